From an optimization exercise on the open Yosys and OpenROAD flow, aimed at a short achievable clock period and few clock cycles; shortcuts taken in it are not production practice. Where RTL was checked, it was by simulation tests only, not by an equivalence proof against the original. Order is by start time. A run may have started before the one above it ended, and the first run may already hold edits. Some runs may be left out. An edit can pass the tests and still lose a function that they never use. No functional check of the RTL was part of runs 5, 6 and 9. The clock cells of runs 8 to 12 and 14 come from the design's own scripts or RTL, not from TritonCTS. The clock port is modelled as an ideal driver, which makes a skipped or thinned clock tree look cheaper than it is; a real chip needs a root buffer or a tree. Power is estimated from default activity; no workload was simulated.

==> flow/config.mk <==
export PLATFORM = sky130hd
export DESIGN_NAME = zoom_coproc
export DESIGN_NICKNAME = zoom_coproc
export VERILOG_FILES = /design/flow/design.v
export SDC_FILE = /design/flow/constraint.sdc
export NUM_CORES = 4
export LEC_CHECK = 0
export CAP_MARGIN = 20
export CORE_MARGIN = 2
export CORE_UTILIZATION = 40
export SLEW_MARGIN = 20
==> flow/design.v <==
module zoom_coproc(
    input             clk,
    input             rst,
    input      [2:0]  INSTRUCTION,
    input      [7:0]  DATA_IN,
    input      [16:0] MEM_ADDR,
    input             SEL_MEM,
    input             ENABLE,
    output reg [7:0]  DATA_OUT,
    output reg        FLAG_DONE,
    output reg        FLAG_ERROR,
    output            FLAG_ZOOM_MAX,
    output            FLAG_ZOOM_MIN,
    output     [16:0] mem1_rdaddr,
    input      [7:0]  mem1_q,
    output     [16:0] mem1_wraddr,
    output     [7:0]  mem1_wdata,
    output            mem1_wren,
    output     [16:0] mem2_wraddr,
    output     [7:0]  mem2_wdata,
    output            mem2_wren,
    output     [16:0] mem3_rdaddr,
    input      [7:0]  mem3_q,
    output     [16:0] mem3_wraddr,
    output     [7:0]  mem3_wdata,
    output            mem3_wren
);
    localparam REFRESH_SCREEN = 3'b000, LOAD = 3'b001, STORE = 3'b010, NHI_ALG = 3'b011;   
    localparam PR_ALG = 3'b100, BA_ALG = 3'b101, NH_ALG = 3'b110, RESET_INST = 3'b111;   
    localparam IDLE = 3'b00, READ_AND_WRITE = 3'b001, ALGORITHM = 3'b010, RESET = 3'b011, COPY_READ = 3'b100, COPY_WRITE = 3'b101, WAIT_WR_OR_RD = 3'b111;  
    reg [2:0] uc_state;
    reg [2:0] last_instruction;
    reg  enable_ff;
    wire enable_pulse;
    always @(posedge clk) enable_ff <= !ENABLE;
    assign enable_pulse = !ENABLE && !enable_ff;
    wire [16:0] addr_mem1, addr_mem3;
    reg [7:0]  data_in_mem1, data_in_mem2;
    reg        wren_mem1, wren_mem2;
    reg wren_mem3;
    wire [7:0] data_out_mem1 = mem1_q;
    wire [7:0] data_out_mem3 = mem3_q;
    reg [16:0] counter_address;
    reg [16:0] addr_wr_mem2;
    reg [16:0] addr_wr_mem1;
    reg [16:0] addr_for_read;
    reg [16:0] addr_for_write;
    reg [7:0] data_to_write;
    assign addr_mem1 = (uc_state != ALGORITHM && uc_state != WAIT_WR_OR_RD && uc_state != READ_AND_WRITE) ? counter_address: addr_for_read;  
    assign addr_mem3 = counter_address;
    assign mem1_rdaddr = addr_mem1;
    assign mem1_wraddr = addr_wr_mem1;
    assign mem1_wdata  = data_in_mem1;
    assign mem1_wren   = wren_mem1;
    assign mem2_wraddr = addr_wr_mem2;
    assign mem2_wdata  = data_in_mem2;
    assign mem2_wren   = wren_mem2;
    assign mem3_rdaddr = addr_mem3;
    assign mem3_wraddr = addr_for_write;
    assign mem3_wdata  = data_to_write;
    assign mem3_wren   = wren_mem3;
    reg [1:0] counter_rd_wr;
    reg [2:0] next_zoom;
    reg [2:0] current_zoom;
    reg has_alg_on_exec;
    reg [9:0] new_x, new_y;
    reg [9:0] old_x, old_y;
    reg [16:0] needed_steps, current_step;
    reg [3:0] op_step;
    reg [31:0] data_to_avg;
    wire [9:0] avg_sum = data_to_avg[7:0] + data_to_avg[15:8] + data_to_avg[23:16] + data_to_avg[31:24];
    assign FLAG_ZOOM_MAX = (current_zoom == 3'b111) ? 1'b1: 1'b0;
    assign FLAG_ZOOM_MIN = (current_zoom == 3'b001) ? 1'b1: 1'b0;
    always @(posedge clk) begin
      if (rst) begin
        uc_state         <= IDLE;
        last_instruction <= RESET_INST;
        has_alg_on_exec  <= 1'b0;
        FLAG_DONE        <= 1'b1;
        FLAG_ERROR       <= 1'b0;
        DATA_OUT         <= 8'd0;
        current_zoom     <= 3'b100;
        next_zoom        <= 3'b100;
        counter_address  <= 17'd0;
        addr_for_read    <= 17'd0;
        wren_mem1        <= 1'b0;
        wren_mem2        <= 1'b0;
        wren_mem3        <= 1'b0;
      end else begin
        case (uc_state) 
            IDLE: begin 
                has_alg_on_exec     <= 1'b0;
                FLAG_DONE           <= 1'b1;
                wren_mem1 <= 1'b0;
                wren_mem2 <= 1'b0;
                wren_mem3 <= 1'b0;
                if (enable_pulse) begin
                    FLAG_DONE <= 1'b0;  
                    counter_address <= 17'd0;
                    counter_rd_wr <= 2'b0;
                    if (INSTRUCTION == LOAD || INSTRUCTION == STORE) begin
                        uc_state         <= READ_AND_WRITE;
                        last_instruction <= INSTRUCTION;
                    end else if (INSTRUCTION >= NHI_ALG && INSTRUCTION <= NH_ALG) begin
                            case (INSTRUCTION)
                                NH_ALG:begin
                                    if (FLAG_ZOOM_MIN) begin
                                        FLAG_DONE <= 1'b1;
                                        uc_state <= IDLE;
                                    end else begin
                                        next_zoom <=  current_zoom - 1'b1;
                                        if (current_zoom == 3'b101) begin
                                            uc_state <= COPY_READ;
                                            last_instruction <= RESET_INST;
                                        end
                                        else if (current_zoom <= 3'b100) begin
                                            last_instruction <= NH_ALG;
                                            uc_state         <= ALGORITHM;
                                        end else if (next_zoom > 3'b100) begin
                                            last_instruction <= NHI_ALG;
                                            uc_state         <= ALGORITHM;
                                        end else begin
                                            FLAG_DONE <= 1'b1;
                                            uc_state <= IDLE;
                                        end
                                    end
                                end
                                NHI_ALG: begin
                                    if (FLAG_ZOOM_MAX) begin
                                        FLAG_DONE <= 1'b1;
                                        uc_state <= IDLE;
                                    end else begin
                                        next_zoom <= current_zoom + 1'b1;
                                        if (current_zoom == 3'b011) begin
                                            uc_state <= COPY_READ;
                                            last_instruction <= RESET_INST;
                                        end
                                        else if (current_zoom >= 3'b100) begin
                                            last_instruction <= NHI_ALG;
                                            uc_state         <= ALGORITHM;
                                        end else if (next_zoom < 3'b100) begin
                                            last_instruction <= NH_ALG;
                                            uc_state         <= ALGORITHM;
                                        end else begin
                                            FLAG_DONE <= 1'b1;
                                            uc_state <= IDLE;
                                        end
                                    end
                                end
                                BA_ALG:begin
                                    if (FLAG_ZOOM_MIN) begin
                                        FLAG_DONE <= 1'b1;
                                        uc_state <= IDLE;
                                    end else begin
                                        next_zoom <=  current_zoom - 1'b1;
                                        if (current_zoom == 3'b101) begin
                                            uc_state <= COPY_READ;
                                            last_instruction <= RESET_INST;
                                        end
                                        else if (current_zoom <= 3'b100) begin
                                            last_instruction <= BA_ALG;
                                            uc_state         <= ALGORITHM;
                                        end else if (current_zoom > 3'b100) begin
                                            last_instruction <= PR_ALG;
                                            uc_state         <= ALGORITHM;
                                        end else begin
                                            FLAG_DONE <= 1'b1;
                                            uc_state <= IDLE;
                                        end
                                    end
                                end
                                PR_ALG: begin
                                    if (FLAG_ZOOM_MAX) begin
                                        FLAG_DONE <= 1'b1;
                                        uc_state <= IDLE;
                                    end else begin
                                        next_zoom <=  current_zoom + 1'b1;
                                        if (current_zoom == 3'b011) begin
                                            uc_state <= COPY_READ;
                                            last_instruction <= RESET_INST;
                                        end
                                        else if (current_zoom >= 3'b100) begin
                                            last_instruction <= PR_ALG;
                                            uc_state         <= ALGORITHM;
                                        end else if (current_zoom < 3'b100) begin
                                            last_instruction <= BA_ALG;
                                            uc_state         <= ALGORITHM;
                                        end else begin
                                            FLAG_DONE <= 1'b1;
                                            uc_state <= IDLE;
                                        end
                                    end
                                end
                            endcase
                            counter_address <= 17'd0;
                            counter_rd_wr <= 2'b0;
                    end else if (INSTRUCTION == RESET_INST) begin
                        last_instruction <= 3'b111;
                        uc_state <= RESET;
                        counter_address <= 17'd0;
                        counter_rd_wr <= 2'b0;
                    end else if (INSTRUCTION == REFRESH_SCREEN) begin
                        last_instruction <= 3'b111;
                        uc_state <= COPY_READ;
                        counter_address <= 17'b0;
                        counter_rd_wr <= 2'b0;
                    end
                end
            end
            READ_AND_WRITE: begin
                if (MEM_ADDR > 17'd76799) begin
                    FLAG_ERROR <= 1'b1;
                end
                FLAG_DONE <= 1'b0;
                if (last_instruction == STORE) begin
                    addr_wr_mem1 <= MEM_ADDR;
                    data_in_mem1 <= DATA_IN;
                    wren_mem1 <= 1'b1;
                    uc_state <= WAIT_WR_OR_RD;
                    counter_rd_wr <= 2'b00;
                end else begin
                    if (SEL_MEM) begin
                        counter_address <= MEM_ADDR;
                        wren_mem3 <= 1'b0;
                    end else begin
                        addr_for_read <= MEM_ADDR;
                        wren_mem1 <= 1'b0;
                    end
                    counter_rd_wr <= 2'b0;
                    uc_state <= WAIT_WR_OR_RD;
                end
            end
            ALGORITHM: begin
                wren_mem1 <= 1'b0;
                FLAG_DONE <= 1'b0;
                case (last_instruction)
                    PR_ALG: begin
                        if (!has_alg_on_exec) begin
                            current_step <= 19'd0;
                            has_alg_on_exec <= 1'b1;
                            needed_steps <= 19'd19199;
                            op_step <= 3'b0;
                            new_x <= 10'b0;
                            new_y <= 10'b0;
                            if (next_zoom == 3'b101) begin
                                old_x <= 10'd80;
                                old_y <= 10'd60;
                            end else if (next_zoom == 3'b110) begin
                                old_x <= 10'd120;
                                old_y <= 10'd90;
                            end else if (next_zoom == 3'b111) begin
                                old_x <= 10'd140;
                                old_y <= 10'd105;
                            end else begin
                                old_x <= 10'd0;
                                old_y <= 10'd0;
                            end
                        end else begin
                            if (current_step >= needed_steps) begin
                                counter_address <= 17'd0;
                                counter_rd_wr <= 2'b0;
                                has_alg_on_exec <= 1'b0;
                                wren_mem3 <= 1'b0;
                                uc_state <= COPY_READ;
                            end else begin
                                if (op_step == 3'b000) begin
                                    addr_for_read <= old_x + (old_y*10'd320);
                                    counter_rd_wr <= 2'b0;
                                    op_step <= 3'b001;
                                    wren_mem3 <= 1'b0;
                                    uc_state <= WAIT_WR_OR_RD;
                                end else if (op_step == 3'b001) begin
                                    data_to_write <= data_out_mem1;
                                    counter_rd_wr <= 2'b0;
                                    addr_for_write <= new_x + (new_y*10'd320);
                                    wren_mem3 <= 1'b1;
                                    op_step <= 3'b010;
                                    uc_state <= WAIT_WR_OR_RD;
                                    new_x <= new_x + 1'b1;
                                end else if (op_step == 3'b010) begin
                                    data_to_write <= data_out_mem1;
                                    counter_rd_wr <= 2'b0;
                                    addr_for_write <= new_x + (new_y*10'd320);
                                    wren_mem3 <= 1'b1;
                                    op_step <= 3'b011;
                                    uc_state <= WAIT_WR_OR_RD;
                                    new_x <= new_x - 1'b1;
                                    new_y <= new_y + 1'b1;
                                end else if (op_step == 3'b011) begin
                                    data_to_write <= data_out_mem1;
                                    counter_rd_wr <= 2'b0;
                                    addr_for_write <= new_x + (new_y*10'd320);
                                    wren_mem3 <= 1'b1;
                                    op_step <= 3'b100;
                                    uc_state <= WAIT_WR_OR_RD;
                                    new_x <= new_x + 1'b1;
                                end else if (op_step == 3'b100) begin
                                    data_to_write <= data_out_mem1;
                                    counter_rd_wr <= 2'b0;
                                    addr_for_write <= new_x + (new_y*10'd320);
                                    wren_mem3 <= 1'b1;
                                    op_step <= 3'b000;
                                    uc_state <= WAIT_WR_OR_RD;
                                    if (new_x >= 10'd319) begin
                                        new_x <= 10'd0;
                                        new_y <= new_y + 1'b1;
                                        if (next_zoom == 3'b101) begin
                                            old_x <= 10'd80;
                                            old_y <= (new_y >> 2'b1) + 10'd60;
                                        end else if (next_zoom == 3'b110) begin
                                            old_x <= 10'd120;
                                            old_y <= (new_y >> 2'd2) + 10'd90;
                                        end else  if (next_zoom == 3'b111) begin
                                            old_x <= 10'd140;
                                            old_y <= (new_y>>2'd3) + 10'd105;
                                        end else begin
                                            old_x <= new_x;
                                            old_y <= new_y;
                                        end
                                    end else begin
                                        new_x <= new_x + 1'b1;
                                        new_y <= new_y - 1'b1;
                                        if (next_zoom == 3'b101) begin
                                            old_x <= (new_x >> 1'b1) + 10'd80;
                                        end else if(next_zoom == 3'b110) begin
                                            old_x <= (new_x >> 2'd2) + 10'd120;
                                        end else if (next_zoom == 3'b111) begin
                                            old_x <= (new_x >> 2'd3) + 10'd140;
                                        end else begin
                                            old_x <= new_x;
                                        end
                                        current_step <= current_step + 1;
                                    end
                                end
                            end
                        end
                    end
                    NHI_ALG: begin
                        if (!has_alg_on_exec) begin
                            has_alg_on_exec <= 1'b1;
                            current_step <= 19'd0;
                            needed_steps <= 19'd76799;
                            op_step <= 3'b0;
                            new_x <= 10'b0;
                            new_y <= 10'b0;
                            if (next_zoom == 3'b101) begin
                                old_x <= 10'd80;
                                old_y <= 10'd60;
                            end else if (next_zoom == 3'b110) begin
                                old_x <= 10'd120;
                                old_y <= 10'd90;
                            end else if (next_zoom == 3'b111) begin
                                old_x <= 10'd140;
                                old_y <= 10'd105;
                            end else begin
                                old_x <= 10'd0;
                                old_y <= 10'd0;
                            end
                        end else begin
                            if (current_step >= needed_steps) begin
                                counter_address <= 17'd0;
                                counter_rd_wr <= 2'b0;
                                has_alg_on_exec <= 1'b0;
                                wren_mem3 <= 1'b0;
                                uc_state <= COPY_READ;
                            end else begin
                                if (op_step == 3'b000) begin
                                    addr_for_read <= old_x + (old_y*10'd320);
                                    counter_rd_wr <= 2'b0;
                                    op_step <= 3'b001;
                                    wren_mem3 <= 1'b0;
                                    uc_state <= WAIT_WR_OR_RD;
                                end else if (op_step == 3'b001) begin
                                    current_step <= current_step + 1'b1;
                                    data_to_write <= data_out_mem1;
                                    counter_rd_wr <= 2'b0;
                                    addr_for_write <= new_x + (new_y*10'd320);
                                    wren_mem3 <= 1'b1;
                                    op_step <= 3'b000;
                                    uc_state <= WAIT_WR_OR_RD;
                                    if (new_x >= 10'd319) begin
                                        new_x <= 10'd0;
                                        new_y <= new_y + 1'b1;
                                        if (next_zoom == 3'b101) begin
                                            old_x <= 10'd80;
                                            old_y <= (new_y>>1'b1) + 10'd60;
                                        end else if (next_zoom == 3'b110) begin
                                            old_x <= 10'd120;
                                            old_y <= (new_y>>2'd2) + 10'd90;
                                        end else if (next_zoom == 3'b111) begin
                                            old_x <= 10'd140;
                                            old_y <= (new_y>>2'd3) + 10'd105;
                                        end else begin
                                            old_x <= new_x;
                                            old_y <= new_y;
                                        end
                                    end else begin
                                        new_x <= new_x + 1'b1;
                                        if (next_zoom == 3'b101) begin
                                            old_x <= (new_x>>1'b1) + 10'd80;
                                        end else if (next_zoom == 3'b110) begin
                                            old_x <= (new_x>>2'd2) + 10'd120;
                                        end else if (next_zoom == 3'b111) begin
                                            old_x <= (new_x>>2'd3) + 10'd140;
                                        end else begin
                                            old_x <= new_x;
                                        end
                                    end
                                end
                            end
                        end
                    end
                    BA_ALG: begin
                        if (!has_alg_on_exec) begin
                            has_alg_on_exec <= 1'b1;
                            current_step <= 19'd0;
                            needed_steps <= 19'd76799;
                            op_step <= 3'b0;
                            new_x <= 10'b0;
                            new_y <= 10'b0;
                            old_x <= 10'd0;
                            old_y <= 10'd0;
                        end else begin
                            if (current_step >= needed_steps) begin
                                counter_address <= 17'd0;
                                counter_rd_wr <= 2'b0;
                                has_alg_on_exec <= 1'b0;
                                wren_mem3 <= 1'b0;
                                uc_state <= COPY_READ;
                            end else begin
                                if ((((new_x < 10'd80 || new_x > 10'd239 ) || (new_y < 10'd60 ||  new_y > 10'd179)) && next_zoom == 3'b011) || (((new_x < 10'd120 || new_x > 10'd199 ) || (new_y < 10'd90 ||  new_y > 10'd149)) && next_zoom == 3'b010) || (((new_x < 10'd140 || new_x > 10'd179 ) || (new_y < 10'd105 ||  new_y > 10'd134)) && next_zoom == 3'b001)) begin
                                    current_step <= current_step + 1'b1;
                                    data_to_write <= 8'b0;
                                    counter_rd_wr <= 2'b0;
                                    wren_mem3 <= 1'b1;
                                    addr_for_write <= new_x + (new_y*10'd320);
                                    op_step <= 3'b000;
                                    if(new_x >= 10'd319) begin
                                        new_x <= 10'd0;
                                        new_y <= new_y + 1'b1;
                                    end else begin
                                        new_x <= new_x + 1'b1;
                                    end
                                    uc_state <= WAIT_WR_OR_RD;
                                end else begin
                                    if (op_step == 3'b000) begin
                                        addr_for_read <= old_x + (old_y*10'd320);
                                        counter_rd_wr <= 2'b0;
                                        wren_mem3 <= 1'b0;
                                        uc_state <= WAIT_WR_OR_RD;
                                        if (next_zoom == 3'b011) begin
                                            old_x <= old_x + 1'b1;
                                        end else if (next_zoom == 3'b010) begin
                                            old_x <= old_x + 2'd2;
                                        end else if (next_zoom == 3'b001) begin
                                            old_x <= old_x + 3'd4;
                                        end
                                        op_step <= 3'b001;
                                    end else if (op_step == 3'b001) begin
                                        data_to_avg[7:0] <= data_out_mem1;
                                        addr_for_read <= old_x + (old_y*10'd320);
                                        counter_rd_wr <= 2'b0;
                                        wren_mem3 <= 1'b0;
                                        uc_state <= WAIT_WR_OR_RD;
                                        if (next_zoom == 3'b011) begin
                                            old_x <= old_x - 1'b1;
                                            old_y <= old_y + 1'b1;
                                        end else if (next_zoom == 3'b010) begin
                                            old_x <= old_x - 2'd2;
                                            old_y <= old_y + 2'd2;
                                        end else if (next_zoom == 3'b001) begin
                                            old_x <= old_x - 3'd4;
                                            old_y <= old_y + 3'd4;
                                        end
                                        op_step <= 3'b010;
                                    end else if (op_step == 3'b010) begin
                                        data_to_avg[15:8] <= data_out_mem1;
                                        addr_for_read <= old_x + (old_y*10'd320);
                                        counter_rd_wr <= 2'b0;
                                        wren_mem3 <= 1'b0;
                                        uc_state <=WAIT_WR_OR_RD;
                                        if (next_zoom == 3'b011) begin
                                            old_x <= old_x + 1'b1;
                                        end else if (next_zoom == 3'b010) begin
                                            old_x <= old_x + 2'd2;
                                        end else if (next_zoom == 3'b001) begin
                                            old_x <= old_x + 3'd4;
                                        end
                                        op_step <= 3'b011;
                                    end else if (op_step == 3'b011) begin
                                        data_to_avg[23:16] <= data_out_mem1;
                                        addr_for_read <= old_x + (old_y*10'd320);
                                        counter_rd_wr <= 2'b0;
                                        wren_mem3 <= 1'b0;
                                        uc_state <= WAIT_WR_OR_RD;
                                        if (((old_x >= 10'd319) && (next_zoom == 3'b011)) || ((old_x >= 10'd318) && (next_zoom == 3'b010)) || ((old_x >= 10'd316) && (next_zoom == 3'b001))) begin
                                            old_x <= 10'd0;
                                            if (next_zoom == 3'b011) begin
                                                old_y <= old_y + 1'b1;
                                            end else if (next_zoom == 3'b010) begin
                                                old_y <= old_y + 2'd2;
                                            end else if (next_zoom == 3'b001) begin
                                                old_y <= old_y + 3'd4;
                                            end
                                        end else begin
                                            if (next_zoom == 3'b011) begin
                                                old_y <= old_y - 1'b1;
                                                old_x <= old_x + 1'b1;
                                            end else if (next_zoom == 3'b010) begin
                                                old_y <= old_y - 2'd2;
                                                old_x <= old_x + 2'd2;
                                            end else if (next_zoom == 3'b001) begin
                                                old_y <= old_y - 3'd4;
                                                old_x <= old_x + 3'd4;
                                            end
                                        end
                                        op_step <= 3'b100;
                                    end else if (op_step == 3'b100) begin
                                        data_to_avg[31:24] <= data_out_mem1;
                                        uc_state <= ALGORITHM;
                                        op_step <= 3'b101;
                                    end else if (op_step == 3'b101) begin
                                        current_step <= current_step + 1'b1;
                                        data_to_write <= avg_sum[9:2];  
                                        addr_for_write <= new_x + (new_y*10'd320);
                                        counter_rd_wr <= 2'b0;
                                        wren_mem3 <= 1'b1;
                                        op_step <= 3'b000;
                                        if (new_x >= 10'd319) begin
                                            new_x <= 10'd0;
                                            new_y <= new_y + 1'b1;
                                        end else begin
                                            new_x <= new_x + 1'b1;
                                        end
                                        uc_state <= WAIT_WR_OR_RD;
                                    end
                                end
                            end
                        end
                    end
                    NH_ALG: begin
                        if (!has_alg_on_exec) begin
                            has_alg_on_exec <= 1'b1;
                            current_step <= 19'd0;
                            needed_steps <= 19'd76799;
                            op_step <= 3'b0;
                            new_x <= 10'b0;
                            new_y <= 10'b0;
                            old_x <= 10'd0;
                            old_y <= 10'd0;
                        end else begin
                            if (current_step >= needed_steps) begin
                                counter_address <= 17'd0;
                                counter_rd_wr <= 2'b0;
                                has_alg_on_exec <= 1'b0;
                                wren_mem3 <= 1'b0;
                                uc_state <= COPY_READ;
                            end else begin
                                if ((((new_x < 10'd80 || new_x > 10'd239 ) || (new_y < 10'd60 ||  new_y > 10'd179)) && next_zoom == 3'b011) || (((new_x < 10'd120 || new_x > 10'd199 ) || (new_y < 10'd90 ||  new_y > 10'd149)) && next_zoom == 3'b010) || (((new_x < 10'd140 || new_x > 10'd179 ) || (new_y < 10'd105 ||  new_y > 10'd134)) && next_zoom == 3'b001)) begin
                                    current_step <= current_step + 1'b1;
                                    data_to_write <= 8'b0;
                                    counter_rd_wr <= 2'b0;
                                    wren_mem3 <= 1'b1;
                                    addr_for_write <= new_x + (new_y*10'd320);
                                    op_step <= 3'b000;
                                    if(new_x >= 10'd319) begin
                                        new_x <= 10'd0;
                                        new_y <= new_y + 1'b1;
                                    end else begin
                                        new_x <= new_x + 1'b1;
                                    end
                                    uc_state <= WAIT_WR_OR_RD;
                                end else begin
                                    if (op_step == 3'b000) begin
                                        if (next_zoom == 3'b011) begin
                                            addr_for_read <= (old_x<<1) + ((old_y<<1)*10'd320);
                                        end else if (next_zoom == 3'b010) begin
                                            addr_for_read <= (old_x<<2) + ((old_y<<2)*10'd320);
                                        end else if (next_zoom == 3'b001) begin
                                            addr_for_read <= (old_x<<3) + ((old_y<<3)*10'd320);
                                        end
                                        counter_rd_wr <= 2'b0;
                                        wren_mem3 <= 1'b0;
                                        uc_state <= WAIT_WR_OR_RD;
                                        if (next_zoom == 3'b011) begin
                                            if (old_x >= 10'd159) begin
                                                old_x <= 10'd0;
                                                old_y <= old_y + 2'd1;
                                            end else begin
                                                old_x <= old_x + 2'd1;
                                            end
                                        end else if (next_zoom == 3'b010) begin
                                            if (old_x >= 10'd79) begin
                                                old_x <= 10'd0;
                                                old_y <= old_y + 2'd1;
                                            end else begin
                                                old_x <= old_x + 2'd1;
                                            end
                                        end else if (next_zoom == 3'b001) begin
                                            if (old_x >= 10'd39) begin
                                                old_x <= 10'd0;
                                                old_y <= old_y + 2'd1;
                                            end else begin
                                                old_x <= old_x + 2'd1;
                                            end
                                        end else begin
                                            old_x <= new_x;
                                            old_y <= new_y;
                                        end
                                        op_step <= 3'b001;
                                    end else if (op_step == 3'b001) begin
                                        current_step <= current_step + 1'b1;
                                        data_to_write <= data_out_mem1;
                                        counter_rd_wr <= 2'b0;
                                        addr_for_write <= new_x + (new_y*10'd320);
                                        wren_mem3 <= 1'b1;
                                        op_step <= 3'b000;
                                        uc_state <= WAIT_WR_OR_RD;
                                        if (new_x >= 10'd319) begin
                                            new_x <= 10'd0;
                                            new_y <= new_y + 1'b1;
                                        end else begin
                                            new_x <= new_x + 1'b1;
                                        end
                                    end
                                end
                            end
                        end
                    end
                endcase
            end
            RESET: begin
                FLAG_DONE <= 1'b0;
                next_zoom <= 3'b100;
                FLAG_ERROR <= 1'b0;
                last_instruction <= RESET_INST;
                counter_address <= 17'd0;
                counter_rd_wr <= 2'b0;
                uc_state       <= COPY_READ;
            end
            COPY_READ: begin
                if(counter_rd_wr == 2'b10) begin
                    wren_mem2 <= 1'b0;  
                    counter_rd_wr <= 2'b00;
                    uc_state <= COPY_WRITE;
                end else begin
                    counter_rd_wr <= counter_rd_wr + 1;
                end
            end
            COPY_WRITE: begin
                if (last_instruction == RESET_INST || last_instruction == STORE) begin
                    data_in_mem2 <= data_out_mem1;
                end else begin
                    data_in_mem2 <= data_out_mem3;
                end
                addr_wr_mem2 <= counter_address;  
                wren_mem2    <= 1'b1;              
                if (counter_rd_wr == 2'b10) begin
                    counter_rd_wr <= 2'b00;
                    if (counter_address == 17'd76799) begin  
                        current_zoom <= next_zoom;
                        FLAG_DONE <= 1'b1;
                        uc_state <= IDLE;  
                    end else begin
                        counter_address <= counter_address + 1'b1;  
                        uc_state <= COPY_READ;  
                    end
                end else begin
                    counter_rd_wr <= counter_rd_wr + 1;
                end
            end
            WAIT_WR_OR_RD: begin
                if (counter_rd_wr == 2'b10) begin
                    counter_rd_wr <= 2'b00;
                    if (last_instruction == LOAD) begin
                        uc_state <= IDLE;
                        if (SEL_MEM) begin
                            DATA_OUT <= data_out_mem3;
                        end else begin
                            DATA_OUT <= data_out_mem1;
                        end
                        FLAG_DONE <= 1'b1;
                    end else if (last_instruction == STORE) begin
                        uc_state <= IDLE;
                        wren_mem1 <= 1'b0;
                        counter_rd_wr <= 2'b0;
                        counter_address <= 17'd0;
                    end else begin
                        wren_mem3 <= 1'b0;
                        uc_state <= ALGORITHM;
                    end
                end else begin
                    counter_rd_wr <= counter_rd_wr + 1;
                end
            end
            default: uc_state <= IDLE;
        endcase
      end
    end
endmodule
==> flow/run.sh <==
#!/bin/bash
# synth_recipe.tcl (not shown) runs the flow's synth.tcl, then flattens the netlist and writes it again
# the make line also repeats each setting of config.mk as NAME=value (left out here)
make -C /OpenROAD-flow-scripts/flow DESIGN_CONFIG=/design/flow/config.mk WORK_HOME=/design/flow/orfs CLKGATE_MAP_FILE= SYNTH_SCRIPT=/design/flow/synth_recipe.tcl finish
==> flow/constraint.sdc <==
create_clock -name core_clock -period 6.0 [get_ports {clk}]
set_input_delay 1.2000 -clock core_clock [delete_from_list [all_inputs] [get_ports {clk}]]
set_output_delay 1.2000 -clock core_clock [all_outputs]
set_load 0.01 [all_outputs]
==> impl_metrics.tcl, run 1 <==
set metrics [dict create \
    synthMuxAreaShare_pct 3.091 \
    synth.distinct_cells 96 \
    std_cell_rows 79 \
    finalMaxSlewViolations 0 \
    synth_compound_area_share_pct 25.43 \
    combPwrFrac_pct 20.2 \
    critical_path_class "reg2reg" \
    power_density_nw_per_um2 207.8 \
    drc 0 \
    drtIter0Drc 2209 \
    ys_top_cells_by_count "nor2_1, nand2_1, a21oi_1" \
    routed_wl_mm 64.76 \
    ys_seq_area_share_pct 33.85 \
    cts_buffer_depth 3 \
    synthXorXnorAreaFrac_pct 5.598 \
    coreArea_sq_um 46560 \
    finalCritPeriodShare_pct 75.06 \
    io_pins 172 \
    path_clk_slew_ps 60 \
    setup-tns-final_ps 0 \
    yosysTopAreaCellShare_pct 27.38 \
    ys_async_sr_fraction_pct 0 \
    crit_path_start_kind "flop" \
    num_antenna_cells 0 \
    grt_overflow 0 \
    ys_ff_latch 233 \
    mappedNetlistArea_sq_um 18860 \
    synth_cells 2222 \
    synthAdderAreaFrac_pct 8.224 \
    r2r_start "new_y[3]$_DFFE_PP_" \
    cts.htree.levels 1 \
    skew_ps 33.86 \
    p_clk_share_pct 38.2 \
    min_path_type "reg2reg" \
    min_from "addr_for_read[1]$_SDFFE_PP0P_" \
    leakage_nw 7.603 \
    initial_utilization_pct 40.52 \
    max_freq_mhz 222.0 \
    holdBufCountCts 0 \
    cap_violations 0 \
    clk-insertion-delay-late_ps 580 \
    dieArea_sq_um 48910 \
    worst_r2r_path_depth 9 \
    synthSimpleGateAreaFrac_pct 18.76 \
    dp_slack_ps 1519 \
    antenna_left 0 \
    yosys_warnings 1 \
    grt_pass1_vias 17340 \
    critPathMaxFanout 24 \
    hold_violations 0 \
    first_pass_iters 7 \
    synth_top_family_by_area "compound AO/OA/AOI/OAI gates" \
    synth_area_leader_cell "edfxtp_1" \
    post-route-util_pct 47.03 \
    power.switching_mw 1.390 \
    end_kind "flop" \
    fin_ws_ps 1496 \
    synth-edff-count 172 \
    drive_above_1_share_pct 6.943 \
    grtUsageTotal_pct 25.22 \
    cts_made_buffers 29 \
    crit_path_end "data_to_avg[1]$_DFFE_PP_" \
    yosys.cell_count.top_type "nor2_1" \
    antenna_found_initial 1 \
    tritoncts "yes" \
    setup_viol 0 \
    cts-root-buf "clkbuf_16" \
    seqPwrFrac_pct 41.5 \
    via_count 18320 \
    cts_sinks 233 \
    p_int_mw 3.159 \
    fin_hold_ws_ps 454.7 \
    p_sw_share_pct 30.56 \
    gp_congestion 0.9859 \
    slew_headroom_pct 27.05 \
    postCtsSetupBuffers 0 \
    final_cell_area_sq_um 21890 \
    dpl_cell_area_sq_um 20960 \
    die_w_um 221.2 \
    timing.rr.end "data_to_avg[1]$_DFFE_PP_" \
    arrival_ps 4670 \
    routedWlPerCell_um 22.13 \
    syn2layout_area_growth_pct 16.06 \
    synth_nets 2382 \
    grt_max_degree 66 \
    hpwl_mm 46.91 \
    ctsResizeCount 0 \
    rsz0062_at_grt "no" \
    n_fill_cell 4452 \
    synthTopCellsByArea "edfxtp_1, dfxtp_1, ha_1, a21oi_1, nor2_1" \
    syn_area_per_cell_sq_um 8.490 \
    viasPerCell 6.261 \
    fin_nets 2457 \
    crit_path_start "new_y[3]$_DFFE_PP_" \
    worst_ep_required_time_ps 6170 \
    tightest_slew_ps 1087 \
    ir_drop_uv 204.6 \
    status "finished clean" \
    port-buffer-count 171 \
    grt_pass1_wl_mm 100.4 \
    ff2ff_setup_slack_ps 1500 \
    final_period_minus_worst_setup_slack_ps 4504 \
    die_h_um 221.2 \
    synthFlopType "edfxtp_1" \
]
==> registers in the layout, summed over array words and instances, names as in the netlist, 3 cells and up <==
register	count
data_in_mem2	8
old_y	10
data_to_avg	32
op_step	4
new_x	10
last_instruction	3
data_to_write	8
new_y	10
addr_for_read	17
current_step	17
data_in_mem1	8
counter_address	17
uc_state	3
DATA_OUT	8
addr_wr_mem2	17
old_x	10
current_zoom	3
addr_for_write	17
addr_wr_mem1	17
next_zoom	3
==> cell usage in the layout, fill, tap and decap left out, drive strengths merged, types with 38 or more instances in the layout <==
cell type        n
a211oi          42
a21oi          179
buf             39
clkdlybuf4s50  170
dfxtp           61
edfxtp         172
ha              92
inv             62
nand2          221
nand3           77
nor2           232
nor3            62
o211ai          38
o21ai          165
xnor2           78
xor2            40
==> how the worst min path moves through the flow <==
stage | endpoint | cells past startpoint
2_1_floorplan | addr_for_read[10]$_SDFFE_PP0P_ | 2
3_3_place_gp | addr_for_read[2]$_SDFFE_PP0P_ | 2
3_5_place_dp | addr_for_read[6]$_SDFFE_PP0P_ | 2
4_1_cts | addr_for_read[6]$_SDFFE_PP0P_ | 2
5_1_grt | addr_for_read[1]$_SDFFE_PP0P_ | 2
6_report | addr_for_read[1]$_SDFFE_PP0P_ | 2
==> cells by family (layout without fill, tap and decap cells) <==
| group | count (synthesis) | after routing |
|---|---|---|
| AOI/OAI and AO/OA | 715 | 715 |
| xor gates and xnor gates | 119 | 119 |
| adders and majority gates | 112 | 112 |
| buffers and inverters | 231 | 328 |
| DFF | 233 | 233 |
| muxes | 55 | 55 |
| and+or+nand+nor | 757 | 757 |
==> metrics by stage <==
| stage | power [mW] | std cells |
|---|---|---|
| 3_3_place_gp | 2.813 | 2872 |
| 6_report | 4.550 | 2926 |
| 4_1_cts | 4.563 | 2926 |
| 5_1_grt | 4.722 | 2926 |
| 2_1_floorplan | 2.482 | 2222 |
| 3_5_place_dp | 2.822 | 2873 |
==> routing by layer <==
layer | part of all wire (%) | wire length [um] | GRT usage, %
met1 | 43 | 28000 | 35.37
met2 | 45 | 29390 | 40.28
met3 | 8.5 | 5474 | 3.506
met4 | 2.9 | 1893 | 7.707
met5 | 0 | 0 | 0
==> cell type report <==
cell class	count	area [sq um]	area share, %
multi-input combinational	1758	11570	52.87
sequential	233	6387	29.17
timing repair buffer	209	1996	9.115
tap	607	759.5	3.469
clock buffer	31	733.2	3.349
inverter	66	247.7	1.132
clock inverter	22	195.2	0.8915
==> critical path: stages, from the launching register on <==
cell and delay (ps):
edfxtp_1 720, inv_1 240, ha_1 280, nand4b_1 110, a211oi_1 280, a311oi_1 90, or3_1 600, nor2_2 480
nand2_1 400, nor4_2 900
==> power groups by stage <==
stage / clock [mW] / sequential, mW / combinational, mW
after floorplan: 0 / 1.87 / 0.616
after global placement: 0 / 1.92 / 0.894
after detailed placement: 0 / 1.92 / 0.902
after CTS: 1.77 / 1.89 / 0.907
after global routing: 1.83 / 1.90 / 0.993
final: 1.74 / 1.89 / 0.920
Testbench counts, summed over its fixed seeds: cycles 55,036,728.
==> inputs of run 2 (changes only) <==
==> flow/design.v (replaced) <==
module zoom_coproc(
    input             clk,
    input             rst,
    input      [2:0]  INSTRUCTION,
    input      [7:0]  DATA_IN,
    input      [16:0] MEM_ADDR,
    input             SEL_MEM,
    input             ENABLE,
    output reg [7:0]  DATA_OUT,
    output reg        FLAG_DONE,
    output reg        FLAG_ERROR,
    output            FLAG_ZOOM_MAX,
    output            FLAG_ZOOM_MIN,
    output     [16:0] mem1_rdaddr,
    input      [7:0]  mem1_q,
    output     [16:0] mem1_wraddr,
    output     [7:0]  mem1_wdata,
    output            mem1_wren,
    output     [16:0] mem2_wraddr,
    output     [7:0]  mem2_wdata,
    output            mem2_wren,
    output     [16:0] mem3_rdaddr,
    input      [7:0]  mem3_q,
    output     [16:0] mem3_wraddr,
    output     [7:0]  mem3_wdata,
    output            mem3_wren
);
    localparam REFRESH_SCREEN = 3'b000, LOAD = 3'b001, STORE = 3'b010, NHI_ALG = 3'b011;
    localparam PR_ALG = 3'b100, BA_ALG = 3'b101, NH_ALG = 3'b110, RESET_INST = 3'b111;
    localparam K_DATA = 2'd0, K_AVG = 2'd1, K_ZERO = 2'd2, K_FIX = 2'd3;
    localparam D_NONE = 2'd0, D_LOAD = 2'd1, D_ACC = 2'd2;
    reg        en_prev;
    reg        busy;
    reg [2:0]  cz;             
    reg        zmax, zmin;
    reg        zs;             
    assign FLAG_ZOOM_MAX = zmax;
    assign FLAG_ZOOM_MIN = zmin;
    always @(posedge clk) en_prev <= ENABLE;
    wire issue   = !busy && !ENABLE && en_prev;
    wire i_store = (INSTRUCTION == STORE);
    wire i_noop  = ((INSTRUCTION == NHI_ALG || INSTRUCTION == PR_ALG) && zmax) ||
                   ((INSTRUCTION == BA_ALG  || INSTRUCTION == NH_ALG) && zmin);
    reg        issue_q;
    reg [2:0]  ins_q;
    reg        sel_q;
    reg        aerr_q;
    reg [16:0] m1_wa;
    reg [7:0]  m1_wd;
    reg        m1_we;
    assign mem1_wraddr = m1_wa;
    assign mem1_wdata  = m1_wd;
    assign mem1_wren   = m1_we;
    always @(posedge clk) begin
        m1_wa <= MEM_ADDR;
        m1_wd <= DATA_IN;
        if (!busy) begin
            ins_q  <= INSTRUCTION;
            sel_q  <= SEL_MEM;
            aerr_q <= (MEM_ADDR > 17'd76799);
        end
    end
    reg        eng;         
    reg [1:0]  st;          
    reg        run;         
    reg        m_copy, m_nhi, m_pr, m_nh, m_ba;
    reg [2:0]  nz;
    reg        z_full, z_empty;    
    reg [2:0]  zlev;               
    reg [1:0]  ld_cnt;
    reg        ld_act;
    wire [2:0] czp1 = cz + 3'd1;
    wire [2:0] czm1 = cz - 3'd1;
    reg [1:0]  c_s;             
    reg [8:0]  c_bx;            
    reg [7:0]  c_by;
    reg [1:0]  c_k;             
    reg [8:0]  c_ix0;           
    reg [7:0]  c_iy0;
    reg [8:0]  c_iend;          
    reg [8:0]  c_iend_last;     
    reg [7:0]  c_jend;          
    reg        c_sub4;          
    reg [8:0]  c_zx0, c_zx1, c_zskip_from, c_zskip_to;
    reg [7:0]  c_zy0, c_zy1, c_ziy0m1, c_ziy1;
    reg        in_act;
    reg [1:0]  sub;
    reg [8:0]  gi, gim1;
    reg [7:0]  gj, gjm1;
    reg        gi_zero, gj_zero, gj_last;
    reg        z_act;
    reg [8:0]  zx;
    reg [7:0]  zy;
    reg        z_inrow;
    reg        z_lastrow;
    wire sub_wrap = c_sub4 ? (sub == 2'd3) : 1'b1;
    wire [8:0] iend_cur = gj_last ? c_iend_last : c_iend;
    wire i_wrap   = (gi == iend_cur);
    wire in_last  = sub_wrap && i_wrap && gj_last;
    wire in_wr    = m_ba ? (sub == 2'd3) : 1'b1;
    wire use_in   = run && in_act && in_wr;
    wire use_z    = run && !use_in && z_act;
    wire z_rowend = (zx == c_zx1);
    wire z_skip   = z_inrow && (zx == c_zskip_from);
    wire z_last   = z_rowend && z_lastrow;
    reg [9:0]  ra_offx;    
    reg [8:0]  ra_offy;
    reg        ra_xz, ra_yz;
    reg [8:0]  rb_x;
    reg [7:0]  rb_y;
    reg [10:0] rc_y5;
    reg [8:0]  rc_x;
    reg [16:0] rd_addr;
    reg [16:0] r3_addr;
    assign mem1_rdaddr = rd_addr;
    assign mem3_rdaddr = r3_addr;
    reg        wa_v, wa_w3, wa_w2, wa_done;
    reg [1:0]  wa_kind, wa_dop;
    reg [8:0]  wa_x;
    reg [7:0]  wa_y;
    reg        wb_v, wb_w3, wb_w2, wb_done;
    reg [1:0]  wb_kind, wb_dop;
    reg [8:0]  wb_x;
    reg [10:0] wb_y5;
    reg        wc_v, wc_w3, wc_w2, wc_done;
    reg [1:0]  wc_kind, wc_dop;
    reg [16:0] wc_addr;
    reg        wd_v, we_v, wf_v, wg_v;
    reg        wd_w3, we_w3, wf_w3, wg_w3;
    reg        wd_w2, we_w2, wf_w2, wg_w2;
    reg        wd_done, we_done, wf_done, wg_done;
    reg [1:0]  wd_kind, we_kind, wf_kind, wg_kind;
    reg [1:0]  wd_dop, we_dop, wf_dop, wg_dop;
    reg [16:0] wd_addr, we_addr, wf_addr, wg_addr;
    reg [7:0]  q1_r;
    reg [9:0]  acc;
    reg [7:0]  fix_r;
    reg [16:0] w_addr;
    reg [7:0]  w_data;
    reg        w3_en, w2_en;
    assign mem3_wraddr = w_addr;
    assign mem3_wdata  = w_data;
    assign mem3_wren   = w3_en;
    assign mem2_wraddr = w_addr;
    assign mem2_wdata  = w_data;
    assign mem2_wren   = w2_en;
    wire done_tok = run && !in_act && !z_act;
    always @(posedge clk) begin
        if (rst) begin
            busy       <= 1'b0;
            FLAG_DONE  <= 1'b1;
            FLAG_ERROR <= 1'b0;
            DATA_OUT   <= 8'd0;
            cz         <= 3'd4;
            zmax       <= 1'b0;
            zmin       <= 1'b0;
            zs         <= 1'b0;
            issue_q    <= 1'b0;
            m1_we      <= 1'b0;
            eng        <= 1'b0;
            st         <= 2'd0;
            run        <= 1'b0;
            ld_act     <= 1'b0;
            ld_cnt     <= 2'd0;
        end else begin
            issue_q <= issue;
            m1_we   <= issue && i_store;
            if (issue) begin
                FLAG_DONE <= i_noop;
                busy      <= !i_noop;
            end
            if (issue_q) begin
                case (ins_q)
                    LOAD: begin
                        if (aerr_q) FLAG_ERROR <= 1'b1;
                        ld_act <= 1'b1;
                        ld_cnt <= 2'd0;
                    end
                    STORE: begin
                        if (aerr_q) FLAG_ERROR <= 1'b1;
                        FLAG_DONE <= 1'b1;
                        busy      <= 1'b0;
                    end
                    default: if (busy) begin
                        eng <= 1'b1;
                        st  <= 2'd1;
                        m_copy <= 1'b0; m_nhi <= 1'b0; m_pr <= 1'b0; m_nh <= 1'b0; m_ba <= 1'b0;
                        z_full <= !zs;
                        z_empty <= 1'b0;
                        zlev <= cz;
                        case (ins_q)
                            REFRESH_SCREEN: begin m_copy <= 1'b1; nz <= cz; end
                            RESET_INST: begin m_copy <= 1'b1; nz <= 3'd4; FLAG_ERROR <= 1'b0; end
                            NH_ALG, BA_ALG: begin
                                nz <= czm1;
                                if (cz == 3'd5) m_copy <= 1'b1;
                                else if (cz <= 3'd4) begin
                                    if (ins_q == NH_ALG) m_nh <= 1'b1; else m_ba <= 1'b1;
                                end else begin
                                    if (ins_q == NH_ALG) m_nhi <= 1'b1; else m_pr <= 1'b1;
                                end
                            end
                            default: begin  
                                nz <= czp1;
                                if (cz == 3'd3) m_copy <= 1'b1;
                                else if (cz >= 3'd4) begin
                                    if (ins_q == NHI_ALG) m_nhi <= 1'b1; else m_pr <= 1'b1;
                                end else begin
                                    if (ins_q == NHI_ALG) m_nh <= 1'b1; else m_ba <= 1'b1;
                                    z_empty <= zs;  
                                end
                            end
                        endcase
                    end
                endcase
            end
            if (ld_act) begin
                ld_cnt <= ld_cnt + 2'd1;
                if (ld_cnt == 2'd1) begin
                    DATA_OUT  <= sel_q ? mem3_q : mem1_q;
                    FLAG_DONE <= 1'b1;
                    busy      <= 1'b0;
                    ld_act    <= 1'b0;
                end
            end
            if (st == 2'd1) st <= 2'd2;
            if (st == 2'd2) begin st <= 2'd0; run <= 1'b1; end
            if (done_tok) run <= 1'b0;
            if (wg_done) begin
                FLAG_DONE <= 1'b1;
                busy      <= 1'b0;
                eng       <= 1'b0;
                cz        <= nz;
                zmax      <= (nz == 3'd7);
                zmin      <= (nz == 3'd1);
                zs        <= m_nh || m_ba;
            end
        end
    end
    always @(posedge clk) begin
        if (st == 2'd1) begin
            case (nz)
                3'd6:    begin c_s <= 2'd2; c_bx <= 9'd120; c_by <= 8'd90;  end
                3'd7:    begin c_s <= 2'd3; c_bx <= 9'd140; c_by <= 8'd105; end
                default: begin c_s <= 2'd1; c_bx <= 9'd80;  c_by <= 8'd60;  end
            endcase
            case (nz)
                3'd2:    begin c_k <= 2'd2; c_ix0 <= 9'd120; c_iy0 <= 8'd90;  end
                3'd1:    begin c_k <= 2'd3; c_ix0 <= 9'd140; c_iy0 <= 8'd105; end
                default: begin c_k <= 2'd1; c_ix0 <= 9'd80;  c_iy0 <= 8'd60;  end
            endcase
            c_sub4 <= m_pr || m_ba;
            if (m_pr) begin
                c_iend <= 9'd159; c_iend_last <= 9'd118; c_jend <= 8'd120;
            end else if (m_nh || m_ba) begin
                case (nz)
                    3'd2:    begin c_iend <= 9'd79;  c_iend_last <= 9'd79;  c_jend <= 8'd59;  end
                    3'd1:    begin c_iend <= 9'd39;  c_iend_last <= 9'd39;  c_jend <= 8'd29;  end
                    default: begin c_iend <= 9'd159; c_iend_last <= 9'd159; c_jend <= 8'd119; end
                endcase
            end else begin
                c_iend <= 9'd319; c_iend_last <= 9'd319; c_jend <= 8'd239;
            end
            case (nz)
                3'd2:    begin c_zskip_from <= 9'd119; c_zskip_to <= 9'd200; c_ziy0m1 <= 8'd89;  c_ziy1 <= 8'd149; end
                3'd1:    begin c_zskip_from <= 9'd139; c_zskip_to <= 9'd180; c_ziy0m1 <= 8'd104; c_ziy1 <= 8'd134; end
                default: begin c_zskip_from <= 9'd79;  c_zskip_to <= 9'd240; c_ziy0m1 <= 8'd59;  c_ziy1 <= 8'd179; end
            endcase
            if (z_full) begin
                c_zx0 <= 9'd0; c_zx1 <= 9'd319; c_zy0 <= 8'd0; c_zy1 <= 8'd239;
            end else begin
                case (zlev)
                    3'd2:    begin c_zx0 <= 9'd120; c_zx1 <= 9'd199; c_zy0 <= 8'd90;  c_zy1 <= 8'd149; end
                    3'd1:    begin c_zx0 <= 9'd140; c_zx1 <= 9'd179; c_zy0 <= 8'd105; c_zy1 <= 8'd134; end
                    default: begin c_zx0 <= 9'd80;  c_zx1 <= 9'd239; c_zy0 <= 8'd60;  c_zy1 <= 8'd179; end
                endcase
            end
        end
    end
    always @(posedge clk) begin
        if (rst) begin
            in_act <= 1'b0;
            z_act  <= 1'b0;
        end else if (st == 2'd2) begin
            in_act  <= 1'b1;
            z_act   <= (m_nh || m_ba) && !z_empty;
            sub     <= 2'd0;
            gi      <= 9'd0;   gim1 <= 9'h1ff; gi_zero <= 1'b1;
            gj      <= 8'd0;   gjm1 <= 8'hff;  gj_zero <= 1'b1;
            gj_last <= (c_jend == 8'd0);
            zx      <= c_zx0;
            zy      <= c_zy0;
            z_inrow <= 1'b0;
            z_lastrow <= (c_zy0 == c_zy1);
        end else if (run) begin
            if (in_act) begin
                if (!sub_wrap) sub <= sub + 2'd1;
                else begin
                    sub <= 2'd0;
                    if (!i_wrap) begin
                        gi <= gi + 9'd1; gim1 <= gi; gi_zero <= 1'b0;
                    end else begin
                        gi <= 9'd0; gim1 <= 9'h1ff; gi_zero <= 1'b1;
                        gj <= gj + 8'd1; gjm1 <= gj; gj_zero <= 1'b0;
                        gj_last <= (gj + 8'd1 == c_jend);
                        if (gj_last) in_act <= 1'b0;
                    end
                end
            end
            if (use_z) begin
                if (z_rowend) begin
                    zx <= c_zx0;
                    zy <= zy + 8'd1;
                    z_lastrow <= (zy + 8'd1 == c_zy1);
                    if (zy == c_ziy0m1) z_inrow <= 1'b1;
                    else if (zy == c_ziy1) z_inrow <= 1'b0;
                    if (z_lastrow) z_act <= 1'b0;
                end else if (z_skip) begin
                    zx <= c_zskip_to;
                end else begin
                    zx <= zx + 9'd1;
                end
            end
        end
    end
    wire [9:0] um1x = m_pr ? {gim1, 1'b1} : {1'b0, gim1};
    wire [8:0] um1y = m_pr ? {gjm1, 1'b1} : {1'b0, gjm1};
    always @(posedge clk) begin
        ra_xz <= gi_zero;
        ra_yz <= gj_zero;
        if (m_nhi || m_pr) begin
            case (c_s)
                2'd2:    begin ra_offx <= um1x >> 2; ra_offy <= um1y >> 2; end
                2'd3:    begin ra_offx <= um1x >> 3; ra_offy <= um1y >> 3; end
                default: begin ra_offx <= um1x >> 1; ra_offy <= um1y >> 1; end
            endcase
        end else if (m_nh || m_ba) begin
            case (c_k)
                2'd2:    begin ra_offx <= {gi, 2'b00} | {sub[0], 1'b0}; ra_offy <= {gj, 2'b00} | {sub[1], 1'b0}; end
                2'd3:    begin ra_offx <= {gi, 3'b000} | {sub[0], 2'b00}; ra_offy <= {gj, 3'b000} | {sub[1], 2'b00}; end
                default: begin ra_offx <= {gi, 1'b0} | sub[0]; ra_offy <= {gj, 1'b0} | sub[1]; end
            endcase
        end else begin
            ra_offx <= {1'b0, gi};
            ra_offy <= {1'b0, gj};
        end
        if (m_nhi || m_pr) begin
            rb_x <= ra_xz ? c_bx : c_bx + ra_offx[8:0];
            rb_y <= ra_yz ? c_by : c_by + ra_offy[7:0];
        end else begin
            rb_x <= ra_offx[8:0];
            rb_y <= ra_offy[7:0];
        end
        rc_y5 <= {1'b0, rb_y, 2'b00} + {3'b000, rb_y};
        rc_x  <= rb_x;
    end
    always @(posedge clk) begin
        if (eng) begin
            rd_addr <= {rc_y5 + {8'd0, rc_x[8:6]}, rc_x[5:0]};
            r3_addr <= 17'd76799;
        end else begin
            rd_addr <= MEM_ADDR;
            r3_addr <= MEM_ADDR;
        end
        if (eng) fix_r <= mem3_q;
    end
    always @(posedge clk) begin
        if (rst) begin
            wa_v <= 1'b0; wb_v <= 1'b0; wc_v <= 1'b0; wd_v <= 1'b0; we_v <= 1'b0; wf_v <= 1'b0; wg_v <= 1'b0;
            wa_done <= 1'b0; wb_done <= 1'b0; wc_done <= 1'b0; wd_done <= 1'b0; we_done <= 1'b0; wf_done <= 1'b0; wg_done <= 1'b0;
            w3_en <= 1'b0; w2_en <= 1'b0;
        end else begin
            wa_done <= done_tok;
            wa_v    <= use_in || use_z;
            if (use_in) begin
                if (m_nhi && in_last) begin
                    wa_kind <= K_FIX; wa_w3 <= 1'b0; wa_w2 <= 1'b1;
                end else begin
                    wa_kind <= m_ba ? K_AVG : K_DATA;
                    wa_w3   <= !m_copy;
                    wa_w2   <= !(m_pr && gj_last);
                end
            end else begin
                if (z_full && z_last) begin
                    wa_kind <= K_FIX; wa_w3 <= 1'b0; wa_w2 <= 1'b1;
                end else begin
                    wa_kind <= K_ZERO; wa_w3 <= 1'b1; wa_w2 <= 1'b1;
                end
            end
            if (run && in_act && m_ba)
                wa_dop <= (sub == 2'd0) ? D_LOAD : D_ACC;
            else
                wa_dop <= D_NONE;
            if (use_in) begin
                if (m_pr) begin
                    wa_x <= {gi[7:0], sub[0]};
                    wa_y <= {gj[6:0], sub[1]};
                end else if (m_nh || m_ba) begin
                    wa_x <= c_ix0 + gi;
                    wa_y <= c_iy0 + gj;
                end else begin
                    wa_x <= gi;
                    wa_y <= gj;
                end
            end else begin
                wa_x <= zx;
                wa_y <= zy;
            end
            wb_v <= wa_v; wb_w3 <= wa_w3; wb_w2 <= wa_w2; wb_done <= wa_done; wb_kind <= wa_kind; wb_dop <= wa_dop;
            wb_x  <= wa_x;
            wb_y5 <= {1'b0, wa_y, 2'b00} + {3'b000, wa_y};
            wc_v <= wb_v; wc_w3 <= wb_w3; wc_w2 <= wb_w2; wc_done <= wb_done; wc_kind <= wb_kind; wc_dop <= wb_dop;
            wc_addr <= {wb_y5 + {8'd0, wb_x[8:6]}, wb_x[5:0]};
            wd_v <= wc_v; wd_w3 <= wc_w3; wd_w2 <= wc_w2; wd_done <= wc_done; wd_kind <= wc_kind; wd_dop <= wc_dop; wd_addr <= wc_addr;
            we_v <= wd_v; we_w3 <= wd_w3; we_w2 <= wd_w2; we_done <= wd_done; we_kind <= wd_kind; we_dop <= wd_dop; we_addr <= wd_addr;
            wf_v <= we_v; wf_w3 <= we_w3; wf_w2 <= we_w2; wf_done <= we_done; wf_kind <= we_kind; wf_dop <= we_dop; wf_addr <= we_addr;
            wg_v <= wf_v; wg_w3 <= wf_w3; wg_w2 <= wf_w2; wg_done <= wf_done; wg_kind <= wf_kind; wg_dop <= wf_dop; wg_addr <= wf_addr;
            w3_en <= wg_v && wg_w3;
            w2_en <= wg_v && wg_w2;
        end
    end
    wire [9:0] sum = acc + {2'b00, q1_r};
    always @(posedge clk) begin
        q1_r <= mem1_q;
        if (wg_dop == D_LOAD) acc <= {2'b00, q1_r};
        else if (wg_dop == D_ACC) acc <= sum;
        w_addr <= wg_addr;
        case (wg_kind)
            K_DATA: w_data <= q1_r;
            K_AVG:  w_data <= sum[9:2];
            K_ZERO: w_data <= 8'd0;
            default: w_data <= fix_r;
        endcase
    end
endmodule
==> impl_metrics.tcl, run 2 <==
set metrics [dict create \
    holdBufCountCts 0 \
    final_common_cell "edfxtp_1" \
    final_cell_area_sq_um 24570 \
    dieArea_sq_um 53700 \
    dpl_cell_area_sq_um 22850 \
    ir_drop_uv 191.1 \
    synth_area_leader_cell "edfxtp_1" \
    cap_violations 0 \
    fin_nets 1982 \
    cts_made_buffers 49 \
    grt_max_degree 95 \
    crit_chain "ha_1 -> inv_1 -> a21o_1 -> nand3_1 -> a21oi_2 -> and2_1" \
    antenna_left 0 \
    antenna_found_initial 0 \
    drtIter0Drc 870 \
    cts_buffer_depth 3 \
    drc 0 \
    std_cell_rows 83 \
    synthFlopType "edfxtp_1" \
    p_sw_share_pct 21.48 \
    ys_seq_area_share_pct 61.81 \
    gp_congestion 0.8528 \
    hpwl_mm 30.88 \
    p_clk_share_pct 42.4 \
    slowest_delay_ps 810 \
    setup_viol 0 \
    skew_ps 22.67 \
    routedWlPerCell_um 17.17 \
    setup-tns-final_ps 0 \
    power_density_nw_per_um2 300.3 \
    num_antenna_cells 0 \
    tightest_slew_ps 1032 \
    viasPerCell 5.089 \
    port-buffer-count 171 \
    crit_path_start_kind "flop" \
    yosysTopAreaCellShare_pct 42.99 \
    clk-insertion-delay-late_ps 590 \
    fin_ws_ps 2704 \
    dp_slack_ps 2180 \
    syn_area_per_cell_sq_um 11.90 \
    mappedNetlistArea_sq_um 20740 \
    grt_overflow 0 \
    synth_cells 1743 \
    critPathMaxFanout 38 \
    cts-root-buf "clkbuf_16" \
    multi_input_area_sq_um 7099 \
    ys_top_cells_by_count "edfxtp_1, dfxtp_1, nand2_1" \
    p_int_mw 5.795 \
    die_h_um 231.7 \
    seqPwrFrac_pct 51.2 \
    cts_sinks 492 \
    final_period_minus_worst_setup_slack_ps 3296 \
    tritoncts "yes" \
    combPwrFrac_pct 6.4 \
    critical_path_class "reg2reg" \
    slew_headroom_pct 30.94 \
    total_power_mw 7.380 \
    initial_utilization_pct 40.43 \
    ctsResizeCount 0 \
    worst_ep_required_time_ps 6240 \
    synthTopCellsByArea "edfxtp_1, dfxtp_1, ha_1, xnor2_1, nand2_1" \
    first_pass_iters 5 \
    coreArea_sq_um 51300 \
    finalMaxSlewViolations 0 \
    yosys_warnings 1 \
    drive_above_1_share_pct 7.870 \
    max_freq_mhz 303.4 \
    io_pins 172 \
    n_fill_cell 4565 \
    path_clk_slew_ps 60 \
    status "finished clean" \
    postCtsSetupBuffers 0 \
    via_count 13160 \
    seqCellArea_sq_um 12820 \
    power.switching_mw 1.585 \
    arrival_ps 3540 \
    yosys.cell_count.top_type "edfxtp_1" \
    ys_ff_latch 492 \
    leakage_nw 9.240 \
    routed_wl_mm 44.39 \
    grt_pass1_vias 12970 \
    syn2layout_area_growth_pct 18.46 \
    end_kind "flop" \
    hold_violations 0 \
    final_cell_mix "edfxtp_1, dfxtp_1, clkdlybuf4s50_1, nand2_1, nor2_1" \
    synth_nets 1860 \
    min_path_type "reg2reg" \
    cts.htree.levels 2 \
    finalCritPeriodShare_pct 54.94 \
    synth-edff-count 297 \
    synth.distinct_cells 71 \
    grt_pass1_wl_mm 70.44 \
    cpMaxStageDelayCell "a21o_1" \
    die_w_um 231.7 \
    rsz0062_at_grt "no" \
    ys_async_sr_fraction_pct 0 \
    grtUsageTotal_pct 16.53 \
]
[run 2: cell count changes after synthesis, moves of 54 or more]
cell	previous run	this run
dfxtp_1	61	195
clkbuf_1	118	64
nor2_1	230	124
a21oi_1	177	94
edfxtp_1	172	297
o21ai_0	158	87
nand2_1	219	143
[run 2: metal layers]
metal	vias to the layer above	share of wire, %	track usage (%)
met1	6275	45	22.12
met4	0	3.1	5.889
met3	88	5.3	2.849
li1	6408	-	-
met5	-	0	0
met2	389	47	27.02
[run 2: power groups by stage]
stage          Combinational (mW)  Clock [mW]  Sequential (mW)
2_1_floorplan               0.283           0             3.85
3_3_place_gp                0.465           0             3.84
3_5_place_dp                0.475           0             3.85
4_1_cts                     0.476        3.22             3.78
5_1_grt                     0.523        3.36             3.79
6_report                    0.474        3.13             3.78
[run 2: path summary, 6_finish.rpt]
check	startpoint	slack, ps	cells after the start	end
worst max-delay path	sub[0]$_SDFFCE_PP0P_	2700	6	zy[1]$_DFFE_PP_
worst min-delay path	rb_x[1]$_DFF_P_	330	0	rc_x[1]$_DFF_P_
worst max register to register	sub[0]$_SDFFCE_PP0P_	2700	6	zy[1]$_DFFE_PP_
worst min register to register	rb_x[1]$_DFF_P_	330	0	rc_x[1]$_DFF_P_
[run 2: cell families (layout without fill, tap and decap cells)]
family	after synthesis	after routing	share of synthesized area [%]
compound gates	315	315	9.355
xor+xnor	114	114	4.952
fa+ha+maj	69	69	4.524
buf+inv	187	350	4.047
flops	492	492	61.81
mux	75	75	3.860
simple gates	491	491	11.45
[run 2: critical path, delay by kind of cell, from the launching register on]
| kind | cells | cell delay [ps] |
|---|---|---|
| buffers and inverters | 1 | 90 |
| AO/OA/AOI/OAI | 2 | 1410 |
| AND/OR/NAND/NOR | 2 | 690 |
| adder cells (fa/ha/maj) | 1 | 250 |
| flip-flops | 1 | 490 |
[run 2: through the flow]
| step | util (%) | hold WS [ps] | instances |
|---|---|---|---|
| 2_1_floorplan | - | 309.6 | 1743 |
| 3_3_place_gp | 44.55 | 311.8 | 2493 |
| 3_5_place_dp | 44.55 | 312.1 | 2493 |
| 4_1_cts | 47.83 | 324.8 | 2585 |
| 5_1_grt | 47.90 | 339.0 | 2586 |
| 6_report | 47.90 | 325.4 | 2586 |
[run 2: final cells by class]
class	count	share of cell area, %
clock buffer	68	5.952
sequential	492	52.18
tap	680	3.463
inverter	73	1.135
clock inverter	24	0.9013
multi-input combinational	1064	28.89
timing repair buffer	185	7.475
Testbench counts for the RTL of run 2, summed over its fixed seeds: cycles 6,516,036.
==> inputs of run 3 (changes only) <==
--- a/flow/config.mk
+++ b/flow/config.mk
@@ -7,2 +7,3 @@
 export LEC_CHECK = 0
+export ABC_CLOCK_PERIOD_IN_PS = 2000
 export CAP_MARGIN = 20
@@ -10,2 +11,4 @@
 export CORE_UTILIZATION = 40
+export SETUP_SLACK_MARGIN = 3.8
 export SLEW_MARGIN = 20
+export TNS_END_PERCENT = 100
==> impl_metrics.tcl, run 3 <==
set metrics [dict create \
    crit_path_start "zmax$_SDFFE_PP0P_" \
    path_clk_slew_ps 60 \
    clk-insertion-delay-late_ps 590 \
    grt_pass1_vias 12840 \
    viasPerCell 5.124 \
    status "finished clean" \
    ys_async_sr_fraction_pct 0 \
    yosys_warnings 1 \
    io_pins 172 \
    crit_path_end "FLAG_ZOOM_MAX" \
    synth_cells 1743 \
    coreArea_sq_um 51300 \
    critical_path_class "reg2out" \
    power_density_nw_per_um2 293.1 \
    dp_slack_ps 1976 \
    arrival_ps 1060 \
    die_h_um 231.7 \
    routed_wl_mm 45.87 \
    hold_violations 0 \
    drtIter0Drc 1030 \
    syn_area_per_cell_sq_um 11.90 \
    mappedNetlistArea_sq_um 20740 \
    slowest_delay_ps 360 \
    grt_overflow 0 \
    num_antenna_cells 0 \
    max_freq_mhz 443.4 \
    cap_violations 0 \
    grtUsageTotal_pct 16.69 \
    std_cell_rows 83 \
    die_w_um 231.7 \
    grt_max_degree 59 \
    synthTopCellsByArea "edfxtp_1, dfxtp_1, ha_1, xnor2_1, nand2_1" \
    setup-tns-final_ps 0 \
    post-route-util_pct 49.52 \
    antenna_left 0 \
    crit_path_start_kind "flop" \
    critical_path.top_delay_family "flip-flops" \
    setup_viol 0 \
    rsz0062_at_grt "yes" \
    cts_made_buffers 50 \
    ys_top_cells_by_count "edfxtp_1, dfxtp_1, nand2_1" \
    cp.buffers_inverters 1 \
    fin_hold_ws_ps 325.3 \
    cts_buffer_depth 3 \
    leakage_nw 9.808 \
    ys_ff_latch 492 \
    port-buffer-count 171 \
    critPathMaxFanout 2 \
    timing.rr.end "wa_x[8]$_DFFE_PN_" \
    path_depth 1 \
    syn2layout_area_growth_pct 22.46 \
    worst_ep_required_time_ps 4800 \
    min_path_type "reg2reg" \
    yosysTopAreaCellShare_pct 42.99 \
    antenna_found_initial 0 \
    synth_nets 1860 \
    cts-root-buf "clkbuf_16" \
    slew_headroom_pct 46.90 \
    final_cell_mix "edfxtp_1, nand2_1, dfxtp_1, nor2_1, buf_6" \
    synth-edff-count 297 \
    min_from "rb_x[4]$_DFF_P_" \
    finalCritPeriodShare_pct 37.59 \
    final_period_minus_worst_setup_slack_ps 2255 \
    fin_ws_ps 3745 \
    tritoncts "yes" \
    ys_seq_area_share_pct 61.81 \
    hpwl_mm 30.62 \
    total_power_mw 7.445 \
    synth_area_leader_cell "edfxtp_1" \
    worst_r2r_path_depth 9 \
    synthFlopType "edfxtp_1" \
    r2r_start "c_iy0[0]$_DFFE_PP_" \
    finalMaxSlewViolations 0 \
    cts_sinks 492 \
    via_count 13630 \
    first_pass_iters 6 \
    initial_utilization_pct 40.43 \
    hold_path_depth 0 \
    ir_drop_uv 192.7 \
    drc 0 \
    skew_ps 14.50 \
    routedWlPerCell_um 17.25 \
    grt_pass1_wl_mm 71.08 \
    crit_chain "buf_6" \
    synth.distinct_cells 71 \
    ff2ff_setup_slack_ps 3790 \
    cts.htree.levels 2 \
    tightest_slew_ps 796.4 \
    n_fill_cell 4522 \
    cpMaxStageDelayCell "dfxtp_4" \
    yosys.cell_count.top_type "edfxtp_1" \
    holdBufCountCts 0 \
    dieArea_sq_um 53700 \
    final_common_cell "edfxtp_1" \
    drive_above_1_share_pct 22.84 \
    end_kind "output pin" \
    gp_congestion 0.8493 \
    fin_nets 2055 \
]
run 3: cells by family (layout without fill, tap and decap cells):
logic type,after synthesis,count (layout),share of synthesized area (%)
flip-flops,492,492,61.81
buffers and inverters,187,420,4.047
AO/OA/AOI/OAI,315,316,9.355
adder cells (fa/ha/maj),69,69,4.524
XOR/XNOR,114,114,4.952
multiplexers,75,75,3.860
AND/OR/NAND/NOR,491,493,11.45
run 3: timing repair:
| action | in CTS | in global routing |
|---|---|---|
| buffers inserted | 30 | 36 |
| endpoints found under the setup margin | 445 | 197 |
| gates resized for setup | 667 | 64 |
| gates cloned | 3 | 1 |
| pin swaps | 9 | 26 |
run 3: how the worst min path moves through the flow:
stage                            to  slack [ps]
floorplan           rc_x[0]$_DFF_P_         310
global placement    rc_x[4]$_DFF_P_         310
detailed placement  rc_x[5]$_DFF_P_         310
CTS                 rc_x[4]$_DFF_P_         330
global route        rc_x[4]$_DFF_P_         330
finish              rc_x[4]$_DFF_P_         330
run 3: layer usage:
layer	wire (um)	track usage, %	share of wire (%)	up-vias
met5	0	0	0	-
met4	1074	4.768	2.3	0
met3	2280	2.910	5.0	74
met2	22290	27.66	49	371
met1	20220	22.48	44	6622
li1	-	-	-	6558
run 3: report_power, final:
group | switching (mW) | internal [mW] | total [mW]
Clock | 1.30 | 1.88 | 3.18
Combinational | 0.249 | 0.241 | 0.490
Sequential | 0.0617 | 3.72 | 3.78
Total | 1.61 | 5.84 | 7.44
run 3: final cells by class:
| class | count | area, sq um | area share, % |
|---|---|---|---|
| Clock inverter | 29 | 341.6 | 1.345 |
| Timing Repair Buffer | 253 | 2283 | 8.989 |
| Tap cell | 680 | 850.8 | 3.349 |
| Timing Repair inverter | 1 | 7.507 | 0.02955 |
| Sequential cell | 492 | 12900 | 50.78 |
| Multi-Input combinational cell | 1067 | 7373 | 29.03 |
| Clock buffer | 64 | 1364 | 5.369 |
| Inverter | 73 | 282.8 | 1.113 |
run 3: metrics by stage:
step | cells | cell area, sq um
final | 2659 | 25400
after global routing | 2659 | 25400
after CTS | 2621 | 24870
after detailed placement | 2495 | 22870
after global placement | 2494 | 22870
after floorplan | 1743 | 20780
==> inputs of run 4 (changes only) <==
--- a/flow/config.mk
+++ b/flow/config.mk
@@ -11,2 +11,5 @@
 export CORE_UTILIZATION = 40
+export CTS_BUF_LIST = sky130_fd_sc_hd__clkbuf_16
+export CTS_CLUSTER_DIAMETER = 100
+export CTS_CLUSTER_SIZE = 30
 export SETUP_SLACK_MARGIN = 3.8
==> impl_metrics.tcl, run 4 <==
set metrics [dict create \
    coreArea_sq_um 51300 \
    synth-edff-count 297 \
    antenna_left 0 \
    crit_top_cell "buf_6" \
    setup-tns-final_ps 0 \
    setup_viol 0 \
    power_density_nw_per_um2 242.1 \
    cts_sinks 492 \
    initial_utilization_pct 40.43 \
    first_pass_iters 6 \
    cap_violations 0 \
    drtIter0Drc 1074 \
    seqPwrFrac_pct 63.7 \
    ys_top_cells_by_count "edfxtp_1, dfxtp_1, nand2_1" \
    port-buffer-count 171 \
    std_cell_rows 83 \
    worst_ep_required_time_ps 4800 \
    cts-root-buf "clkbuf_16" \
    slew_headroom_pct 45.86 \
    synth_nets 1860 \
    arrival_ps 1120 \
    combPwrFrac_pct 8.4 \
    fin_nets 2030 \
    cp.buffers_inverters 2 \
    routed_wl_mm 44.96 \
    cts.htree.levels 1 \
    gp_congestion 0.8493 \
    dp_slack_ps 1976 \
    synth_cells 1743 \
    ys_ff_latch 492 \
    holdBufCountCts 0 \
    drive_above_1_share_pct 21.08 \
    p_sw_share_pct 22.06 \
    tightest_slew_ps 812.1 \
    grt_pass1_wl_mm 69.85 \
    cts_made_buffers 20 \
    drc 0 \
    power.switching_mw 1.305 \
    mappedNetlistArea_sq_um 20740 \
    viasPerCell 5.119 \
    finalCritPeriodShare_pct 38.60 \
    max_freq_mhz 431.8 \
    io_pins 172 \
    status "finished clean" \
    dp_cells 2495 \
    antenna_found_initial 0 \
    tritoncts "yes" \
    dieArea_sq_um 53700 \
    critPathMaxFanout 2 \
    yosys.cell_count.top_type "edfxtp_1" \
    path_clk_slew_ps 120 \
    via_count 13340 \
    fin_ws_ps 3684 \
    grt_max_degree 59 \
    ir_drop_uv 194.1 \
    crit_path_start_kind "flop" \
    yosys_warnings 1 \
    slowest_delay_ps 350 \
    leakage_nw 9.373 \
    n_fill_cell 4626 \
    p_clk_share_pct 27.9 \
    ys_seq_area_share_pct 61.81 \
    syn_area_per_cell_sq_um 11.90 \
    final_common_cell "edfxtp_1" \
    finalMaxSlewViolations 0 \
    grt_pass1_vias 12580 \
    routedWlPerCell_um 17.25 \
    synthTopCellsByArea "edfxtp_1, dfxtp_1, ha_1, xnor2_1, nand2_1" \
    multi_input_area_sq_um 7426 \
    yosysTopAreaCellShare_pct 42.99 \
    synth_area_leader_cell "edfxtp_1" \
    hpwl_mm 30.62 \
    synth.distinct_cells 71 \
    crit_chain "buf_6 -> buf_6" \
    clk-insertion-delay-late_ps 560 \
    num_antenna_cells 0 \
    skew_ps 29.23 \
    hold_violations 0 \
    grt_overflow 0 \
    instances_no_fill 2606 \
    synthFlopType "edfxtp_1" \
    syn2layout_area_growth_pct 17.82 \
    end_kind "output pin" \
    ys_async_sr_fraction_pct 0 \
    critical_path.top_delay_family "flip-flops" \
    p_int_mw 4.613 \
    final_period_minus_worst_setup_slack_ps 2316 \
    die_w_um 231.7 \
    grtUsageTotal_pct 16.20 \
    final_cell_mix "edfxtp_1, nand2_1, dfxtp_1, nor2_1, buf_6" \
    cpMaxStageDelayCell "dfxtp_2" \
    critical_path_class "reg2out" \
    die_h_um 231.7 \
    rsz0062_at_grt "yes" \
    min_path_type "reg2reg" \
    seqCellArea_sq_um 12900 \
    cts_buffer_depth 3 \
]
[run 4: cell count changes in the layout (fill, tap and decap cells not counted), moves of 4 or more]
cell,delta
clkbuf_1,-8
buf_4,-7
clkbuf_8,-6
inv_6,-4
clkinv_2,-7
buf_6,+13
bufinv_16,-6
clkinvlp_4,-5
clkbuf_16,-29
inv_1,+12
[run 4: per-stage QoR]
stage	area, sq um	hold slack (ps)	power [mW]	utilization [%]
floorplan	20780	309.6	4.130	-
global placement	22870	312.4	4.312	44.57
detailed placement	22870	312.1	4.324	44.59
CTS	23850	328.6	5.970	46.48
global route	24440	346.2	6.172	47.64
finish	24440	329.3	5.918	47.64
[run 4: area by class of cell]
| class | count | area share (%) |
|---|---|---|
| Multi-Input combinational cell | 1068 | 30.38 |
| Clock buffer | 21 | 2.150 |
| Sequential cell | 492 | 52.80 |
| Timing Repair inverter | 1 | 0.03072 |
| Tap cell | 680 | 3.481 |
| Inverter | 73 | 1.157 |
| Clock inverter | 14 | 0.2816 |
| Timing Repair Buffer | 257 | 9.717 |
[run 4: timing repair]
| item | 4_1_cts | 5_1_grt |
|---|---|---|
| setup buffers | 38 | 32 |
| pin swaps | 10 | 31 |
| gates resized for setup | 676 | 83 |
| setup endpoints to repair | 454 | 198 |
| cloned | 3 | 2 |
[run 4: cells by family after synthesis]
kind of cell	Yosys count	synth area share, %
XOR/XNOR	114	4.952
AO/OA/AOI/OAI	315	9.355
adder cells (fa/ha/maj)	69	4.524
multiplexers	75	3.860
buffers and inverters	187	4.047
AND/OR/NAND/NOR	491	11.45
flip-flops	492	61.81
[run 4: power groups by stage]
stage | registers, mW | clock network, mW | logic, mW
after CTS | 3.77 | 1.71 | 0.486
after detailed placement | 3.85 | 0 | 0.477
after global placement | 3.84 | 0 | 0.469
after global routing | 3.79 | 1.83 | 0.550
final | 3.77 | 1.65 | 0.497
after floorplan | 3.85 | 0 | 0.284
[run 4: worst paths after layout]
kind | from | to | slack, ps | depth (start not counted)
max reg2reg | c_iy0[0]$_DFFE_PP_ | wa_x[8]$_DFFE_PN_ | 3770 | 9
max | w_data[7]$_DFF_P_ | mem2_wdata[7] | 3680 | 2
min | rb_x[5]$_DFF_P_ | rc_x[5]$_DFF_P_ | 330 | 0
min reg2reg | rb_x[5]$_DFF_P_ | rc_x[5]$_DFF_P_ | 330 | 0
[run 4: layer usage]
metal | share of wire (%) | global-route usage (%) | up-vias
met3 | 4.8 | 1.658 | 49
li1 | - | - | 6471
met5 | 0 | 0 | -
met4 | 1.8 | 3.265 | 0
met1 | 44 | 22.32 | 6489
met2 | 49 | 27.77 | 330
==> inputs of run 5 (changes only) <==
==> flow/design.v (replaced) <==
module zoom_coproc(
    input             clk,
    input             rst,
    input      [2:0]  INSTRUCTION,
    input      [7:0]  DATA_IN,
    input      [16:0] MEM_ADDR,
    input             SEL_MEM,
    input             ENABLE,
    output reg [7:0]  DATA_OUT,
    output reg        FLAG_DONE,
    output reg        FLAG_ERROR,
    output            FLAG_ZOOM_MAX,
    output            FLAG_ZOOM_MIN,
    output     [16:0] mem1_rdaddr,
    input      [7:0]  mem1_q,
    output     [16:0] mem1_wraddr,
    output     [7:0]  mem1_wdata,
    output            mem1_wren,
    output     [16:0] mem2_wraddr,
    output     [7:0]  mem2_wdata,
    output            mem2_wren,
    output     [16:0] mem3_rdaddr,
    input      [7:0]  mem3_q,
    output     [16:0] mem3_wraddr,
    output     [7:0]  mem3_wdata,
    output            mem3_wren
);
    localparam REFRESH_SCREEN = 3'b000, LOAD = 3'b001, STORE = 3'b010, NHI_ALG = 3'b011;
    localparam PR_ALG = 3'b100, BA_ALG = 3'b101, NH_ALG = 3'b110, RESET_INST = 3'b111;
    localparam K_DATA = 2'd0, K_AVG = 2'd1, K_ZERO = 2'd2, K_FIX = 2'd3;
    localparam D_NONE = 2'd0, D_LOAD = 2'd1, D_ACC = 2'd2;
    reg        en_prev;
    reg        busy;
    reg [2:0]  cz;             
    reg        zmax, zmin;
    reg        zs;             
    assign FLAG_ZOOM_MAX = zmax;
    assign FLAG_ZOOM_MIN = zmin;
    always @(posedge clk) en_prev <= ENABLE;
    wire issue   = !busy && !ENABLE && en_prev;
    wire i_store = (INSTRUCTION == STORE);
    wire i_noop  = ((INSTRUCTION == NHI_ALG || INSTRUCTION == PR_ALG) && zmax) ||
                   ((INSTRUCTION == BA_ALG  || INSTRUCTION == NH_ALG) && zmin);
    reg        issue_q;
    reg [2:0]  ins_q;
    reg        sel_q;
    reg        aerr_q;
    reg [16:0] m1_wa;
    reg [7:0]  m1_wd;
    reg        m1_we;
    assign mem1_wraddr = m1_wa;
    assign mem1_wdata  = m1_wd;
    assign mem1_wren   = m1_we;
    always @(posedge clk) begin
        m1_wa <= MEM_ADDR;
        m1_wd <= DATA_IN;
        if (!busy) begin
            ins_q  <= INSTRUCTION;
            sel_q  <= SEL_MEM;
            aerr_q <= (MEM_ADDR > 17'd76799);
        end
    end
    reg        eng;         
    reg [1:0]  st;          
    reg        run;         
    reg        m_copy, m_nhi, m_pr, m_nh, m_ba;
    reg [2:0]  nz;
    reg        z_full, z_empty;    
    reg [2:0]  zlev;               
    reg [1:0]  ld_cnt;
    reg        ld_act;
    wire [2:0] czp1 = cz + 3'd1;
    wire [2:0] czm1 = cz - 3'd1;
    reg [1:0]  c_s;             
    reg [8:0]  c_bx;            
    reg [7:0]  c_by;
    reg [1:0]  c_k;             
    reg [8:0]  c_ix0;           
    reg [7:0]  c_iy0;
    reg [8:0]  c_iend_m1;       
    reg [8:0]  c_iend_last_m1;  
    reg [7:0]  c_jend_m1;       
    reg        c_sub4;          
    reg [8:0]  c_zx0, c_zx1m1, c_zskip_from_m1, c_zskip_to;
    reg [7:0]  c_zy0, c_zy1m1, c_ziy0m1, c_ziy1;
    reg        in_act;
    reg [1:0]  sub;
    reg        sub_last;
    reg [8:0]  gi, gim1;
    reg [7:0]  gj, gjm1;
    reg        gi_zero, gj_zero, gj_last, i_last;
    reg [8:0]  wxi;
    reg [7:0]  wyi;
    reg        z_act;
    reg [8:0]  zx;
    reg [7:0]  zy;
    reg        z_inrow, z_lastrow, z_rowend, z_atskip;
    wire in_last  = sub_last && i_last && gj_last;
    wire in_wr    = !m_ba || sub_last;
    wire use_in   = run && in_act && in_wr;
    wire use_z    = run && !use_in && z_act;
    wire z_last   = z_rowend && z_lastrow;
    wire done_tok = run && !in_act && !z_act;
    always @(posedge clk) begin
        if (rst) begin
            busy       <= 1'b0;
            FLAG_DONE  <= 1'b1;
            FLAG_ERROR <= 1'b0;
            DATA_OUT   <= 8'd0;
            cz         <= 3'd4;
            zmax       <= 1'b0;
            zmin       <= 1'b0;
            zs         <= 1'b0;
            issue_q    <= 1'b0;
            m1_we      <= 1'b0;
            eng        <= 1'b0;
            st         <= 2'd0;
            run        <= 1'b0;
            ld_act     <= 1'b0;
        end else begin
            issue_q <= issue;
            m1_we   <= issue && i_store;
            if (issue) begin
                FLAG_DONE <= i_noop;
                busy      <= !i_noop;
            end
            if (issue_q) begin
                case (ins_q)
                    LOAD: begin
                        if (aerr_q) FLAG_ERROR <= 1'b1;
                        ld_act <= 1'b1;
                    end
                    STORE: begin
                        if (aerr_q) FLAG_ERROR <= 1'b1;
                        FLAG_DONE <= 1'b1;
                        busy      <= 1'b0;
                    end
                    default: if (busy) begin
                        eng <= 1'b1;
                        st  <= 2'd1;
                        if (ins_q == RESET_INST) FLAG_ERROR <= 1'b0;
                    end
                endcase
            end
            if (ld_act && ld_cnt == 2'd1) begin
                DATA_OUT  <= sel_q ? mem3_q : mem1_q;
                FLAG_DONE <= 1'b1;
                busy      <= 1'b0;
                ld_act    <= 1'b0;
            end
            if (st == 2'd1) st <= 2'd2;
            if (st == 2'd2) begin st <= 2'd0; run <= 1'b1; end
            if (done_tok) run <= 1'b0;
            if (wf_done) begin
                FLAG_DONE <= 1'b1;
                busy      <= 1'b0;
                eng       <= 1'b0;
                cz        <= nz;
                zmax      <= (nz == 3'd7);
                zmin      <= (nz == 3'd1);
                zs        <= m_nh || m_ba;
            end
        end
    end
    always @(posedge clk) begin
        ld_cnt <= ld_act ? ld_cnt + 2'd1 : 2'd0;
    end
    always @(posedge clk) begin
        if (issue_q) begin
            m_copy <= 1'b0; m_nhi <= 1'b0; m_pr <= 1'b0; m_nh <= 1'b0; m_ba <= 1'b0;
            z_full  <= !zs;
            z_empty <= 1'b0;
            zlev    <= cz;
            case (ins_q)
                REFRESH_SCREEN: begin m_copy <= 1'b1; nz <= cz; end
                RESET_INST:     begin m_copy <= 1'b1; nz <= 3'd4; end
                NH_ALG, BA_ALG: begin
                    nz <= czm1;
                    if (cz == 3'd5) m_copy <= 1'b1;
                    else if (cz <= 3'd4) begin
                        if (ins_q == NH_ALG) m_nh <= 1'b1; else m_ba <= 1'b1;
                    end else begin
                        if (ins_q == NH_ALG) m_nhi <= 1'b1; else m_pr <= 1'b1;
                    end
                end
                default: begin  
                    nz <= czp1;
                    if (cz == 3'd3) m_copy <= 1'b1;
                    else if (cz >= 3'd4) begin
                        if (ins_q == NHI_ALG) m_nhi <= 1'b1; else m_pr <= 1'b1;
                    end else begin
                        if (ins_q == NHI_ALG) m_nh <= 1'b1; else m_ba <= 1'b1;
                        z_empty <= zs;  
                    end
                end
            endcase
        end
    end
    always @(posedge clk) begin
        if (st == 2'd1) begin
            case (nz)
                3'd6:    begin c_s <= 2'd2; c_bx <= 9'd120; c_by <= 8'd90;  end
                3'd7:    begin c_s <= 2'd3; c_bx <= 9'd140; c_by <= 8'd105; end
                default: begin c_s <= 2'd1; c_bx <= 9'd80;  c_by <= 8'd60;  end
            endcase
            case (nz)
                3'd2:    c_k <= 2'd2;
                3'd1:    c_k <= 2'd3;
                default: c_k <= 2'd1;
            endcase
            c_sub4 <= m_pr || m_ba;
            if (m_pr) begin
                c_ix0 <= 9'd0; c_iy0 <= 8'd0;
                c_iend_m1 <= 9'd158; c_iend_last_m1 <= 9'd117; c_jend_m1 <= 8'd119;
            end else if (m_nh || m_ba) begin
                case (nz)
                    3'd2:    begin c_ix0 <= 9'd120; c_iy0 <= 8'd90;  c_iend_m1 <= 9'd78;  c_iend_last_m1 <= 9'd78;  c_jend_m1 <= 8'd58;  end
                    3'd1:    begin c_ix0 <= 9'd140; c_iy0 <= 8'd105; c_iend_m1 <= 9'd38;  c_iend_last_m1 <= 9'd38;  c_jend_m1 <= 8'd28;  end
                    default: begin c_ix0 <= 9'd80;  c_iy0 <= 8'd60;  c_iend_m1 <= 9'd158; c_iend_last_m1 <= 9'd158; c_jend_m1 <= 8'd118; end
                endcase
            end else begin
                c_ix0 <= 9'd0; c_iy0 <= 8'd0;
                c_iend_m1 <= 9'd318; c_iend_last_m1 <= 9'd318; c_jend_m1 <= 8'd238;
            end
            case (nz)
                3'd2:    begin c_zskip_from_m1 <= 9'd118; c_zskip_to <= 9'd200; c_ziy0m1 <= 8'd89;  c_ziy1 <= 8'd149; end
                3'd1:    begin c_zskip_from_m1 <= 9'd138; c_zskip_to <= 9'd180; c_ziy0m1 <= 8'd104; c_ziy1 <= 8'd134; end
                default: begin c_zskip_from_m1 <= 9'd78;  c_zskip_to <= 9'd240; c_ziy0m1 <= 8'd59;  c_ziy1 <= 8'd179; end
            endcase
            if (z_full) begin
                c_zx0 <= 9'd0; c_zx1m1 <= 9'd318; c_zy0 <= 8'd0; c_zy1m1 <= 8'd238;
            end else begin
                case (zlev)
                    3'd2:    begin c_zx0 <= 9'd120; c_zx1m1 <= 9'd198; c_zy0 <= 8'd90;  c_zy1m1 <= 8'd148; end
                    3'd1:    begin c_zx0 <= 9'd140; c_zx1m1 <= 9'd178; c_zy0 <= 8'd105; c_zy1m1 <= 8'd133; end
                    default: begin c_zx0 <= 9'd80;  c_zx1m1 <= 9'd238; c_zy0 <= 8'd60;  c_zy1m1 <= 8'd178; end
                endcase
            end
        end
    end
    always @(posedge clk) begin
        if (rst) begin
            in_act <= 1'b0;
            z_act  <= 1'b0;
        end else if (st == 2'd2) begin
            in_act <= 1'b1;
            z_act  <= (m_nh || m_ba) && !z_empty;
        end else if (run) begin
            if (in_act && in_last) in_act <= 1'b0;
            if (use_z && z_last) z_act <= 1'b0;
        end
    end
    always @(posedge clk) begin
        if (st == 2'd2) begin
            sub      <= 2'd0;
            sub_last <= !c_sub4;
            gi       <= 9'd0;   gim1 <= 9'h1ff; gi_zero <= 1'b1; i_last <= 1'b0;
            gj       <= 8'd0;   gjm1 <= 8'hff;  gj_zero <= 1'b1; gj_last <= 1'b0;
            wxi      <= c_ix0;
            wyi      <= c_iy0;
            zx       <= c_zx0;
            zy       <= c_zy0;
            z_inrow  <= 1'b0;
            z_lastrow <= 1'b0;
            z_rowend <= 1'b0;
            z_atskip <= 1'b0;
        end else begin
            if (in_act) begin
                if (!sub_last) begin
                    sub      <= sub + 2'd1;
                    sub_last <= (sub == 2'd2);
                end else begin
                    sub      <= 2'd0;
                    sub_last <= !c_sub4;
                    if (!i_last) begin
                        gi <= gi + 9'd1; gim1 <= gi; gi_zero <= 1'b0;
                        wxi <= wxi + 9'd1;
                        i_last <= (gi == (gj_last ? c_iend_last_m1 : c_iend_m1));
                    end else begin
                        gi <= 9'd0; gim1 <= 9'h1ff; gi_zero <= 1'b1;
                        wxi <= c_ix0;
                        i_last <= 1'b0;
                        gj <= gj + 8'd1; gjm1 <= gj; gj_zero <= 1'b0;
                        wyi <= wyi + 8'd1;
                        gj_last <= (gj == c_jend_m1);
                    end
                end
            end
            if (use_z) begin
                if (z_rowend) begin
                    zx <= c_zx0;
                    zy <= zy + 8'd1;
                    z_lastrow <= (zy == c_zy1m1);
                    if (zy == c_ziy0m1) z_inrow <= 1'b1;
                    else if (zy == c_ziy1) z_inrow <= 1'b0;
                    z_rowend <= 1'b0;
                    z_atskip <= 1'b0;
                end else if (z_atskip) begin
                    zx <= c_zskip_to;
                    z_rowend <= 1'b0;
                    z_atskip <= 1'b0;
                end else begin
                    zx <= zx + 9'd1;
                    z_rowend <= (zx == c_zx1m1);
                    z_atskip <= z_inrow && (zx == c_zskip_from_m1);
                end
            end
        end
    end
    reg [8:0]  ra_x;
    reg [7:0]  ra_y;
    reg [16:0] rd_addr;
    reg [16:0] r3_addr;
    reg [7:0]  fix_r;
    assign mem1_rdaddr = rd_addr;
    assign mem3_rdaddr = r3_addr;
    wire [9:0] um1x = m_pr ? {gim1, 1'b1} : {1'b0, gim1};
    wire [8:0] um1y = m_pr ? {gjm1, 1'b1} : {1'b0, gjm1};
    reg  [8:0] shx;
    reg  [7:0] shy;
    always @(*) begin
        case (c_s)
            2'd2:    begin shx = um1x[9:2]; shy = um1y[8:2]; end
            2'd3:    begin shx = um1x[9:3]; shy = um1y[8:3]; end
            default: begin shx = um1x[9:1]; shy = um1y[8:1]; end
        endcase
    end
    reg  [8:0] kx;
    reg  [7:0] ky;
    always @(*) begin
        case (c_k)
            2'd2:    begin kx = {gi[6:0], sub[0], 1'b0};  ky = {gj[5:0], sub[1], 1'b0};  end
            2'd3:    begin kx = {gi[5:0], sub[0], 2'b00}; ky = {gj[4:0], sub[1], 2'b00}; end
            default: begin kx = {gi[7:0], sub[0]};        ky = {gj[6:0], sub[1]};        end
        endcase
    end
    always @(posedge clk) begin
        if (m_nhi || m_pr) begin
            ra_x <= c_bx + (gi_zero ? 9'd0 : shx);
            ra_y <= c_by + (gj_zero ? 8'd0 : shy);
        end else if (m_nh || m_ba) begin
            ra_x <= kx;
            ra_y <= ky;
        end else begin
            ra_x <= gi;
            ra_y <= gj;
        end
        if (eng) begin
            rd_addr <= {{1'b0, ra_y, 2'b00} + {3'b000, ra_y} + {8'd0, ra_x[8:6]}, ra_x[5:0]};
            r3_addr <= 17'd76799;
            fix_r   <= mem3_q;
        end else begin
            rd_addr <= MEM_ADDR;
            r3_addr <= MEM_ADDR;
        end
    end
    reg        wa_v, wb_v, wc_v, wd_v, wf_v;
    reg        wa_done, wb_done, wc_done, wd_done, wf_done;
    reg        wa_w3, wb_w3, wc_w3, wd_w3, wf_w3;
    reg        wa_w2, wb_w2, wc_w2, wd_w2, wf_w2;
    reg [1:0]  wa_kind, wb_kind, wc_kind, wd_kind, wf_kind;
    reg [1:0]  wa_dop, wb_dop, wc_dop, wd_dop, wf_dop;
    reg [8:0]  wa_x;
    reg [7:0]  wa_y;
    reg [16:0] wb_addr, wc_addr, wd_addr, wf_addr;
    reg [7:0]  q1_r;
    reg [9:0]  acc;
    reg [16:0] w_addr;
    reg [7:0]  w_data;
    reg        w3_en, w2_en;
    assign mem3_wraddr = w_addr;
    assign mem3_wdata  = w_data;
    assign mem3_wren   = w3_en;
    assign mem2_wraddr = w_addr;
    assign mem2_wdata  = w_data;
    assign mem2_wren   = w2_en;
    always @(posedge clk) begin
        if (rst) begin
            wa_v <= 1'b0; wb_v <= 1'b0; wc_v <= 1'b0; wd_v <= 1'b0; wf_v <= 1'b0;
            wa_done <= 1'b0; wb_done <= 1'b0; wc_done <= 1'b0; wd_done <= 1'b0; wf_done <= 1'b0;
            w3_en <= 1'b0; w2_en <= 1'b0;
        end else begin
            wa_v    <= use_in || use_z;
            wa_done <= done_tok;
            wb_v <= wa_v; wb_done <= wa_done;
            wc_v <= wb_v; wc_done <= wb_done;
            wd_v <= wc_v; wd_done <= wc_done;
            wf_v <= wd_v; wf_done <= wd_done;
            w3_en <= wf_v && wf_w3;
            w2_en <= wf_v && wf_w2;
        end
    end
    always @(posedge clk) begin
        if (use_in) begin
            if (m_nhi && in_last) begin
                wa_kind <= K_FIX; wa_w3 <= 1'b0; wa_w2 <= 1'b1;
            end else begin
                wa_kind <= m_ba ? K_AVG : K_DATA;
                wa_w3   <= !m_copy;
                wa_w2   <= !(m_pr && gj_last);
            end
            if (m_pr) begin
                wa_x <= {gi[7:0], sub[0]};
                wa_y <= {gj[6:0], sub[1]};
            end else begin
                wa_x <= wxi;
                wa_y <= wyi;
            end
        end else begin
            if (z_full && z_last) begin
                wa_kind <= K_FIX; wa_w3 <= 1'b0; wa_w2 <= 1'b1;
            end else begin
                wa_kind <= K_ZERO; wa_w3 <= 1'b1; wa_w2 <= 1'b1;
            end
            wa_x <= zx;
            wa_y <= zy;
        end
        if (in_act && m_ba)
            wa_dop <= (sub == 2'd0) ? D_LOAD : D_ACC;
        else
            wa_dop <= D_NONE;
        wb_w3 <= wa_w3; wb_w2 <= wa_w2; wb_kind <= wa_kind; wb_dop <= wa_dop;
        wb_addr <= {{1'b0, wa_y, 2'b00} + {3'b000, wa_y} + {8'd0, wa_x[8:6]}, wa_x[5:0]};
        wc_w3 <= wb_w3; wc_w2 <= wb_w2; wc_kind <= wb_kind; wc_dop <= wb_dop; wc_addr <= wb_addr;
        wd_w3 <= wc_w3; wd_w2 <= wc_w2; wd_kind <= wc_kind; wd_dop <= wc_dop; wd_addr <= wc_addr;
        wf_w3 <= wd_w3; wf_w2 <= wd_w2; wf_kind <= wd_kind; wf_dop <= wd_dop; wf_addr <= wd_addr;
    end
    wire [9:0] sum = acc + {2'b00, q1_r};
    always @(posedge clk) begin
        q1_r <= mem1_q;
        if (wf_dop == D_LOAD) acc <= {2'b00, q1_r};
        else if (wf_dop == D_ACC) acc <= sum;
        w_addr <= wf_addr;
        case (wf_kind)
            K_DATA: w_data <= q1_r;
            K_AVG:  w_data <= sum[9:2];
            K_ZERO: w_data <= 8'd0;
            default: w_data <= fix_r;
        endcase
    end
endmodule
--- a/flow/config.mk
+++ b/flow/config.mk
@@ -11,5 +11,2 @@
 export CORE_UTILIZATION = 40
-export CTS_BUF_LIST = sky130_fd_sc_hd__clkbuf_16
-export CTS_CLUSTER_DIAMETER = 100
-export CTS_CLUSTER_SIZE = 30
 export SETUP_SLACK_MARGIN = 3.8
==> impl_metrics.tcl, run 5 <==
set metrics [dict create \
    ys_ff_latch 429 \
    crit_path_start_kind "flop" \
    tritoncts "yes" \
    antenna_found_initial 0 \
    num_antenna_cells 0 \
    tightest_slew_ps 872.7 \
    synthFlopType "dfxtp_1" \
    dpl_cell_area_sq_um 19330 \
    cts_made_buffers 47 \
    grt_pass1_vias 11820 \
    via_count 12160 \
    hpwl_mm 27.31 \
    final_cell_area_sq_um 21570 \
    final_common_cell "dfxtp_1" \
    critical_path_class "reg2reg" \
    setup_viol 0 \
    yosysTopAreaCellShare_pct 35.96 \
    finalMaxSlewViolations 0 \
    worst_ep_required_time_ps 6430 \
    cts_buffer_depth 3 \
    hold_violations 0 \
    ys_async_sr_fraction_pct 0 \
    p_clk_share_pct 43.2 \
    drive_above_1_share_pct 23.20 \
    combPwrFrac_pct 9.2 \
    initial_utilization_pct 40.38 \
    slew_headroom_pct 41.82 \
    antenna_left 0 \
    r2r_start "m_pr$_DFFE_PP_" \
    power_density_nw_per_um2 309.3 \
    status "finished clean" \
    crit_path_start "m_pr$_DFFE_PP_" \
    synth.distinct_cells 72 \
    io_pins 172 \
    clk-insertion-delay-late_ps 590 \
    ff2ff_setup_slack_ps 3210 \
    skew_ps 16.02 \
    die_h_um 212.1 \
    mappedNetlistArea_sq_um 17320 \
    gp_congestion 0.8727 \
    yosys.cell_count.top_type "dfxtp_1" \
    crit_path_end "ra_x[8]$_DFF_P_" \
    grtUsageTotal_pct 17.90 \
    ir_drop_uv 225.5 \
    finalCritPeriodShare_pct 46.54 \
    first_pass_iters 5 \
    n_fill_cell 3839 \
    multi_input_area_sq_um 7071 \
    setup-tns-final_ps 0 \
    rsz0062_at_grt "yes" \
    leakage_nw 8.738 \
    min_path_type "reg2reg" \
    path_clk_slew_ps 60 \
    dieArea_sq_um 44970 \
    total_power_mw 6.672 \
    worst_r2r_path_depth 13 \
    yosys_warnings 1 \
    std_cell_rows 76 \
    cts_sinks 429 \
    grt_overflow 0 \
    synth_cells 1631 \
    max_freq_mhz 358.1 \
    synth-edff-count 118 \
    seqCellArea_sq_um 9858 \
    routedWlPerCell_um 16.90 \
    arrival_ps 3220 \
    viasPerCell 5.058 \
    routed_wl_mm 40.63 \
    grt_max_degree 50 \
    power.switching_mw 1.596 \
    drc 0 \
    ys_top_cells_by_count "dfxtp_1, nand2_1, edfxtp_1" \
    syn2layout_area_growth_pct 24.56 \
    cap_violations 0 \
    synthTopCellsByArea "dfxtp_1, edfxtp_1, ha_1, mux2i_1, nand2_1" \
    ys_seq_area_share_pct 56.42 \
    timing.rr.end "ra_x[8]$_DFF_P_" \
    coreArea_sq_um 42890 \
    fin_nets 1898 \
    p_int_mw 5.076 \
    die_w_um 212.1 \
    final_cell_mix "dfxtp_1, nand2_1, edfxtp_1, nor2_1, buf_6" \
    cts-root-buf "clkbuf_16" \
    seqPwrFrac_pct 47.6 \
    drtIter0Drc 763 \
    p_sw_share_pct 23.92 \
    end_kind "flop" \
    hold_path_depth 0 \
    post-route-util_pct 50.29 \
    port-buffer-count 171 \
    critPathMaxFanout 8 \
    synth_nets 1749 \
    syn_area_per_cell_sq_um 10.62 \
    grt_pass1_wl_mm 63.74 \
    cts.htree.levels 2 \
    synth_area_leader_cell "dfxtp_1" \
    final_period_minus_worst_setup_slack_ps 2793 \
]
==> run 5: changes by cell type after synthesis, sizes merged, moves of 14 or more <==
cell,previous run,this run
a211oi,13,34
a21oi,94,71
clkbuf,65,80
dfxtp,195,311
edfxtp,297,118
nor2,124,110
xnor2,65,51
==> run 5: power groups by stage <==
| stage | sequential, mW | combinational [mW] | clock [mW] |
|---|---|---|---|
| CTS | 3.17 | 0.584 | 2.97 |
| global placement | 3.23 | 0.536 | 0 |
| detailed placement | 3.23 | 0.546 | 0 |
| floorplan | 3.19 | 0.382 | 0 |
| global route | 3.18 | 0.685 | 3.09 |
| finish | 3.17 | 0.614 | 2.88 |
==> run 5: cells by family after synthesis <==
group	Yosys count	share of synthesized area, %
buffers and inverters	189	4.711
multiplexers	66	3.902
AO/OA/AOI/OAI	302	11.14
flip-flops	429	56.42
AND/OR/NAND/NOR	472	13.21
XOR/XNOR	103	5.210
adder cells (fa/ha/maj)	70	5.405
==> run 5: layout make-up <==
cell class | instances | share of cell area [%]
flip-flops and latches | 429 | 45.71
multi-input cells | 1015 | 32.78
repair buffers | 220 | 9.723
clock buffers | 68 | 6.149
well taps | 585 | 3.394
inverters | 67 | 1.166
clock inverters | 20 | 1.079
==> run 5: worst min-delay path by stage <==
stage / endpoint / from / slack [ps]
floorplan: w_addr[0]$_DFF_P_ / wf_addr[0]$_DFF_P_ / 310
global route: wf_addr[4]$_DFF_P_ / wd_addr[4]$_DFF_P_ / 330
detailed placement: w_addr[10]$_DFF_P_ / wf_addr[10]$_DFF_P_ / 310
finish: wd_kind[0]$_DFF_P_ / wc_kind[0]$_DFF_P_ / 320
global placement: wc_addr[12]$_DFF_P_ / wb_addr[12]$_DFF_P_ / 310
CTS: wd_kind[0]$_DFF_P_ / wc_kind[0]$_DFF_P_ / 310
==> run 5: routing by layer <==
metal  vias to the layer above  GRT usage (%)  wire (um)
li1                       5939              -          -
met1                      5835          23.85      18380
met2                       316          29.23      19030
met3                        69          3.338       2240
met4                         0          6.144        988
met5                         -              0          0
==> run 5: worst max-delay path: stages, from the launching register on <==
cell and delay [ps]:
edfxtp_1 530, buf_6 190, nor2b_4 280, nor2_4 110
nand2_2 90, a311oi_2 90, ha_2 230, fa_2 340
a21o_1 200, a21oi_2 150, o21bai_1 100, a21oi_2 130
xnor2_1 120, a21oi_1 80
==> run 5: metrics by stage <==
| stage | setup slack (ps) | hold WS (ps) | cells |
|---|---|---|---|
| 5_1_grt | 3040 | 325.8 | 2404 |
| 3_5_place_dp | 2715 | 312.1 | 2272 |
| 2_1_floorplan | 3409 | 309.6 | 1631 |
| 3_3_place_gp | 2869 | 310.8 | 2272 |
| 6_report | 3207 | 315.9 | 2404 |
| 4_1_cts | 3282 | 306.7 | 2390 |
==> run 5: what timing repair did <==
item | CTS | global route
endpoints found under the setup margin | 183 | 177
cloned | 3 | 0
hold buffers | 0 | 0
pin swaps | 36 | 22
setup buffers | 27 | 12
resized for setup | 665 | 57
==> inputs of run 6 (changes only) <==
--- a/flow/config.mk
+++ b/flow/config.mk
@@ -7,3 +7,3 @@
 export LEC_CHECK = 0
-export ABC_CLOCK_PERIOD_IN_PS = 2000
+export ABC_CLOCK_PERIOD_IN_PS = 1800
 export CAP_MARGIN = 20
@@ -11,3 +11,6 @@
 export CORE_UTILIZATION = 40
-export SETUP_SLACK_MARGIN = 3.8
+export CTS_BUF_LIST = sky130_fd_sc_hd__clkbuf_16
+export CTS_CLUSTER_DIAMETER = 60
+export CTS_CLUSTER_SIZE = 40
+export SETUP_SLACK_MARGIN = 4.0
 export SLEW_MARGIN = 20
==> impl_metrics.tcl, run 6 <==
set metrics [dict create \
    status "finished clean" \
    grt_pass1_vias 11620 \
    yosysTopAreaCellShare_pct 35.96 \
    initial_utilization_pct 40.38 \
    syn2layout_area_growth_pct 23.51 \
    yosys.cell_count.top_type "dfxtp_1" \
    drc 0 \
    leakage_nw 8.649 \
    ff2ff_setup_slack_ps 3350 \
    arrival_ps 3130 \
    coreArea_sq_um 42890 \
    synth_top_family_by_area "simple AND/OR/NAND/NOR gates" \
    r2r_start "m_pr$_DFFE_PP_" \
    grtUsageTotal_pct 17.49 \
    ys_async_sr_fraction_pct 0 \
    drive_above_1_share_pct 24.50 \
    finalCritPeriodShare_pct 44.23 \
    cts-root-buf "clkbuf_16" \
    synthSimpleGateAreaFrac_pct 13.21 \
    viasPerCell 5.079 \
    tightest_slew_ps 879.1 \
    critical_path_class "reg2reg" \
    synth_area_leader_cell "dfxtp_1" \
    cts.htree.levels 2 \
    slew_headroom_pct 41.39 \
    synthMuxAreaShare_pct 3.902 \
    std_cell_rows 76 \
    syn_area_per_cell_sq_um 10.62 \
    mappedNetlistArea_sq_um 17320 \
    via_count 12150 \
    synth_nets 1749 \
    worst_ep_required_time_ps 6470 \
    synthAdderAreaFrac_pct 5.405 \
    end_kind "flop" \
    routedWlPerCell_um 16.74 \
    crit_path_start "m_pr$_DFFE_PP_" \
    ys_top_cells_by_count "dfxtp_1, nand2_1, edfxtp_1" \
    max_freq_mhz 376.8 \
    timing.rr.end "ra_y[6]$_DFF_P_" \
    clk-insertion-delay-late_ps 570 \
    port-buffer-count 171 \
    yosys_warnings 1 \
    setup-tns-final_ps 0 \
    grt_overflow 0 \
    grt_max_degree 50 \
    hpwl_mm 27.01 \
    critPathMaxFanout 6 \
    antenna_left 0 \
    first_pass_iters 5 \
    setup_viol 0 \
    cts_buffer_depth 3 \
    die_h_um 212.1 \
    num_antenna_cells 0 \
    ys_ff_latch 429 \
    synth_cells 1631 \
    die_w_um 212.1 \
    finalMaxSlewViolations 0 \
    final_common_cell "dfxtp_1" \
    synth.distinct_cells 72 \
    synth_compound_area_share_pct 11.14 \
    antenna_found_initial 0 \
    io_pins 172 \
    cts_made_buffers 35 \
    dieArea_sq_um 44970 \
    synth-edff-count 118 \
    dp_cells 2274 \
    cts_sinks 429 \
    worst_r2r_path_depth 11 \
    ys_seq_area_share_pct 56.42 \
    routed_wl_mm 40.06 \
    synthFlopType "dfxtp_1" \
    crit_path_end "ra_y[6]$_DFF_P_" \
    instances_no_fill 2393 \
    synthTopCellsByArea "dfxtp_1, edfxtp_1, ha_1, mux2i_1, nand2_1" \
    n_fill_cell 3864 \
    synthXorXnorAreaFrac_pct 5.210 \
    fin_nets 1901 \
    power_density_nw_per_um2 291.1 \
    final_cell_mix "dfxtp_1, nand2_1, edfxtp_1, nor2_1, buf_6" \
    hold_violations 0 \
    tritoncts "yes" \
    ir_drop_uv 232.5 \
    grt_pass1_wl_mm 62.29 \
    gp_congestion 0.9022 \
    path_clk_slew_ps 100 \
    min_path_type "reg2reg" \
    skew_ps 33.99 \
    rsz0062_at_grt "yes" \
    cap_violations 0 \
    crit_path_start_kind "flop" \
    final_period_minus_worst_setup_slack_ps 2654 \
    drtIter0Drc 773 \
]
run 6: worst min-delay path by stage:
stage,startpoint,end,slack [ps],depth (start not counted)
global route,wf_addr[7]$_DFF_P_,w_addr[7]$_DFF_P_,330,0
global placement,wd_dop[1]$_DFF_P_,wf_dop[1]$_DFF_P_,310,0
finish,wf_addr[7]$_DFF_P_,w_addr[7]$_DFF_P_,320,0
detailed placement,wf_addr[13]$_DFF_P_,w_addr[13]$_DFF_P_,310,0
CTS,wa_kind[0]$_DFF_P_,wb_kind[0]$_DFF_P_,320,0
floorplan,wf_addr[0]$_DFF_P_,w_addr[0]$_DFF_P_,310,0
run 6: routing by layer:
layer | vias to the layer above | global-route usage [%] | share of wire [%]
li1 | 5947 | - | -
met1 | 5838 | 23.87 | 46
met2 | 315 | 28.46 | 47
met3 | 54 | 3.146 | 5.4
met4 | 0 | 4.954 | 2.1
met5 | - | 0 | 0
run 6: critical path: stages, from the launching register on:
cell	delay, ps
edfxtp_1	470
nor2b_4	330
buf_4	170
a22oi_1	100
a311oi_1	310
ha_2	250
inv_2	40
fa_2	370
nor2b_4	130
o41ai_2	80
xor2_1	160
a21oi_1	160
run 6: power by group:
part	total, mW	switching [mW]	internal, mW
registers	3.16	0.0980	3.06
clock network	2.44	1.22	1.21
logic	0.626	0.304	0.322
total	6.22	1.63	4.60
run 6: cells by family after synthesis:
family / count (synthesis)
compound gates: 302
flops: 429
mux: 66
simple gates: 472
xor+xnor: 103
buf+inv: 189
fa+ha+maj: 70
run 6: stage by stage:
stage | power (mW) | util [%] | worst slack (ps) | hold slack, ps | instance area [sq um]
6_report | 6.224 | 49.87 | 3346 | 322.5 | 21390
5_1_grt | 6.484 | 49.87 | 3230 | 327.0 | 21390
4_1_cts | 6.243 | 48.85 | 3385 | 321.9 | 20950
3_5_place_dp | 3.771 | 45.15 | 2516 | 312.1 | 19360
3_3_place_gp | 3.762 | 45.15 | 2619 | 310.8 | 19360
2_1_floorplan | 3.574 | - | 3413 | 309.6 | 17430
run 6: timing repair:
action                     in CTS  in global routing
buffers inserted               39                 15
hold buffers                    0                  0
pin swaps                      37                 46
gates cloned                    2                  0
setup endpoints to repair     207                177
gates resized for setup       661                 79
run 6: layout make-up:
| type | instances | area, sq um | share of cell area (%) |
|---|---|---|---|
| inverter | 67 | 251.5 | 1.176 |
| clock inverter | 27 | 336.6 | 1.574 |
| timing repair buffer | 236 | 2148 | 10.05 |
| multi-input combinational | 1014 | 7193 | 33.64 |
| tap | 585 | 732.0 | 3.423 |
| sequential | 429 | 9848 | 46.05 |
| clock buffer | 35 | 875.8 | 4.095 |
==> inputs of run 7 (changes only) <==
--- a/flow/design.v
+++ b/flow/design.v
@@ -153,3 +153,3 @@
             if (done_tok) run <= 1'b0;
-            if (wf_done) begin
+            if (wg_done) begin
                 FLAG_DONE <= 1'b1;
@@ -309,4 +309,7 @@
     end
-    reg [8:0]  ra_x;
-    reg [7:0]  ra_y;
+    reg [8:0]  ra_offx, rb_x, rc_x;
+    reg [7:0]  ra_offy, rb_y;
+    reg [10:0] rc_y5;
+    reg [8:0]  c_rbx;           
+    reg [7:0]  c_rby;
     reg [16:0] rd_addr;
@@ -337,14 +340,22 @@
     always @(posedge clk) begin
+        if (st == 2'd2) begin
+            c_rbx <= (m_nhi || m_pr) ? c_bx : 9'd0;
+            c_rby <= (m_nhi || m_pr) ? c_by : 8'd0;
+        end
         if (m_nhi || m_pr) begin
-            ra_x <= c_bx + (gi_zero ? 9'd0 : shx);
-            ra_y <= c_by + (gj_zero ? 8'd0 : shy);
+            ra_offx <= gi_zero ? 9'd0 : shx;
+            ra_offy <= gj_zero ? 8'd0 : shy;
         end else if (m_nh || m_ba) begin
-            ra_x <= kx;
-            ra_y <= ky;
+            ra_offx <= kx;
+            ra_offy <= ky;
         end else begin
-            ra_x <= gi;
-            ra_y <= gj;
+            ra_offx <= gi;
+            ra_offy <= gj;
         end
+        rb_x <= c_rbx + ra_offx;
+        rb_y <= c_rby + ra_offy;
+        rc_y5 <= {1'b0, rb_y, 2'b00} + {3'b000, rb_y};
+        rc_x  <= rb_x;
         if (eng) begin
-            rd_addr <= {{1'b0, ra_y, 2'b00} + {3'b000, ra_y} + {8'd0, ra_x[8:6]}, ra_x[5:0]};
+            rd_addr <= {rc_y5 + {8'd0, rc_x[8:6]}, rc_x[5:0]};
             r3_addr <= 17'd76799;
@@ -356,11 +367,12 @@
     end
-    reg        wa_v, wb_v, wc_v, wd_v, wf_v;
-    reg        wa_done, wb_done, wc_done, wd_done, wf_done;
-    reg        wa_w3, wb_w3, wc_w3, wd_w3, wf_w3;
-    reg        wa_w2, wb_w2, wc_w2, wd_w2, wf_w2;
-    reg [1:0]  wa_kind, wb_kind, wc_kind, wd_kind, wf_kind;
-    reg [1:0]  wa_dop, wb_dop, wc_dop, wd_dop, wf_dop;
-    reg [8:0]  wa_x;
+    reg        wa_v, wb_v, wc_v, wd_v, we_v, wf_v, wg_v;
+    reg        wa_done, wb_done, wc_done, wd_done, we_done, wf_done, wg_done;
+    reg        wa_w3, wb_w3, wc_w3, wd_w3, we_w3, wf_w3, wg_w3;
+    reg        wa_w2, wb_w2, wc_w2, wd_w2, we_w2, wf_w2, wg_w2;
+    reg [1:0]  wa_kind, wb_kind, wc_kind, wd_kind, we_kind, wf_kind, wg_kind;
+    reg [1:0]  wa_dop, wb_dop, wc_dop, wd_dop, we_dop, wf_dop, wg_dop;
+    reg [8:0]  wa_x, wb_x;
     reg [7:0]  wa_y;
-    reg [16:0] wb_addr, wc_addr, wd_addr, wf_addr;
+    reg [10:0] wb_y5;
+    reg [16:0] wc_addr, wd_addr, we_addr, wf_addr, wg_addr;
     reg [7:0]  q1_r;
@@ -378,4 +390,4 @@
         if (rst) begin
-            wa_v <= 1'b0; wb_v <= 1'b0; wc_v <= 1'b0; wd_v <= 1'b0; wf_v <= 1'b0;
-            wa_done <= 1'b0; wb_done <= 1'b0; wc_done <= 1'b0; wd_done <= 1'b0; wf_done <= 1'b0;
+            wa_v <= 1'b0; wb_v <= 1'b0; wc_v <= 1'b0; wd_v <= 1'b0; we_v <= 1'b0; wf_v <= 1'b0; wg_v <= 1'b0;
+            wa_done <= 1'b0; wb_done <= 1'b0; wc_done <= 1'b0; wd_done <= 1'b0; we_done <= 1'b0; wf_done <= 1'b0; wg_done <= 1'b0;
             w3_en <= 1'b0; w2_en <= 1'b0;
@@ -387,5 +399,7 @@
             wd_v <= wc_v; wd_done <= wc_done;
-            wf_v <= wd_v; wf_done <= wd_done;
-            w3_en <= wf_v && wf_w3;
-            w2_en <= wf_v && wf_w2;
+            we_v <= wd_v; we_done <= wd_done;
+            wf_v <= we_v; wf_done <= we_done;
+            wg_v <= wf_v; wg_done <= wf_done;
+            w3_en <= wg_v && wg_w3;
+            w2_en <= wg_v && wg_w2;
         end
@@ -422,6 +436,10 @@
         wb_w3 <= wa_w3; wb_w2 <= wa_w2; wb_kind <= wa_kind; wb_dop <= wa_dop;
-        wb_addr <= {{1'b0, wa_y, 2'b00} + {3'b000, wa_y} + {8'd0, wa_x[8:6]}, wa_x[5:0]};
-        wc_w3 <= wb_w3; wc_w2 <= wb_w2; wc_kind <= wb_kind; wc_dop <= wb_dop; wc_addr <= wb_addr;
+        wb_x  <= wa_x;
+        wb_y5 <= {1'b0, wa_y, 2'b00} + {3'b000, wa_y};
+        wc_w3 <= wb_w3; wc_w2 <= wb_w2; wc_kind <= wb_kind; wc_dop <= wb_dop;
+        wc_addr <= {wb_y5 + {8'd0, wb_x[8:6]}, wb_x[5:0]};
         wd_w3 <= wc_w3; wd_w2 <= wc_w2; wd_kind <= wc_kind; wd_dop <= wc_dop; wd_addr <= wc_addr;
-        wf_w3 <= wd_w3; wf_w2 <= wd_w2; wf_kind <= wd_kind; wf_dop <= wd_dop; wf_addr <= wd_addr;
+        we_w3 <= wd_w3; we_w2 <= wd_w2; we_kind <= wd_kind; we_dop <= wd_dop; we_addr <= wd_addr;
+        wf_w3 <= we_w3; wf_w2 <= we_w2; wf_kind <= we_kind; wf_dop <= we_dop; wf_addr <= we_addr;
+        wg_w3 <= wf_w3; wg_w2 <= wf_w2; wg_kind <= wf_kind; wg_dop <= wf_dop; wg_addr <= wf_addr;
     end
@@ -430,6 +448,6 @@
         q1_r <= mem1_q;
-        if (wf_dop == D_LOAD) acc <= {2'b00, q1_r};
-        else if (wf_dop == D_ACC) acc <= sum;
-        w_addr <= wf_addr;
-        case (wf_kind)
+        if (wg_dop == D_LOAD) acc <= {2'b00, q1_r};
+        else if (wg_dop == D_ACC) acc <= sum;
+        w_addr <= wg_addr;
+        case (wg_kind)
             K_DATA: w_data <= q1_r;
--- a/flow/config.mk
+++ b/flow/config.mk
@@ -11,5 +11,2 @@
 export CORE_UTILIZATION = 40
-export CTS_BUF_LIST = sky130_fd_sc_hd__clkbuf_16
-export CTS_CLUSTER_DIAMETER = 60
-export CTS_CLUSTER_SIZE = 40
 export SETUP_SLACK_MARGIN = 4.0
==> impl_metrics.tcl, run 7 <==
set metrics [dict create \
    status "finished clean" \
    yosys.cell_count.top_type "dfxtp_1" \
    grt_max_degree 52 \
    power_density_nw_per_um2 332.4 \
    setup-tns-final_ps 0 \
    fin_nets 2038 \
    synth_area_leader_cell "dfxtp_1" \
    seqCellArea_sq_um 11880 \
    coreArea_sq_um 48650 \
    skew_ps 16.39 \
    die_w_um 225.2 \
    setup_viol 0 \
    grtUsageTotal_pct 16.94 \
    leakage_nw 9.583 \
    synth_cells 1796 \
    num_antenna_cells 0 \
    ys_ff_latch 526 \
    tightest_slew_ps 846.8 \
    final_period_minus_worst_setup_slack_ps 2265 \
    first_pass_iters 5 \
    synthTopCellsByArea "dfxtp_1, edfxtp_1, ha_1, o21ai_0, xnor2_1" \
    crit_path_start_kind "flop" \
    slew_headroom_pct 43.43 \
    antenna_found_initial 0 \
    max_freq_mhz 441.6 \
    yosys_warnings 1 \
    cpMaxStageDelayCell "dfxtp_2" \
    port-buffer-count 171 \
    antenna_left 0 \
    grt_pass1_vias 12420 \
    path_clk_slew_ps 60 \
    tritoncts "yes" \
    n_fill_cell 4361 \
    slowest_delay_ps 360 \
    die_h_um 225.2 \
    routed_wl_mm 43.45 \
    synth.distinct_cells 68 \
    grt_pass1_wl_mm 67.88 \
    clk-insertion-delay-late_ps 610 \
    yosysTopAreaCellShare_pct 41.02 \
    gp_congestion 0.8274 \
    cts_made_buffers 54 \
    grt_overflow 0 \
    rsz0062_at_grt "yes" \
    hpwl_mm 30.15 \
    end_kind "output pin" \
    ys_async_sr_fraction_pct 0 \
    dieArea_sq_um 50720 \
    drive_above_1_share_pct 19.68 \
    critPathMaxFanout 2 \
    final_common_cell "dfxtp_1" \
    multi_input_area_sq_um 7129 \
    io_pins 172 \
    hold_violations 0 \
    drtIter0Drc 832 \
    drc 0 \
    holdBufCountCts 0 \
    viasPerCell 5.020 \
    via_count 13050 \
    arrival_ps 1060 \
    final_cell_mix "dfxtp_1, nor2_1, nand2_1, edfxtp_1, o21ai_0" \
    mappedNetlistArea_sq_um 19570 \
    std_cell_rows 81 \
    finalMaxSlewViolations 0 \
    cts_buffer_depth 3 \
    synth-edff-count 125 \
    total_power_mw 7.928 \
    critical_path_class "reg2out" \
    cap_violations 0 \
    ys_top_cells_by_count "dfxtp_1, nor2_1, nand2_1" \
    syn_area_per_cell_sq_um 10.90 \
    syn2layout_area_growth_pct 21.86 \
    cp.buffers_inverters 1 \
    min_path_type "reg2reg" \
    cts-root-buf "clkbuf_16" \
    synthFlopType "dfxtp_1" \
    initial_utilization_pct 40.23 \
    critical_path.top_delay_family "flip-flops" \
    crit_chain "buf_6" \
    worst_ep_required_time_ps 4800 \
    ir_drop_uv 206.9 \
    cts_sinks 526 \
    synth_nets 1903 \
    ys_seq_area_share_pct 60.19 \
    finalCritPeriodShare_pct 37.75 \
    cts.htree.levels 2 \
    routedWlPerCell_um 16.72 \
]
## run 7: cell type report
type / instances / share of cell area [%]
clock buffer: 78 / 6.689
clock inverter: 24 / 1.081
inverter: 73 / 1.149
multi-input combinational: 1077 / 29.89
sequential: 526 / 49.81
tap: 622 / 3.263
timing repair buffer: 199 / 8.116
## run 7: through the flow
step / setup slack, ps / hold WS (ps) / instance area [sq um] / instances / util (%)
2_1_floorplan: 3979 / 309.6 / 19580 / 1796 / -
3_3_place_gp: 3367 / 310.1 / 21570 / 2477 / 44.34
3_5_place_dp: 3313 / 312.1 / 21570 / 2477 / 44.34
4_1_cts: 3692 / 318.3 / 23480 / 2590 / 48.27
5_1_grt: 3684 / 321.3 / 23850 / 2599 / 49.03
6_report: 3735 / 319.0 / 23850 / 2599 / 49.03
## run 7: cells by family (layout without fill, tap and decap cells)
logic type                 after synthesis  after routing  share of synthesized area, %
buffers and inverters                  193            374                         4.257
xor gates and xnor gates               118            118                         5.280
adders and majority gates               59             59                         4.078
DFF                                    526            526                         60.19
muxes                                   63             63                         3.311
AOI/OAI and AO/OA                      310            310                         9.672
and+or+nand+nor                        527            527                         13.21
## run 7: routing by layer
metal / vias up / track usage [%] / routed length, um / part of all wire, %
met1: 6244 / 22.97 / 19770 / 46
met3: 65 / 3.286 / 2513 / 5.8
met4: 0 / 4.657 / 870 / 2.0
met2: 304 / 27.64 / 20290 / 47
li1: 6433 / - / - / -
met5: - / 0 / 0 / 0
## run 7: power by group
part	leakage [nW]	internal (mW)	switching (mW)
Clock	0.897	1.99	1.40
Sequential	4.47	3.79	0.139
Combinational	4.21	0.303	0.301
Total	9.58	6.09	1.84
## run 7: path summary, 6_finish.rpt
kind | from | end | slack (ps) | depth (start not counted)
setup reg to reg | c_rby[4]$_SDFFCE_PP0P_ | rb_y[7]$_DFF_P_ | 4060 | 6
setup / recovery | DATA_OUT[2]$_SDFFE_PP0P_ | DATA_OUT[2] | 3740 | 1
hold / removal | we_addr[14]$_DFF_P_ | wf_addr[14]$_DFF_P_ | 320 | 0
hold reg to reg | we_addr[14]$_DFF_P_ | wf_addr[14]$_DFF_P_ | 320 | 0
## run 7: repair_timing
| item | CTS | global route |
|---|---|---|
| gates resized for setup | 656 | 82 |
| setup buffers | 11 | 9 |
| endpoints found under the setup margin | 193 | 201 |
| pin swaps | 2 | 8 |
Testbench counts for the RTL of run 7, summed over its fixed seeds: cycles 6,516,036.
==> inputs of run 8 (changes only) <==
==> flow/flow/run.sh (new file) <==
#!/bin/bash
# Own layout flow: the standard flow (standard.sh), except that the clock
# tree is built by flow/mcts.tcl instead of TritonCTS: the clock port drives 4
# clkbuf_16, each drives a group of leaf clkbuf_16, each leaf a compact,
# balanced cluster of about 27 flip-flops (two buffer levels, small skew).
# The rest of the CTS step (placement legalisation, timing repair) is ORFS's.
# Each step's full output goes to its own log file in this folder.
set -euo pipefail
W=$(pwd)
bash standard.sh synth > log_1_synth.txt 2>&1
bash standard.sh floorplan place > log_2_floorplan_place.txt 2>&1
rm -rf "$W/scripts_mcts"
cp -r "$FLOW_HOME/scripts" "$W/scripts_mcts"
python3 - "$W" > log_3_patch.txt 2>&1 <<'PY'
import sys
w = sys.argv[1]
p = w + '/scripts_mcts/cts.tcl'
s = open(p).read()
old = 'log_cmd clock_tree_synthesis {*}$cts_args'
assert old in s
s = s.replace(old, 'source %s/flow/mcts.tcl\n'
                   'mcts_build clk 30 4 sky130_fd_sc_hd__clkbuf_16\n'
                   'global_connect\n'
                   'set_propagated_clock [all_clocks]' % w)
open(p, 'w').write(s)
print('patched', p)
PY
SCRIPTS_DIR="$W/scripts_mcts" bash standard.sh cts > log_4_cts.txt 2>&1
bash standard.sh finish > log_5_finish.txt 2>&1
==> flow/flow/mcts.tcl (new file) <==
# Manual two-level clock tree: the clock port drives NL1 first-level
# clkbuf_16 buffers, each drives a group of leaf clkbuf_16 buffers, each leaf
# drives a compact cluster of flip-flop clock pins. Clusters are made by
# recursive median bisection of the sink positions, so they are balanced.

proc mcts_split {pts maxn} {
  # pts: list of {x y item}; returns list of clusters (lists of pts)
  if {[llength $pts] <= $maxn} { return [list $pts] }
  set xs {}; set ys {}
  foreach p $pts { lappend xs [lindex $p 0]; lappend ys [lindex $p 1] }
  set xr [expr {[tcl::mathfunc::max {*}$xs] - [tcl::mathfunc::min {*}$xs]}]
  set yr [expr {[tcl::mathfunc::max {*}$ys] - [tcl::mathfunc::min {*}$ys]}]
  set idx [expr {$xr >= $yr ? 0 : 1}]
  set s [lsort -real -index $idx $pts]
  set h [expr {[llength $s] / 2}]
  return [concat [mcts_split [lrange $s 0 [expr {$h - 1}]] $maxn] [mcts_split [lrange $s $h end] $maxn]]
}

proc mcts_split_n {pts n} {
  # split pts into n (power of two) balanced groups
  if {$n <= 1} { return [list $pts] }
  set xs {}; set ys {}
  foreach p $pts { lappend xs [lindex $p 0]; lappend ys [lindex $p 1] }
  set xr [expr {[tcl::mathfunc::max {*}$xs] - [tcl::mathfunc::min {*}$xs]}]
  set yr [expr {[tcl::mathfunc::max {*}$ys] - [tcl::mathfunc::min {*}$ys]}]
  set idx [expr {$xr >= $yr ? 0 : 1}]
  set s [lsort -real -index $idx $pts]
  set h [expr {[llength $s] / 2}]
  set m [expr {$n / 2}]
  return [concat [mcts_split_n [lrange $s 0 [expr {$h - 1}]] $m] [mcts_split_n [lrange $s $h end] $m]]
}

proc mcts_centroid {pts} {
  set sx 0.0; set sy 0.0
  foreach p $pts { set sx [expr {$sx + [lindex $p 0]}]; set sy [expr {$sy + [lindex $p 1]}] }
  set n [llength $pts]
  return [list [expr {int($sx / $n)}] [expr {int($sy / $n)}]]
}

proc mcts_build {clkport leafmax nl1 bufname} {
  set db [ord::get_db]
  set block [ord::get_db_block]
  set master [$db findMaster $bufname]
  set bt [$block findBTerm $clkport]
  set clknet [$bt getNet]
  set pts {}
  foreach it [$clknet getITerms] {
    set inst [$it getInst]
    set bb [$inst getBBox]
    set x [expr {([$bb xMin] + [$bb xMax]) / 2}]
    set y [expr {([$bb yMin] + [$bb yMax]) / 2}]
    lappend pts [list $x $y $it]
  }
  set clusters [mcts_split $pts $leafmax]
  # round the number of leaves to a multiple of nl1 by grouping
  set leaves {}
  set li 0
  foreach c $clusters {
    set cen [mcts_centroid $c]
    set name "mcts_leaf_$li"
    set inst [odb::dbInst_create $block $master $name]
    $inst setLocation [lindex $cen 0] [lindex $cen 1]
    $inst setPlacementStatus PLACED
    set net [odb::dbNet_create $block "mcts_leafnet_$li"]
    $net setSigType CLOCK
    [$inst findITerm X] connect $net
    foreach p $c {
      set it [lindex $p 2]
      $it disconnect
      $it connect $net
    }
    lappend leaves [list [lindex $cen 0] [lindex $cen 1] $inst]
    incr li
  }
  set groups [mcts_split_n $leaves $nl1]
  set gi 0
  foreach g $groups {
    set cen [mcts_centroid $g]
    set name "mcts_l1_$gi"
    set inst [odb::dbInst_create $block $master $name]
    $inst setLocation [lindex $cen 0] [lindex $cen 1]
    $inst setPlacementStatus PLACED
    set net [odb::dbNet_create $block "mcts_l1net_$gi"]
    $net setSigType CLOCK
    [$inst findITerm X] connect $net
    [$inst findITerm A] connect $clknet
    foreach p $g {
      [[lindex $p 2] findITerm A] connect $net
    }
    incr gi
  }
  $clknet setSigType CLOCK
  puts "MCTS leaves [llength $leaves] l1 [llength $groups] sinks [llength $pts]"
}
==> flow/standard.sh (new file) <==
#!/bin/bash
# synth_recipe.tcl (not shown) runs the flow's synth.tcl, then flattens the netlist and writes it again
# the make line also repeats each setting of config.mk as NAME=value (left out here)
make -C /OpenROAD-flow-scripts/flow DESIGN_CONFIG=/design/flow/config.mk WORK_HOME=/design/flow/orfs CLKGATE_MAP_FILE= SYNTH_SCRIPT=/design/flow/synth_recipe.tcl "${@:-finish}"
removed: flow/run.sh
==> impl_metrics.tcl, run 8 <==
set metrics [dict create \
    coreArea_sq_um 48650 \
    synthSimpleGateAreaFrac_pct 13.21 \
    grt_pass1_vias 12220 \
    synthTopCellsByArea "dfxtp_1, edfxtp_1, ha_1, o21ai_0, xnor2_1" \
    antenna_left 0 \
    ys_top_cells_by_count "dfxtp_1, nor2_1, nand2_1" \
    r2r_start "c_rby[4]$_SDFFCE_PP0P_" \
    slew_headroom_pct 45.37 \
    ir_drop_uv 150.1 \
    critical_path_class "reg2out" \
    num_antenna_cells 0 \
    final_cell_mix "dfxtp_1, nor2_1, nand2_1, edfxtp_1, o21ai_0" \
    end_kind "output pin" \
    port-buffer-count 171 \
    synthAdderAreaFrac_pct 4.079 \
    status "finished clean" \
    instances_no_fill 2533 \
    max_freq_mhz 490.6 \
    grt_overflow 0 \
    dp_cells 2477 \
    synthMuxAreaShare_pct 3.311 \
    syn_area_per_cell_sq_um 10.90 \
    final_common_cell "dfxtp_1" \
    yosys.cell_count.top_type "dfxtp_1" \
    worst_ep_required_time_ps 4800 \
    n_fill_cell 4439 \
    crit_path_start "DATA_OUT[3]$_SDFFE_PP0P_" \
    synthXorXnorAreaFrac_pct 5.280 \
    viasPerCell 5.061 \
    yosys_warnings 1 \
    grt_pass1_wl_mm 67.37 \
    hpwl_mm 30.15 \
    setup_viol 0 \
    rsz0062_at_grt "yes" \
    syn2layout_area_growth_pct 17.34 \
    cap_violations 0 \
    first_pass_iters 5 \
    arrival_ps 840 \
    synth_top_family_by_area "simple AND/OR/NAND/NOR gates" \
    via_count 12820 \
    worst_r2r_path_depth 6 \
    drive_above_1_share_pct 18.21 \
    cpMaxStageDelayCell "dfxtp_2" \
    dieArea_sq_um 50720 \
    io_pins 172 \
    synth_area_leader_cell "dfxtp_1" \
    grtUsageTotal_pct 16.45 \
    total_power_mw 6.688 \
    setup-tns-final_ps 0 \
    leakage_nw 9.152 \
    synth_cells 1796 \
    ys_seq_area_share_pct 60.19 \
    ys_async_sr_fraction_pct 0 \
    slowest_delay_ps 370 \
    gp_congestion 0.8274 \
    cp.buffers_inverters 1 \
    min_path_type "reg2reg" \
    crit_chain "buf_6" \
    fin_nets 2020 \
    initial_utilization_pct 40.23 \
    final_period_minus_worst_setup_slack_ps 2038 \
    critical_path.top_delay_family "flip-flops" \
    power_density_nw_per_um2 291.2 \
    drtIter0Drc 890 \
    crit_path_start_kind "flop" \
    skew_ps 32.11 \
    finalCritPeriodShare_pct 33.97 \
    grt_max_degree 52 \
    yosysTopAreaCellShare_pct 41.02 \
    finalMaxSlewViolations 0 \
    die_w_um 225.2 \
    synth_compound_area_share_pct 9.672 \
    mappedNetlistArea_sq_um 19570 \
    synth.distinct_cells 68 \
    path_depth 1 \
    antenna_found_initial 1 \
    routed_wl_mm 42.95 \
    path_clk_slew_ps 70 \
    hold_violations 0 \
    synth_nets 1903 \
    drc 0 \
    timing.rr.end "rb_y[7]$_DFF_P_" \
    die_h_um 225.2 \
    synth-edff-count 125 \
    synthFlopType "dfxtp_1" \
    ys_ff_latch 526 \
    tightest_slew_ps 819.4 \
    clk-insertion-delay-late_ps 380 \
    critPathMaxFanout 2 \
    routedWlPerCell_um 16.96 \
    crit_path_end "DATA_OUT[3]" \
    ff2ff_setup_slack_ps 4050 \
    std_cell_rows 81 \
]
run 8: cell types whose count changed in the layout (fill, tap and decap cells not counted), sizes merged:
cell	before	now
dlymetal6s2s	1	0
clkbuf	80	40
bufbuf	0	1
bufinv	3	0
inv	76	73
clkinvlp	5	0
clkinv	13	0
clkdlybuf4s50	45	43
run 8: cell type report:
cell class,count,area [sq um],share of cell area [%]
multi-input cells,1077,7158,31.17
well taps,622,778.2,3.389
plain buffers,36,900.9,3.922
repair buffers,199,1976,8.602
flip-flops and latches,526,11880,51.73
inverters,73,274.0,1.193
run 8: layer usage:
metal / wire length, um / global-route usage [%] / vias up
li1: - / - / 6359
met1: 19840 / 23.41 / 6071
met2: 20160 / 27.52 / 337
met3: 2167 / 1.538 / 52
met4: 777 / 2.948 / 0
met5: 0 / 0 / -
run 8: cell families after synthesis:
family                   Yosys count
multiplexers                      63
AND/OR/NAND/NOR                  527
AO/OA/AOI/OAI                    310
buffers and inverters            193
adder cells (fa/ha/maj)           59
XOR/XNOR                         118
flip-flops                       526
run 8: power breakdown:
| group | switching, mW | internal [mW] | total [mW] |
|---|---|---|---|
| sequential | 0.140 | 3.79 | 3.93 |
| clock | 1.09 | 1.07 | 2.15 |
| combinational | 0.304 | 0.306 | 0.611 |
| total | 1.53 | 5.16 | 6.69 |
run 8: worst min-delay path by stage:
stage	start	end	slack (ps)	cells after the start
after floorplan	ra_offx[0]$_DFF_P_	rb_x[0]$_DFF_P_	310	0
after detailed placement	wg_addr[14]$_DFF_P_	w_addr[14]$_DFF_P_	310	0
after CTS	wg_addr[14]$_DFF_P_	w_addr[14]$_DFF_P_	320	0
final	wf_kind[0]$_DFF_P_	wg_kind[0]$_DFF_P_	320	0
after global routing	wc_addr[6]$_DFF_P_	wd_addr[6]$_DFF_P_	330	0
after global placement	we_dop[0]$_DFF_P_	wf_dop[0]$_DFF_P_	310	0
run 8: timing repair:
item                       in CTS  in global routing
pin swaps                       3                 11
resized for setup             667                 90
setup buffers                  10                  9
gates cloned                    1                  0
hold buffers                    0                  0
setup endpoints to repair     204                192
run 8: per-stage QoR:
| step | instance area, sq um | utilization [%] | hold slack, ps | setup WS (ps) |
|---|---|---|---|---|
| after floorplan | 19580 | - | 309.6 | 3979 |
| after detailed placement | 21570 | 44.34 | 312.1 | 3313 |
| after global placement | 21570 | 44.34 | 310.1 | 3367 |
| after global routing | 22970 | 47.21 | 329.7 | 3949 |
| after CTS | 22600 | 46.45 | 322.8 | 3912 |
| final | 22970 | 47.21 | 319.5 | 3962 |
==> inputs of run 9 (changes only) <==
--- a/flow/design.v
+++ b/flow/design.v
@@ -35,2 +35,4 @@
     reg        zmax, zmin;
+    reg        done_n, err_n, zmax_n, zmin_n;
+    reg [7:0]  dout_n;
     reg        zs;             
@@ -41,4 +43,4 @@
     wire i_store = (INSTRUCTION == STORE);
-    wire i_noop  = ((INSTRUCTION == NHI_ALG || INSTRUCTION == PR_ALG) && zmax) ||
-                   ((INSTRUCTION == BA_ALG  || INSTRUCTION == NH_ALG) && zmin);
+    wire i_noop  = ((INSTRUCTION == NHI_ALG || INSTRUCTION == PR_ALG) && !zmax_n) ||
+                   ((INSTRUCTION == BA_ALG  || INSTRUCTION == NH_ALG) && !zmin_n);
     reg        issue_q;
@@ -56,7 +58,5 @@
         m1_wd <= DATA_IN;
-        if (!busy) begin
-            ins_q  <= INSTRUCTION;
-            sel_q  <= SEL_MEM;
-            aerr_q <= (MEM_ADDR > 17'd76799);
-        end
+        ins_q  <= INSTRUCTION;
+        sel_q  <= SEL_MEM;
+        aerr_q <= (MEM_ADDR > 17'd76799);
     end
@@ -106,8 +106,8 @@
             busy       <= 1'b0;
-            FLAG_DONE  <= 1'b1;
-            FLAG_ERROR <= 1'b0;
-            DATA_OUT   <= 8'd0;
+            {FLAG_DONE, done_n}  <= 2'b10;
+            {FLAG_ERROR, err_n}  <= 2'b01;
+            {DATA_OUT, dout_n}   <= {8'd0, 8'hff};
             cz         <= 3'd4;
-            zmax       <= 1'b0;
-            zmin       <= 1'b0;
+            {zmax, zmax_n} <= 2'b01;
+            {zmin, zmin_n} <= 2'b01;
             zs         <= 1'b0;
@@ -120,2 +120,7 @@
         end else begin
+            FLAG_DONE  <= !done_n;
+            FLAG_ERROR <= !err_n;
+            DATA_OUT   <= ~dout_n;
+            zmax       <= !zmax_n;
+            zmin       <= !zmin_n;
             issue_q <= issue;
@@ -123,3 +128,3 @@
             if (issue) begin
-                FLAG_DONE <= i_noop;
+                {FLAG_DONE, done_n} <= {i_noop, !i_noop};
                 busy      <= !i_noop;
@@ -129,3 +134,3 @@
                     LOAD: begin
-                        if (aerr_q) FLAG_ERROR <= 1'b1;
+                        if (aerr_q) {FLAG_ERROR, err_n} <= 2'b10;
                         ld_act <= 1'b1;
@@ -133,4 +138,4 @@
                     STORE: begin
-                        if (aerr_q) FLAG_ERROR <= 1'b1;
-                        FLAG_DONE <= 1'b1;
+                        if (aerr_q) {FLAG_ERROR, err_n} <= 2'b10;
+                        {FLAG_DONE, done_n} <= 2'b10;
                         busy      <= 1'b0;
@@ -140,3 +145,3 @@
                         st  <= 2'd1;
-                        if (ins_q == RESET_INST) FLAG_ERROR <= 1'b0;
+                        if (ins_q == RESET_INST) {FLAG_ERROR, err_n} <= 2'b01;
                     end
@@ -145,4 +150,4 @@
             if (ld_act && ld_cnt == 2'd1) begin
-                DATA_OUT  <= sel_q ? mem3_q : mem1_q;
-                FLAG_DONE <= 1'b1;
+                {DATA_OUT, dout_n} <= {sel_q ? mem3_q : mem1_q, ~(sel_q ? mem3_q : mem1_q)};
+                {FLAG_DONE, done_n} <= 2'b10;
                 busy      <= 1'b0;
@@ -154,3 +159,3 @@
             if (wg_done) begin
-                FLAG_DONE <= 1'b1;
+                {FLAG_DONE, done_n} <= 2'b10;
                 busy      <= 1'b0;
@@ -158,4 +163,4 @@
                 cz        <= nz;
-                zmax      <= (nz == 3'd7);
-                zmin      <= (nz == 3'd1);
+                {zmax, zmax_n} <= {nz == 3'd7, nz != 3'd7};
+                {zmin, zmin_n} <= {nz == 3'd1, nz != 3'd1};
                 zs        <= m_nh || m_ba;
@@ -385,4 +390,7 @@
     assign mem3_wren   = w3_en;
-    assign mem2_wraddr = w_addr;
-    assign mem2_wdata  = w_data;
+    reg [16:0] w2_addr;
+    reg [7:0]  wdata_nx;
+    reg [7:0]  w2_data;
+    assign mem2_wraddr = w2_addr;
+    assign mem2_wdata  = w2_data;
     assign mem2_wren   = w2_en;
@@ -393,3 +401,6 @@
             w3_en <= 1'b0; w2_en <= 1'b0;
+            w2_addr <= 17'd0; w2_data <= 8'd0;
         end else begin
+            w2_addr <= wg_addr;
+            w2_data <= wdata_nx;
             wa_v    <= use_in || use_z;
@@ -446,2 +457,10 @@
     wire [9:0] sum = acc + {2'b00, q1_r};
+    always @(*) begin
+        case (wg_kind)
+            K_DATA:  wdata_nx = q1_r;
+            K_AVG:   wdata_nx = sum[9:2];
+            K_ZERO:  wdata_nx = 8'd0;
+            default: wdata_nx = fix_r;
+        endcase
+    end
     always @(posedge clk) begin
@@ -451,8 +470,3 @@
         w_addr <= wg_addr;
-        case (wg_kind)
-            K_DATA: w_data <= q1_r;
-            K_AVG:  w_data <= sum[9:2];
-            K_ZERO: w_data <= 8'd0;
-            default: w_data <= fix_r;
-        endcase
+        w_data <= wdata_nx;
     end
--- a/flow/config.mk
+++ b/flow/config.mk
@@ -11,3 +11,3 @@
 export CORE_UTILIZATION = 40
-export SETUP_SLACK_MARGIN = 4.0
+export SETUP_SLACK_MARGIN = 4.2
 export SLEW_MARGIN = 20
==> impl_metrics.tcl, run 9 <==
set metrics [dict create \
    die_h_um 230.1 \
    finalCritPeriodShare_pct 34.98 \
    routedWlPerCell_um 16.73 \
    end_kind "flop" \
    yosysTopAreaCellShare_pct 43.36 \
    fin_nets 2155 \
    hold_path_depth 0 \
    worst_ep_required_time_ps 6270 \
    finalMaxSlewViolations 0 \
    dp_slack_ps 3160 \
    min_path_type "reg2reg" \
    drc 0 \
    final_common_cell "dfxtp_1" \
    synth_nets 1986 \
    first_pass_iters 5 \
    status "finished clean" \
    grt_pass1_wl_mm 70.45 \
    syn_area_per_cell_sq_um 10.89 \
    grt_pass1_vias 13030 \
    tightest_slew_ps 868.6 \
    synth-edff-count 120 \
    hpwl_mm 30.88 \
    dp_cells 2632 \
    mappedNetlistArea_sq_um 20450 \
    worst_r2r_path_depth 7 \
    crit_chain "ha_4 -> a211o_1 -> a211oi_4 -> o21bai_1 -> xnor2_1 -> buf_4 -> o311ai_2" \
    grt_overflow 0 \
    dpl_cell_area_sq_um 22710 \
    clk-insertion-delay-late_ps 370 \
    viasPerCell 5.065 \
    hold_end "wd_addr[8]$_DFF_P_" \
    slowest_delay_ps 430 \
    slew_headroom_pct 42.01 \
    ys_seq_area_share_pct 60.97 \
    dieArea_sq_um 52960 \
    synth.distinct_cells 71 \
    arrival_ps 2360 \
    instances_no_fill 2718 \
    antenna_left 0 \
    timing.rr.end "w2_data[5]$_SDFF_PP0_" \
    yosys_warnings 1 \
    cpMaxStageDelayCell "edfxtp_1" \
    ff2ff_setup_slack_ps 3900 \
    std_cell_rows 82 \
    cap_violations 0 \
    total_power_mw 6.988 \
    port-buffer-count 171 \
    critPathMaxFanout 4 \
    setup-tns-final_ps 0 \
    synthTopCellsByArea "dfxtp_1, edfxtp_1, ha_1, nor2_1, nand2_1" \
    ys_top_cells_by_count "dfxtp_1, nor2_1, nand2_1" \
    crit_path_start_kind "flop" \
    synth_cells 1879 \
    setup_viol 0 \
    path_clk_slew_ps 80 \
    post-route-util_pct 48.93 \
    fin_ws_ps 3901 \
    holdBufCountCts 0 \
    final_cell_area_sq_um 24600 \
    grt_max_degree 50 \
    ir_drop_uv 180.1 \
    min_from "wc_addr[8]$_DFF_P_" \
    skew_ps 28.77 \
    num_antenna_cells 0 \
    final_cell_mix "dfxtp_1, nor2_1, nand2_1, edfxtp_1" \
    io_pins 172 \
    final_period_minus_worst_setup_slack_ps 2099 \
    hold_violations 0 \
    gp_congestion 0.8318 \
    yosys.cell_count.top_type "dfxtp_1" \
    via_count 13770 \
    coreArea_sq_um 50270 \
    antenna_found_initial 0 \
    rsz0062_at_grt "yes" \
    r2r_start "acc[1]$_DFFE_PP_" \
    power_density_nw_per_um2 284.1 \
    syn2layout_area_growth_pct 20.26 \
    ys_async_sr_fraction_pct 0 \
    drtIter0Drc 990 \
    routed_wl_mm 45.46 \
    initial_utilization_pct 40.69 \
    grtUsageTotal_pct 16.16 \
    synthFlopType "dfxtp_1" \
    drive_above_1_share_pct 21.90 \
    ys_ff_latch 563 \
    die_w_um 230.1 \
    fin_hold_ws_ps 321.5 \
    max_freq_mhz 476.5 \
    synth_area_leader_cell "dfxtp_1" \
    leakage_nw 9.970 \
    critical_path_class "reg2reg" \
]
## run 9: cell types whose count changed after synthesis, sizes merged, moves of 11 or more
cell,delta
a211o,+13
inv,+14
buf,-29
nand2,+11
dfxtp,+42
o21ai,-17
nor2b,+37
## run 9: how the worst max path moves through the flow
| stage | start | end | slack (ps) | cells after the start |
|---|---|---|---|---|
| floorplan | acc[1]$_DFFE_PP_ | w2_data[7]$_SDFF_PP0_ | 4000 | 6 |
| global placement | st[0]$_SDFFE_PP0P_ | wxi[3]$_DFFE_PP_ | 3220 | 6 |
| detailed placement | st[0]$_SDFFE_PP0P_ | wxi[6]$_DFFE_PP_ | 3160 | 6 |
| CTS | acc[1]$_DFFE_PP_ | w2_data[7]$_SDFF_PP0_ | 3930 | 6 |
| global route | acc[1]$_DFFE_PP_ | w2_data[5]$_SDFF_PP0_ | 3820 | 7 |
| finish | acc[1]$_DFFE_PP_ | w2_data[5]$_SDFF_PP0_ | 3900 | 7 |
## run 9: per-layer routing
layer / vias up / GRT usage, % / routed length, um
li1: 6753 / - / -
met3: 56 / 1.600 / 1775
met1: 6673 / 22.17 / 20580
met5: - / 0 / 0
met4: 0 / 3.165 / 961
met2: 284 / 27.80 / 22140
## run 9: area by class of cell
type,count,area (sq um)
buffer,36,900.9
fill,4546,25670
inverter,88,346.6
multi-input combinational,1133,7904
sequential,563,12580
tap,672,840.8
timing repair buffer,226,2022
## run 9: cells by family after synthesis
kind of cell    Yosys count  share of synthesized area, %
buf+inv                 185                         3.438
compound gates          321                         9.989
flops                   563                         60.97
xor+xnor                110                         4.710
mux                      54                         2.710
fa+ha+maj                59                         3.903
simple gates            587                         14.28
## run 9: critical path, delay by kind of cell, from the launching register on
family          cells  cell delay (ps)
buf+inv             1              160
flops               1              430
compound gates      4             1010
xor+xnor            1              160
fa+ha+maj           1              240
## run 9: report_power, final
group          leakage, nW  internal (mW)  switching (mW)
clock network        0.444           1.07            1.12
logic                 4.76          0.327           0.320
registers             4.77           4.02           0.138
## run 9: what timing repair did
| item | CTS | global route |
|---|---|---|
| buffers inserted | 28 | 18 |
| setup endpoints to repair | 336 | 217 |
| gates resized for setup | 699 | 157 |
| pin swaps | 40 | 35 |
| cloned | 2 | 2 |
==> inputs of run 10 (changes only) <==
--- a/flow/design.v
+++ b/flow/design.v
@@ -74,2 +74,3 @@
     reg [1:0]  c_s;             
+    reg [2:0]  c_smask;         
     reg [8:0]  c_bx;            
@@ -88,5 +89,7 @@
     reg        sub_last;
-    reg [8:0]  gi, gim1;
-    reg [7:0]  gj, gjm1;
+    reg [8:0]  gi;
+    reg [7:0]  gj;
     reg        gi_zero, gj_zero, gj_last, i_last;
+    reg [8:0]  srx;             
+    reg [7:0]  sry;
     reg [8:0]  wxi;
@@ -216,2 +219,7 @@
             c_sub4 <= m_pr || m_ba;
+            case (nz)
+                3'd6:    c_smask <= m_pr ? 3'd1 : 3'd3;
+                3'd7:    c_smask <= m_pr ? 3'd3 : 3'd7;
+                default: c_smask <= m_pr ? 3'd0 : 3'd1;
+            endcase
             if (m_pr) begin
@@ -261,4 +269,6 @@
             sub_last <= !c_sub4;
-            gi       <= 9'd0;   gim1 <= 9'h1ff; gi_zero <= 1'b1; i_last <= 1'b0;
-            gj       <= 8'd0;   gjm1 <= 8'hff;  gj_zero <= 1'b1; gj_last <= 1'b0;
+            gi       <= 9'd0;   gi_zero <= 1'b1; i_last <= 1'b0;
+            gj       <= 8'd0;   gj_zero <= 1'b1; gj_last <= 1'b0;
+            srx      <= c_bx;
+            sry      <= c_by;
             wxi      <= c_ix0;
@@ -280,3 +290,4 @@
                     if (!i_last) begin
-                        gi <= gi + 9'd1; gim1 <= gi; gi_zero <= 1'b0;
+                        gi <= gi + 9'd1; gi_zero <= 1'b0;
+                        if (!gi_zero && (gi[2:0] & c_smask) == 3'd0) srx <= srx + 9'd1;
                         wxi <= wxi + 9'd1;
@@ -284,6 +295,8 @@
                     end else begin
-                        gi <= 9'd0; gim1 <= 9'h1ff; gi_zero <= 1'b1;
+                        gi <= 9'd0; gi_zero <= 1'b1;
+                        srx <= c_bx;
+                        if (!gj_zero && (gj[2:0] & c_smask) == 3'd0) sry <= sry + 8'd1;
                         wxi <= c_ix0;
                         i_last <= 1'b0;
-                        gj <= gj + 8'd1; gjm1 <= gj; gj_zero <= 1'b0;
+                        gj <= gj + 8'd1; gj_zero <= 1'b0;
                         wyi <= wyi + 8'd1;
@@ -314,7 +327,5 @@
     end
-    reg [8:0]  ra_offx, rb_x, rc_x;
-    reg [7:0]  ra_offy, rb_y;
-    reg [10:0] rc_y5;
-    reg [8:0]  c_rbx;           
-    reg [7:0]  c_rby;
+    reg [8:0]  ra_x, rb_x;
+    reg [7:0]  ra_y;
+    reg [10:0] rb_y5;
     reg [16:0] rd_addr;
@@ -324,13 +335,2 @@
     assign mem3_rdaddr = r3_addr;
-    wire [9:0] um1x = m_pr ? {gim1, 1'b1} : {1'b0, gim1};
-    wire [8:0] um1y = m_pr ? {gjm1, 1'b1} : {1'b0, gjm1};
-    reg  [8:0] shx;
-    reg  [7:0] shy;
-    always @(*) begin
-        case (c_s)
-            2'd2:    begin shx = um1x[9:2]; shy = um1y[8:2]; end
-            2'd3:    begin shx = um1x[9:3]; shy = um1y[8:3]; end
-            default: begin shx = um1x[9:1]; shy = um1y[8:1]; end
-        endcase
-    end
     reg  [8:0] kx;
@@ -345,22 +345,16 @@
     always @(posedge clk) begin
-        if (st == 2'd2) begin
-            c_rbx <= (m_nhi || m_pr) ? c_bx : 9'd0;
-            c_rby <= (m_nhi || m_pr) ? c_by : 8'd0;
-        end
         if (m_nhi || m_pr) begin
-            ra_offx <= gi_zero ? 9'd0 : shx;
-            ra_offy <= gj_zero ? 8'd0 : shy;
+            ra_x <= srx;
+            ra_y <= sry;
         end else if (m_nh || m_ba) begin
-            ra_offx <= kx;
-            ra_offy <= ky;
+            ra_x <= kx;
+            ra_y <= ky;
         end else begin
-            ra_offx <= gi;
-            ra_offy <= gj;
+            ra_x <= gi;
+            ra_y <= gj;
         end
-        rb_x <= c_rbx + ra_offx;
-        rb_y <= c_rby + ra_offy;
-        rc_y5 <= {1'b0, rb_y, 2'b00} + {3'b000, rb_y};
-        rc_x  <= rb_x;
+        rb_y5 <= {1'b0, ra_y, 2'b00} + {3'b000, ra_y};
+        rb_x  <= ra_x;
         if (eng) begin
-            rd_addr <= {rc_y5 + {8'd0, rc_x[8:6]}, rc_x[5:0]};
+            rd_addr <= {rb_y5 + {8'd0, rb_x[8:6]}, rb_x[5:0]};
             r3_addr <= 17'd76799;
@@ -456,7 +450,15 @@
     end
+    reg [9:0]  sum_r;
+    reg [7:0]  q2_r;
     wire [9:0] sum = acc + {2'b00, q1_r};
+    always @(posedge clk) begin
+        q1_r  <= mem1_q;
+        acc   <= (wf_dop == D_LOAD) ? {2'b00, q1_r} : sum;
+        sum_r <= sum;
+        q2_r  <= q1_r;
+    end
     always @(*) begin
         case (wg_kind)
-            K_DATA:  wdata_nx = q1_r;
-            K_AVG:   wdata_nx = sum[9:2];
+            K_DATA:  wdata_nx = q2_r;
+            K_AVG:   wdata_nx = sum_r[9:2];
             K_ZERO:  wdata_nx = 8'd0;
@@ -466,5 +468,2 @@
     always @(posedge clk) begin
-        q1_r <= mem1_q;
-        if (wg_dop == D_LOAD) acc <= {2'b00, q1_r};
-        else if (wg_dop == D_ACC) acc <= sum;
         w_addr <= wg_addr;
==> impl_metrics.tcl, run 10 <==
set metrics [dict create \
    grtUsageTotal_pct 15.61 \
    routed_wl_mm 41.32 \
    synth-edff-count 125 \
    ys_ff_latch 556 \
    coreArea_sq_um 47750 \
    dieArea_sq_um 50110 \
    yosysTopAreaCellShare_pct 44.63 \
    synth.distinct_cells 57 \
    final_common_cell "dfxtp_1" \
    viasPerCell 4.895 \
    die_h_um 223.9 \
    port-buffer-count 171 \
    power_density_nw_per_um2 295.6 \
    worst_ep_required_time_ps 4800 \
    clk-insertion-delay-late_ps 370 \
    finalCritPeriodShare_pct 33.84 \
    initial_utilization_pct 40.49 \
    antenna_left 0 \
    hpwl_mm 28.12 \
    status "finished clean" \
    cpMaxStageDelayCell "dfxtp_2" \
    synthFlopType "dfxtp_1" \
    max_freq_mhz 492.5 \
    rsz0062_at_grt "yes" \
    tightest_slew_ps 808.5 \
    critical_path_class "reg2out" \
    finalMaxSlewViolations 0 \
    slowest_delay_ps 360 \
    cap_violations 0 \
    slew_headroom_pct 45.97 \
    fin_hold_ws_ps 322.7 \
    ir_drop_uv 190.4 \
    grt_max_degree 65 \
    setup-tns-final_ps 0 \
    std_cell_rows 80 \
    critPathMaxFanout 1 \
    synth_area_leader_cell "dfxtp_1" \
    ys_async_sr_fraction_pct 0 \
    die_w_um 223.9 \
    synth_nets 1786 \
    first_pass_iters 5 \
    arrival_ps 830 \
    routedWlPerCell_um 16.66 \
    crit_chain "buf_6" \
    min_path_type "reg2reg" \
    grt_pass1_vias 11860 \
    grt_overflow 0 \
    mappedNetlistArea_sq_um 19330 \
    via_count 12140 \
    path_clk_slew_ps 70 \
    cp.buffers_inverters 1 \
    ys_top_cells_by_count "dfxtp_1, nand2_1, edfxtp_1" \
    io_pins 172 \
    num_antenna_cells 0 \
    crit_path_start_kind "flop" \
    final_period_minus_worst_setup_slack_ps 2030 \
    dp_cells 2399 \
    drc 0 \
    end_kind "output pin" \
    leakage_nw 9.367 \
    syn2layout_area_growth_pct 19.75 \
    synth_cells 1694 \
    final_cell_mix "dfxtp_1, nand2_1, edfxtp_1, nor2_1, o21ai_0" \
    ys_seq_area_share_pct 64.04 \
    hold_violations 0 \
    critical_path.top_delay_family "flip-flops" \
    grt_pass1_wl_mm 63.90 \
    gp_congestion 0.7988 \
    skew_ps 29.94 \
    fin_nets 1959 \
    syn_area_per_cell_sq_um 11.41 \
    drive_above_1_share_pct 21.98 \
    yosys_warnings 1 \
    yosys.cell_count.top_type "dfxtp_1" \
    antenna_found_initial 0 \
    setup_viol 0 \
    synthTopCellsByArea "dfxtp_1, edfxtp_1, xor2_1, nand2_1, ha_1" \
    instances_no_fill 2480 \
    drtIter0Drc 708 \
]
[run 10: cell count changes after synthesis, sizes merged, moves of 7 or more]
cell / delta
nor2: -35
ha: -13
o22ai: -16
clkbuf: -13
nor2b: -12
nor3: -13
a211oi: -7
xor2: +10
mux2: +7
dfxtp: -12
nand3: -17
inv: -19
[run 10: metrics by stage]
stage	util (%)	power [mW]	cell area, sq um	setup slack (ps)
final	48.49	6.844	23150	3970
after global routing	48.49	7.132	23150	3951
after CTS	47.08	6.859	22480	3943
after detailed placement	45.14	4.680	21550	3304
after global placement	45.14	4.669	21550	3347
after floorplan	-	4.483	19420	3967
[run 10: worst paths after layout]
path                        start                 end  slack (ps)  cells after the start
max          FLAG_DONE$_SDFF_PP1_           FLAG_DONE        3970                      1
min            wf_addr[7]$_DFF_P_  wg_addr[7]$_DFF_P_         320                      0
max reg2reg       q1_r[0]$_DFF_P_   acc[8]$_SDFF_PP0_        4100                      7
min reg2reg    wf_addr[7]$_DFF_P_  wg_addr[7]$_DFF_P_         320                      0
[run 10: cells by family after synthesis]
logic type               after synthesis  synth area share, %
buffers and inverters                156                3.126
adder cells (fa/ha/maj)               44                3.081
multiplexers                          65                3.482
XOR/XNOR                             118                5.346
AO/OA/AOI/OAI                        260                8.284
flip-flops                           556                64.04
AND/OR/NAND/NOR                      495                12.64
[run 10: repair_timing]
item,4_1_cts,5_1_grt
gates cloned,0,3
hold buffers,0,0
buffers inserted,27,15
pin swaps,32,33
resized for setup,662,134
endpoints found under the setup margin,282,192
[run 10: report_power, final]
part | total [mW] | internal (mW) | switching [mW]
logic | 0.626 | 0.341 | 0.285
registers | 4.04 | 3.95 | 0.0937
clock network | 2.17 | 1.07 | 1.11
total | 6.84 | 5.36 | 1.48
[run 10: final cells by class]
| class | count | area, sq um |
|---|---|---|
| Inverter | 68 | 259.0 |
| Timing Repair Buffer | 222 | 1964 |
| Sequential cell | 556 | 12500 |
| Tap cell | 615 | 769.5 |
| Buffer | 36 | 900.9 |
| Fill cell | 4320 | 24590 |
| Multi-Input combinational cell | 983 | 6756 |
[run 10: metal layers]
metal,up-vias,track usage [%],routed length [um]
met3,50,1.430,1612
met4,0,3.484,942
met1,5805,21.41,18610
met2,213,26.86,20160
li1,6072,-,-
met5,-,0,0
Testbench counts for the RTL of run 10, summed over its fixed seeds: cycles 6,516,036.
==> inputs of run 11 (changes only) <==
--- a/flow/flow/run.sh
+++ b/flow/flow/run.sh
@@ -21,3 +21,3 @@
 s = s.replace(old, 'source %s/flow/mcts.tcl\n'
-                   'mcts_build clk 30 4 sky130_fd_sc_hd__clkbuf_16\n'
+                   'mcts_build clk 18 4 sky130_fd_sc_hd__clkbuf_16 sky130_fd_sc_hd__clkbuf_8\n'
                    'global_connect\n'
--- a/flow/flow/mcts.tcl
+++ b/flow/flow/mcts.tcl
@@ -39,3 +39,3 @@
 
-proc mcts_build {clkport leafmax nl1 bufname} {
+proc mcts_build {clkport leafmax nl1 bufname {leafbuf ""}} {
   set db [ord::get_db]
@@ -43,2 +43,4 @@
   set master [$db findMaster $bufname]
+  if {$leafbuf eq ""} { set leafbuf $bufname }
+  set lmaster [$db findMaster $leafbuf]
   set bt [$block findBTerm $clkport]
@@ -60,3 +62,3 @@
     set name "mcts_leaf_$li"
-    set inst [odb::dbInst_create $block $master $name]
+    set inst [odb::dbInst_create $block $lmaster $name]
     $inst setLocation [lindex $cen 0] [lindex $cen 1]
--- a/flow/config.mk
+++ b/flow/config.mk
@@ -10,3 +10,3 @@
 export CORE_MARGIN = 2
-export CORE_UTILIZATION = 40
+export CORE_UTILIZATION = 55
 export SETUP_SLACK_MARGIN = 4.2
==> impl_metrics.tcl, run 11 <==
set metrics [dict create \
    final_common_cell "dfxtp_1" \
    ys_seq_area_share_pct 64.04 \
    num_antenna_cells 0 \
    ys_ff_latch 556 \
    first_pass_iters 5 \
    p_clk_share_pct 26.0 \
    rsz0062_at_grt "yes" \
    clk-insertion-delay-late_ps 350 \
    drtIter0Drc 597 \
    max_freq_mhz 499.5 \
    critical_path_class "reg2out" \
    yosysTopAreaCellShare_pct 44.63 \
    crit_chain "buf_6" \
    hold_violations 0 \
    setup-tns-final_ps 0 \
    die_h_um 191.5 \
    via_count 12070 \
    io_pins 172 \
    grt_max_degree 53 \
    synth_nets 1786 \
    std_cell_rows 68 \
    holdBufCountCts 0 \
    r2r_start "q1_r[0]$_DFF_P_" \
    timing.rr.end "acc[8]$_SDFF_PP0_" \
    path_depth 1 \
    routed_wl_mm 38.74 \
    path_clk_slew_ps 110 \
    grtUsageTotal_pct 20.25 \
    coreArea_sq_um 34540 \
    worst_ep_required_time_ps 4800 \
    fin_nets 1953 \
    die_w_um 191.5 \
    skew_ps 36.85 \
    ys_async_sr_fraction_pct 0 \
    ys_top_cells_by_count "dfxtp_1, nand2_1, edfxtp_1" \
    critical_path.top_delay_family "flip-flops" \
    yosys.cell_count.top_type "dfxtp_1" \
    yosys_warnings 1 \
    crit_path_end "mem1_rdaddr[7]" \
    viasPerCell 5.216 \
    crit_path_start "rd_addr[7]$_DFF_P_" \
    gp_congestion 0.8192 \
    antenna_left 0 \
    finalMaxSlewViolations 0 \
    synthFlopType "dfxtp_1" \
    synth_area_leader_cell "dfxtp_1" \
    slew_headroom_pct 39.35 \
    dieArea_sq_um 36670 \
    grt_pass1_vias 11260 \
    p_sw_share_pct 22.34 \
    setup_viol 0 \
    arrival_ps 800 \
    critPathMaxFanout 1 \
    ir_drop_uv 190.3 \
    fin_hold_ws_ps 323.3 \
    worst_r2r_path_depth 7 \
    tightest_slew_ps 909.8 \
    final_cell_area_sq_um 22270 \
    leakage_nw 9.108 \
    final_cell_mix "dfxtp_1, nand2_1, edfxtp_1, nor2_1, buf_2" \
    synth.distinct_cells 57 \
    grt_pass1_wl_mm 59.97 \
    status "finished clean" \
    syn_area_per_cell_sq_um 11.41 \
    cp.buffers_inverters 1 \
    hpwl_mm 25.87 \
    drive_above_1_share_pct 20.17 \
    initial_utilization_pct 55.97 \
    cap_violations 0 \
    power.switching_mw 1.406 \
    dpl_cell_area_sq_um 21360 \
    synth-edff-count 125 \
    combPwrFrac_pct 9.8 \
    post-route-util_pct 64.47 \
    n_fill_cell 2812 \
    synthTopCellsByArea "dfxtp_1, edfxtp_1, xor2_1, nand2_1, ha_1" \
    antenna_found_initial 1 \
    p_int_mw 4.889 \
    ff2ff_setup_slack_ps 4170 \
    port-buffer-count 171 \
    grt_overflow 0 \
    synth_cells 1694 \
    routedWlPerCell_um 16.74 \
    crit_path_start_kind "flop" \
    end_kind "output pin" \
    final_period_minus_worst_setup_slack_ps 2002 \
    seqPwrFrac_pct 64.2 \
    finalCritPeriodShare_pct 33.37 \
    syn2layout_area_growth_pct 15.20 \
    slowest_delay_ps 340 \
    mappedNetlistArea_sq_um 19330 \
    drc 0 \
    cpMaxStageDelayCell "dfxtp_2" \
    min_path_type "reg2reg" \
    power_density_nw_per_um2 282.7 \
]
## run 11: cell counts after synthesis
Identical to the previous run, type by type.
## run 11: final cells by class
cell class | instances | area, sq um | share of cell area, %
well taps | 455 | 569.3 | 2.556
plain buffers | 36 | 540.5 | 2.427
multi-input cells | 982 | 6664 | 29.92
flip-flops and latches | 556 | 12460 | 55.97
repair buffers | 217 | 1774 | 7.966
inverters | 68 | 259.0 | 1.163
## run 11: metal layers
metal  vias to the layer above  track usage (%)  share of wire, %
met5                         -                0                 0
met4                         0            3.254               1.7
met3                        42            2.515               5.4
met2                       251            33.50                46
met1                      5720            29.07                47
li1                       6057                -                 -
## run 11: how the worst min path moves through the flow
stage / to / slack, ps / from / cells after the start
global route: wg_addr[9]$_DFF_P_ / 330 / wf_addr[9]$_DFF_P_ / 0
floorplan: rb_x[0]$_DFF_P_ / 310 / ra_x[0]$_DFF_P_ / 0
global placement: wd_w2$_DFF_P_ / 310 / wc_w2$_DFF_P_ / 0
CTS: wg_w2$_DFF_P_ / 320 / wf_w2$_DFF_P_ / 0
finish: wg_w2$_DFF_P_ / 320 / wf_w2$_DFF_P_ / 0
detailed placement: wc_addr[0]$_DFF_P_ / 310 / wb_x[0]$_DFF_P_ / 0
## run 11: cell families (layout without fill, tap and decap cells)
group	after synthesis	after routing	share of synthesized area (%)
AND/OR/NAND/NOR	495	495	12.64
buffers and inverters	156	321	3.126
adder cells (fa/ha/maj)	44	44	3.081
XOR/XNOR	118	118	5.346
AO/OA/AOI/OAI	260	260	8.284
multiplexers	65	65	3.482
flip-flops	556	556	64.04
## run 11: stage by stage
step                std cells  power [mW]  setup slack (ps)
detailed placement       2240       4.675              3363
finish                   2314       6.295              3998
CTS                      2296       6.308              3981
floorplan                1694       4.483              3967
global route             2314       6.573              3958
global placement         2240       4.663              3365
## run 11: power by group through the flow
stage          logic, mW  clock network (mW)  registers (mW)
4_1_cts            0.575                1.69            4.04
5_1_grt            0.680                1.83            4.06
6_report           0.618                1.64            4.04
3_5_place_dp       0.554                   0            4.12
3_3_place_gp       0.544                   0            4.12
2_1_floorplan      0.388                   0            4.10
## run 11: timing repair
action                                  CTS  global route
gates resized for setup                 652            74
gates cloned                              1             0
endpoints found under the setup margin  254           204
pin swaps                                40            31
buffers inserted                         19            18
==> inputs of run 12 (changes only) <==
--- a/flow/flow/run.sh
+++ b/flow/flow/run.sh
@@ -3,4 +3,4 @@
 # tree is built by flow/mcts.tcl instead of TritonCTS: the clock port drives 4
-# clkbuf_16, each drives a group of leaf clkbuf_16, each leaf a compact,
-# balanced cluster of about 27 flip-flops (two buffer levels, small skew).
+# clkbuf_16, each drives a group of leaf clkbuf_8, each leaf a compact,
+# balanced cluster of at most 18 flip-flops (two buffer levels, small skew).
 # The rest of the CTS step (placement legalisation, timing repair) is ORFS's.
--- a/flow/flow/mcts.tcl
+++ b/flow/flow/mcts.tcl
@@ -1,3 +1,3 @@
 # Manual two-level clock tree: the clock port drives NL1 first-level
-# clkbuf_16 buffers, each drives a group of leaf clkbuf_16 buffers, each leaf
+# clkbuf_16 buffers, each drives a group of leaf buffers, each leaf
 # drives a compact cluster of flip-flop clock pins. Clusters are made by
==> impl_metrics.tcl, run 12 <==
set metrics [dict create \
    std_cell_rows 68 \
    synth_cells 1694 \
    antenna_left 0 \
    ff2ff_setup_slack_ps 4170 \
    critical_path.top_delay_family "flip-flops" \
    skew_ps 36.85 \
    antenna_found_initial 1 \
    hold_end "wg_w2$_DFF_P_" \
    arrival_ps 800 \
    syn2layout_area_growth_pct 15.20 \
    n_fill_cell 2812 \
    syn_area_per_cell_sq_um 11.41 \
    num_antenna_cells 0 \
    crit_path_start_kind "flop" \
    grtUsageMet2_pct 33.50 \
    grt_overflow 0 \
    grtUsageMet3_pct 2.515 \
    grt_pass1_vias 11260 \
    die_h_um 191.5 \
    met1_usage_pct 29.07 \
    ys_ff_latch 556 \
    ys_top_cells_by_count "dfxtp_1, nand2_1, edfxtp_1" \
    synth_nets 1786 \
    grtUsageTotal_pct 20.25 \
    ys_async_sr_fraction_pct 0 \
    max_freq_mhz 499.5 \
    finalMaxSlewViolations 0 \
    die_w_um 191.5 \
    post-route-util_pct 64.47 \
    final_period_minus_worst_setup_slack_ps 2002 \
    r2r_start "q1_r[0]$_DFF_P_" \
    p_clk_share_pct 26.0 \
    end_kind "output pin" \
    hold_path_depth 0 \
    crit_chain "buf_6" \
    worst_r2r_path_depth 7 \
    power.switching_mw 1.406 \
    synthTopCellsByArea "dfxtp_1, edfxtp_1, xor2_1, nand2_1, ha_1" \
    fin_hold_ws_ps 323.3 \
    via_count 12070 \
    min_path_type "reg2reg" \
    seqPwrFrac_pct 64.2 \
    fin_ws_ps 3998 \
    routedWlPerCell_um 16.74 \
    hold_violations 0 \
    combPwrFrac_pct 9.8 \
    drive_above_1_share_pct 20.17 \
    cpMaxStageDelayCell "dfxtp_2" \
    mappedNetlistArea_sq_um 19330 \
    rsz0062_at_grt "yes" \
    path_clk_slew_ps 110 \
    port-buffer-count 171 \
    hpwl_mm 25.87 \
    synthFlopType "dfxtp_1" \
    dieArea_sq_um 36670 \
    synth_area_leader_cell "dfxtp_1" \
    first_pass_iters 5 \
    coreArea_sq_um 34540 \
    total_power_mw 6.295 \
    setup-tns-final_ps 0 \
    ys_seq_area_share_pct 64.04 \
    min_from "wf_w2$_DFF_P_" \
    yosysTopAreaCellShare_pct 44.63 \
    status "finished clean" \
    drtIter0Drc 597 \
    drc 0 \
    viasPerCell 5.216 \
    p_sw_share_pct 22.34 \
    cp.buffers_inverters 1 \
    ir_drop_uv 190.3 \
    clk-insertion-delay-late_ps 350 \
    tightest_slew_ps 909.8 \
    dp_slack_ps 3363 \
    timing.rr.end "acc[8]$_SDFF_PP0_" \
    worst_ep_required_time_ps 4800 \
    yosys.cell_count.top_type "dfxtp_1" \
    synth.distinct_cells 57 \
    critical_path_class "reg2out" \
    io_pins 172 \
    setup_viol 0 \
    cap_violations 0 \
    leakage_nw 9.108 \
    fin_nets 1953 \
    routed_wl_mm 38.74 \
    initial_utilization_pct 55.97 \
    gp_congestion 0.8192 \
    slew_headroom_pct 39.35 \
    final_common_cell "dfxtp_1" \
    finalCritPeriodShare_pct 33.37 \
    multi_input_area_sq_um 6664 \
    seqCellArea_sq_um 12460 \
    slowest_delay_ps 340 \
    grt_pass1_wl_mm 59.97 \
    power_density_nw_per_um2 282.7 \
    grt_max_degree 53 \
    final_cell_mix "dfxtp_1, nand2_1, edfxtp_1, nor2_1, buf_2" \
    critPathMaxFanout 1 \
    top_usage_layer "met2" \
    p_int_mw 4.889 \
    synth-edff-count 125 \
    yosys_warnings 1 \
]
==> run 12: cell counts in the layout (fill, tap and decap cells not counted) <==
No cell type changed its count.
==> run 12: power groups by stage <==
stage	clock network [mW]	registers, mW	logic, mW
5_1_grt	1.83	4.06	0.680
3_3_place_gp	0	4.12	0.544
3_5_place_dp	0	4.12	0.554
2_1_floorplan	0	4.10	0.388
4_1_cts	1.69	4.04	0.575
6_report	1.64	4.04	0.618
==> run 12: worst max-delay path by stage <==
stage | from | endpoint | slack, ps | cells after the start
2_1_floorplan | INSTRUCTION[0] | FLAG_DONE$_SDFF_PP1_ | 3970 | 5
3_3_place_gp | INSTRUCTION[0] | FLAG_DONE$_SDFF_PP1_ | 3360 | 6
6_report | rd_addr[7]$_DFF_P_ | mem1_rdaddr[7] | 4000 | 1
4_1_cts | rd_addr[9]$_DFF_P_ | mem1_rdaddr[9] | 3980 | 1
3_5_place_dp | INSTRUCTION[0] | FLAG_DONE$_SDFF_PP1_ | 3360 | 6
5_1_grt | rd_addr[9]$_DFF_P_ | mem1_rdaddr[9] | 3960 | 1
==> run 12: kinds of logic after synthesis <==
group / Yosys count / synth area share (%)
buffers and inverters: 156 / 3.126
flip-flops: 556 / 64.04
adder cells (fa/ha/maj): 44 / 3.081
XOR/XNOR: 118 / 5.346
AO/OA/AOI/OAI: 260 / 8.284
AND/OR/NAND/NOR: 495 / 12.64
multiplexers: 65 / 3.482
==> run 12: final cells by class <==
cell class | instances | share of cell area (%)
repair buffers | 217 | 7.966
plain buffers | 36 | 2.427
inverters | 68 | 1.163
well taps | 455 | 2.556
multi-input cells | 982 | 29.92
flip-flops and latches | 556 | 55.97
==> run 12: timing repair <==
action / 4_1_cts / 5_1_grt
pin swaps: 40 / 31
setup endpoints to repair: 254 / 204
cloned: 1 / 0
endpoints found under the hold margin: 0 / 0
setup buffers: 19 / 18
resized for setup: 652 / 74
hold buffers: 0 / 0
==> run 12: metal layers <==
layer | up-vias | part of all wire, %
li1 | 6057 | -
met1 | 5720 | 47
met2 | 251 | 46
met3 | 42 | 5.4
met4 | 0 | 1.7
met5 | - | 0
==> run 12: per-stage QoR <==
step	std cells	instance area, sq um
6_report	2314	22270
5_1_grt	2314	22270
4_1_cts	2296	21880
3_5_place_dp	2240	21360
3_3_place_gp	2240	21360
2_1_floorplan	1694	19420
==> inputs of run 13 (changes only) <==
--- a/flow/flow/run.sh
+++ b/flow/flow/run.sh
@@ -5,2 +5,3 @@
 # balanced cluster of at most 18 flip-flops (two buffer levels, small skew).
+# Output-port buffers become buf_8 and the flip-flops driving them dfxtp_4.
 # The rest of the CTS step (placement legalisation, timing repair) is ORFS's.
@@ -22,2 +23,3 @@
                    'mcts_build clk 18 4 sky130_fd_sc_hd__clkbuf_16 sky130_fd_sc_hd__clkbuf_8\n'
+                   'mcts_upsize_outputs sky130_fd_sc_hd__buf_8\n'
                    'global_connect\n'
--- a/flow/flow/mcts.tcl
+++ b/flow/flow/mcts.tcl
@@ -96 +96,25 @@
 }
+
+# Upsize each output port's buffer and the flip-flop that drives it: the
+# paths to the outputs are the slowest in the design.
+proc mcts_upsize_outputs {bufcell} {
+  set n 0
+  foreach port [get_ports -quiet *] {
+    if {[get_property $port direction] ne "output"} { continue }
+    foreach drv [get_pins -quiet -of_objects [get_nets -of_objects $port] -filter "direction == output"] {
+      set buf [get_cells -of_objects $drv]
+      if {![string match "sky130_fd_sc_hd__buf_*" [get_property $buf ref_name]]} { continue }
+      replace_cell $buf $bufcell
+      incr n
+      set in [get_pins -of_objects $buf -filter "direction == input"]
+      foreach fdrv [get_pins -quiet -of_objects [get_nets -of_objects $in] -filter "direction == output"] {
+        set ff [get_cells -of_objects $fdrv]
+        set ref [get_property $ff ref_name]
+        if {[regexp {^sky130_fd_sc_hd__dfxtp_[0-9]+$} $ref]} {
+          replace_cell $ff sky130_fd_sc_hd__dfxtp_4
+        }
+      }
+    }
+  }
+  puts "MCTS upsized $n output buffers"
+}
==> impl_metrics.tcl, run 13 <==
set metrics [dict create \
    yosys_warnings 1 \
    hpwl_mm 25.87 \
    std_cell_rows 68 \
    initial_utilization_pct 55.97 \
    ys_seq_area_share_pct 64.04 \
    synth_area_leader_cell "dfxtp_1" \
    port-buffer-count 171 \
    synthFlopType "dfxtp_1" \
    ys_ff_latch 556 \
    syn_area_per_cell_sq_um 11.41 \
    synth-edff-count 125 \
    yosysTopAreaCellShare_pct 44.63 \
    die_h_um 191.5 \
    die_w_um 191.5 \
    io_pins 172 \
    ys_top_cells_by_count "dfxtp_1, nand2_1, edfxtp_1" \
    yosys.cell_count.top_type "dfxtp_1" \
    ys_async_sr_fraction_pct 0 \
    mappedNetlistArea_sq_um 19330 \
    synth_nets 1786 \
    failed_stage "clock tree synthesis" \
    stop_error "[ERROR STA-0100] unsupported object type Port." \
    status "did not finish" \
    synthTopCellsByArea "dfxtp_1, edfxtp_1, xor2_1, nand2_1, ha_1" \
    synth.distinct_cells 57 \
    synth_cells 1694 \
    gp_congestion 0.8192 \
]
run 13: cell counts after synthesis:
Identical to the previous run, type by type.
run 13: logic make-up after synthesis:
family	count (synthesis)	synth area share (%)
AND/OR/NAND/NOR	495	12.64
multiplexers	65	3.482
XOR/XNOR	118	5.346
flip-flops	556	64.04
adder cells (fa/ha/maj)	44	3.081
AO/OA/AOI/OAI	260	8.284
buffers and inverters	156	3.126
run 13: through the flow:
step,instances,cell area (sq um),worst slack (ps)
2_1_floorplan,1694,19420,3967
3_3_place_gp,2240,21360,3365
3_5_place_dp,2240,21360,3363
run 13: worst max path at each step:
| stage | from | endpoint | slack (ps) | depth (start not counted) |
|---|---|---|---|---|
| 2_1_floorplan | INSTRUCTION[0] | FLAG_DONE$_SDFF_PP1_ | 3970 | 5 |
| 3_3_place_gp | INSTRUCTION[0] | FLAG_DONE$_SDFF_PP1_ | 3360 | 6 |
| 3_5_place_dp | INSTRUCTION[0] | FLAG_DONE$_SDFF_PP1_ | 3360 | 6 |
run 13: power by group through the flow:
stage | logic [mW] | registers [mW] | clock network (mW)
2_1_floorplan | 0.388 | 4.10 | 0
3_3_place_gp | 0.544 | 4.12 | 0
3_5_place_dp | 0.554 | 4.12 | 0
==> inputs of run 14 (changes only) <==
--- a/flow/flow/mcts.tcl
+++ b/flow/flow/mcts.tcl
@@ -100,16 +100,23 @@
 proc mcts_upsize_outputs {bufcell} {
+  set block [ord::get_db_block]
   set n 0
-  foreach port [get_ports -quiet *] {
-    if {[get_property $port direction] ne "output"} { continue }
-    foreach drv [get_pins -quiet -of_objects [get_nets -of_objects $port] -filter "direction == output"] {
-      set buf [get_cells -of_objects $drv]
-      if {![string match "sky130_fd_sc_hd__buf_*" [get_property $buf ref_name]]} { continue }
-      replace_cell $buf $bufcell
+  foreach bt [$block getBTerms] {
+    if {[$bt getIoType] ne "OUTPUT"} { continue }
+    set net [$bt getNet]
+    foreach it [$net getITerms] {
+      if {![$it isOutputSignal]} { continue }
+      set buf [$it getInst]
+      if {![regexp {^sky130_fd_sc_hd__(buf|clkbuf|clkdlybuf|dlygate|dlymetal)} [[$buf getMaster] getName]]} { continue }
+      replace_cell [$buf getName] $bufcell
       incr n
-      set in [get_pins -of_objects $buf -filter "direction == input"]
-      foreach fdrv [get_pins -quiet -of_objects [get_nets -of_objects $in] -filter "direction == output"] {
-        set ff [get_cells -of_objects $fdrv]
-        set ref [get_property $ff ref_name]
-        if {[regexp {^sky130_fd_sc_hd__dfxtp_[0-9]+$} $ref]} {
-          replace_cell $ff sky130_fd_sc_hd__dfxtp_4
+      foreach bit [$buf getITerms] {
+        if {![$bit isInputSignal]} { continue }
+        set inet [$bit getNet]
+        if {$inet eq "NULL"} { continue }
+        foreach fit [$inet getITerms] {
+          if {![$fit isOutputSignal]} { continue }
+          set ff [$fit getInst]
+          if {[regexp {^sky130_fd_sc_hd__dfxtp_[0-9]+$} [[$ff getMaster] getName]]} {
+            replace_cell [$ff getName] sky130_fd_sc_hd__dfxtp_4
+          }
         }
==> impl_metrics.tcl, run 14 <==
set metrics [dict create \
    tightest_slew_ps 897.3 \
    mappedNetlistArea_sq_um 19330 \
    antenna_found_initial 1 \
    die_w_um 191.5 \
    final_period_minus_worst_setup_slack_ps 2027 \
    slew_headroom_pct 40.18 \
    path_depth 1 \
    final_common_cell "dfxtp_1" \
    die_h_um 191.5 \
    finalMaxSlewViolations 0 \
    slowest_delay_ps 360 \
    ir_drop_uv 190.3 \
    drtIter0Drc 647 \
    first_pass_iters 5 \
    critPathMaxFanout 1 \
    yosys_warnings 1 \
    antenna_left 0 \
    p_clk_share_pct 25.9 \
    worst_ep_required_time_ps 4800 \
    grt_pass1_vias 11480 \
    max_freq_mhz 493.4 \
    fin_nets 1953 \
    ys_async_sr_fraction_pct 0 \
    synth_compound_area_share_pct 8.284 \
    syn2layout_area_growth_pct 22.40 \
    routedWlPerCell_um 16.88 \
    grt_pass1_wl_mm 61.08 \
    initial_utilization_pct 55.97 \
    hold_violations 0 \
    coreArea_sq_um 34540 \
    min_path_type "reg2reg" \
    synthTopCellsByArea "dfxtp_1, edfxtp_1, xor2_1, nand2_1, ha_1" \
    synthFlopType "dfxtp_1" \
    p_int_mw 4.889 \
    end_kind "output pin" \
    critical_path_class "reg2out" \
    gp_congestion 0.8192 \
    arrival_ps 830 \
    rsz0062_at_grt "yes" \
    crit_path_start_kind "flop" \
    setup_viol 0 \
    num_antenna_cells 0 \
    r2r_start "q1_r[0]$_DFF_P_" \
    hpwl_mm 25.87 \
    cpMaxStageDelayCell "dfxtp_4" \
    final_cell_mix "dfxtp_1, nand2_1, dfxtp_4, buf_8, edfxtp_1" \
    yosys.cell_count.top_type "dfxtp_1" \
    ff2ff_setup_slack_ps 4170 \
    power_density_nw_per_um2 266.2 \
    timing.rr.end "acc[8]$_SDFF_PP0_" \
    drc 0 \
    synthMuxAreaShare_pct 3.482 \
    dpl_cell_area_sq_um 21360 \
    status "finished clean" \
    port-buffer-count 171 \
    synth_cells 1694 \
    io_pins 172 \
    synthAdderAreaFrac_pct 3.081 \
    synth_nets 1786 \
    critical_path.top_delay_family "flip-flops" \
    ys_top_cells_by_count "dfxtp_1, nand2_1, edfxtp_1" \
    crit_chain "buf_8" \
    path_clk_slew_ps 110 \
    grt_max_degree 53 \
    final_cell_area_sq_um 23660 \
    synth-edff-count 125 \
    crit_path_end "mem1_rdaddr[7]" \
    p_sw_share_pct 22.39 \
    grtUsageTotal_pct 20.68 \
    via_count 12170 \
    skew_ps 37.41 \
    setup-tns-final_ps 0 \
    holdBufCountCts 0 \
    leakage_nw 9.440 \
    synthXorXnorAreaFrac_pct 5.346 \
    synth.distinct_cells 57 \
    syn_area_per_cell_sq_um 11.41 \
    cap_violations 0 \
    seqPwrFrac_pct 63.7 \
    ys_seq_area_share_pct 64.04 \
    fin_hold_ws_ps 319.6 \
    std_cell_rows 68 \
    grt_overflow 0 \
    drive_above_1_share_pct 24.64 \
    yosysTopAreaCellShare_pct 44.63 \
    combPwrFrac_pct 10.4 \
    viasPerCell 5.261 \
    synth_top_family_by_area "simple AND/OR/NAND/NOR gates" \
    routed_wl_mm 39.06 \
    crit_path_start "rd_addr[7]$_DFF_P_" \
    power.switching_mw 1.410 \
    synthSimpleGateAreaFrac_pct 12.64 \
    clk-insertion-delay-late_ps 350 \
    finalCritPeriodShare_pct 33.78 \
    dieArea_sq_um 36670 \
    worst_r2r_path_depth 7 \
    cp.buffers_inverters 1 \
    n_fill_cell 2596 \
    ys_ff_latch 556 \
    synth_area_leader_cell "dfxtp_1" \
]
-- run 14: per-stage QoR --
stage / setup slack [ps] / power [mW] / util (%) / cells
after floorplan: 3967 / 4.483 / - / 1694
after global placement: 3365 / 4.663 / 61.84 / 2240
after detailed placement: 3363 / 4.675 / 61.84 / 2240
after CTS: 3952 / 6.323 / 67.61 / 2295
after global routing: 3932 / 6.588 / 68.51 / 2314
final: 3973 / 6.299 / 68.51 / 2314
-- run 14: worst min-delay path by stage --
stage / from / end / slack, ps / cells after the start
2_1_floorplan: ra_x[0]$_DFF_P_ / rb_x[0]$_DFF_P_ / 310 / 0
6_report: wf_w2$_DFF_P_ / wg_w2$_DFF_P_ / 320 / 0
3_5_place_dp: wb_x[0]$_DFF_P_ / wc_addr[0]$_DFF_P_ / 310 / 0
4_1_cts: wf_w2$_DFF_P_ / wg_w2$_DFF_P_ / 320 / 0
3_3_place_gp: wc_w2$_DFF_P_ / wd_w2$_DFF_P_ / 310 / 0
5_1_grt: wf_addr[5]$_DFF_P_ / wg_addr[5]$_DFF_P_ / 330 / 0
-- run 14: cell type report --
type | count | area, sq um | share of cell area [%]
buffer | 36 | 540.5 | 2.284
inverter | 68 | 259.0 | 1.094
timing repair buffer | 217 | 2741 | 11.58
multi-input combinational | 982 | 6676 | 28.21
tap | 455 | 569.3 | 2.406
sequential | 556 | 12880 | 54.42
-- run 14: what timing repair did --
action	CTS	global route
setup buffers	18	19
resized for setup	98	46
gates cloned	1	0
setup endpoints to repair	254	193
pin swaps	41	29
-- run 14: metal layers --
layer / part of all wire (%) / vias up / GRT usage (%) / wire [um]
met1: 45 / 5817 / 29.08 / 17740
met4: 1.7 / 0 / 3.609 / 657
met5: 0 / - / 0 / 0
met3: 5.3 / 46 / 2.442 / 2067
li1: - / 6056 / - / -
met2: 48 / 255 / 34.89 / 18590
-- run 14: kinds of logic (layout without fill, tap and decap cells) --
logic type / after synthesis / after routing
flops: 556 / 556
simple gates: 495 / 495
compound gates: 260 / 260
buf+inv: 156 / 321
xor+xnor: 118 / 118
mux: 65 / 65
fa+ha+maj: 44 / 44
-- run 14: power by group through the flow --
stage	clock [mW]	combinational (mW)	sequential, mW
2_1_floorplan	0	0.388	4.10
3_3_place_gp	0	0.544	4.12
3_5_place_dp	0	0.554	4.12
4_1_cts	1.69	0.616	4.01
5_1_grt	1.84	0.720	4.03
6_report	1.63	0.656	4.01

-- port drivers added, routing unchanged --
The flow's constraints put no driver on any port. The routed layouts listed below were extracted and timed again, unchanged, in two steps.
Step 1 assumes that a clkbuf_16 drives the clock port and a buf_2 every other input.
Step 2 adds t to the input delays and takes it off the output delays; t is the mean of the earliest and latest rising clock arrival at the registers after step 1. Input paths then give back, and output paths get back, about the clock's delay inside the block.
a / b / c = ideal ports / drivers / drivers and shift; a / b = the first two.
| run | t (ns) | slack for setup (ns) | worst slew at a driven data input, ns | pins driven straight from the clock port |
|---|---|---|---|---|
| run 1 | 0.619 | 1.496 / 1.496 / 1.496 | 0.06 | 1 |
| run 2 | 0.634 | 2.704 / 2.704 / 2.265 | 0.10 | 1 |
| run 3 | 0.639 | 3.745 / 3.691 / 3.230 | 0.05 | 1 |
| run 4 | 0.605 | 3.684 / 3.630 / 3.256 | 0.06 | 1 |
| run 5 | 0.633 | 3.207 / 3.207 / 3.207 | 0.05 | 1 |
| run 6 | 0.601 | 3.346 / 3.346 / 3.346 | 0.05 | 1 |
| run 7 | 0.655 | 3.735 / 3.679 / 3.437 | 0.08 | 1 |
| run 8 | 0.477 | 3.962 / 3.843 / 3.638 | 0.07 | 4 |
| run 9 | 0.480 | 3.901 / 3.880 / 3.754 | 0.05 | 4 |
| run 10 | 0.471 | 3.970 / 3.850 / 3.742 | 0.09 | 4 |
| run 11 | 0.442 | 3.998 / 3.892 / 3.767 | 0.05 | 4 |
| run 12 | 0.442 | 3.998 / 3.892 / 3.767 | 0.05 | 4 |
| run 14 | 0.441 | 3.973 / 3.867 / 3.783 | 0.05 | 4 |
After both steps every run listed still meets setup and hold. The setup slack of run 3, which loses most, moves by -0.054 ns with the drivers and by -0.515 ns with both steps.
